This is an optimization exercise on Yosys and OpenROAD, whose aim is small area, not a production implementation.
Where RTL was checked, it was by simulation tests only, not by an equivalence proof against the original.
Runs are listed by start time; runs that overlapped did not see each other's results, and the first one shown may already differ from the original design.
Some runs may be left out. An edit can pass the tests and still lose a function that they never use.
Function not checked in run 3: the RTL went through the layout flow alone.

## design/flow/constraint.sdc

```tcl
create_clock -name core_clock -period 8.5 [get_ports {clk}]
set_input_delay 1.7000 -clock core_clock [delete_from_list [all_inputs] [get_ports {clk}]]
set_output_delay 1.7000 -clock core_clock [all_outputs]
set_load 0.01 [all_outputs]
```

## design/flow/run.sh

```bash
#!/bin/bash
# synth_recipe.tcl (not shown) runs the flow's synth.tcl, then flattens the netlist and writes it again
# the make line also repeats each setting of config.mk as NAME=value (left out here)
make -C /OpenROAD-flow-scripts/flow DESIGN_CONFIG=/design/flow/config.mk WORK_HOME=/design/flow/orfs CLKGATE_MAP_FILE= SYNTH_SCRIPT=/design/flow/synth_recipe.tcl finish
```

## design/flow/config.mk

```make
export PLATFORM = sky130hd
export DESIGN_NAME = fp_mult
export DESIGN_NICKNAME = fp_mult
export VERILOG_FILES = /design/flow/design.v
export SDC_FILE = /design/flow/constraint.sdc
export NUM_CORES = 4
export LEC_CHECK = 0
export CAP_MARGIN = 20
export CORE_MARGIN = 2
export CORE_UTILIZATION = 40
export SLEW_MARGIN = 20
```

## design/flow/design.v

```verilog
`default_nettype none
module fp_mult (
    input  var logic        clk,
    input  var logic        rst,
    input  var logic        valid_i,
    input  var logic [31:0] num_a_i,
    input  var logic [31:0] num_b_i,
    output var logic [31:0] num_o,
    output var logic        valid_o
);
localparam int unsigned W_MANT     = 23;
localparam int unsigned W_MANT_EXT = W_MANT + 1;
localparam int unsigned W_MULT     = W_MANT_EXT * 2;
localparam int unsigned W_MULT_IDX = $clog2(W_MULT);
localparam int unsigned W_EXP      = 8;
localparam logic [7:0]  BIAS       = 127;
localparam logic [7:0]  LOWEST_SUM = BIAS - 8'(W_MANT_EXT);
logic                  sign_a;
logic                  sign_b;
logic                  res_sign;
logic [W_EXP-1:0]      exponent_a;
logic [W_EXP-1:0]      exponent_b;
logic [W_MANT-1:0]     mantissa_a;
logic [W_MANT-1:0]     mantissa_b;
logic [W_MANT_EXT-1:0] mantissa_ext_a;
logic [W_MANT_EXT-1:0] mantissa_ext_b;
logic [W_MULT-1:0]     mult_res_full;
logic [W_EXP-1:0]      raw_exponent_sum;
logic [W_EXP-1:0]      bias_adjust_sum;
logic [4:0]            subnormal_shift;
logic                  exp_all_high;
logic                  exp_all_low;
logic                  res_sign_p1;
logic [W_EXP-1:0]      raw_exponent_sum_p1;
logic                  exp_all_low_p1;
logic                  exp_all_high_p1;
logic [W_EXP-1:0]      exponent_sum;
logic                  exponent_overflow;
logic                  exponent_underflow;
logic [W_MULT-1:0]     mult_res_full_p1;
logic [4:0]            subnormal_shift_p1;
logic [W_EXP-1:0]      bias_adjust_sum_p1;
logic                  prev_ones;
logic [W_MULT-1:0]     pri_onehot;
logic [W_MULT_IDX-1:0] normalize_shamt;
logic                  valid_p1;
logic                  res_sign_p2;
logic [W_EXP-1:0]      raw_exponent_sum_p2;
logic [W_EXP-1:0]      exponent_sum_p2;
logic                  exponent_overflow_p2;
logic                  exponent_underflow_p2;
logic [W_EXP-1:0]      res_exponent;
logic [W_MANT-1:0]     res_mantissa;
logic [W_MULT-1:0]     mult_res_full_p2;
logic [4:0]            subnormal_shift_p2;
logic [W_MULT_IDX-1:0] normalize_shamt_p2;
logic [W_MULT-1:0]     mult_res_shifted;
always_comb begin
    { sign_a, exponent_a, mantissa_a } = num_a_i;
    { sign_b, exponent_b, mantissa_b } = num_b_i;
    if (exponent_a != '0)
        mantissa_ext_a = { 1'b1, mantissa_a };
    else
        mantissa_ext_a = { 1'b0, mantissa_a };
    if (exponent_b != '0)
        mantissa_ext_b = { 1'b1, mantissa_b };
    else
        mantissa_ext_b = { 1'b0, mantissa_b };
    mult_res_full      = mantissa_ext_a * mantissa_ext_b;
    raw_exponent_sum   = exponent_a + exponent_b;
    bias_adjust_sum    = raw_exponent_sum - BIAS;
    subnormal_shift    = 5'(23'd127 - raw_exponent_sum);
    exp_all_high       =  exponent_a[7] &&  exponent_b[7];
    exp_all_low        = !exponent_a[7] && !exponent_b[7];
    res_sign           = sign_a ^ sign_b;
end
always_ff @(posedge clk)
    if (valid_i) begin
        mult_res_full_p1    <= mult_res_full;
        raw_exponent_sum_p1 <= raw_exponent_sum;
        bias_adjust_sum_p1  <= bias_adjust_sum;
        subnormal_shift_p1  <= subnormal_shift;
        exp_all_high_p1     <= exp_all_high;
        exp_all_low_p1      <= exp_all_low;
        res_sign_p1         <= res_sign;
    end
always_ff @(posedge clk)
    if (rst)
        valid_p1 <= '0;
    else
        valid_p1 <= valid_i;
always_comb begin
    for (int i = W_MULT-1; i >= 0; i--) begin
        prev_ones = '0;
        for (int j = W_MULT-1; j > i; j--)
            prev_ones |= mult_res_full_p1[j];
        pri_onehot[i] = mult_res_full_p1[i] && !prev_ones;
    end
    normalize_shamt = '0;
    for (int unsigned i = 0; i < W_MULT; i++)
        if (pri_onehot[W_MULT-1-i])
            normalize_shamt |= W_MULT_IDX'(i);
    exponent_sum       = bias_adjust_sum_p1 + 8'(mult_res_full_p1[47]);
    exponent_overflow  = exp_all_high_p1 && (!exponent_sum[7] || exponent_sum == '1);
    exponent_underflow = exp_all_low_p1  && (bias_adjust_sum_p1[7] || exponent_sum == '0);
end
always_ff @(posedge clk)
    if (valid_p1) begin
        normalize_shamt_p2    <= normalize_shamt;
        exponent_sum_p2       <= exponent_sum;
        exponent_overflow_p2  <= exponent_overflow;
        exponent_underflow_p2 <= exponent_underflow;
        mult_res_full_p2      <= mult_res_full_p1;
        raw_exponent_sum_p2   <= raw_exponent_sum_p1;
        subnormal_shift_p2    <= subnormal_shift_p1;
        res_sign_p2           <= res_sign_p1;
    end
always_ff @(posedge clk)
    if (rst)
        valid_o <= '0;
    else
        valid_o <= valid_p1;
always_comb begin
    mult_res_shifted = '0;
    if (exponent_overflow_p2) begin
        res_exponent = 8'b11111110;
        res_mantissa = '1;
    end else if (exponent_underflow_p2) begin
        res_exponent = '0;
        if (raw_exponent_sum_p2 > LOWEST_SUM)
            res_mantissa = 23'(mult_res_full_p2[W_MULT-1-:W_MANT_EXT] >> subnormal_shift_p2);
        else
            res_mantissa = '0;
    end else begin
        res_exponent = exponent_sum_p2;
        mult_res_shifted = mult_res_full_p2 << normalize_shamt_p2;
        res_mantissa     = mult_res_shifted[W_MULT-2-:W_MANT];
    end
    num_o = { res_sign_p2, res_exponent, res_mantissa };
end
endmodule
`resetall
```

==> results of run 1 <==
-- worst max path at each step --
stage	start	end	slack [ns]	depth (start not counted)
after floorplan	num_a_i[30]	mult_res_full_p1[46]$_DFFE_PP_	0.38	23
after global placement	num_a_i[30]	mult_res_full_p1[46]$_DFFE_PP_	-0.99	25
after detailed placement	num_a_i[30]	mult_res_full_p1[46]$_DFFE_PP_	-1.12	26
after CTS	num_a_i[28]	mult_res_full_p1[46]$_DFFE_PP_	0.002	25
after global routing	num_b_i[30]	mult_res_full_p1[46]$_DFFE_PP_	-0.007	25
final	num_b_i[0]	mult_res_full_p1[47]$_DFFE_PP_	0.24	25
-- metal layers --
layer	up-vias	global-route usage [%]
met2	493	36.50
met1	10558	27.80
met5	-	0
met4	0	4.418
li1	9475	-
met3	97	2.435
-- cell usage in the layout (no fill, tap or decap), drive strengths merged, types with 27 or more instances in the layout --
cell type	count
ha	186
xnor2	41
mux4	48
a211oi	28
o21ai	56
fa	483
a21oi	96
buf	228
a21o	27
edfxtp	143
inv	537
nor2	82
and2	195
nand2	466
mux2i	72
clkdlybuf4s50	86
-- state kept, by name, indices dropped and copies added, names as in the netlist, 4 cells and up --
register / count
raw_exponent_sum_p1: 5
raw_exponent_sum_p2: 5
subnormal_shift_p1: 4
bias_adjust_sum_p1: 8
mult_res_full_p2: 48
normalize_shamt_p2: 6
exponent_sum_p2: 8
mult_res_full_p1: 48
subnormal_shift_p2: 5
-- cells by family (layout without fill, tap and decap cells) --
family / count (synthesis) / count (layout) / share of synthesized area, %
other: 0 / 1 / 0
XOR/XNOR: 61 / 61 / 1.951
buffers and inverters: 681 / 890 / 9.402
flip-flops: 145 / 145 / 15.82
multiplexers: 133 / 133 / 7.113
AND/OR/NAND/NOR: 863 / 863 / 14.63
AO/OA/AOI/OAI: 304 / 304 / 7.277
adder cells (fa/ha/maj): 669 / 669 / 43.80
-- critical path: stages --
cell,delay [ns]
sky130_fd_sc_hd__clkdlybuf4s50_1,0.40
sky130_fd_sc_hd__buf_4,0.18
sky130_fd_sc_hd__buf_4,0.19
sky130_fd_sc_hd__and2_1,0.18
sky130_fd_sc_hd__fa_1,0.54
sky130_fd_sc_hd__inv_1,0.06
sky130_fd_sc_hd__fa_1,0.53
sky130_fd_sc_hd__inv_1,0.06
sky130_fd_sc_hd__fa_1,0.55
sky130_fd_sc_hd__ha_1,0.14
sky130_fd_sc_hd__inv_1,0.05
sky130_fd_sc_hd__fa_1,0.47
sky130_fd_sc_hd__inv_1,0.05
sky130_fd_sc_hd__fa_1,0.58
sky130_fd_sc_hd__fa_1,0.43
sky130_fd_sc_hd__ha_1,0.34
sky130_fd_sc_hd__a21oi_2,0.09
sky130_fd_sc_hd__o2111ai_1,0.22
sky130_fd_sc_hd__o22ai_2,0.14
sky130_fd_sc_hd__o41a_4,0.48
sky130_fd_sc_hd__o31ai_4,0.32
sky130_fd_sc_hd__a41oi_2,0.19
sky130_fd_sc_hd__a31o_2,0.31
sky130_fd_sc_hd__mux2i_1,0.15
sky130_fd_sc_hd__nand4_1,0.08
-- per-stage QoR --
step	utilization [%]	setup slack (ns)	area, um2	hold slack (ns)	TNS, ns
6_report	47.16	0.2422	31840	0.4167	0
2_1_floorplan	-	0.3812	27390	0.4003	0
3_3_place_gp	45.90	-0.9858	30990	0.4041	-5.738
4_1_cts	46.84	0.002447	31630	0.4226	0
3_5_place_dp	45.90	-1.120	30990	0.4088	-7.203
5_1_grt	47.15	-0.007194	31840	0.4358	-0.01196
-- final cells by class --
type	count	area [um2]	share of cell area, %
Timing Repair Buffer	326	3151	9.895
Clock buffer	18	429.2	1.348
Clock inverter	14	147.6	0.4637
Antenna cell	1	2.502	0.007860
Multi-Input combinational cell	2030	20680	64.96
Inverter	532	1997	6.272
Sequential cell	145	4338	13.62
Tap cell	873	1092	3.431
-- synthesized netlist by cell type, types with 6 or more instances --
cell type	count
sky130_fd_sc_hd__o21ai_0	51
sky130_fd_sc_hd__a21oi_1	95
sky130_fd_sc_hd__o211ai_1	6
sky130_fd_sc_hd__buf_2	11
sky130_fd_sc_hd__xor2_1	20
sky130_fd_sc_hd__a21o_1	27
sky130_fd_sc_hd__nor3_1	24
sky130_fd_sc_hd__nor2b_1	17
sky130_fd_sc_hd__and2_1	195
sky130_fd_sc_hd__a31oi_1	17
sky130_fd_sc_hd__o21bai_1	13
sky130_fd_sc_hd__inv_1	528
sky130_fd_sc_hd__nor4_1	13
sky130_fd_sc_hd__mux2i_1	72
sky130_fd_sc_hd__nor2_1	82
sky130_fd_sc_hd__fa_1	483
sky130_fd_sc_hd__mux2_2	13
sky130_fd_sc_hd__mux4_2	48
sky130_fd_sc_hd__and3_1	6
sky130_fd_sc_hd__a211oi_1	28
sky130_fd_sc_hd__nand3_1	20
sky130_fd_sc_hd__edfxtp_1	143
sky130_fd_sc_hd__nand4_1	9
sky130_fd_sc_hd__clkbuf_1	132
sky130_fd_sc_hd__ha_1	186
sky130_fd_sc_hd__xnor2_1	41
sky130_fd_sc_hd__nand2_1	466
sky130_fd_sc_hd__o221ai_1	12
sky130_fd_sc_hd__nand2b_1	6
-- what timing repair did --
action / CTS / global route
gates resized for setup: 11 / 42
setup buffers: 1 / 1
pin swaps: 7 / 25
hold buffers: 0 / 0
endpoints found under the setup margin: 6 / 10
==> impl_metrics.json, run 1 <==
{
  "tritoncts_num_sinks": 145,
  "worst-setup-path-type": "primary input to flop",
  "clk_root_buffer_cell": "sky130_fd_sc_hd__clkbuf_16",
  "outcome": "timing/DRC/antenna clean",
  "remaining_drc_errors": 0,
  "start_kind": "primary input",
  "antenna_found_initial": 0,
  "area.growth.synth_to_final_pct": 16.24,
  "routed_wl_um": 71350,
  "place.detailed.hpwl_um": 60830,
  "synth.ff_latch_count": 145,
  "number_of_global_route_vias_before_repair": 22475,
  "yosysWarningCount": 1,
  "worst_pin_slew_ns": 0.9676,
  "postSynthCellCount": 2856,
  "fmaxAchievable_ghz": 0.1211,
  "dr_vias_cell": 5.236,
  "route.met2.wl_um": 35700,
  "number_of_max_cap_violations": 0,
  "ys_seq_area_share_pct": 15.82,
  "detail_route.wirelength.met1_um": 31570,
  "max_slew_margin_pct": 35.49,
  "finalSetupViolations": 0,
  "hold_removal_path_class": "flop to flop",
  "placement_rows": 95,
  "clkLatencyLatePin_ns": 0.44,
  "routed-wl-met3_um": 2812,
  "starting_density_of_the_core_pct": 40.57,
  "hold_path_depth": 0,
  "highest_layer": "met4",
  "netlist_top_cells_area": "sky130_fd_sc_hd__fa_1 35%, sky130_fd_sc_hd__edfxtp_1 16%, sky130_fd_sc_hd__ha_1 8.5%",
  "slew_violations": 0,
  "synth_top_area_share_pct": 35.30,
  "hold_end": "raw_exponent_sum_p2[4]$_DFFE_PP_",
  "timing.reg2reg.setup_slack_ns": 5.68,
  "synthArstFlopShare_pct": 0,
  "final_clock_period_utilization_by_the_worst_path_pct": 97.15,
  "global_route.overflow_total": 0,
  "first_pass_grt_wire_length_um": 118000,
  "floorplan.die_area_um2": 70580,
  "clkSlewWorstSetupHoldPaths_ns": 0.06,
  "numCtsBuffers": 17,
  "hp-start": "raw_exponent_sum_p1[4]$_DFFE_PP_",
  "nets": 3788,
  "synth_area_um2": 27390,
  "cts_tree": "yes",
  "largest_net_degree_at_the_start_of_global_routing": 74,
  "worstSetupEndpointType": "flop",
  "core_area_um2": 67510,
  "r2r_cells": 7,
  "synth_top_cell_by_area": "sky130_fd_sc_hd__fa_1",
  "timing.rr.start": "mult_res_full_p1[47]$_DFFE_PP_",
  "num_vias": 20623,
  "finalWeightedCongestion": 0.9457,
  "clock-skew-final_ns": 0.01455,
  "die_w_um": 265.7,
  "chipHeight_um": 265.7,
  "clock_path_buffers": 2,
  "critical_path.max_fanout": 13,
  "ys_types": 75,
  "grtUsageTotal_pct": 20.83,
  "drt_pass1_iterations": 5,
  "timing.final.hold_violations": 0,
  "routed_wire_length_per_instance_um": 18.11,
  "period_minus_slack_ns": 8.258,
  "detail_route.iter0.violations": 1188,
  "io_buffers": 99,
  "fillerInstances": 6296,
  "worstPathArrival_ns": 8.43,
  "cp.required_ns": 8.68,
  "htree_num_levels": 4,
  "stdcell_count": 3939,
  "drive_gt1_share_pct": 11.94,
  "synth-edff-count": 143,
  "ioPinCount": 100,
  "syn-mean-instance-area_um2": 9.590,
  "dpl.cell_count": 3905,
  "antenna_left": 0,
  "synth_ff_type": "sky130_fd_sc_hd__edfxtp_1",
  "crit-reg2reg-capture": "normalize_shamt_p2[0]$_SDFFCE_PP1P_"
}
Power of run 1 is left out: the tool's default activity adds up to more than one toggle a clock period on the data nets, which glitch-free logic cannot reach.
==> run 2, diff against run 1 <==
==> design/flow/design.v (replaced) <==
`default_nettype none
module fa_cell (input a, input b, input c, output s, output co);
    assign s  = a ^ b ^ c;
    assign co = (a & b) | (a & c) | (b & c);
endmodule
module fa1_cell (input a, input b, output s, output co);
    assign s  = ~(a ^ b);
    assign co = a | b;
endmodule
module ha_cell (input a, input b, output s, output co);
    assign s  = a ^ b;
    assign co = a & b;
endmodule
module fp_mult (
    input  var logic        clk,
    input  var logic        rst,
    input  var logic        valid_i,
    input  var logic [31:0] num_a_i,
    input  var logic [31:0] num_b_i,
    output var logic [31:0] num_o,
    output var logic        valid_o
);
logic        sa, sb;
logic [7:0]  ea, eb;
logic [22:0] fa, fb;
logic        pn_a, pn_b, pn;
logic [23:0] n0, n1, n2, n3, n4, n5;
logic [23:0] y0;
logic [7:0]  raw0;
always_comb begin
    {sa, ea, fa} = num_a_i;
    {sb, eb, fb} = num_b_i;
    pn_a = (ea == 8'd0) & eb[7];
    pn_b = (eb == 8'd0) & ea[7];
    pn   = pn_a | pn_b;
    n0   = pn_b ? {1'b0, fb} : {(ea != 8'd0), fa};
    y0   = pn_b ? {1'b1, fa} : {(eb != 8'd0), fb};
    n1   = (pn & ~|n0[23:8])  ? {n0[7:0], 16'd0} : n0;
    n2   = (pn & ~|n1[23:16]) ? {n1[15:0], 8'd0} : n1;
    n3   = (pn & ~|n2[23:20]) ? {n2[19:0], 4'd0} : n2;
    n4   = (pn & ~|n3[23:22]) ? {n3[21:0], 2'd0} : n3;
    n5   = (pn & ~n4[23])     ? {n4[22:0], 1'd0} : n4;
    raw0 = ea + eb;
end
logic [23:0] x_q, y_q;
logic [7:0]  raw_q;
logic        hi_q, lo_q, pn_q, sign_q, valid_q;
always_ff @(posedge clk) begin
    x_q    <= n5;
    y_q    <= y0;
    raw_q  <= raw0;
    hi_q   <= ea[7] & eb[7];
    lo_q   <= ~ea[7] & ~eb[7];
    pn_q   <= pn;
    sign_q <= sa ^ sb;
end
always_ff @(posedge clk)
    if (rst) valid_q <= 1'b0;
    else     valid_q <= valid_i;
logic [25:0] yb;
logic [11:0] one, two, neg;
logic [24:0] pp0, pp1, pp2, pp3, pp4, pp5, pp6, pp7, pp8, pp9, pp10, pp11;
logic [23:0] pp12;
logic [24:0] xe0, xe1;
always_comb begin
    yb = {1'b0, y_q, 1'b0};
    for (int i = 0; i < 12; i++) begin
        one[i] = yb[2*i+1] ^ yb[2*i];
        two[i] = (yb[2*i+2] & ~yb[2*i+1] & ~yb[2*i]) | (~yb[2*i+2] & yb[2*i+1] & yb[2*i]);
        neg[i] = yb[2*i+2];
    end
    xe0 = {1'b0, x_q};
    xe1 = {x_q, 1'b0};
    pp0 = (({25{one[0]}} & xe0) | ({25{two[0]}} & xe1)) ^ {25{neg[0]}};
    pp1 = (({25{one[1]}} & xe0) | ({25{two[1]}} & xe1)) ^ {25{neg[1]}};
    pp2 = (({25{one[2]}} & xe0) | ({25{two[2]}} & xe1)) ^ {25{neg[2]}};
    pp3 = (({25{one[3]}} & xe0) | ({25{two[3]}} & xe1)) ^ {25{neg[3]}};
    pp4 = (({25{one[4]}} & xe0) | ({25{two[4]}} & xe1)) ^ {25{neg[4]}};
    pp5 = (({25{one[5]}} & xe0) | ({25{two[5]}} & xe1)) ^ {25{neg[5]}};
    pp6 = (({25{one[6]}} & xe0) | ({25{two[6]}} & xe1)) ^ {25{neg[6]}};
    pp7 = (({25{one[7]}} & xe0) | ({25{two[7]}} & xe1)) ^ {25{neg[7]}};
    pp8 = (({25{one[8]}} & xe0) | ({25{two[8]}} & xe1)) ^ {25{neg[8]}};
    pp9 = (({25{one[9]}} & xe0) | ({25{two[9]}} & xe1)) ^ {25{neg[9]}};
    pp10 = (({25{one[10]}} & xe0) | ({25{two[10]}} & xe1)) ^ {25{neg[10]}};
    pp11 = (({25{one[11]}} & xe0) | ({25{two[11]}} & xe1)) ^ {25{neg[11]}};
    pp12 = {24{y_q[23]}} & x_q;
end
wire nneg0 = ~neg[0];
wire nneg1 = ~neg[1];
wire nneg2 = ~neg[2];
wire nneg3 = ~neg[3];
wire nneg4 = ~neg[4];
wire nneg5 = ~neg[5];
wire nneg6 = ~neg[6];
wire nneg7 = ~neg[7];
wire nneg8 = ~neg[8];
wire nneg9 = ~neg[9];
wire nneg10 = ~neg[10];
wire nneg11 = ~neg[11];
wire w1;
wire w2;
ha_cell u_w1 (.a(pp0[16]),.b(pp1[14]),.s(w1),.co(w2));
wire w3;
wire w4;
ha_cell u_w3 (.a(pp0[17]),.b(pp1[15]),.s(w3),.co(w4));
wire w5;
wire w6;
fa_cell u_w5 (.a(pp0[18]),.b(pp1[16]),.c(pp2[14]),.s(w5),.co(w6));
wire w7;
wire w8;
ha_cell u_w7 (.a(pp3[12]),.b(pp4[10]),.s(w7),.co(w8));
wire w9;
wire w10;
fa_cell u_w9 (.a(pp0[19]),.b(pp1[17]),.c(pp2[15]),.s(w9),.co(w10));
wire w11;
wire w12;
ha_cell u_w11 (.a(pp3[13]),.b(pp4[11]),.s(w11),.co(w12));
wire w13;
wire w14;
fa_cell u_w13 (.a(pp0[20]),.b(pp1[18]),.c(pp2[16]),.s(w13),.co(w14));
wire w15;
wire w16;
fa_cell u_w15 (.a(pp3[14]),.b(pp4[12]),.c(pp5[10]),.s(w15),.co(w16));
wire w17;
wire w18;
ha_cell u_w17 (.a(pp6[8]),.b(pp7[6]),.s(w17),.co(w18));
wire w19;
wire w20;
fa_cell u_w19 (.a(pp0[21]),.b(pp1[19]),.c(pp2[17]),.s(w19),.co(w20));
wire w21;
wire w22;
fa_cell u_w21 (.a(pp3[15]),.b(pp4[13]),.c(pp5[11]),.s(w21),.co(w22));
wire w23;
wire w24;
ha_cell u_w23 (.a(pp6[9]),.b(pp7[7]),.s(w23),.co(w24));
wire w25;
wire w26;
fa_cell u_w25 (.a(pp0[22]),.b(pp1[20]),.c(pp2[18]),.s(w25),.co(w26));
wire w27;
wire w28;
fa_cell u_w27 (.a(pp3[16]),.b(pp4[14]),.c(pp5[12]),.s(w27),.co(w28));
wire w29;
wire w30;
fa_cell u_w29 (.a(pp6[10]),.b(pp7[8]),.c(pp8[6]),.s(w29),.co(w30));
wire w31;
wire w32;
ha_cell u_w31 (.a(pp9[4]),.b(pp10[2]),.s(w31),.co(w32));
wire w33;
wire w34;
fa_cell u_w33 (.a(pp0[23]),.b(pp1[21]),.c(pp2[19]),.s(w33),.co(w34));
wire w35;
wire w36;
fa_cell u_w35 (.a(pp3[17]),.b(pp4[15]),.c(pp5[13]),.s(w35),.co(w36));
wire w37;
wire w38;
fa_cell u_w37 (.a(pp6[11]),.b(pp7[9]),.c(pp8[7]),.s(w37),.co(w38));
wire w39;
wire w40;
ha_cell u_w39 (.a(pp9[5]),.b(pp10[3]),.s(w39),.co(w40));
wire w41;
wire w42;
fa_cell u_w41 (.a(pp0[24]),.b(pp1[22]),.c(pp2[20]),.s(w41),.co(w42));
wire w43;
wire w44;
fa_cell u_w43 (.a(pp3[18]),.b(pp4[16]),.c(pp5[14]),.s(w43),.co(w44));
wire w45;
wire w46;
fa_cell u_w45 (.a(pp6[12]),.b(pp7[10]),.c(pp8[8]),.s(w45),.co(w46));
wire w47;
wire w48;
fa_cell u_w47 (.a(pp9[6]),.b(pp10[4]),.c(pp11[2]),.s(w47),.co(w48));
wire w49;
wire w50;
fa_cell u_w49 (.a(neg[0]),.b(pp1[23]),.c(pp2[21]),.s(w49),.co(w50));
wire w51;
wire w52;
fa_cell u_w51 (.a(pp3[19]),.b(pp4[17]),.c(pp5[15]),.s(w51),.co(w52));
wire w53;
wire w54;
fa_cell u_w53 (.a(pp6[13]),.b(pp7[11]),.c(pp8[9]),.s(w53),.co(w54));
wire w55;
wire w56;
fa_cell u_w55 (.a(pp9[7]),.b(pp10[5]),.c(pp11[3]),.s(w55),.co(w56));
wire w57;
wire w58;
fa_cell u_w57 (.a(neg[0]),.b(pp1[24]),.c(pp2[22]),.s(w57),.co(w58));
wire w59;
wire w60;
fa_cell u_w59 (.a(pp3[20]),.b(pp4[18]),.c(pp5[16]),.s(w59),.co(w60));
wire w61;
wire w62;
fa_cell u_w61 (.a(pp6[14]),.b(pp7[12]),.c(pp8[10]),.s(w61),.co(w62));
wire w63;
wire w64;
fa_cell u_w63 (.a(pp9[8]),.b(pp10[6]),.c(pp11[4]),.s(w63),.co(w64));
wire w65;
wire w66;
fa_cell u_w65 (.a(nneg0),.b(nneg1),.c(pp2[23]),.s(w65),.co(w66));
wire w67;
wire w68;
fa_cell u_w67 (.a(pp3[21]),.b(pp4[19]),.c(pp5[17]),.s(w67),.co(w68));
wire w69;
wire w70;
fa_cell u_w69 (.a(pp6[15]),.b(pp7[13]),.c(pp8[11]),.s(w69),.co(w70));
wire w71;
wire w72;
fa_cell u_w71 (.a(pp9[9]),.b(pp10[7]),.c(pp11[5]),.s(w71),.co(w72));
wire w73;
wire w74;
fa_cell u_w73 (.a(pp2[24]),.b(pp3[22]),.c(pp4[20]),.s(w73),.co(w74));
wire w75;
wire w76;
fa_cell u_w75 (.a(pp5[18]),.b(pp6[16]),.c(pp7[14]),.s(w75),.co(w76));
wire w77;
wire w78;
fa_cell u_w77 (.a(pp8[12]),.b(pp9[10]),.c(pp10[8]),.s(w77),.co(w78));
wire w79;
wire w80;
ha_cell u_w79 (.a(pp11[6]),.b(pp12[4]),.s(w79),.co(w80));
wire w81;
wire w82;
fa_cell u_w81 (.a(nneg2),.b(pp3[23]),.c(pp4[21]),.s(w81),.co(w82));
wire w83;
wire w84;
fa_cell u_w83 (.a(pp5[19]),.b(pp6[17]),.c(pp7[15]),.s(w83),.co(w84));
wire w85;
wire w86;
fa_cell u_w85 (.a(pp8[13]),.b(pp9[11]),.c(pp10[9]),.s(w85),.co(w86));
wire w87;
wire w88;
fa_cell u_w87 (.a(pp3[24]),.b(pp4[22]),.c(pp5[20]),.s(w87),.co(w88));
wire w89;
wire w90;
fa_cell u_w89 (.a(pp6[18]),.b(pp7[16]),.c(pp8[14]),.s(w89),.co(w90));
wire w91;
wire w92;
ha_cell u_w91 (.a(pp9[12]),.b(pp10[10]),.s(w91),.co(w92));
wire w93;
wire w94;
fa_cell u_w93 (.a(nneg3),.b(pp4[23]),.c(pp5[21]),.s(w93),.co(w94));
wire w95;
wire w96;
fa_cell u_w95 (.a(pp6[19]),.b(pp7[17]),.c(pp8[15]),.s(w95),.co(w96));
wire w97;
wire w98;
fa_cell u_w97 (.a(pp4[24]),.b(pp5[22]),.c(pp6[20]),.s(w97),.co(w98));
wire w99;
wire w100;
ha_cell u_w99 (.a(pp7[18]),.b(pp8[16]),.s(w99),.co(w100));
wire w101;
wire w102;
fa_cell u_w101 (.a(nneg4),.b(pp5[23]),.c(pp6[21]),.s(w101),.co(w102));
wire w103;
wire w104;
ha_cell u_w103 (.a(pp5[24]),.b(pp6[22]),.s(w103),.co(w104));
wire w105;
wire w106;
ha_cell u_w105 (.a(pp0[10]),.b(pp1[8]),.s(w105),.co(w106));
wire w107;
wire w108;
ha_cell u_w107 (.a(pp0[11]),.b(pp1[9]),.s(w107),.co(w108));
wire w109;
wire w110;
fa_cell u_w109 (.a(pp0[12]),.b(pp1[10]),.c(pp2[8]),.s(w109),.co(w110));
wire w111;
wire w112;
ha_cell u_w111 (.a(pp3[6]),.b(pp4[4]),.s(w111),.co(w112));
wire w113;
wire w114;
fa_cell u_w113 (.a(pp0[13]),.b(pp1[11]),.c(pp2[9]),.s(w113),.co(w114));
wire w115;
wire w116;
ha_cell u_w115 (.a(pp3[7]),.b(pp4[5]),.s(w115),.co(w116));
wire w117;
wire w118;
fa_cell u_w117 (.a(pp0[14]),.b(pp1[12]),.c(pp2[10]),.s(w117),.co(w118));
wire w119;
wire w120;
fa_cell u_w119 (.a(pp3[8]),.b(pp4[6]),.c(pp5[4]),.s(w119),.co(w120));
wire w121;
wire w122;
ha_cell u_w121 (.a(pp6[2]),.b(pp7[0]),.s(w121),.co(w122));
wire w123;
wire w124;
fa_cell u_w123 (.a(pp0[15]),.b(pp1[13]),.c(pp2[11]),.s(w123),.co(w124));
wire w125;
wire w126;
fa_cell u_w125 (.a(pp3[9]),.b(pp4[7]),.c(pp5[5]),.s(w125),.co(w126));
wire w127;
wire w128;
ha_cell u_w127 (.a(pp6[3]),.b(pp7[1]),.s(w127),.co(w128));
wire w129;
wire w130;
fa_cell u_w129 (.a(pp2[12]),.b(pp3[10]),.c(pp4[8]),.s(w129),.co(w130));
wire w131;
wire w132;
fa_cell u_w131 (.a(pp5[6]),.b(pp6[4]),.c(pp7[2]),.s(w131),.co(w132));
wire w133;
wire w134;
fa_cell u_w133 (.a(pp8[0]),.b(neg[8]),.c(w1),.s(w133),.co(w134));
wire w135;
wire w136;
fa_cell u_w135 (.a(pp2[13]),.b(pp3[11]),.c(pp4[9]),.s(w135),.co(w136));
wire w137;
wire w138;
fa_cell u_w137 (.a(pp5[7]),.b(pp6[5]),.c(pp7[3]),.s(w137),.co(w138));
wire w139;
wire w140;
fa_cell u_w139 (.a(pp8[1]),.b(w2),.c(w3),.s(w139),.co(w140));
wire w141;
wire w142;
fa_cell u_w141 (.a(pp5[8]),.b(pp6[6]),.c(pp7[4]),.s(w141),.co(w142));
wire w143;
wire w144;
fa_cell u_w143 (.a(pp8[2]),.b(pp9[0]),.c(neg[9]),.s(w143),.co(w144));
wire w145;
wire w146;
fa_cell u_w145 (.a(w4),.b(w5),.c(w7),.s(w145),.co(w146));
wire w147;
wire w148;
fa_cell u_w147 (.a(pp5[9]),.b(pp6[7]),.c(pp7[5]),.s(w147),.co(w148));
wire w149;
wire w150;
fa_cell u_w149 (.a(pp8[3]),.b(pp9[1]),.c(w6),.s(w149),.co(w150));
wire w151;
wire w152;
fa_cell u_w151 (.a(w8),.b(w9),.c(w11),.s(w151),.co(w152));
wire w153;
wire w154;
fa_cell u_w153 (.a(pp8[4]),.b(pp9[2]),.c(pp10[0]),.s(w153),.co(w154));
wire w155;
wire w156;
fa_cell u_w155 (.a(neg[10]),.b(w10),.c(w12),.s(w155),.co(w156));
wire w157;
wire w158;
fa_cell u_w157 (.a(w13),.b(w15),.c(w17),.s(w157),.co(w158));
wire w159;
wire w160;
fa_cell u_w159 (.a(pp8[5]),.b(pp9[3]),.c(pp10[1]),.s(w159),.co(w160));
wire w161;
wire w162;
fa_cell u_w161 (.a(w14),.b(w16),.c(w18),.s(w161),.co(w162));
wire w163;
wire w164;
fa_cell u_w163 (.a(w19),.b(w21),.c(w23),.s(w163),.co(w164));
wire w165;
wire w166;
fa_cell u_w165 (.a(pp11[0]),.b(neg[11]),.c(w20),.s(w165),.co(w166));
wire w167;
wire w168;
fa_cell u_w167 (.a(w22),.b(w24),.c(w25),.s(w167),.co(w168));
wire w169;
wire w170;
fa_cell u_w169 (.a(w27),.b(w29),.c(w31),.s(w169),.co(w170));
wire w171;
wire w172;
fa_cell u_w171 (.a(pp11[1]),.b(w26),.c(w28),.s(w171),.co(w172));
wire w173;
wire w174;
fa_cell u_w173 (.a(w30),.b(w32),.c(w33),.s(w173),.co(w174));
wire w175;
wire w176;
fa_cell u_w175 (.a(w35),.b(w37),.c(w39),.s(w175),.co(w176));
wire w177;
wire w178;
fa_cell u_w177 (.a(pp12[0]),.b(w34),.c(w36),.s(w177),.co(w178));
wire w179;
wire w180;
fa_cell u_w179 (.a(w38),.b(w40),.c(w41),.s(w179),.co(w180));
wire w181;
wire w182;
fa_cell u_w181 (.a(w43),.b(w45),.c(w47),.s(w181),.co(w182));
wire w183;
wire w184;
fa_cell u_w183 (.a(pp12[1]),.b(w42),.c(w44),.s(w183),.co(w184));
wire w185;
wire w186;
fa_cell u_w185 (.a(w46),.b(w48),.c(w49),.s(w185),.co(w186));
wire w187;
wire w188;
fa_cell u_w187 (.a(w51),.b(w53),.c(w55),.s(w187),.co(w188));
wire w189;
wire w190;
fa_cell u_w189 (.a(pp12[2]),.b(w50),.c(w52),.s(w189),.co(w190));
wire w191;
wire w192;
fa_cell u_w191 (.a(w54),.b(w56),.c(w57),.s(w191),.co(w192));
wire w193;
wire w194;
fa_cell u_w193 (.a(w59),.b(w61),.c(w63),.s(w193),.co(w194));
wire w195;
wire w196;
fa_cell u_w195 (.a(pp12[3]),.b(w58),.c(w60),.s(w195),.co(w196));
wire w197;
wire w198;
fa_cell u_w197 (.a(w62),.b(w64),.c(w65),.s(w197),.co(w198));
wire w199;
wire w200;
fa_cell u_w199 (.a(w67),.b(w69),.c(w71),.s(w199),.co(w200));
wire w201;
wire w202;
fa_cell u_w201 (.a(w66),.b(w68),.c(w70),.s(w201),.co(w202));
wire w203;
wire w204;
fa_cell u_w203 (.a(w72),.b(w73),.c(w75),.s(w203),.co(w204));
wire w205;
wire w206;
fa1_cell u_w205 (.a(w77),.b(w79),.s(w205),.co(w206));
wire w207;
wire w208;
fa_cell u_w207 (.a(pp11[7]),.b(pp12[5]),.c(w74),.s(w207),.co(w208));
wire w209;
wire w210;
fa_cell u_w209 (.a(w76),.b(w78),.c(w80),.s(w209),.co(w210));
wire w211;
wire w212;
fa_cell u_w211 (.a(w81),.b(w83),.c(w85),.s(w211),.co(w212));
wire w213;
wire w214;
fa_cell u_w213 (.a(pp11[8]),.b(pp12[6]),.c(w82),.s(w213),.co(w214));
wire w215;
wire w216;
fa_cell u_w215 (.a(w84),.b(w86),.c(w87),.s(w215),.co(w216));
wire w217;
wire w218;
fa1_cell u_w217 (.a(w89),.b(w91),.s(w217),.co(w218));
wire w219;
wire w220;
fa_cell u_w219 (.a(pp9[13]),.b(pp10[11]),.c(pp11[9]),.s(w219),.co(w220));
wire w221;
wire w222;
fa_cell u_w221 (.a(pp12[7]),.b(w88),.c(w90),.s(w221),.co(w222));
wire w223;
wire w224;
fa_cell u_w223 (.a(w92),.b(w93),.c(w95),.s(w223),.co(w224));
wire w225;
wire w226;
fa_cell u_w225 (.a(pp9[14]),.b(pp10[12]),.c(pp11[10]),.s(w225),.co(w226));
wire w227;
wire w228;
fa_cell u_w227 (.a(pp12[8]),.b(w94),.c(w96),.s(w227),.co(w228));
wire w229;
wire w230;
fa1_cell u_w229 (.a(w97),.b(w99),.s(w229),.co(w230));
wire w231;
wire w232;
fa_cell u_w231 (.a(pp7[19]),.b(pp8[17]),.c(pp9[15]),.s(w231),.co(w232));
wire w233;
wire w234;
fa_cell u_w233 (.a(pp10[13]),.b(pp11[11]),.c(pp12[9]),.s(w233),.co(w234));
wire w235;
wire w236;
fa_cell u_w235 (.a(w98),.b(w100),.c(w101),.s(w235),.co(w236));
wire w237;
wire w238;
fa_cell u_w237 (.a(pp7[20]),.b(pp8[18]),.c(pp9[16]),.s(w237),.co(w238));
wire w239;
wire w240;
fa_cell u_w239 (.a(pp10[14]),.b(pp11[12]),.c(pp12[10]),.s(w239),.co(w240));
wire w241;
wire w242;
fa1_cell u_w241 (.a(w102),.b(w103),.s(w241),.co(w242));
wire w243;
wire w244;
fa_cell u_w243 (.a(nneg5),.b(pp6[23]),.c(pp7[21]),.s(w243),.co(w244));
wire w245;
wire w246;
fa_cell u_w245 (.a(pp8[19]),.b(pp9[17]),.c(pp10[15]),.s(w245),.co(w246));
wire w247;
wire w248;
fa_cell u_w247 (.a(pp11[13]),.b(pp12[11]),.c(w104),.s(w247),.co(w248));
wire w249;
wire w250;
fa_cell u_w249 (.a(pp6[24]),.b(pp7[22]),.c(pp8[20]),.s(w249),.co(w250));
wire w251;
wire w252;
fa_cell u_w251 (.a(pp9[18]),.b(pp10[16]),.c(pp11[14]),.s(w251),.co(w252));
wire w253;
assign w253 = ~pp12[12];
wire w254;
wire w255;
fa_cell u_w254 (.a(nneg6),.b(pp7[23]),.c(pp8[21]),.s(w254),.co(w255));
wire w256;
wire w257;
fa_cell u_w256 (.a(pp9[19]),.b(pp10[17]),.c(pp11[15]),.s(w256),.co(w257));
wire w258;
wire w259;
fa_cell u_w258 (.a(pp7[24]),.b(pp8[22]),.c(pp9[20]),.s(w258),.co(w259));
wire w260;
wire w261;
ha_cell u_w260 (.a(pp10[18]),.b(pp11[16]),.s(w260),.co(w261));
wire w262;
wire w263;
fa_cell u_w262 (.a(nneg7),.b(pp8[23]),.c(pp9[21]),.s(w262),.co(w263));
wire w264;
wire w265;
ha_cell u_w264 (.a(pp8[24]),.b(pp9[22]),.s(w264),.co(w265));
wire w266;
wire w267;
ha_cell u_w266 (.a(pp0[6]),.b(pp1[4]),.s(w266),.co(w267));
wire w268;
wire w269;
ha_cell u_w268 (.a(pp0[7]),.b(pp1[5]),.s(w268),.co(w269));
wire w270;
wire w271;
fa_cell u_w270 (.a(pp0[8]),.b(pp1[6]),.c(pp2[4]),.s(w270),.co(w271));
wire w272;
wire w273;
ha_cell u_w272 (.a(pp3[2]),.b(pp4[0]),.s(w272),.co(w273));
wire w274;
wire w275;
fa_cell u_w274 (.a(pp0[9]),.b(pp1[7]),.c(pp2[5]),.s(w274),.co(w275));
wire w276;
wire w277;
ha_cell u_w276 (.a(pp3[3]),.b(pp4[1]),.s(w276),.co(w277));
wire w278;
wire w279;
fa_cell u_w278 (.a(pp2[6]),.b(pp3[4]),.c(pp4[2]),.s(w278),.co(w279));
wire w280;
wire w281;
fa_cell u_w280 (.a(pp5[0]),.b(neg[5]),.c(w105),.s(w280),.co(w281));
wire w282;
wire w283;
fa_cell u_w282 (.a(pp2[7]),.b(pp3[5]),.c(pp4[3]),.s(w282),.co(w283));
wire w284;
wire w285;
fa_cell u_w284 (.a(pp5[1]),.b(w106),.c(w107),.s(w284),.co(w285));
wire w286;
wire w287;
fa_cell u_w286 (.a(pp5[2]),.b(pp6[0]),.c(neg[6]),.s(w286),.co(w287));
wire w288;
wire w289;
fa_cell u_w288 (.a(w108),.b(w109),.c(w111),.s(w288),.co(w289));
wire w290;
wire w291;
fa_cell u_w290 (.a(pp5[3]),.b(pp6[1]),.c(w110),.s(w290),.co(w291));
wire w292;
wire w293;
fa_cell u_w292 (.a(w112),.b(w113),.c(w115),.s(w292),.co(w293));
wire w294;
wire w295;
fa_cell u_w294 (.a(neg[7]),.b(w114),.c(w116),.s(w294),.co(w295));
wire w296;
wire w297;
fa_cell u_w296 (.a(w117),.b(w119),.c(w121),.s(w296),.co(w297));
wire w298;
wire w299;
fa_cell u_w298 (.a(w118),.b(w120),.c(w122),.s(w298),.co(w299));
wire w300;
wire w301;
fa_cell u_w300 (.a(w123),.b(w125),.c(w127),.s(w300),.co(w301));
wire w302;
wire w303;
fa_cell u_w302 (.a(w124),.b(w126),.c(w128),.s(w302),.co(w303));
wire w304;
wire w305;
fa_cell u_w304 (.a(w129),.b(w131),.c(w133),.s(w304),.co(w305));
wire w306;
wire w307;
fa_cell u_w306 (.a(w130),.b(w132),.c(w134),.s(w306),.co(w307));
wire w308;
wire w309;
fa_cell u_w308 (.a(w135),.b(w137),.c(w139),.s(w308),.co(w309));
wire w310;
wire w311;
fa_cell u_w310 (.a(w136),.b(w138),.c(w140),.s(w310),.co(w311));
wire w312;
wire w313;
fa_cell u_w312 (.a(w141),.b(w143),.c(w145),.s(w312),.co(w313));
wire w314;
wire w315;
fa_cell u_w314 (.a(w142),.b(w144),.c(w146),.s(w314),.co(w315));
wire w316;
wire w317;
fa_cell u_w316 (.a(w147),.b(w149),.c(w151),.s(w316),.co(w317));
wire w318;
wire w319;
fa_cell u_w318 (.a(w148),.b(w150),.c(w152),.s(w318),.co(w319));
wire w320;
wire w321;
fa_cell u_w320 (.a(w153),.b(w155),.c(w157),.s(w320),.co(w321));
wire w322;
wire w323;
fa_cell u_w322 (.a(w154),.b(w156),.c(w158),.s(w322),.co(w323));
wire w324;
wire w325;
fa_cell u_w324 (.a(w159),.b(w161),.c(w163),.s(w324),.co(w325));
wire w326;
wire w327;
fa_cell u_w326 (.a(w160),.b(w162),.c(w164),.s(w326),.co(w327));
wire w328;
wire w329;
fa_cell u_w328 (.a(w165),.b(w167),.c(w169),.s(w328),.co(w329));
wire w330;
wire w331;
fa_cell u_w330 (.a(w166),.b(w168),.c(w170),.s(w330),.co(w331));
wire w332;
wire w333;
fa_cell u_w332 (.a(w171),.b(w173),.c(w175),.s(w332),.co(w333));
wire w334;
wire w335;
fa_cell u_w334 (.a(w172),.b(w174),.c(w176),.s(w334),.co(w335));
wire w336;
wire w337;
fa_cell u_w336 (.a(w177),.b(w179),.c(w181),.s(w336),.co(w337));
wire w338;
wire w339;
fa_cell u_w338 (.a(w178),.b(w180),.c(w182),.s(w338),.co(w339));
wire w340;
wire w341;
fa_cell u_w340 (.a(w183),.b(w185),.c(w187),.s(w340),.co(w341));
wire w342;
wire w343;
fa_cell u_w342 (.a(w184),.b(w186),.c(w188),.s(w342),.co(w343));
wire w344;
wire w345;
fa_cell u_w344 (.a(w189),.b(w191),.c(w193),.s(w344),.co(w345));
wire w346;
wire w347;
fa_cell u_w346 (.a(w190),.b(w192),.c(w194),.s(w346),.co(w347));
wire w348;
wire w349;
fa_cell u_w348 (.a(w195),.b(w197),.c(w199),.s(w348),.co(w349));
wire w350;
wire w351;
fa_cell u_w350 (.a(w196),.b(w198),.c(w200),.s(w350),.co(w351));
wire w352;
wire w353;
fa_cell u_w352 (.a(w201),.b(w203),.c(w205),.s(w352),.co(w353));
wire w354;
wire w355;
fa_cell u_w354 (.a(w202),.b(w204),.c(w206),.s(w354),.co(w355));
wire w356;
wire w357;
fa_cell u_w356 (.a(w207),.b(w209),.c(w211),.s(w356),.co(w357));
wire w358;
wire w359;
fa_cell u_w358 (.a(w208),.b(w210),.c(w212),.s(w358),.co(w359));
wire w360;
wire w361;
fa_cell u_w360 (.a(w213),.b(w215),.c(w217),.s(w360),.co(w361));
wire w362;
wire w363;
fa_cell u_w362 (.a(w214),.b(w216),.c(w218),.s(w362),.co(w363));
wire w364;
wire w365;
fa_cell u_w364 (.a(w219),.b(w221),.c(w223),.s(w364),.co(w365));
wire w366;
wire w367;
fa_cell u_w366 (.a(w220),.b(w222),.c(w224),.s(w366),.co(w367));
wire w368;
wire w369;
fa_cell u_w368 (.a(w225),.b(w227),.c(w229),.s(w368),.co(w369));
wire w370;
wire w371;
fa_cell u_w370 (.a(w226),.b(w228),.c(w230),.s(w370),.co(w371));
wire w372;
wire w373;
fa_cell u_w372 (.a(w231),.b(w233),.c(w235),.s(w372),.co(w373));
wire w374;
wire w375;
fa_cell u_w374 (.a(w232),.b(w234),.c(w236),.s(w374),.co(w375));
wire w376;
wire w377;
fa_cell u_w376 (.a(w237),.b(w239),.c(w241),.s(w376),.co(w377));
wire w378;
wire w379;
fa_cell u_w378 (.a(w238),.b(w240),.c(w242),.s(w378),.co(w379));
wire w380;
wire w381;
fa_cell u_w380 (.a(w243),.b(w245),.c(w247),.s(w380),.co(w381));
wire w382;
wire w383;
fa_cell u_w382 (.a(w244),.b(w246),.c(w248),.s(w382),.co(w383));
wire w384;
wire w385;
fa_cell u_w384 (.a(w249),.b(w251),.c(w253),.s(w384),.co(w385));
wire w386;
wire w387;
fa_cell u_w386 (.a(pp12[13]),.b(w250),.c(w252),.s(w386),.co(w387));
wire w388;
wire w389;
fa_cell u_w388 (.a(pp12[12]),.b(w254),.c(w256),.s(w388),.co(w389));
wire w390;
wire w391;
fa_cell u_w390 (.a(pp12[14]),.b(w255),.c(w257),.s(w390),.co(w391));
wire w392;
wire w393;
fa1_cell u_w392 (.a(w258),.b(w260),.s(w392),.co(w393));
wire w394;
wire w395;
fa_cell u_w394 (.a(pp10[19]),.b(pp11[17]),.c(pp12[15]),.s(w394),.co(w395));
wire w396;
wire w397;
fa_cell u_w396 (.a(w259),.b(w261),.c(w262),.s(w396),.co(w397));
wire w398;
wire w399;
fa_cell u_w398 (.a(pp10[20]),.b(pp11[18]),.c(pp12[16]),.s(w398),.co(w399));
wire w400;
wire w401;
fa1_cell u_w400 (.a(w263),.b(w264),.s(w400),.co(w401));
wire w402;
wire w403;
fa_cell u_w402 (.a(nneg8),.b(pp9[23]),.c(pp10[21]),.s(w402),.co(w403));
wire w404;
wire w405;
fa_cell u_w404 (.a(pp11[19]),.b(pp12[17]),.c(w265),.s(w404),.co(w405));
wire w406;
wire w407;
fa_cell u_w406 (.a(pp9[24]),.b(pp10[22]),.c(pp11[20]),.s(w406),.co(w407));
wire w408;
assign w408 = ~pp12[18];
wire w409;
wire w410;
fa_cell u_w409 (.a(nneg9),.b(pp10[23]),.c(pp11[21]),.s(w409),.co(w410));
wire w411;
wire w412;
ha_cell u_w411 (.a(pp10[24]),.b(pp11[22]),.s(w411),.co(w412));
wire w413;
wire w414;
ha_cell u_w413 (.a(pp0[4]),.b(pp1[2]),.s(w413),.co(w414));
wire w415;
wire w416;
ha_cell u_w415 (.a(pp0[5]),.b(pp1[3]),.s(w415),.co(w416));
wire w417;
wire w418;
fa_cell u_w417 (.a(pp2[2]),.b(pp3[0]),.c(neg[3]),.s(w417),.co(w418));
wire w419;
wire w420;
fa_cell u_w419 (.a(pp2[3]),.b(pp3[1]),.c(w267),.s(w419),.co(w420));
wire w421;
wire w422;
fa_cell u_w421 (.a(neg[4]),.b(w269),.c(w270),.s(w421),.co(w422));
wire w423;
wire w424;
fa_cell u_w423 (.a(w271),.b(w273),.c(w274),.s(w423),.co(w424));
wire w425;
wire w426;
fa_cell u_w425 (.a(w275),.b(w277),.c(w278),.s(w425),.co(w426));
wire w427;
wire w428;
fa_cell u_w427 (.a(w279),.b(w281),.c(w282),.s(w427),.co(w428));
wire w429;
wire w430;
fa_cell u_w429 (.a(w283),.b(w285),.c(w286),.s(w429),.co(w430));
wire w431;
wire w432;
fa_cell u_w431 (.a(w287),.b(w289),.c(w290),.s(w431),.co(w432));
wire w433;
wire w434;
fa_cell u_w433 (.a(w291),.b(w293),.c(w294),.s(w433),.co(w434));
wire w435;
wire w436;
fa_cell u_w435 (.a(w295),.b(w297),.c(w298),.s(w435),.co(w436));
wire w437;
wire w438;
fa_cell u_w437 (.a(w299),.b(w301),.c(w302),.s(w437),.co(w438));
wire w439;
wire w440;
fa_cell u_w439 (.a(w303),.b(w305),.c(w306),.s(w439),.co(w440));
wire w441;
wire w442;
fa_cell u_w441 (.a(w307),.b(w309),.c(w310),.s(w441),.co(w442));
wire w443;
wire w444;
fa_cell u_w443 (.a(w311),.b(w313),.c(w314),.s(w443),.co(w444));
wire w445;
wire w446;
fa_cell u_w445 (.a(w315),.b(w317),.c(w318),.s(w445),.co(w446));
wire w447;
wire w448;
fa_cell u_w447 (.a(w319),.b(w321),.c(w322),.s(w447),.co(w448));
wire w449;
wire w450;
fa_cell u_w449 (.a(w323),.b(w325),.c(w326),.s(w449),.co(w450));
wire w451;
wire w452;
fa_cell u_w451 (.a(w327),.b(w329),.c(w330),.s(w451),.co(w452));
wire w453;
wire w454;
fa_cell u_w453 (.a(w331),.b(w333),.c(w334),.s(w453),.co(w454));
wire w455;
wire w456;
fa_cell u_w455 (.a(w335),.b(w337),.c(w338),.s(w455),.co(w456));
wire w457;
wire w458;
fa_cell u_w457 (.a(w339),.b(w341),.c(w342),.s(w457),.co(w458));
wire w459;
wire w460;
fa_cell u_w459 (.a(w343),.b(w345),.c(w346),.s(w459),.co(w460));
wire w461;
wire w462;
fa_cell u_w461 (.a(w347),.b(w349),.c(w350),.s(w461),.co(w462));
wire w463;
wire w464;
fa_cell u_w463 (.a(w351),.b(w353),.c(w354),.s(w463),.co(w464));
wire w465;
wire w466;
fa_cell u_w465 (.a(w355),.b(w357),.c(w358),.s(w465),.co(w466));
wire w467;
wire w468;
fa_cell u_w467 (.a(w359),.b(w361),.c(w362),.s(w467),.co(w468));
wire w469;
wire w470;
fa_cell u_w469 (.a(w363),.b(w365),.c(w366),.s(w469),.co(w470));
wire w471;
wire w472;
fa_cell u_w471 (.a(w367),.b(w369),.c(w370),.s(w471),.co(w472));
wire w473;
wire w474;
fa_cell u_w473 (.a(w371),.b(w373),.c(w374),.s(w473),.co(w474));
wire w475;
wire w476;
fa_cell u_w475 (.a(w375),.b(w377),.c(w378),.s(w475),.co(w476));
wire w477;
wire w478;
fa_cell u_w477 (.a(w379),.b(w381),.c(w382),.s(w477),.co(w478));
wire w479;
wire w480;
fa_cell u_w479 (.a(w383),.b(w385),.c(w386),.s(w479),.co(w480));
wire w481;
wire w482;
fa_cell u_w481 (.a(w387),.b(w389),.c(w390),.s(w481),.co(w482));
wire w483;
wire w484;
fa_cell u_w483 (.a(w391),.b(w393),.c(w394),.s(w483),.co(w484));
wire w485;
wire w486;
fa_cell u_w485 (.a(w395),.b(w397),.c(w398),.s(w485),.co(w486));
wire w487;
wire w488;
fa_cell u_w487 (.a(w399),.b(w401),.c(w402),.s(w487),.co(w488));
wire w489;
wire w490;
fa_cell u_w489 (.a(w403),.b(w405),.c(w406),.s(w489),.co(w490));
wire w491;
wire w492;
fa_cell u_w491 (.a(pp12[19]),.b(w407),.c(pp12[18]),.s(w491),.co(w492));
wire w493;
wire w494;
fa_cell u_w493 (.a(pp12[20]),.b(w410),.c(w411),.s(w493),.co(w494));
wire w495;
wire w496;
fa_cell u_w495 (.a(nneg10),.b(pp11[23]),.c(pp12[21]),.s(w495),.co(w496));
wire w497;
wire w498;
ha_cell u_w497 (.a(pp11[24]),.b(pp12[22]),.s(w497),.co(w498));
wire w499;
wire w500;
ha_cell u_w499 (.a(pp0[2]),.b(pp1[0]),.s(w499),.co(w500));
wire w501;
wire w502;
ha_cell u_w501 (.a(pp0[3]),.b(pp1[1]),.s(w501),.co(w502));
wire w503;
wire w504;
fa_cell u_w503 (.a(pp2[0]),.b(neg[2]),.c(w413),.s(w503),.co(w504));
wire w505;
wire w506;
fa_cell u_w505 (.a(pp2[1]),.b(w414),.c(w415),.s(w505),.co(w506));
wire w507;
wire w508;
fa_cell u_w507 (.a(w266),.b(w416),.c(w417),.s(w507),.co(w508));
wire w509;
wire w510;
fa_cell u_w509 (.a(w268),.b(w418),.c(w419),.s(w509),.co(w510));
wire w511;
wire w512;
fa_cell u_w511 (.a(w272),.b(w420),.c(w421),.s(w511),.co(w512));
wire w513;
wire w514;
fa_cell u_w513 (.a(w276),.b(w422),.c(w423),.s(w513),.co(w514));
wire w515;
wire w516;
fa_cell u_w515 (.a(w280),.b(w424),.c(w425),.s(w515),.co(w516));
wire w517;
wire w518;
fa_cell u_w517 (.a(w284),.b(w426),.c(w427),.s(w517),.co(w518));
wire w519;
wire w520;
fa_cell u_w519 (.a(w288),.b(w428),.c(w429),.s(w519),.co(w520));
wire w521;
wire w522;
fa_cell u_w521 (.a(w292),.b(w430),.c(w431),.s(w521),.co(w522));
wire w523;
wire w524;
fa_cell u_w523 (.a(w296),.b(w432),.c(w433),.s(w523),.co(w524));
wire w525;
wire w526;
fa_cell u_w525 (.a(w300),.b(w434),.c(w435),.s(w525),.co(w526));
wire w527;
wire w528;
fa_cell u_w527 (.a(w304),.b(w436),.c(w437),.s(w527),.co(w528));
wire w529;
wire w530;
fa_cell u_w529 (.a(w308),.b(w438),.c(w439),.s(w529),.co(w530));
wire w531;
wire w532;
fa_cell u_w531 (.a(w312),.b(w440),.c(w441),.s(w531),.co(w532));
wire w533;
wire w534;
fa_cell u_w533 (.a(w316),.b(w442),.c(w443),.s(w533),.co(w534));
wire w535;
wire w536;
fa_cell u_w535 (.a(w320),.b(w444),.c(w445),.s(w535),.co(w536));
wire w537;
wire w538;
fa_cell u_w537 (.a(w324),.b(w446),.c(w447),.s(w537),.co(w538));
wire w539;
wire w540;
fa_cell u_w539 (.a(w328),.b(w448),.c(w449),.s(w539),.co(w540));
wire w541;
wire w542;
fa_cell u_w541 (.a(w332),.b(w450),.c(w451),.s(w541),.co(w542));
wire w543;
wire w544;
fa_cell u_w543 (.a(w336),.b(w452),.c(w453),.s(w543),.co(w544));
wire w545;
wire w546;
fa_cell u_w545 (.a(w340),.b(w454),.c(w455),.s(w545),.co(w546));
wire w547;
wire w548;
fa_cell u_w547 (.a(w344),.b(w456),.c(w457),.s(w547),.co(w548));
wire w549;
wire w550;
fa_cell u_w549 (.a(w348),.b(w458),.c(w459),.s(w549),.co(w550));
wire w551;
wire w552;
fa_cell u_w551 (.a(w352),.b(w460),.c(w461),.s(w551),.co(w552));
wire w553;
wire w554;
fa_cell u_w553 (.a(w356),.b(w462),.c(w463),.s(w553),.co(w554));
wire w555;
wire w556;
fa_cell u_w555 (.a(w360),.b(w464),.c(w465),.s(w555),.co(w556));
wire w557;
wire w558;
fa_cell u_w557 (.a(w364),.b(w466),.c(w467),.s(w557),.co(w558));
wire w559;
wire w560;
fa_cell u_w559 (.a(w368),.b(w468),.c(w469),.s(w559),.co(w560));
wire w561;
wire w562;
fa_cell u_w561 (.a(w372),.b(w470),.c(w471),.s(w561),.co(w562));
wire w563;
wire w564;
fa_cell u_w563 (.a(w376),.b(w472),.c(w473),.s(w563),.co(w564));
wire w565;
wire w566;
fa_cell u_w565 (.a(w380),.b(w474),.c(w475),.s(w565),.co(w566));
wire w567;
wire w568;
fa_cell u_w567 (.a(w384),.b(w476),.c(w477),.s(w567),.co(w568));
wire w569;
wire w570;
fa_cell u_w569 (.a(w388),.b(w478),.c(w479),.s(w569),.co(w570));
wire w571;
wire w572;
fa_cell u_w571 (.a(w392),.b(w480),.c(w481),.s(w571),.co(w572));
wire w573;
wire w574;
fa_cell u_w573 (.a(w396),.b(w482),.c(w483),.s(w573),.co(w574));
wire w575;
wire w576;
fa_cell u_w575 (.a(w400),.b(w484),.c(w485),.s(w575),.co(w576));
wire w577;
wire w578;
fa_cell u_w577 (.a(w404),.b(w486),.c(w487),.s(w577),.co(w578));
wire w579;
wire w580;
fa_cell u_w579 (.a(w408),.b(w488),.c(w489),.s(w579),.co(w580));
wire w581;
wire w582;
fa_cell u_w581 (.a(w409),.b(w490),.c(w491),.s(w581),.co(w582));
wire w583;
wire w584;
fa1_cell u_w583 (.a(w492),.b(w493),.s(w583),.co(w584));
wire w585;
wire w586;
fa_cell u_w585 (.a(w412),.b(w494),.c(w495),.s(w585),.co(w586));
wire w587;
wire w588;
fa1_cell u_w587 (.a(w496),.b(w497),.s(w587),.co(w588));
wire w589;
wire w590;
fa_cell u_w589 (.a(nneg11),.b(pp12[23]),.c(w498),.s(w589),.co(w590));
logic [47:0] ra, rb, prod;
assign ra = {w588, w586, w584, w582, w580, w578, w576, w574, w572, w570, w568, w566, w564, w562, w560, w558, w556, w554, w552, w550, w548, w546, w544, w542, w540, w538, w536, w534, w532, w530, w528, w526, w524, w522, w520, w518, w516, w514, w512, w510, w508, w506, w504, w502, w500, neg[1], pp0[1], pp0[0]};
assign rb = {w589, w587, w585, w583, w581, w579, w577, w575, w573, w571, w569, w567, w565, w563, w561, w559, w557, w555, w553, w551, w549, w547, w545, w543, w541, w539, w537, w535, w533, w531, w529, w527, w525, w523, w521, w519, w517, w515, w513, w511, w509, w507, w505, w503, w501, w499, 1'b0, neg[0]};
wire adg0 = pp0[0] & neg[0];
wire adp0 = pp0[0] ^ neg[0];
wire adg2 = neg[1] & w499;
wire adp2 = neg[1] ^ w499;
wire adg3 = w500 & w501;
wire adp3 = w500 ^ w501;
wire adg4 = w502 & w503;
wire adp4 = w502 ^ w503;
wire adg5 = w504 & w505;
wire adp5 = w504 ^ w505;
wire adg6 = w506 & w507;
wire adp6 = w506 ^ w507;
wire adg7 = w508 & w509;
wire adp7 = w508 ^ w509;
wire adg8 = w510 & w511;
wire adp8 = w510 ^ w511;
wire adg9 = w512 & w513;
wire adp9 = w512 ^ w513;
wire adg10 = w514 & w515;
wire adp10 = w514 ^ w515;
wire adg11 = w516 & w517;
wire adp11 = w516 ^ w517;
wire adg12 = w518 & w519;
wire adp12 = w518 ^ w519;
wire adg13 = w520 & w521;
wire adp13 = w520 ^ w521;
wire adg14 = w522 & w523;
wire adp14 = w522 ^ w523;
wire adg15 = w524 & w525;
wire adp15 = w524 ^ w525;
wire adg16 = w526 & w527;
wire adp16 = w526 ^ w527;
wire adg17 = w528 & w529;
wire adp17 = w528 ^ w529;
wire adg18 = w530 & w531;
wire adp18 = w530 ^ w531;
wire adg19 = w532 & w533;
wire adp19 = w532 ^ w533;
wire adg20 = w534 & w535;
wire adp20 = w534 ^ w535;
wire adg21 = w536 & w537;
wire adp21 = w536 ^ w537;
wire adg22 = w538 & w539;
wire adp22 = w538 ^ w539;
wire adg23 = w540 & w541;
wire adp23 = w540 ^ w541;
wire adg24 = w542 & w543;
wire adp24 = w542 ^ w543;
wire adg25 = w544 & w545;
wire adp25 = w544 ^ w545;
wire adg26 = w546 & w547;
wire adp26 = w546 ^ w547;
wire adg27 = w548 & w549;
wire adp27 = w548 ^ w549;
wire adg28 = w550 & w551;
wire adp28 = w550 ^ w551;
wire adg29 = w552 & w553;
wire adp29 = w552 ^ w553;
wire adg30 = w554 & w555;
wire adp30 = w554 ^ w555;
wire adg31 = w556 & w557;
wire adp31 = w556 ^ w557;
wire adg32 = w558 & w559;
wire adp32 = w558 ^ w559;
wire adg33 = w560 & w561;
wire adp33 = w560 ^ w561;
wire adg34 = w562 & w563;
wire adp34 = w562 ^ w563;
wire adg35 = w564 & w565;
wire adp35 = w564 ^ w565;
wire adg36 = w566 & w567;
wire adp36 = w566 ^ w567;
wire adg37 = w568 & w569;
wire adp37 = w568 ^ w569;
wire adg38 = w570 & w571;
wire adp38 = w570 ^ w571;
wire adg39 = w572 & w573;
wire adp39 = w572 ^ w573;
wire adg40 = w574 & w575;
wire adp40 = w574 ^ w575;
wire adg41 = w576 & w577;
wire adp41 = w576 ^ w577;
wire adg42 = w578 & w579;
wire adp42 = w578 ^ w579;
wire adg43 = w580 & w581;
wire adp43 = w580 ^ w581;
wire adg44 = w582 & w583;
wire adp44 = w582 ^ w583;
wire adg45 = w584 & w585;
wire adp45 = w584 ^ w585;
wire adg46 = w586 & w587;
wire adp46 = w586 ^ w587;
wire adg47 = w588 & w589;
wire adp47 = w588 ^ w589;
wire adu0_1G = (pp0[1] & adg0);
wire adu0_1P = (pp0[1] & adp0);
wire adu0_3G = (adg3 | (adp3 & adg2));
wire adu0_3P = (adp3 & adp2);
wire adu0_5G = (adg5 | (adp5 & adg4));
wire adu0_5P = (adp5 & adp4);
wire adu0_7G = (adg7 | (adp7 & adg6));
wire adu0_7P = (adp7 & adp6);
wire adu0_9G = (adg9 | (adp9 & adg8));
wire adu0_9P = (adp9 & adp8);
wire adu0_11G = (adg11 | (adp11 & adg10));
wire adu0_11P = (adp11 & adp10);
wire adu0_13G = (adg13 | (adp13 & adg12));
wire adu0_13P = (adp13 & adp12);
wire adu0_15G = (adg15 | (adp15 & adg14));
wire adu0_15P = (adp15 & adp14);
wire adu0_17G = (adg17 | (adp17 & adg16));
wire adu0_17P = (adp17 & adp16);
wire adu0_19G = (adg19 | (adp19 & adg18));
wire adu0_19P = (adp19 & adp18);
wire adu0_21G = (adg21 | (adp21 & adg20));
wire adu0_21P = (adp21 & adp20);
wire adu0_23G = (adg23 | (adp23 & adg22));
wire adu0_23P = (adp23 & adp22);
wire adu0_25G = (adg25 | (adp25 & adg24));
wire adu0_25P = (adp25 & adp24);
wire adu0_27G = (adg27 | (adp27 & adg26));
wire adu0_27P = (adp27 & adp26);
wire adu0_29G = (adg29 | (adp29 & adg28));
wire adu0_29P = (adp29 & adp28);
wire adu0_31G = (adg31 | (adp31 & adg30));
wire adu0_31P = (adp31 & adp30);
wire adu0_33G = (adg33 | (adp33 & adg32));
wire adu0_33P = (adp33 & adp32);
wire adu0_35G = (adg35 | (adp35 & adg34));
wire adu0_35P = (adp35 & adp34);
wire adu0_37G = (adg37 | (adp37 & adg36));
wire adu0_37P = (adp37 & adp36);
wire adu0_39G = (adg39 | (adp39 & adg38));
wire adu0_39P = (adp39 & adp38);
wire adu0_41G = (adg41 | (adp41 & adg40));
wire adu0_41P = (adp41 & adp40);
wire adu0_43G = (adg43 | (adp43 & adg42));
wire adu0_43P = (adp43 & adp42);
wire adu0_45G = (adg45 | (adp45 & adg44));
wire adu0_45P = (adp45 & adp44);
wire adu0_47G = (adg47 | (adp47 & adg46));
wire adu0_47P = (adp47 & adp46);
wire adu1_3G = (adu0_3G | (adu0_3P & adu0_1G));
wire adu1_3P = (adu0_3P & adu0_1P);
wire adu1_7G = (adu0_7G | (adu0_7P & adu0_5G));
wire adu1_7P = (adu0_7P & adu0_5P);
wire adu1_11G = (adu0_11G | (adu0_11P & adu0_9G));
wire adu1_11P = (adu0_11P & adu0_9P);
wire adu1_15G = (adu0_15G | (adu0_15P & adu0_13G));
wire adu1_15P = (adu0_15P & adu0_13P);
wire adu1_19G = (adu0_19G | (adu0_19P & adu0_17G));
wire adu1_19P = (adu0_19P & adu0_17P);
wire adu1_23G = (adu0_23G | (adu0_23P & adu0_21G));
wire adu1_23P = (adu0_23P & adu0_21P);
wire adu1_27G = (adu0_27G | (adu0_27P & adu0_25G));
wire adu1_27P = (adu0_27P & adu0_25P);
wire adu1_31G = (adu0_31G | (adu0_31P & adu0_29G));
wire adu1_31P = (adu0_31P & adu0_29P);
wire adu1_35G = (adu0_35G | (adu0_35P & adu0_33G));
wire adu1_35P = (adu0_35P & adu0_33P);
wire adu1_39G = (adu0_39G | (adu0_39P & adu0_37G));
wire adu1_39P = (adu0_39P & adu0_37P);
wire adu1_43G = (adu0_43G | (adu0_43P & adu0_41G));
wire adu1_43P = (adu0_43P & adu0_41P);
wire adu1_47G = (adu0_47G | (adu0_47P & adu0_45G));
wire adu1_47P = (adu0_47P & adu0_45P);
wire adu2_7G = (adu1_7G | (adu1_7P & adu1_3G));
wire adu2_7P = (adu1_7P & adu1_3P);
wire adu2_15G = (adu1_15G | (adu1_15P & adu1_11G));
wire adu2_15P = (adu1_15P & adu1_11P);
wire adu2_23G = (adu1_23G | (adu1_23P & adu1_19G));
wire adu2_23P = (adu1_23P & adu1_19P);
wire adu2_31G = (adu1_31G | (adu1_31P & adu1_27G));
wire adu2_31P = (adu1_31P & adu1_27P);
wire adu2_39G = (adu1_39G | (adu1_39P & adu1_35G));
wire adu2_39P = (adu1_39P & adu1_35P);
wire adu2_47G = (adu1_47G | (adu1_47P & adu1_43G));
wire adu2_47P = (adu1_47P & adu1_43P);
wire adu3_15G = (adu2_15G | (adu2_15P & adu2_7G));
wire adu3_15P = (adu2_15P & adu2_7P);
wire adu3_31G = (adu2_31G | (adu2_31P & adu2_23G));
wire adu3_31P = (adu2_31P & adu2_23P);
wire adu3_47G = (adu2_47G | (adu2_47P & adu2_39G));
wire adu3_47P = (adu2_47P & adu2_39P);
wire adu4_31G = (adu3_31G | (adu3_31P & adu3_15G));
wire adu4_31P = (adu3_31P & adu3_15P);
wire add7_47G = (adu3_47G | (adu3_47P & adu4_31G));
wire add7_47P = (adu3_47P & adu4_31P);
wire add8_23G = (adu2_23G | (adu2_23P & adu3_15G));
wire add8_23P = (adu2_23P & adu3_15P);
wire add8_39G = (adu2_39G | (adu2_39P & adu4_31G));
wire add8_39P = (adu2_39P & adu4_31P);
wire add9_11G = (adu1_11G | (adu1_11P & adu2_7G));
wire add9_11P = (adu1_11P & adu2_7P);
wire add9_19G = (adu1_19G | (adu1_19P & adu3_15G));
wire add9_19P = (adu1_19P & adu3_15P);
wire add9_27G = (adu1_27G | (adu1_27P & add8_23G));
wire add9_27P = (adu1_27P & add8_23P);
wire add9_35G = (adu1_35G | (adu1_35P & adu4_31G));
wire add9_35P = (adu1_35P & adu4_31P);
wire add9_43G = (adu1_43G | (adu1_43P & add8_39G));
wire add9_43P = (adu1_43P & add8_39P);
wire add10_5G = (adu0_5G | (adu0_5P & adu1_3G));
wire add10_5P = (adu0_5P & adu1_3P);
wire add10_9G = (adu0_9G | (adu0_9P & adu2_7G));
wire add10_9P = (adu0_9P & adu2_7P);
wire add10_13G = (adu0_13G | (adu0_13P & add9_11G));
wire add10_13P = (adu0_13P & add9_11P);
wire add10_17G = (adu0_17G | (adu0_17P & adu3_15G));
wire add10_17P = (adu0_17P & adu3_15P);
wire add10_21G = (adu0_21G | (adu0_21P & add9_19G));
wire add10_21P = (adu0_21P & add9_19P);
wire add10_25G = (adu0_25G | (adu0_25P & add8_23G));
wire add10_25P = (adu0_25P & add8_23P);
wire add10_29G = (adu0_29G | (adu0_29P & add9_27G));
wire add10_29P = (adu0_29P & add9_27P);
wire add10_33G = (adu0_33G | (adu0_33P & adu4_31G));
wire add10_33P = (adu0_33P & adu4_31P);
wire add10_37G = (adu0_37G | (adu0_37P & add9_35G));
wire add10_37P = (adu0_37P & add9_35P);
wire add10_41G = (adu0_41G | (adu0_41P & add8_39G));
wire add10_41P = (adu0_41P & add8_39P);
wire add10_45G = (adu0_45G | (adu0_45P & add9_43G));
wire add10_45P = (adu0_45P & add9_43P);
wire add11_2G = (adg2 | (adp2 & adu0_1G));
wire add11_2P = (adp2 & adu0_1P);
wire add11_4G = (adg4 | (adp4 & adu1_3G));
wire add11_4P = (adp4 & adu1_3P);
wire add11_6G = (adg6 | (adp6 & add10_5G));
wire add11_6P = (adp6 & add10_5P);
wire add11_8G = (adg8 | (adp8 & adu2_7G));
wire add11_8P = (adp8 & adu2_7P);
wire add11_10G = (adg10 | (adp10 & add10_9G));
wire add11_10P = (adp10 & add10_9P);
wire add11_12G = (adg12 | (adp12 & add9_11G));
wire add11_12P = (adp12 & add9_11P);
wire add11_14G = (adg14 | (adp14 & add10_13G));
wire add11_14P = (adp14 & add10_13P);
wire add11_16G = (adg16 | (adp16 & adu3_15G));
wire add11_16P = (adp16 & adu3_15P);
wire add11_18G = (adg18 | (adp18 & add10_17G));
wire add11_18P = (adp18 & add10_17P);
wire add11_20G = (adg20 | (adp20 & add9_19G));
wire add11_20P = (adp20 & add9_19P);
wire add11_22G = (adg22 | (adp22 & add10_21G));
wire add11_22P = (adp22 & add10_21P);
wire add11_24G = (adg24 | (adp24 & add8_23G));
wire add11_24P = (adp24 & add8_23P);
wire add11_26G = (adg26 | (adp26 & add10_25G));
wire add11_26P = (adp26 & add10_25P);
wire add11_28G = (adg28 | (adp28 & add9_27G));
wire add11_28P = (adp28 & add9_27P);
wire add11_30G = (adg30 | (adp30 & add10_29G));
wire add11_30P = (adp30 & add10_29P);
wire add11_32G = (adg32 | (adp32 & adu4_31G));
wire add11_32P = (adp32 & adu4_31P);
wire add11_34G = (adg34 | (adp34 & add10_33G));
wire add11_34P = (adp34 & add10_33P);
wire add11_36G = (adg36 | (adp36 & add9_35G));
wire add11_36P = (adp36 & add9_35P);
wire add11_38G = (adg38 | (adp38 & add10_37G));
wire add11_38P = (adp38 & add10_37P);
wire add11_40G = (adg40 | (adp40 & add8_39G));
wire add11_40P = (adp40 & add8_39P);
wire add11_42G = (adg42 | (adp42 & add10_41G));
wire add11_42P = (adp42 & add10_41P);
wire add11_44G = (adg44 | (adp44 & add9_43G));
wire add11_44P = (adp44 & add9_43P);
wire add11_46G = (adg46 | (adp46 & add10_45G));
wire add11_46P = (adp46 & add10_45P);
assign prod[23] = (adp23 ^ add11_22G);
assign prod[24] = (adp24 ^ add8_23G);
assign prod[25] = (adp25 ^ add11_24G);
assign prod[26] = (adp26 ^ add10_25G);
assign prod[27] = (adp27 ^ add11_26G);
assign prod[28] = (adp28 ^ add9_27G);
assign prod[29] = (adp29 ^ add11_28G);
assign prod[30] = (adp30 ^ add10_29G);
assign prod[31] = (adp31 ^ add11_30G);
assign prod[32] = (adp32 ^ adu4_31G);
assign prod[33] = (adp33 ^ add11_32G);
assign prod[34] = (adp34 ^ add10_33G);
assign prod[35] = (adp35 ^ add11_34G);
assign prod[36] = (adp36 ^ add9_35G);
assign prod[37] = (adp37 ^ add11_36G);
assign prod[38] = (adp38 ^ add10_37G);
assign prod[39] = (adp39 ^ add11_38G);
assign prod[40] = (adp40 ^ add8_39G);
assign prod[41] = (adp41 ^ add11_40G);
assign prod[42] = (adp42 ^ add10_41G);
assign prod[43] = (adp43 ^ add11_42G);
assign prod[44] = (adp44 ^ add9_43G);
assign prod[45] = (adp45 ^ add11_44G);
assign prod[46] = (adp46 ^ add10_45G);
assign prod[47] = (adp47 ^ add11_46G);
assign prod[22:0] = '0;
logic [7:0]  e0, e1, e;
logic        p47, ovf0, ovf1, ovf, unf_e, raw127, unf, gt103;
logic [4:0]  sub, r;
logic [24:0] v, v1, v2, v3, v4, v5;
logic [7:0]  res_exp;
logic [22:0] res_man;
always_comb begin
    e0     = raw_q + 8'd129;
    e1     = raw_q + 8'd130;
    ovf0   = hi_q & (~e0[7] | (e0 == 8'hff));
    ovf1   = hi_q & (~e1[7] | (e1 == 8'hff));
    unf_e  = lo_q & e0[7];                      
    raw127 = lo_q & (raw_q == 8'd127);          
    gt103  = raw_q > 8'd103;
    sub    = gt103 ? ~raw_q[4:0] : 5'd31;
    r      = unf_e ? ((sub == 5'd31) ? 5'd31 : sub + 5'd1) : 5'd0;
    p47    = prod[47] & ~pn_q;
    e      = p47 ? e1 : e0;
    ovf    = p47 ? ovf1 : ovf0;
    unf    = unf_e | (raw127 & ~p47);
    v      = prod[47:23];
    v1     = r[4] ? {16'd0, v[24:16]} : v;
    v2     = r[3] ? {8'd0, v1[24:8]}  : v1;
    v3     = r[2] ? {4'd0, v2[24:4]}  : v2;
    v4     = r[1] ? {2'd0, v3[24:2]}  : v3;
    v5     = (unf_e ? r[0] : (prod[47] | raw127)) ? {1'd0, v4[24:1]} : v4;
    res_man = v5[22:0] | {23{ovf}};
    res_exp = ovf ? 8'd254 : (unf ? 8'd0 : e);
end
always_ff @(posedge clk)
    num_o <= {sign_q, res_exp, res_man};
always_ff @(posedge clk)
    if (rst) valid_o <= 1'b0;
    else     valid_o <= valid_q;
endmodule
`resetall
--- a/design/flow/config.mk
+++ b/design/flow/config.mk
@@ -6,6 +6,8 @@
 export NUM_CORES = 4
 export LEC_CHECK = 0
+export ABC_AREA = 1
 export CAP_MARGIN = 20
 export CORE_MARGIN = 2
-export CORE_UTILIZATION = 40
+export CORE_UTILIZATION = 65
 export SLEW_MARGIN = 20
+export SYNTH_HIERARCHICAL = 1
==> run 2 against run 1 <==
Net effect:
- cell count fell by 27%
- die area fell by 56%
- first-iteration DRC count rose by 100%
- count of clock-buffer cells in the layout fell by 9
- non-clock buffer count fell by 139
- critical path depth rose by 6
- critical path type is now flop to flop
==> impl_metrics.json, run 2 <==
{
  "outcome": "timing/DRC/antenna clean",
  "area.growth.synth_to_final_pct": 8.544,
  "start_kind": "flop",
  "grt.met1_usage_pct": 51.97,
  "seqCellArea_um2": 1884,
  "antenna_left": 0,
  "num_vias": 18454,
  "floorplan.die_area_um2": 31020,
  "dr_vias_cell": 6.439,
  "io_buffers": 99,
  "starting_density_of_the_core_pct": 65.50,
  "grt_most_used_layer": "met2",
  "fillerInstances": 2419,
  "ys_seq_area_share_pct": 9.772,
  "synthTopCellsByCount": "469 x sky130_fd_sc_hd__nand2_1, 304 x sky130_fd_sc_hd__xor2_1, 275 x sky130_fd_sc_hd__o22ai_1",
  "period_minus_slack_ns": 8.063,
  "synthMostInstantiatedCell": "sky130_fd_sc_hd__nand2_1",
  "worst-setup-path-type": "flop to flop",
  "crit-reg2reg-capture": "num_o[22]$_DFF_P_",
  "postSynthCellCount": 2461,
  "global_route.overflow_total": 0,
  "tritoncts_num_sinks": 94,
  "ys_types": 49,
  "timing.rr.start": "y_q[5]$_DFF_P_",
  "timing.final.hold_violations": 0,
  "clk_root_buffer_cell": "sky130_fd_sc_hd__clkbuf_16",
  "core_area_um2": 29400,
  "routed_wire_length_per_instance_um": 22.62,
  "cts_tree": "yes",
  "totalNegativeSetupSlack_ns": 0,
  "yosysWarningCount": 7,
  "drive_gt1_share_pct": 6.704,
  "finalSetupViolations": 0,
  "place.detailed.hpwl_um": 49590,
  "critical_path.max_fanout": 31,
  "syn-mean-instance-area_um2": 7.825,
  "largestRegisters": "num_o: 32 flops, x_q: 24 flops, y_q: 24 flops",
  "synth.ff_latch_count": 94,
  "placement_rows": 63,
  "number_of_max_cap_violations": 0,
  "timing.reg2reg.setup_slack_ns": 0.44,
  "synth_top_cell_by_area": "sky130_fd_sc_hd__fa_1",
  "hp-start": "sign_q$_DFF_P_",
  "fmaxAchievable_ghz": 0.1240,
  "finalWeightedCongestion": 1.008,
  "max_slew_margin_pct": 18.81,
  "clock_path_buffers": 2,
  "die_w_um": 176.1,
  "drt_pass1_iterations": 6,
  "synth_area_um2": 19260,
  "grt_use_met2_pct": 66.42,
  "clock-skew-final_ns": 0.01613,
  "clkLatencyLatePin_ns": 0.39,
  "worst_path_max_delay_cell": "sky130_fd_sc_hd__fa_1",
  "remaining_drc_errors": 0,
  "synth_top_area_share_pct": 27.96,
  "hold_path_depth": 0,
  "crit_path_max_incr_delay_ns": 0.63,
  "hold_end": "num_o[31]$_DFF_P_",
  "rsz0062_at_grt": "no",
  "mostFrequentLayoutCell": "sky130_fd_sc_hd__nand2_1",
  "htree_num_levels": 3,
  "synth_ff_type": "sky130_fd_sc_hd__dfxtp_1",
  "detail_route.iter0.violations": 2419,
  "antenna_found_initial": 0,
  "number_of_global_route_vias_before_repair": 18279,
  "worstPathArrival_ns": 8.29,
  "chipHeight_um": 176.1,
  "grtUsageTotal_pct": 42.06,
  "worstSetupEndpointType": "flop",
  "routed_wl_um": 64820,
  "largest_net_degree_at_the_start_of_global_routing": 65,
  "largest_reg_flops": 32,
  "ioPinCount": 100,
  "layout.cells.most_common_list": "469 x sky130_fd_sc_hd__nand2_1, 304 x sky130_fd_sc_hd__xor2_1, 275 x sky130_fd_sc_hd__o22ai_1, 269 x sky130_fd_sc_hd__fa_1, 227 x sky130_fd_sc_hd__inv_1",
  "largest_register": "num_o",
  "worst_path_most_repeated_cell": "sky130_fd_sc_hd__fa_1",
  "synth-edff-count": 0,
  "first_pass_grt_wire_length_um": 99480,
  "hold_removal_path_class": "flop to flop",
  "clkSlewWorstSetupHoldPaths_ns": 0.09,
  "r2r_cells": 31,
  "slew_violations": 0,
  "final_clock_period_utilization_by_the_worst_path_pct": 94.85,
  "groute.layer.met3.usage_pct": 10.94,
  "synthArstFlopShare_pct": 0,
  "antennaDiodeCount": 0,
  "netlist_top_cells_area": "sky130_fd_sc_hd__fa_1 28%, sky130_fd_sc_hd__xor2_1 14%, sky130_fd_sc_hd__dfxtp_1 9.8%",
  "nets": 2903,
  "multiInputGateArea_um2": 15700,
  "worst_pin_slew_ns": 1.201,
  "cp.required_ns": 8.72,
  "postCtsSetupRepairBufs": 0,
  "numCtsBuffers": 9
}
run 2: cell types whose count changed in the layout (fill, tap and decap cells not counted), moves of 143 or more:
cell,previous run,this run
sky130_fd_sc_hd__edfxtp_1,143,0
sky130_fd_sc_hd__and2_1,194,0
sky130_fd_sc_hd__inv_1,528,227
sky130_fd_sc_hd__o22ai_1,5,275
sky130_fd_sc_hd__fa_1,481,269
sky130_fd_sc_hd__xor2_1,20,304
run 2: critical path: cells and delay by family, from the launching register on:
| family | cells | cell delay (ns) |
|---|---|---|
| compound gates | 5 | 1.15 |
| xor+xnor | 1 | 0.17 |
| fa+ha+maj | 7 | 3.36 |
| buf+inv | 5 | 1.08 |
| flops | 1 | 0.40 |
| simple gates | 13 | 1.70 |
run 2: cells by family after synthesis:
kind of cell | share of synthesized area (%)
AND/OR/NAND/NOR | 16.67
AO/OA/AOI/OAI | 15.42
buffers and inverters | 8.778
adder cells (fa/ha/maj) | 34.20
XOR/XNOR | 14.24
flip-flops | 9.772
multiplexers | 0.9291
run 2: layer usage:
layer  vias up  part of all wire, %  wire length [um]
met5         -                    0                 0
met4         0                  6.6              4300
met3       289                   11              7217
met2      1311                   45             29140
met1      8728                   37             24160
li1       8126                    -                 -
run 2: worst max path at each step:
stage / from / endpoint / slack, ns / depth (start not counted)
4_1_cts: y_q[11]$_DFF_P_ / num_o[22]$_DFF_P_ / 0.29 / 30
3_3_place_gp: y_q[9]$_DFF_P_ / num_o[22]$_DFF_P_ / 0.54 / 31
3_5_place_dp: y_q[9]$_DFF_P_ / num_o[22]$_DFF_P_ / 0.30 / 31
2_1_floorplan: y_q[5]$_DFF_P_ / num_o[22]$_DFF_P_ / 1.02 / 33
6_report: y_q[5]$_DFF_P_ / num_o[22]$_DFF_P_ / 0.44 / 31
5_1_grt: y_q[15]$_DFF_P_ / num_o[22]$_DFF_P_ / 0.06 / 32
run 2: area by class of cell:
class	instances	share of cell area, %
Sequential cell	94	9.015
Tap cell	390	2.334
Clock buffer	9	1.077
Clock inverter	7	0.3532
Multi-Input combinational cell	1946	75.12
Inverter	233	4.184
Timing Repair Buffer	187	7.919
run 2: repair_timing:
action | 4_1_cts | 5_1_grt
gates resized for setup | 0 | 5
hold buffers | 0 | 0
endpoints found under the setup margin | 0 | 31
run 2: per-stage QoR:
| stage | worst slack, ns | cells | util, % | hold WS [ns] | cell area, um2 |
|---|---|---|---|---|---|
| 2_1_floorplan | 1.018 | 2461 | - | 0.3096 | 19260 |
| 3_3_place_gp | 0.5411 | 2850 | 70.00 | 0.3171 | 20580 |
| 3_5_place_dp | 0.3027 | 2850 | 70.00 | 0.3219 | 20580 |
| 4_1_cts | 0.2886 | 2866 | 71.02 | 0.3443 | 20880 |
| 5_1_grt | 0.05989 | 2866 | 71.09 | 0.3516 | 20900 |
| 6_report | 0.4374 | 2866 | 71.09 | 0.3433 | 20900 |
run 2: per-module statistics from Yosys, one instance, submodules excluded:
module / cell area, um2 / cells inside
fa_cell: 20.02 / 1
fp_mult: 13540 / 2135
ha_cell: 12.51 / 1
fa1_cell: 27.53 / 5
Power of run 2 is left out for the same reason.
## Run 3: large edit since run 2, in outline
design/flow/design.v: 1320 -> 2225 lines; modules unchanged: 0
  fa_cell: edited, 4 -> 4 lines
  ha_cell: edited, 4 -> 4 lines
  xor2_cell: new, 3 lines
  xnor2_cell: new, 3 lines
  nand2_cell: new, 3 lines
  nor2_cell: new, 3 lines
  or2_cell: new, 3 lines
  inv_cell: new, 3 lines
  aoi21_cell: new, 3 lines
  oai21_cell: new, 3 lines
  sel3_cell: new, 3 lines
  fp_mult: edited, 1306 -> 2188 lines, shown in part
  removed: fa1_cell
==> module fa_cell as of run 3 <==
module fa_cell (input a, input b, input c, output s, output co);
    assign s = a ^ b ^ c;
    assign co = (a & b) | (a & c) | (b & c);
endmodule
==> module ha_cell as of run 3 <==
module ha_cell (input a, input b, output s, output co);
    assign s = a ^ b;
    assign co = a & b;
endmodule
==> module xor2_cell as of run 3 <==
module xor2_cell (input a, input b, output y);
    assign y = a ^ b;
endmodule
==> module xnor2_cell as of run 3 <==
module xnor2_cell (input a, input b, output y);
    assign y = ~(a ^ b);
endmodule
==> module nand2_cell as of run 3 <==
module nand2_cell (input a, input b, output y);
    assign y = ~(a & b);
endmodule
==> module nor2_cell as of run 3 <==
module nor2_cell (input a, input b, output y);
    assign y = ~(a | b);
endmodule
==> module or2_cell as of run 3 <==
module or2_cell (input a, input b, output y);
    assign y = a | b;
endmodule
==> module inv_cell as of run 3 <==
module inv_cell (input a, output y);
    assign y = ~a;
endmodule
==> module aoi21_cell as of run 3 <==
module aoi21_cell (input a, input b, input c, output y);
    assign y = ~((a & b) | c);
endmodule
==> module oai21_cell as of run 3 <==
module oai21_cell (input a, input b, input c, output y);
    assign y = ~((a | b) & c);
endmodule
==> module sel3_cell as of run 3 <==
module sel3_cell (input s1, input s2, input s3, input a, input b, input c, output y);
    assign y = ~((s1 & a) | (s2 & b) | (s3 & c));
endmodule
==> module fp_mult, changes in run 3, first 42 of 2786 lines <==
@@ -45,1233 +45,2103 @@
     if (rst) valid_q <= 1'b0;
     else     valid_q <= valid_i;
-logic [25:0] yb;
-logic [11:0] one, two, neg;
-logic [24:0] pp0, pp1, pp2, pp3, pp4, pp5, pp6, pp7, pp8, pp9, pp10, pp11;
-logic [23:0] pp12;
-logic [24:0] xe0, xe1;
-always_comb begin
-    yb = {1'b0, y_q, 1'b0};
+logic [11:0] s1, s2, s3;
+always_comb
     for (int i = 0; i < 12; i++) begin
-        one[i] = yb[2*i+1] ^ yb[2*i];
-        two[i] = (yb[2*i+2] & ~yb[2*i+1] & ~yb[2*i]) | (~yb[2*i+2] & yb[2*i+1] & yb[2*i]);
-        neg[i] = yb[2*i+2];
+        s1[i] = ~y_q[2*i+1] &  y_q[2*i];
+        s2[i] =  y_q[2*i+1] & ~y_q[2*i];
+        s3[i] =  y_q[2*i+1] &  y_q[2*i];
     end
-    xe0 = {1'b0, x_q};
-    xe1 = {x_q, 1'b0};
-    pp0 = (({25{one[0]}} & xe0) | ({25{two[0]}} & xe1)) ^ {25{neg[0]}};
-    pp1 = (({25{one[1]}} & xe0) | ({25{two[1]}} & xe1)) ^ {25{neg[1]}};
-    pp2 = (({25{one[2]}} & xe0) | ({25{two[2]}} & xe1)) ^ {25{neg[2]}};
-    pp3 = (({25{one[3]}} & xe0) | ({25{two[3]}} & xe1)) ^ {25{neg[3]}};
-    pp4 = (({25{one[4]}} & xe0) | ({25{two[4]}} & xe1)) ^ {25{neg[4]}};
-    pp5 = (({25{one[5]}} & xe0) | ({25{two[5]}} & xe1)) ^ {25{neg[5]}};
-    pp6 = (({25{one[6]}} & xe0) | ({25{two[6]}} & xe1)) ^ {25{neg[6]}};
-    pp7 = (({25{one[7]}} & xe0) | ({25{two[7]}} & xe1)) ^ {25{neg[7]}};
-    pp8 = (({25{one[8]}} & xe0) | ({25{two[8]}} & xe1)) ^ {25{neg[8]}};
-    pp9 = (({25{one[9]}} & xe0) | ({25{two[9]}} & xe1)) ^ {25{neg[9]}};
-    pp10 = (({25{one[10]}} & xe0) | ({25{two[10]}} & xe1)) ^ {25{neg[10]}};
-    pp11 = (({25{one[11]}} & xe0) | ({25{two[11]}} & xe1)) ^ {25{neg[11]}};
-    pp12 = {24{y_q[23]}} & x_q;
-end
-wire nneg0 = ~neg[0];
-wire nneg1 = ~neg[1];
-wire nneg2 = ~neg[2];
-wire nneg3 = ~neg[3];
-wire nneg4 = ~neg[4];
-wire nneg5 = ~neg[5];
--- a/design/flow/config.mk
+++ b/design/flow/config.mk
@@ -6,8 +6,9 @@
 export NUM_CORES = 4
 export LEC_CHECK = 0
-export ABC_AREA = 1
 export CAP_MARGIN = 20
+export CELL_PAD_IN_SITES_DETAIL_PLACEMENT = 2
+export CELL_PAD_IN_SITES_GLOBAL_PLACEMENT = 2
 export CORE_MARGIN = 2
-export CORE_UTILIZATION = 65
+export CORE_UTILIZATION = 40
 export SLEW_MARGIN = 20
 export SYNTH_HIERARCHICAL = 1
==> run 3 against run 2 <==
Net effect:
- still clean
- clock skew shrank 0.0030 ns
- first-iteration DRC count grew 50%
- synthesized area shrank 14%
- core utilization shrank 23 points
- critical path type unchanged
- critical endpoint is now exp_q[6]$_DFF_P_
- largest cell class unchanged
==> impl_metrics.json, run 3 <==
{
  "worst_path_most_repeated_cell": "sky130_fd_sc_hd__fa_1",
  "detail_route.wirelength.met1_um": 30170,
  "number_of_max_cap_violations": 0,
  "largestRegisters": "v_q: 25 flops, x_q: 24 flops, y_q: 24 flops",
  "antenna_found_initial": 1,
  "dr_vias_cell": 7.215,
  "yosysWarningCount": 7,
  "synth_top_area_share_pct": 26.49,
  "syn-mean-instance-area_um2": 9.799,
  "finalWeightedCongestion": 0.9239,
  "antenna_left": 0,
  "clock-skew-final_ns": 0.01318,
  "worstPathBufferInverterCount": 4,
  "fmaxAchievable_ghz": 0.1234,
  "max_slew_margin_pct": 19.61,
  "drt_pass1_iterations": 15,
  "dpl.cell_count": 2437,
  "synthArstFlopShare_pct": 0,
  "critical_path.max_fanout": 5,
  "detailed_place.area_um2": 19090,
  "finalSetupViolations": 0,
  "final_clock_period_utilization_by_the_worst_path_pct": 95.37,
  "outcome": "timing/DRC/antenna clean",
  "netlist_top_cells_area": "sky130_fd_sc_hd__fa_1 26%, sky130_fd_sc_hd__a222oi_1 19%, sky130_fd_sc_hd__dfxtp_1 12%",
  "worstSetupEndpointType": "flop",
  "synth-edff-count": 0,
  "worst_pin_slew_ns": 1.206,
  "slew_violations": 0,
  "critPathTopFamily": "adder cells",
  "synthMostInstantiatedCell": "sky130_fd_sc_hd__a222oi_1",
  "synth_area_um2": 16630,
  "worstPathArrival_ns": 8.37,
  "htree_num_levels": 3,
  "mostFrequentLayoutCell": "sky130_fd_sc_hd__a222oi_1",
  "clkLatencyLatePin_ns": 0.38,
  "largest_register": "v_q",
  "final_design_area_no_fill_um2": 19770,
  "number_of_global_route_vias_before_repair": 18791,
  "remaining_drc_errors": 0,
  "hold_removal_path_class": "flop to flop",
  "num_vias": 17778,
  "highest_layer": "met4",
  "routed_wire_length_per_instance_um": 30.95,
  "tritoncts_num_sinks": 102,
  "ys_seq_area_share_pct": 12.28,
  "cts_tree": "yes",
  "fillerInstances": 4365,
  "io_buffers": 99,
  "synthTopCellsByCount": "310 x sky130_fd_sc_hd__a222oi_1, 220 x sky130_fd_sc_hd__fa_1, 162 x sky130_fd_sc_hd__nand2_1",
  "layout.core_utilization_pct": 48.31,
  "place.detailed.hpwl_um": 56790,
  "clk_root_buffer_cell": "sky130_fd_sc_hd__clkbuf_16",
  "worst-setup-path-type": "flop to flop",
  "routed-wl-met3_um": 8917,
  "ioPinCount": 100,
  "clock_path_buffers": 2,
  "cts_hold_repair.buffers": 0,
  "placement_rows": 74,
  "layout.cells.most_common_list": "310 x sky130_fd_sc_hd__a222oi_1, 218 x sky130_fd_sc_hd__fa_1, 162 x sky130_fd_sc_hd__nand2_1, 119 x sky130_fd_sc_hd__buf_4, 112 x sky130_fd_sc_hd__nor2_1",
  "numCtsBuffers": 9,
  "grtUsageTotal_pct": 33.84,
  "starting_density_of_the_core_pct": 40.63,
  "clkSlewWorstSetupHoldPaths_ns": 0.08,
  "routed_wl_um": 76270,
  "route.met2.wl_um": 35100,
  "cp.required_ns": 8.77,
  "detail_route.iter0.violations": 3631,
  "synth.ff_latch_count": 102,
  "die_w_um": 207.9,
  "first_pass_grt_wire_length_um": 115000,
  "chipHeight_um": 207.9,
  "crit_path_max_incr_delay_ns": 0.78,
  "synth_ff_type": "sky130_fd_sc_hd__dfxtp_1",
  "largest_net_degree_at_the_start_of_global_routing": 41,
  "seqCellArea_um2": 2044,
  "period_minus_slack_ns": 8.107,
  "multiInputGateArea_um2": 14720,
  "ys_types": 72,
  "postSynthCellCount": 1697,
  "timing.final.hold_violations": 0,
  "nets": 2250,
  "stdcell_count": 2464,
  "area.growth.synth_to_final_pct": 18.90,
  "synth_top_cell_by_area": "sky130_fd_sc_hd__fa_1",
  "floorplan.die_area_um2": 43220,
  "worst_path_max_delay_cell": "sky130_fd_sc_hd__a222oi_1",
  "global_route.overflow_total": 0,
  "core_area_um2": 40920,
  "largest_reg_flops": 25,
  "drive_gt1_share_pct": 14.81,
  "start_kind": "flop"
}
-- run 3: changes by cell type in the layout (fill, tap and decap cells not counted), sizes merged, moves of 70 or more --
cell	delta
xor2	-226
o22ai	-272
inv	-200
mux2i	+107
nand2	-313
a21oi	+70
a222oi	+310
nand3	-117
-- run 3: what timing repair did --
| item | in CTS | in global routing |
|---|---|---|
| pin swaps | 0 | 18 |
| setup buffers | 0 | 10 |
| setup endpoints to repair | 7 | 9 |
| resized for setup | 3 | 45 |
-- run 3: logic make-up after synthesis --
family / after synthesis / synth area share, %
compound gates: 577 / 29.95
simple gates: 430 / 11.94
fa+ha+maj: 257 / 29.27
xor+xnor: 130 / 6.847
mux: 119 / 7.449
flops: 102 / 12.28
buf+inv: 81 / 2.242
other cells: 1 / 0.02255
-- run 3: Yosys stat by module, one instance, submodules excluded, excerpt --
module	flops+latches	cells	copies in the design
inv_cell	0	1	15
xor2_cell	0	1	69
fp_mult	102	790	1
or2_cell	0	1	21
xnor2_cell	0	1	44
nand2_cell	0	1	39
sel3_cell	0	1	310
ha_cell	0	1	23
nor2_cell	0	1	61
fa_cell	0	1	219
-- run 3: cell type report --
| cell class | count | share of cell area [%] |
|---|---|---|
| multi-input cells | 1560 | 74.47 |
| diodes | 1 | 0.01266 |
| inverters | 35 | 0.6835 |
| well taps | 532 | 3.367 |
| clock buffers | 9 | 1.139 |
| flip-flops and latches | 102 | 10.34 |
| clock inverters | 7 | 0.4620 |
| repair buffers | 218 | 9.530 |
-- run 3: metal layers --
layer / global-route usage (%) / up-vias
met2: 53.79 / 1222
met4: 9.171 / 0
met5: 0.2225 / -
met1: 45.01 / 9079
met3: 9.781 / 200
li1: - / 7277
-- run 3: worst paths after layout --
kind | from | to | slack, ns | cells past startpoint
worst max register to register | x_q[3]$_DFF_P_ | exp_q[6]$_DFF_P_ | 0.39 | 34
worst min register to register | sign_q$_DFF_P_ | sgn_q$_DFF_P_ | 0.34 | 0
worst max-delay path | x_q[3]$_DFF_P_ | exp_q[6]$_DFF_P_ | 0.39 | 34
worst min-delay path | sign_q$_DFF_P_ | sgn_q$_DFF_P_ | 0.34 | 0
-- run 3: worst reg2reg max path, delay by kind of cell (launching register included) --
family | cells | cell delay [ns]
adder cells (fa/ha/maj) | 6 | 2.91
flip-flops | 1 | 0.44
AND/OR/NAND/NOR | 9 | 1.33
XOR/XNOR | 2 | 0.46
AO/OA/AOI/OAI | 13 | 2.26
buffers and inverters | 4 | 0.62
-- run 3: through the flow --
step           setup TNS, ns  hold WS (ns)  setup WS (ns)
6_report                   0        0.3371         0.3932
5_1_grt              -0.2071        0.3517        -0.1103
4_1_cts                    0        0.3431        0.01555
3_5_place_dp          -1.372        0.3236        -0.3689
3_3_place_gp        -0.04282        0.3144       -0.04282
2_1_floorplan              0        0.3096         0.3552
Power of run 3 is not shown: the default activity estimate is doubtful for this run.
==> run 4, diff against run 3 <==
--- a/design/flow/design.v
+++ b/design/flow/design.v
@@ -336,5 +336,5 @@
 inv_cell u_w135 (.a(w111), .y(w135));
 wire w136;
-sel3_cell u_w136 (.s1(s1[0]), .s2(s2[0]), .s3(s3[0]), .a(x_q[0]), .b(1'b0), .c(x_q[0]), .y(w136));
+nand2_cell u_w136 (.a(y_q[0]), .b(x_q[0]), .y(w136));
 wire w137;
 sel3_cell u_w137 (.s1(s1[0]), .s2(s2[0]), .s3(s3[0]), .a(x_q[1]), .b(x_q[0]), .c(w1), .y(w137));
@@ -386,7 +386,7 @@
 sel3_cell u_w160 (.s1(s1[0]), .s2(s2[0]), .s3(s3[0]), .a(1'b0), .b(x_q[23]), .c(w134), .y(w160));
 wire w161;
-sel3_cell u_w161 (.s1(s1[0]), .s2(s2[0]), .s3(s3[0]), .a(1'b0), .b(1'b0), .c(w135), .y(w161));
+nand2_cell u_w161 (.a(s3[0]), .b(w135), .y(w161));
 wire w162;
-sel3_cell u_w162 (.s1(s1[1]), .s2(s2[1]), .s3(s3[1]), .a(x_q[0]), .b(1'b0), .c(x_q[0]), .y(w162));
+nand2_cell u_w162 (.a(y_q[2]), .b(x_q[0]), .y(w162));
 wire w163;
 sel3_cell u_w163 (.s1(s1[1]), .s2(s2[1]), .s3(s3[1]), .a(x_q[1]), .b(x_q[0]), .c(w1), .y(w163));
@@ -438,7 +438,7 @@
 sel3_cell u_w186 (.s1(s1[1]), .s2(s2[1]), .s3(s3[1]), .a(1'b0), .b(x_q[23]), .c(w134), .y(w186));
 wire w187;
-sel3_cell u_w187 (.s1(s1[1]), .s2(s2[1]), .s3(s3[1]), .a(1'b0), .b(1'b0), .c(w135), .y(w187));
+nand2_cell u_w187 (.a(s3[1]), .b(w135), .y(w187));
 wire w188;
-sel3_cell u_w188 (.s1(s1[2]), .s2(s2[2]), .s3(s3[2]), .a(x_q[0]), .b(1'b0), .c(x_q[0]), .y(w188));
+nand2_cell u_w188 (.a(y_q[4]), .b(x_q[0]), .y(w188));
 wire w189;
 sel3_cell u_w189 (.s1(s1[2]), .s2(s2[2]), .s3(s3[2]), .a(x_q[1]), .b(x_q[0]), .c(w1), .y(w189));
@@ -490,7 +490,7 @@
 sel3_cell u_w212 (.s1(s1[2]), .s2(s2[2]), .s3(s3[2]), .a(1'b0), .b(x_q[23]), .c(w134), .y(w212));
 wire w213;
-sel3_cell u_w213 (.s1(s1[2]), .s2(s2[2]), .s3(s3[2]), .a(1'b0), .b(1'b0), .c(w135), .y(w213));
+nand2_cell u_w213 (.a(s3[2]), .b(w135), .y(w213));
 wire w214;
-sel3_cell u_w214 (.s1(s1[3]), .s2(s2[3]), .s3(s3[3]), .a(x_q[0]), .b(1'b0), .c(x_q[0]), .y(w214));
+nand2_cell u_w214 (.a(y_q[6]), .b(x_q[0]), .y(w214));
 wire w215;
 sel3_cell u_w215 (.s1(s1[3]), .s2(s2[3]), .s3(s3[3]), .a(x_q[1]), .b(x_q[0]), .c(w1), .y(w215));
@@ -542,7 +542,7 @@
 sel3_cell u_w238 (.s1(s1[3]), .s2(s2[3]), .s3(s3[3]), .a(1'b0), .b(x_q[23]), .c(w134), .y(w238));
 wire w239;
-sel3_cell u_w239 (.s1(s1[3]), .s2(s2[3]), .s3(s3[3]), .a(1'b0), .b(1'b0), .c(w135), .y(w239));
+nand2_cell u_w239 (.a(s3[3]), .b(w135), .y(w239));
 wire w240;
-sel3_cell u_w240 (.s1(s1[4]), .s2(s2[4]), .s3(s3[4]), .a(x_q[0]), .b(1'b0), .c(x_q[0]), .y(w240));
+nand2_cell u_w240 (.a(y_q[8]), .b(x_q[0]), .y(w240));
 wire w241;
 sel3_cell u_w241 (.s1(s1[4]), .s2(s2[4]), .s3(s3[4]), .a(x_q[1]), .b(x_q[0]), .c(w1), .y(w241));
@@ -594,7 +594,7 @@
 sel3_cell u_w264 (.s1(s1[4]), .s2(s2[4]), .s3(s3[4]), .a(1'b0), .b(x_q[23]), .c(w134), .y(w264));
 wire w265;
-sel3_cell u_w265 (.s1(s1[4]), .s2(s2[4]), .s3(s3[4]), .a(1'b0), .b(1'b0), .c(w135), .y(w265));
+nand2_cell u_w265 (.a(s3[4]), .b(w135), .y(w265));
 wire w266;
-sel3_cell u_w266 (.s1(s1[5]), .s2(s2[5]), .s3(s3[5]), .a(x_q[0]), .b(1'b0), .c(x_q[0]), .y(w266));
+nand2_cell u_w266 (.a(y_q[10]), .b(x_q[0]), .y(w266));
 wire w267;
 sel3_cell u_w267 (.s1(s1[5]), .s2(s2[5]), .s3(s3[5]), .a(x_q[1]), .b(x_q[0]), .c(w1), .y(w267));
@@ -646,7 +646,7 @@
 sel3_cell u_w290 (.s1(s1[5]), .s2(s2[5]), .s3(s3[5]), .a(1'b0), .b(x_q[23]), .c(w134), .y(w290));
 wire w291;
-sel3_cell u_w291 (.s1(s1[5]), .s2(s2[5]), .s3(s3[5]), .a(1'b0), .b(1'b0), .c(w135), .y(w291));
+nand2_cell u_w291 (.a(s3[5]), .b(w135), .y(w291));
 wire w292;
-sel3_cell u_w292 (.s1(s1[6]), .s2(s2[6]), .s3(s3[6]), .a(x_q[0]), .b(1'b0), .c(x_q[0]), .y(w292));
+nand2_cell u_w292 (.a(y_q[12]), .b(x_q[0]), .y(w292));
 wire w293;
 sel3_cell u_w293 (.s1(s1[6]), .s2(s2[6]), .s3(s3[6]), .a(x_q[1]), .b(x_q[0]), .c(w1), .y(w293));
@@ -698,7 +698,7 @@
 sel3_cell u_w316 (.s1(s1[6]), .s2(s2[6]), .s3(s3[6]), .a(1'b0), .b(x_q[23]), .c(w134), .y(w316));
 wire w317;
-sel3_cell u_w317 (.s1(s1[6]), .s2(s2[6]), .s3(s3[6]), .a(1'b0), .b(1'b0), .c(w135), .y(w317));
+nand2_cell u_w317 (.a(s3[6]), .b(w135), .y(w317));
 wire w318;
-sel3_cell u_w318 (.s1(s1[7]), .s2(s2[7]), .s3(s3[7]), .a(x_q[0]), .b(1'b0), .c(x_q[0]), .y(w318));
+nand2_cell u_w318 (.a(y_q[14]), .b(x_q[0]), .y(w318));
 wire w319;
 sel3_cell u_w319 (.s1(s1[7]), .s2(s2[7]), .s3(s3[7]), .a(x_q[1]), .b(x_q[0]), .c(w1), .y(w319));
@@ -750,7 +750,7 @@
 sel3_cell u_w342 (.s1(s1[7]), .s2(s2[7]), .s3(s3[7]), .a(1'b0), .b(x_q[23]), .c(w134), .y(w342));
 wire w343;
-sel3_cell u_w343 (.s1(s1[7]), .s2(s2[7]), .s3(s3[7]), .a(1'b0), .b(1'b0), .c(w135), .y(w343));
+nand2_cell u_w343 (.a(s3[7]), .b(w135), .y(w343));
 wire w344;
-sel3_cell u_w344 (.s1(s1[8]), .s2(s2[8]), .s3(s3[8]), .a(x_q[0]), .b(1'b0), .c(x_q[0]), .y(w344));
+nand2_cell u_w344 (.a(y_q[16]), .b(x_q[0]), .y(w344));
 wire w345;
 sel3_cell u_w345 (.s1(s1[8]), .s2(s2[8]), .s3(s3[8]), .a(x_q[1]), .b(x_q[0]), .c(w1), .y(w345));
@@ -802,7 +802,7 @@
 sel3_cell u_w368 (.s1(s1[8]), .s2(s2[8]), .s3(s3[8]), .a(1'b0), .b(x_q[23]), .c(w134), .y(w368));
 wire w369;
-sel3_cell u_w369 (.s1(s1[8]), .s2(s2[8]), .s3(s3[8]), .a(1'b0), .b(1'b0), .c(w135), .y(w369));
+nand2_cell u_w369 (.a(s3[8]), .b(w135), .y(w369));
 wire w370;
-sel3_cell u_w370 (.s1(s1[9]), .s2(s2[9]), .s3(s3[9]), .a(x_q[0]), .b(1'b0), .c(x_q[0]), .y(w370));
+nand2_cell u_w370 (.a(y_q[18]), .b(x_q[0]), .y(w370));
 wire w371;
 sel3_cell u_w371 (.s1(s1[9]), .s2(s2[9]), .s3(s3[9]), .a(x_q[1]), .b(x_q[0]), .c(w1), .y(w371));
@@ -854,7 +854,7 @@
 sel3_cell u_w394 (.s1(s1[9]), .s2(s2[9]), .s3(s3[9]), .a(1'b0), .b(x_q[23]), .c(w134), .y(w394));
 wire w395;
-sel3_cell u_w395 (.s1(s1[9]), .s2(s2[9]), .s3(s3[9]), .a(1'b0), .b(1'b0), .c(w135), .y(w395));
+nand2_cell u_w395 (.a(s3[9]), .b(w135), .y(w395));
 wire w396;
-sel3_cell u_w396 (.s1(s1[10]), .s2(s2[10]), .s3(s3[10]), .a(x_q[0]), .b(1'b0), .c(x_q[0]), .y(w396));
+nand2_cell u_w396 (.a(y_q[20]), .b(x_q[0]), .y(w396));
 wire w397;
 sel3_cell u_w397 (.s1(s1[10]), .s2(s2[10]), .s3(s3[10]), .a(x_q[1]), .b(x_q[0]), .c(w1), .y(w397));
@@ -906,7 +906,7 @@
 sel3_cell u_w420 (.s1(s1[10]), .s2(s2[10]), .s3(s3[10]), .a(1'b0), .b(x_q[23]), .c(w134), .y(w420));
 wire w421;
-sel3_cell u_w421 (.s1(s1[10]), .s2(s2[10]), .s3(s3[10]), .a(1'b0), .b(1'b0), .c(w135), .y(w421));
+nand2_cell u_w421 (.a(s3[10]), .b(w135), .y(w421));
 wire w422;
-sel3_cell u_w422 (.s1(s1[11]), .s2(s2[11]), .s3(s3[11]), .a(x_q[0]), .b(1'b0), .c(x_q[0]), .y(w422));
+nand2_cell u_w422 (.a(y_q[22]), .b(x_q[0]), .y(w422));
 wire w423;
 sel3_cell u_w423 (.s1(s1[11]), .s2(s2[11]), .s3(s3[11]), .a(x_q[1]), .b(x_q[0]), .c(w1), .y(w423));
@@ -958,473 +958,473 @@
 sel3_cell u_w446 (.s1(s1[11]), .s2(s2[11]), .s3(s3[11]), .a(1'b0), .b(x_q[23]), .c(w134), .y(w446));
 wire w447;
-sel3_cell u_w447 (.s1(s1[11]), .s2(s2[11]), .s3(s3[11]), .a(1'b0), .b(1'b0), .c(w135), .y(w447));
+nand2_cell u_w447 (.a(s3[11]), .b(w135), .y(w447));
 wire w448;
-xnor2_cell u_w448 (.a(w154), .b(w178), .y(w448));
+xnor2_cell u_w448 (.a(w370), .b(w346), .y(w448));
 wire w449;
-or2_cell u_w449 (.a(w154), .b(w178), .y(w449));
+or2_cell u_w449 (.a(w370), .b(w346), .y(w449));
 wire w450;
 wire w451;
-fa_cell u_w450 (.a(w155), .b(w179), .c(w203), .s(w450), .co(w451));
+fa_cell u_w450 (.a(w371), .b(w347), .c(w323), .s(w450), .co(w451));
 wire w452;
 wire w453;
-fa_cell u_w452 (.a(w156), .b(w180), .c(w204), .s(w452), .co(w453));
+fa_cell u_w452 (.a(w396), .b(w372), .c(w348), .s(w452), .co(w453));
 wire w454;
-xnor2_cell u_w454 (.a(w228), .b(w252), .y(w454));
+xnor2_cell u_w454 (.a(w324), .b(w300), .y(w454));
 wire w455;
-or2_cell u_w455 (.a(w228), .b(w252), .y(w455));
+or2_cell u_w455 (.a(w324), .b(w300), .y(w455));
 wire w456;
 wire w457;
-fa_cell u_w456 (.a(w157), .b(w181), .c(w205), .s(w456), .co(w457));
+fa_cell u_w456 (.a(w397), .b(w373), .c(w349), .s(w456), .co(w457));
 wire w458;
 wire w459;
-fa_cell u_w458 (.a(w229), .b(w253), .c(w277), .s(w458), .co(w459));
+fa_cell u_w458 (.a(w325), .b(w301), .c(w277), .s(w458), .co(w459));
 wire w460;
 wire w461;
-fa_cell u_w460 (.a(w158), .b(w182), .c(w206), .s(w460), .co(w461));
+fa_cell u_w460 (.a(w422), .b(w398), .c(w374), .s(w460), .co(w461));
 wire w462;
 wire w463;
-fa_cell u_w462 (.a(w230), .b(w254), .c(w278), .s(w462), .co(w463));
+fa_cell u_w462 (.a(w350), .b(w326), .c(w302), .s(w462), .co(w463));
 wire w464;
-xnor2_cell u_w464 (.a(w302), .b(w326), .y(w464));
+xnor2_cell u_w464 (.a(w278), .b(w254), .y(w464));
 wire w465;
-or2_cell u_w465 (.a(w302), .b(w326), .y(w465));
+or2_cell u_w465 (.a(w278), .b(w254), .y(w465));
 wire w466;
 wire w467;
-fa_cell u_w466 (.a(w159), .b(w183), .c(w207), .s(w466), .co(w467));
+fa_cell u_w466 (.a(w423), .b(w399), .c(w375), .s(w466), .co(w467));
 wire w468;
 wire w469;
-fa_cell u_w468 (.a(w231), .b(w255), .c(w279), .s(w468), .co(w469));
+fa_cell u_w468 (.a(w351), .b(w327), .c(w303), .s(w468), .co(w469));
 wire w470;
 wire w471;
-fa_cell u_w470 (.a(w303), .b(w327), .c(w351), .s(w470), .co(w471));
+fa_cell u_w470 (.a(w279), .b(w255), .c(w231), .s(w470), .co(w471));
 wire w472;
 wire w473;
-fa_cell u_w472 (.a(w160), .b(w184), .c(w208), .s(w472), .co(w473));
+fa_cell u_w472 (.a(w424), .b(w400), .c(w376), .s(w472), .co(w473));
 wire w474;
 wire w475;
-fa_cell u_w474 (.a(w232), .b(w256), .c(w280), .s(w474), .co(w475));
+fa_cell u_w474 (.a(w352), .b(w328), .c(w304), .s(w474), .co(w475));
 wire w476;
 wire w477;
-fa_cell u_w476 (.a(w304), .b(w328), .c(w352), .s(w476), .co(w477));
+fa_cell u_w476 (.a(w280), .b(w256), .c(w232), .s(w476), .co(w477));
 wire w478;
 wire w479;
-fa_cell u_w478 (.a(w161), .b(w185), .c(w209), .s(w478), .co(w479));
+fa_cell u_w478 (.a(w425), .b(w401), .c(w377), .s(w478), .co(w479));
 wire w480;
 wire w481;
-fa_cell u_w480 (.a(w233), .b(w257), .c(w281), .s(w480), .co(w481));
+fa_cell u_w480 (.a(w353), .b(w329), .c(w305), .s(w480), .co(w481));
 wire w482;
 wire w483;
-fa_cell u_w482 (.a(w305), .b(w329), .c(w353), .s(w482), .co(w483));
+fa_cell u_w482 (.a(w281), .b(w257), .c(w233), .s(w482), .co(w483));
 wire w484;
 wire w485;
-fa_cell u_w484 (.a(w186), .b(w210), .c(w234), .s(w484), .co(w485));
+fa_cell u_w484 (.a(w426), .b(w402), .c(w378), .s(w484), .co(w485));
 wire w486;
 wire w487;
-fa_cell u_w486 (.a(w258), .b(w282), .c(w306), .s(w486), .co(w487));
+fa_cell u_w486 (.a(w354), .b(w330), .c(w306), .s(w486), .co(w487));
 wire w488;
-xnor2_cell u_w488 (.a(w330), .b(w354), .y(w488));
+xnor2_cell u_w488 (.a(w282), .b(w258), .y(w488));
 wire w489;
-or2_cell u_w489 (.a(w330), .b(w354), .y(w489));
+or2_cell u_w489 (.a(w282), .b(w258), .y(w489));
 wire w490;
 wire w491;
-fa_cell u_w490 (.a(w187), .b(w211), .c(w235), .s(w490), .co(w491));
+fa_cell u_w490 (.a(w427), .b(w403), .c(w379), .s(w490), .co(w491));
 wire w492;
 wire w493;
-fa_cell u_w492 (.a(w259), .b(w283), .c(w307), .s(w492), .co(w493));
+fa_cell u_w492 (.a(w355), .b(w331), .c(w307), .s(w492), .co(w493));
 wire w494;
-xnor2_cell u_w494 (.a(w331), .b(w355), .y(w494));
+xnor2_cell u_w494 (.a(w283), .b(w259), .y(w494));
 wire w495;
-or2_cell u_w495 (.a(w331), .b(w355), .y(w495));
+or2_cell u_w495 (.a(w283), .b(w259), .y(w495));
 wire w496;
 wire w497;
-fa_cell u_w496 (.a(w212), .b(w236), .c(w260), .s(w496), .co(w497));
+fa_cell u_w496 (.a(w428), .b(w404), .c(w380), .s(w496), .co(w497));
 wire w498;
 wire w499;
-fa_cell u_w498 (.a(w284), .b(w308), .c(w332), .s(w498), .co(w499));
+fa_cell u_w498 (.a(w356), .b(w332), .c(w308), .s(w498), .co(w499));
 wire w500;
 wire w501;
-fa_cell u_w500 (.a(w213), .b(w237), .c(w261), .s(w500), .co(w501));
+fa_cell u_w500 (.a(w429), .b(w405), .c(w381), .s(w500), .co(w501));
 wire w502;
-xnor2_cell u_w502 (.a(w285), .b(w309), .y(w502));
+xnor2_cell u_w502 (.a(w357), .b(w333), .y(w502));
 wire w503;
-or2_cell u_w503 (.a(w285), .b(w309), .y(w503));
+or2_cell u_w503 (.a(w357), .b(w333), .y(w503));
 wire w504;
 wire w505;
-fa_cell u_w504 (.a(w238), .b(w262), .c(w286), .s(w504), .co(w505));
+fa_cell u_w504 (.a(w430), .b(w406), .c(w382), .s(w504), .co(w505));
 wire w506;
-xnor2_cell u_w506 (.a(w239), .b(w263), .y(w506));
+xnor2_cell u_w506 (.a(w431), .b(w407), .y(w506));
 wire w507;
-or2_cell u_w507 (.a(w239), .b(w263), .y(w507));
+or2_cell u_w507 (.a(w431), .b(w407), .y(w507));
 wire w508;
-xnor2_cell u_w508 (.a(w148), .b(w172), .y(w508));
+xnor2_cell u_w508 (.a(w292), .b(w268), .y(w508));
 wire w509;
-or2_cell u_w509 (.a(w148), .b(w172), .y(w509));
+or2_cell u_w509 (.a(w292), .b(w268), .y(w509));
 wire w510;
 wire w511;
-fa_cell u_w510 (.a(w149), .b(w173), .c(w197), .s(w510), .co(w511));
+fa_cell u_w510 (.a(w293), .b(w269), .c(w245), .s(w510), .co(w511));
 wire w512;
 wire w513;
-fa_cell u_w512 (.a(w150), .b(w174), .c(w198), .s(w512), .co(w513));
+fa_cell u_w512 (.a(w318), .b(w294), .c(w270), .s(w512), .co(w513));
 wire w514;
-xnor2_cell u_w514 (.a(w222), .b(w246), .y(w514));
+xnor2_cell u_w514 (.a(w246), .b(w222), .y(w514));
 wire w515;
-or2_cell u_w515 (.a(w222), .b(w246), .y(w515));
+or2_cell u_w515 (.a(w246), .b(w222), .y(w515));
 wire w516;
 wire w517;
-fa_cell u_w516 (.a(w151), .b(w175), .c(w199), .s(w516), .co(w517));
+fa_cell u_w516 (.a(w319), .b(w295), .c(w271), .s(w516), .co(w517));
 wire w518;
 wire w519;
-fa_cell u_w518 (.a(w223), .b(w247), .c(w271), .s(w518), .co(w519));
+fa_cell u_w518 (.a(w247), .b(w223), .c(w199), .s(w518), .co(w519));
 wire w520;
 wire w521;
-fa_cell u_w520 (.a(w152), .b(w176), .c(w200), .s(w520), .co(w521));
+fa_cell u_w520 (.a(w344), .b(w320), .c(w296), .s(w520), .co(w521));
 wire w522;
 wire w523;
-fa_cell u_w522 (.a(w224), .b(w248), .c(w272), .s(w522), .co(w523));
+fa_cell u_w522 (.a(w272), .b(w248), .c(w224), .s(w522), .co(w523));
 wire w524;
-xnor2_cell u_w524 (.a(w296), .b(w320), .y(w524));
+xnor2_cell u_w524 (.a(w200), .b(w176), .y(w524));
 wire w525;
-or2_cell u_w525 (.a(w296), .b(w320), .y(w525));
+or2_cell u_w525 (.a(w200), .b(w176), .y(w525));
 wire w526;
 wire w527;
-fa_cell u_w526 (.a(w153), .b(w177), .c(w201), .s(w526), .co(w527));
+fa_cell u_w526 (.a(w345), .b(w321), .c(w297), .s(w526), .co(w527));
 wire w528;
 wire w529;
-fa_cell u_w528 (.a(w225), .b(w249), .c(w273), .s(w528), .co(w529));
+fa_cell u_w528 (.a(w273), .b(w249), .c(w225), .s(w528), .co(w529));
 wire w530;
 wire w531;
-fa_cell u_w530 (.a(w297), .b(w321), .c(w345), .s(w530), .co(w531));
+fa_cell u_w530 (.a(w201), .b(w177), .c(w153), .s(w530), .co(w531));
 wire w532;
 wire w533;
-fa_cell u_w532 (.a(w202), .b(w226), .c(w250), .s(w532), .co(w533));
+fa_cell u_w532 (.a(w322), .b(w298), .c(w274), .s(w532), .co(w533));
 wire w534;
 wire w535;
-fa_cell u_w534 (.a(w274), .b(w298), .c(w322), .s(w534), .co(w535));
+fa_cell u_w534 (.a(w448), .b(w250), .c(w226), .s(w534), .co(w535));
 wire w536;
 wire w537;
-fa_cell u_w536 (.a(w346), .b(w370), .c(w448), .s(w536), .co(w537));
+fa_cell u_w536 (.a(w202), .b(w178), .c(w154), .s(w536), .co(w537));
 wire w538;
 wire w539;
-fa_cell u_w538 (.a(w227), .b(w251), .c(w275), .s(w538), .co(w539));
+fa_cell u_w538 (.a(w299), .b(w449), .c(w275), .s(w538), .co(w539));
 wire w540;
 wire w541;
-fa_cell u_w540 (.a(w299), .b(w323), .c(w347), .s(w540), .co(w541));
+fa_cell u_w540 (.a(w251), .b(w227), .c(w203), .s(w540), .co(w541));
 wire w542;
 wire w543;
-fa_cell u_w542 (.a(w371), .b(w449), .c(w450), .s(w542), .co(w543));
+fa_cell u_w542 (.a(w450), .b(w179), .c(w155), .s(w542), .co(w543));
 wire w544;
 wire w545;
-fa_cell u_w544 (.a(w276), .b(w300), .c(w324), .s(w544), .co(w545));
+fa_cell u_w544 (.a(w276), .b(w252), .c(w451), .s(w544), .co(w545));
 wire w546;
 wire w547;
-fa_cell u_w546 (.a(w348), .b(w372), .c(w396), .s(w546), .co(w547));
+fa_cell u_w546 (.a(w228), .b(w452), .c(w454), .s(w546), .co(w547));
 wire w548;
 wire w549;
-fa_cell u_w548 (.a(w451), .b(w452), .c(w454), .s(w548), .co(w549));
+fa_cell u_w548 (.a(w204), .b(w180), .c(w156), .s(w548), .co(w549));
 wire w550;
 wire w551;
-fa_cell u_w550 (.a(w301), .b(w325), .c(w349), .s(w550), .co(w551));
+fa_cell u_w550 (.a(w453), .b(w253), .c(w455), .s(w550), .co(w551));
 wire w552;
 wire w553;
-fa_cell u_w552 (.a(w373), .b(w397), .c(w453), .s(w552), .co(w553));
+fa_cell u_w552 (.a(w229), .b(w456), .c(w205), .s(w552), .co(w553));
 wire w554;
 wire w555;
-fa_cell u_w554 (.a(w455), .b(w456), .c(w458), .s(w554), .co(w555));
+fa_cell u_w554 (.a(w181), .b(w157), .c(w458), .s(w554), .co(w555));
 wire w556;
 wire w557;
-fa_cell u_w556 (.a(w350), .b(w374), .c(w398), .s(w556), .co(w557));
+fa_cell u_w556 (.a(w457), .b(w460), .c(w230), .s(w556), .co(w557));
 wire w558;
 wire w559;
-fa_cell u_w558 (.a(w422), .b(w457), .c(w459), .s(w558), .co(w559));
+fa_cell u_w558 (.a(w206), .b(w459), .c(w182), .s(w558), .co(w559));
 wire w560;
 wire w561;
-fa_cell u_w560 (.a(w460), .b(w462), .c(w464), .s(w560), .co(w561));
+fa_cell u_w560 (.a(w462), .b(w464), .c(w158), .s(w560), .co(w561));
 wire w562;
 wire w563;
-fa_cell u_w562 (.a(w375), .b(w399), .c(w423), .s(w562), .co(w563));
+fa_cell u_w562 (.a(w461), .b(w466), .c(w463), .s(w562), .co(w563));
 wire w564;
 wire w565;
-fa_cell u_w564 (.a(w461), .b(w463), .c(w465), .s(w564), .co(w565));
+fa_cell u_w564 (.a(w207), .b(w465), .c(w183), .s(w564), .co(w565));
 wire w566;
 wire w567;
-fa_cell u_w566 (.a(w466), .b(w468), .c(w470), .s(w566), .co(w567));
+fa_cell u_w566 (.a(w468), .b(w159), .c(w470), .s(w566), .co(w567));
 wire w568;
 wire w569;
-fa_cell u_w568 (.a(w376), .b(w400), .c(w424), .s(w568), .co(w569));
+fa_cell u_w568 (.a(w467), .b(w472), .c(w469), .s(w568), .co(w569));
 wire w570;
 wire w571;
-fa_cell u_w570 (.a(w467), .b(w469), .c(w471), .s(w570), .co(w571));
+fa_cell u_w570 (.a(w208), .b(w184), .c(w474), .s(w570), .co(w571));
 wire w572;
 wire w573;
-fa_cell u_w572 (.a(w472), .b(w474), .c(w476), .s(w572), .co(w573));
+fa_cell u_w572 (.a(w160), .b(w471), .c(w476), .s(w572), .co(w573));
 wire w574;
 wire w575;
-fa_cell u_w574 (.a(w377), .b(w401), .c(w425), .s(w574), .co(w575));
+fa_cell u_w574 (.a(w473), .b(w478), .c(w475), .s(w574), .co(w575));
 wire w576;
 wire w577;
-fa_cell u_w576 (.a(w473), .b(w475), .c(w477), .s(w576), .co(w577));
+fa_cell u_w576 (.a(w209), .b(w185), .c(w480), .s(w576), .co(w577));
 wire w578;
 wire w579;
-fa_cell u_w578 (.a(w478), .b(w480), .c(w482), .s(w578), .co(w579));
+fa_cell u_w578 (.a(w161), .b(w477), .c(w482), .s(w578), .co(w579));
 wire w580;
 wire w581;
-fa_cell u_w580 (.a(w378), .b(w402), .c(w426), .s(w580), .co(w581));
+fa_cell u_w580 (.a(w479), .b(w484), .c(w234), .s(w580), .co(w581));
 wire w582;
 wire w583;
-fa_cell u_w582 (.a(w479), .b(w481), .c(w483), .s(w582), .co(w583));
+fa_cell u_w582 (.a(w481), .b(w210), .c(w186), .s(w582), .co(w583));
 wire w584;
 wire w585;
-fa_cell u_w584 (.a(w484), .b(w486), .c(w488), .s(w584), .co(w585));
+fa_cell u_w584 (.a(w486), .b(w488), .c(w483), .s(w584), .co(w585));
 wire w586;
 wire w587;
-fa_cell u_w586 (.a(w379), .b(w403), .c(w427), .s(w586), .co(w587));
+fa_cell u_w586 (.a(w485), .b(w490), .c(w235), .s(w586), .co(w587));
 wire w588;
 wire w589;
-fa_cell u_w588 (.a(w485), .b(w487), .c(w489), .s(w588), .co(w589));
+fa_cell u_w588 (.a(w487), .b(w211), .c(w489), .s(w588), .co(w589));
 wire w590;
 wire w591;
-fa_cell u_w590 (.a(w490), .b(w492), .c(w494), .s(w590), .co(w591));
+fa_cell u_w590 (.a(w187), .b(w492), .c(w494), .s(w590), .co(w591));
 wire w592;
 wire w593;
-fa_cell u_w592 (.a(w356), .b(w380), .c(w404), .s(w592), .co(w593));
+fa_cell u_w592 (.a(w491), .b(w284), .c(w260), .s(w592), .co(w593));
 wire w594;
 wire w595;
-fa_cell u_w594 (.a(w428), .b(w491), .c(w493), .s(w594), .co(w595));
+fa_cell u_w594 (.a(w496), .b(w236), .c(w493), .s(w594), .co(w595));
 wire w596;
 wire w597;
-fa_cell u_w596 (.a(w495), .b(w496), .c(w498), .s(w596), .co(w597));
+fa_cell u_w596 (.a(w212), .b(w495), .c(w498), .s(w596), .co(w597));
 wire w598;
 wire w599;
-fa_cell u_w598 (.a(w333), .b(w357), .c(w381), .s(w598), .co(w599));
+fa_cell u_w598 (.a(w309), .b(w497), .c(w285), .s(w598), .co(w599));
 wire w600;
 wire w601;
-fa_cell u_w600 (.a(w405), .b(w429), .c(w497), .s(w600), .co(w601));
+fa_cell u_w600 (.a(w502), .b(w261), .c(w500), .s(w600), .co(w601));
 wire w602;
 wire w603;
-fa_cell u_w602 (.a(w499), .b(w500), .c(w502), .s(w602), .co(w603));
+fa_cell u_w602 (.a(w237), .b(w499), .c(w213), .s(w602), .co(w603));
 wire w604;
 wire w605;
-fa_cell u_w604 (.a(w310), .b(w334), .c(w358), .s(w604), .co(w605));
+fa_cell u_w604 (.a(w358), .b(w334), .c(w310), .s(w604), .co(w605));
 wire w606;
 wire w607;
-fa_cell u_w606 (.a(w382), .b(w406), .c(w430), .s(w606), .co(w607));
+fa_cell u_w606 (.a(w501), .b(w286), .c(w503), .s(w606), .co(w607));
 wire w608;
 wire w609;
-fa_cell u_w608 (.a(w501), .b(w503), .c(w504), .s(w608), .co(w609));
+fa_cell u_w608 (.a(w262), .b(w504), .c(w238), .s(w608), .co(w609));
 wire w610;
 wire w611;
-fa_cell u_w610 (.a(w287), .b(w311), .c(w335), .s(w610), .co(w611));
+fa_cell u_w610 (.a(w383), .b(w359), .c(w506), .s(w610), .co(w611));
 wire w612;
 wire w613;
-fa_cell u_w612 (.a(w359), .b(w383), .c(w407), .s(w612), .co(w613));
+fa_cell u_w612 (.a(w335), .b(w311), .c(w505), .s(w612), .co(w613));
 wire w614;
 wire w615;
-fa_cell u_w614 (.a(w431), .b(w505), .c(w506), .s(w614), .co(w615));
+fa_cell u_w614 (.a(w287), .b(w263), .c(w239), .s(w614), .co(w615));
 wire w616;
 wire w617;
-fa_cell u_w616 (.a(w264), .b(w288), .c(w312), .s(w616), .co(w617));
+fa_cell u_w616 (.a(w432), .b(w408), .c(w384), .s(w616), .co(w617));
 wire w618;
 wire w619;
-fa_cell u_w618 (.a(w336), .b(w360), .c(w384), .s(w618), .co(w619));
+fa_cell u_w618 (.a(w360), .b(w507), .c(w336), .s(w618), .co(w619));
 wire w620;
 wire w621;
-fa_cell u_w620 (.a(w408), .b(w432), .c(w507), .s(w620), .co(w621));
+fa_cell u_w620 (.a(w312), .b(w288), .c(w264), .s(w620), .co(w621));
 wire w622;
 wire w623;
-fa_cell u_w622 (.a(w265), .b(w289), .c(w313), .s(w622), .co(w623));
+fa_cell u_w622 (.a(w433), .b(w409), .c(w385), .s(w622), .co(w623));
 wire w624;
 wire w625;
-fa_cell u_w624 (.a(w337), .b(w361), .c(w385), .s(w624), .co(w625));
+fa_cell u_w624 (.a(w361), .b(w337), .c(w313), .s(w624), .co(w625));
 wire w626;
-xnor2_cell u_w626 (.a(w409), .b(w433), .y(w626));
+xnor2_cell u_w626 (.a(w289), .b(w265), .y(w626));
 wire w627;
-or2_cell u_w627 (.a(w409), .b(w433), .y(w627));
+or2_cell u_w627 (.a(w289), .b(w265), .y(w627));
 wire w628;
 wire w629;
-fa_cell u_w628 (.a(w290), .b(w314), .c(w338), .s(w628), .co(w629));
+fa_cell u_w628 (.a(w434), .b(w410), .c(w386), .s(w628), .co(w629));
 wire w630;
 wire w631;
-fa_cell u_w630 (.a(w362), .b(w386), .c(w410), .s(w630), .co(w631));
+fa_cell u_w630 (.a(w362), .b(w338), .c(w314), .s(w630), .co(w631));
 wire w632;
 wire w633;
-fa_cell u_w632 (.a(w291), .b(w315), .c(w339), .s(w632), .co(w633));
+fa_cell u_w632 (.a(w435), .b(w411), .c(w387), .s(w632), .co(w633));
 wire w634;
-xnor2_cell u_w634 (.a(w363), .b(w387), .y(w634));
+xnor2_cell u_w634 (.a(w363), .b(w339), .y(w634));
 wire w635;
-or2_cell u_w635 (.a(w363), .b(w387), .y(w635));
+or2_cell u_w635 (.a(w363), .b(w339), .y(w635));
 wire w636;
 wire w637;
-fa_cell u_w636 (.a(w316), .b(w340), .c(w364), .s(w636), .co(w637));
+fa_cell u_w636 (.a(w436), .b(w412), .c(w388), .s(w636), .co(w637));
 wire w638;
-xnor2_cell u_w638 (.a(w317), .b(w341), .y(w638));
+xnor2_cell u_w638 (.a(w437), .b(w413), .y(w638));
 wire w639;
-or2_cell u_w639 (.a(w317), .b(w341), .y(w639));
+or2_cell u_w639 (.a(w437), .b(w413), .y(w639));
 wire w640;
-xnor2_cell u_w640 (.a(w144), .b(w168), .y(w640));
+xnor2_cell u_w640 (.a(w240), .b(w216), .y(w640));
 wire w641;
-or2_cell u_w641 (.a(w144), .b(w168), .y(w641));
+or2_cell u_w641 (.a(w240), .b(w216), .y(w641));
 wire w642;
 wire w643;
-fa_cell u_w642 (.a(w145), .b(w169), .c(w193), .s(w642), .co(w643));
+fa_cell u_w642 (.a(w241), .b(w217), .c(w193), .s(w642), .co(w643));
 wire w644;
 wire w645;
-fa_cell u_w644 (.a(w146), .b(w170), .c(w194), .s(w644), .co(w645));
+fa_cell u_w644 (.a(w266), .b(w242), .c(w218), .s(w644), .co(w645));
 wire w646;
-xnor2_cell u_w646 (.a(w218), .b(w242), .y(w646));
+xnor2_cell u_w646 (.a(w194), .b(w170), .y(w646));
 wire w647;
-or2_cell u_w647 (.a(w218), .b(w242), .y(w647));
+or2_cell u_w647 (.a(w194), .b(w170), .y(w647));
 wire w648;
 wire w649;
-fa_cell u_w648 (.a(w147), .b(w171), .c(w195), .s(w648), .co(w649));
+fa_cell u_w648 (.a(w267), .b(w243), .c(w219), .s(w648), .co(w649));
 wire w650;
 wire w651;
-fa_cell u_w650 (.a(w219), .b(w243), .c(w267), .s(w650), .co(w651));
+fa_cell u_w650 (.a(w195), .b(w171), .c(w147), .s(w650), .co(w651));
 wire w652;
 wire w653;
-fa_cell u_w652 (.a(w196), .b(w220), .c(w244), .s(w652), .co(w653));
+fa_cell u_w652 (.a(w244), .b(w220), .c(w196), .s(w652), .co(w653));
 wire w654;
 wire w655;
-fa_cell u_w654 (.a(w268), .b(w292), .c(w508), .s(w654), .co(w655));
+fa_cell u_w654 (.a(w508), .b(w172), .c(w148), .s(w654), .co(w655));
 wire w656;
 wire w657;
-fa_cell u_w656 (.a(w221), .b(w245), .c(w269), .s(w656), .co(w657));
+fa_cell u_w656 (.a(w221), .b(w509), .c(w197), .s(w656), .co(w657));
 wire w658;
 wire w659;
-fa_cell u_w658 (.a(w293), .b(w509), .c(w510), .s(w658), .co(w659));
+fa_cell u_w658 (.a(w173), .b(w149), .c(w510), .s(w658), .co(w659));
 wire w660;
 wire w661;
-fa_cell u_w660 (.a(w270), .b(w294), .c(w318), .s(w660), .co(w661));
+fa_cell u_w660 (.a(w198), .b(w174), .c(w511), .s(w660), .co(w661));
 wire w662;
 wire w663;
-fa_cell u_w662 (.a(w511), .b(w512), .c(w514), .s(w662), .co(w663));
+fa_cell u_w662 (.a(w150), .b(w512), .c(w514), .s(w662), .co(w663));
 wire w664;
 wire w665;
-fa_cell u_w664 (.a(w295), .b(w319), .c(w513), .s(w664), .co(w665));
+fa_cell u_w664 (.a(w513), .b(w175), .c(w515), .s(w664), .co(w665));
 wire w666;
 wire w667;
-fa_cell u_w666 (.a(w515), .b(w516), .c(w518), .s(w666), .co(w667));
+fa_cell u_w666 (.a(w151), .b(w516), .c(w518), .s(w666), .co(w667));
 wire w668;
 wire w669;
-fa_cell u_w668 (.a(w344), .b(w517), .c(w519), .s(w668), .co(w669));
+fa_cell u_w668 (.a(w517), .b(w520), .c(w152), .s(w668), .co(w669));
 wire w670;
 wire w671;
-fa_cell u_w670 (.a(w520), .b(w522), .c(w524), .s(w670), .co(w671));
+fa_cell u_w670 (.a(w519), .b(w522), .c(w524), .s(w670), .co(w671));
 wire w672;
 wire w673;
-fa_cell u_w672 (.a(w521), .b(w523), .c(w525), .s(w672), .co(w673));
+fa_cell u_w672 (.a(w521), .b(w526), .c(w523), .s(w672), .co(w673));
 wire w674;
 wire w675;
-fa_cell u_w674 (.a(w526), .b(w528), .c(w530), .s(w674), .co(w675));
+fa_cell u_w674 (.a(w525), .b(w528), .c(w530), .s(w674), .co(w675));
 wire w676;
 wire w677;
-fa_cell u_w676 (.a(w527), .b(w529), .c(w531), .s(w676), .co(w677));
+fa_cell u_w676 (.a(w527), .b(w532), .c(w529), .s(w676), .co(w677));
 wire w678;
 wire w679;
-fa_cell u_w678 (.a(w532), .b(w534), .c(w536), .s(w678), .co(w679));
+fa_cell u_w678 (.a(w534), .b(w531), .c(w536), .s(w678), .co(w679));
 wire w680;
 wire w681;
-fa_cell u_w680 (.a(w533), .b(w535), .c(w537), .s(w680), .co(w681));
+fa_cell u_w680 (.a(w533), .b(w538), .c(w535), .s(w680), .co(w681));
 wire w682;
 wire w683;
-fa_cell u_w682 (.a(w538), .b(w540), .c(w542), .s(w682), .co(w683));
+fa_cell u_w682 (.a(w540), .b(w537), .c(w542), .s(w682), .co(w683));
 wire w684;
 wire w685;
-fa_cell u_w684 (.a(w539), .b(w541), .c(w543), .s(w684), .co(w685));
+fa_cell u_w684 (.a(w539), .b(w541), .c(w544), .s(w684), .co(w685));
 wire w686;
 wire w687;
-fa_cell u_w686 (.a(w544), .b(w546), .c(w548), .s(w686), .co(w687));
+fa_cell u_w686 (.a(w546), .b(w543), .c(w548), .s(w686), .co(w687));
 wire w688;
 wire w689;
-fa_cell u_w688 (.a(w545), .b(w547), .c(w549), .s(w688), .co(w689));
+fa_cell u_w688 (.a(w545), .b(w547), .c(w550), .s(w688), .co(w689));
 wire w690;
 wire w691;
-fa_cell u_w690 (.a(w550), .b(w552), .c(w554), .s(w690), .co(w691));
+fa_cell u_w690 (.a(w552), .b(w549), .c(w554), .s(w690), .co(w691));
 wire w692;
 wire w693;
-fa_cell u_w692 (.a(w551), .b(w553), .c(w555), .s(w692), .co(w693));
+fa_cell u_w692 (.a(w551), .b(w553), .c(w556), .s(w692), .co(w693));
 wire w694;
 wire w695;
-fa_cell u_w694 (.a(w556), .b(w558), .c(w560), .s(w694), .co(w695));
+fa_cell u_w694 (.a(w555), .b(w558), .c(w560), .s(w694), .co(w695));
 wire w696;
 wire w697;
-fa_cell u_w696 (.a(w557), .b(w559), .c(w561), .s(w696), .co(w697));
+fa_cell u_w696 (.a(w557), .b(w559), .c(w562), .s(w696), .co(w697));
 wire w698;
 wire w699;
-fa_cell u_w698 (.a(w562), .b(w564), .c(w566), .s(w698), .co(w699));
+fa_cell u_w698 (.a(w561), .b(w564), .c(w566), .s(w698), .co(w699));
 wire w700;
 wire w701;
-fa_cell u_w700 (.a(w563), .b(w565), .c(w567), .s(w700), .co(w701));
+fa_cell u_w700 (.a(w563), .b(w565), .c(w568), .s(w700), .co(w701));
 wire w702;
 wire w703;
-fa_cell u_w702 (.a(w568), .b(w570), .c(w572), .s(w702), .co(w703));
+fa_cell u_w702 (.a(w570), .b(w567), .c(w572), .s(w702), .co(w703));
 wire w704;
 wire w705;
-fa_cell u_w704 (.a(w569), .b(w571), .c(w573), .s(w704), .co(w705));
+fa_cell u_w704 (.a(w569), .b(w571), .c(w574), .s(w704), .co(w705));
 wire w706;
 wire w707;
-fa_cell u_w706 (.a(w574), .b(w576), .c(w578), .s(w706), .co(w707));
+fa_cell u_w706 (.a(w576), .b(w573), .c(w578), .s(w706), .co(w707));
 wire w708;
 wire w709;
-fa_cell u_w708 (.a(w575), .b(w577), .c(w579), .s(w708), .co(w709));
+fa_cell u_w708 (.a(w575), .b(w580), .c(w577), .s(w708), .co(w709));
 wire w710;
 wire w711;
-fa_cell u_w710 (.a(w580), .b(w582), .c(w584), .s(w710), .co(w711));
+fa_cell u_w710 (.a(w582), .b(w579), .c(w584), .s(w710), .co(w711));
 wire w712;
 wire w713;
-fa_cell u_w712 (.a(w581), .b(w583), .c(w585), .s(w712), .co(w713));
+fa_cell u_w712 (.a(w581), .b(w586), .c(w583), .s(w712), .co(w713));
 wire w714;
 wire w715;
-fa_cell u_w714 (.a(w586), .b(w588), .c(w590), .s(w714), .co(w715));
+fa_cell u_w714 (.a(w588), .b(w590), .c(w585), .s(w714), .co(w715));
 wire w716;
 wire w717;
-fa_cell u_w716 (.a(w587), .b(w589), .c(w591), .s(w716), .co(w717));
+fa_cell u_w716 (.a(w587), .b(w592), .c(w589), .s(w716), .co(w717));
 wire w718;
 wire w719;
-fa_cell u_w718 (.a(w592), .b(w594), .c(w596), .s(w718), .co(w719));
+fa_cell u_w718 (.a(w591), .b(w594), .c(w596), .s(w718), .co(w719));
 wire w720;
 wire w721;
-fa_cell u_w720 (.a(w593), .b(w595), .c(w597), .s(w720), .co(w721));
+fa_cell u_w720 (.a(w593), .b(w598), .c(w600), .s(w720), .co(w721));
 wire w722;
 wire w723;
-fa_cell u_w722 (.a(w598), .b(w600), .c(w602), .s(w722), .co(w723));
+fa_cell u_w722 (.a(w595), .b(w597), .c(w602), .s(w722), .co(w723));
 wire w724;
 wire w725;
-fa_cell u_w724 (.a(w599), .b(w601), .c(w603), .s(w724), .co(w725));
+fa_cell u_w724 (.a(w599), .b(w604), .c(w601), .s(w724), .co(w725));
 wire w726;
 wire w727;
-fa_cell u_w726 (.a(w604), .b(w606), .c(w608), .s(w726), .co(w727));
+fa_cell u_w726 (.a(w606), .b(w603), .c(w608), .s(w726), .co(w727));
 wire w728;
 wire w729;
-fa_cell u_w728 (.a(w605), .b(w607), .c(w609), .s(w728), .co(w729));
+fa_cell u_w728 (.a(w605), .b(w610), .c(w607), .s(w728), .co(w729));
 wire w730;
 wire w731;
-fa_cell u_w730 (.a(w610), .b(w612), .c(w614), .s(w730), .co(w731));
+fa_cell u_w730 (.a(w612), .b(w609), .c(w614), .s(w730), .co(w731));
 wire w732;
 wire w733;
-fa_cell u_w732 (.a(w611), .b(w613), .c(w615), .s(w732), .co(w733));
+fa_cell u_w732 (.a(w616), .b(w611), .c(w618), .s(w732), .co(w733));
 wire w734;
 wire w735;
-fa_cell u_w734 (.a(w616), .b(w618), .c(w620), .s(w734), .co(w735));
+fa_cell u_w734 (.a(w613), .b(w615), .c(w620), .s(w734), .co(w735));
 wire w736;
 wire w737;
-fa_cell u_w736 (.a(w617), .b(w619), .c(w621), .s(w736), .co(w737));
+fa_cell u_w736 (.a(w617), .b(w622), .c(w619), .s(w736), .co(w737));
 wire w738;
 wire w739;
-fa_cell u_w738 (.a(w622), .b(w624), .c(w626), .s(w738), .co(w739));
+fa_cell u_w738 (.a(w626), .b(w624), .c(w621), .s(w738), .co(w739));
 wire w740;
 wire w741;
-fa_cell u_w740 (.a(w434), .b(w623), .c(w625), .s(w740), .co(w741));
+fa_cell u_w740 (.a(w623), .b(w290), .c(w628), .s(w740), .co(w741));
 wire w742;
 wire w743;
-fa_cell u_w742 (.a(w627), .b(w628), .c(w630), .s(w742), .co(w743));
+fa_cell u_w742 (.a(w625), .b(w627), .c(w630), .s(w742), .co(w743));
 wire w744;
 wire w745;
-fa_cell u_w744 (.a(w411), .b(w435), .c(w629), .s(w744), .co(w745));
+fa_cell u_w744 (.a(w315), .b(w629), .c(w291), .s(w744), .co(w745));
 wire w746;
 wire w747;
-fa_cell u_w746 (.a(w631), .b(w632), .c(w634), .s(w746), .co(w747));
+fa_cell u_w746 (.a(w634), .b(w632), .c(w631), .s(w746), .co(w747));
 wire w748;
 wire w749;
-fa_cell u_w748 (.a(w388), .b(w412), .c(w436), .s(w748), .co(w749));
+fa_cell u_w748 (.a(w364), .b(w340), .c(w316), .s(w748), .co(w749));
 wire w750;
 wire w751;
@@ -1432,44 +1432,44 @@
 wire w752;
 wire w753;
-fa_cell u_w752 (.a(w365), .b(w389), .c(w413), .s(w752), .co(w753));
+fa_cell u_w752 (.a(w389), .b(w365), .c(w341), .s(w752), .co(w753));
 wire w754;
 wire w755;
-fa_cell u_w754 (.a(w437), .b(w637), .c(w638), .s(w754), .co(w755));
+fa_cell u_w754 (.a(w638), .b(w317), .c(w637), .s(w754), .co(w755));
 wire w756;
 wire w757;
-fa_cell u_w756 (.a(w342), .b(w366), .c(w390), .s(w756), .co(w757));
+fa_cell u_w756 (.a(w438), .b(w414), .c(w390), .s(w756), .co(w757));
 wire w758;
 wire w759;
-fa_cell u_w758 (.a(w414), .b(w438), .c(w639), .s(w758), .co(w759));
+fa_cell u_w758 (.a(w366), .b(w639), .c(w342), .s(w758), .co(w759));
 wire w760;
 wire w761;
-fa_cell u_w760 (.a(w343), .b(w367), .c(w391), .s(w760), .co(w761));
+fa_cell u_w760 (.a(w439), .b(w415), .c(w391), .s(w760), .co(w761));
 wire w762;
-xnor2_cell u_w762 (.a(w415), .b(w439), .y(w762));
+xnor2_cell u_w762 (.a(w367), .b(w343), .y(w762));
 wire w763;
-or2_cell u_w763 (.a(w415), .b(w439), .y(w763));
+or2_cell u_w763 (.a(w367), .b(w343), .y(w763));
 wire w764;
 wire w765;
-fa_cell u_w764 (.a(w368), .b(w392), .c(w416), .s(w764), .co(w765));
+fa_cell u_w764 (.a(w440), .b(w416), .c(w392), .s(w764), .co(w765));
 wire w766;
-xnor2_cell u_w766 (.a(w369), .b(w393), .y(w766));
+xnor2_cell u_w766 (.a(w441), .b(w417), .y(w766));
 wire w767;
-or2_cell u_w767 (.a(w369), .b(w393), .y(w767));
+or2_cell u_w767 (.a(w441), .b(w417), .y(w767));
 wire w768;
-xnor2_cell u_w768 (.a(w142), .b(w166), .y(w768));
+xnor2_cell u_w768 (.a(w214), .b(w190), .y(w768));
 wire w769;
-or2_cell u_w769 (.a(w142), .b(w166), .y(w769));
+or2_cell u_w769 (.a(w214), .b(w190), .y(w769));
 wire w770;
 wire w771;
-fa_cell u_w770 (.a(w143), .b(w167), .c(w191), .s(w770), .co(w771));
+fa_cell u_w770 (.a(w215), .b(w191), .c(w167), .s(w770), .co(w771));
 wire w772;
 wire w773;
-fa_cell u_w772 (.a(w192), .b(w216), .c(w240), .s(w772), .co(w773));
+fa_cell u_w772 (.a(w192), .b(w168), .c(w144), .s(w772), .co(w773));
 wire w774;
 wire w775;
-fa_cell u_w774 (.a(w217), .b(w241), .c(w641), .s(w774), .co(w775));
+fa_cell u_w774 (.a(w169), .b(w641), .c(w145), .s(w774), .co(w775));
 wire w776;
 wire w777;
-fa_cell u_w776 (.a(w266), .b(w643), .c(w644), .s(w776), .co(w777));
+fa_cell u_w776 (.a(w146), .b(w643), .c(w644), .s(w776), .co(w777));
 wire w778;
 wire w779;
@@ -1477,8 +1477,8 @@
 wire w780;
 wire w781;
-fa_cell u_w780 (.a(w649), .b(w651), .c(w652), .s(w780), .co(w781));
+fa_cell u_w780 (.a(w649), .b(w652), .c(w651), .s(w780), .co(w781));
 wire w782;
 wire w783;
-fa_cell u_w782 (.a(w653), .b(w655), .c(w656), .s(w782), .co(w783));
+fa_cell u_w782 (.a(w653), .b(w656), .c(w655), .s(w782), .co(w783));
 wire w784;
 wire w785;
@@ -1489,5 +1489,5 @@
 wire w788;
 wire w789;
-fa_cell u_w788 (.a(w665), .b(w667), .c(w668), .s(w788), .co(w789));
+fa_cell u_w788 (.a(w665), .b(w668), .c(w667), .s(w788), .co(w789));
 wire w790;
 wire w791;
@@ -1495,94 +1495,94 @@
 wire w792;
 wire w793;
-fa_cell u_w792 (.a(w673), .b(w675), .c(w676), .s(w792), .co(w793));
+fa_cell u_w792 (.a(w673), .b(w676), .c(w675), .s(w792), .co(w793));
 wire w794;
 wire w795;
-fa_cell u_w794 (.a(w677), .b(w679), .c(w680), .s(w794), .co(w795));
+fa_cell u_w794 (.a(w677), .b(w680), .c(w679), .s(w794), .co(w795));
 wire w796;
 wire w797;
-fa_cell u_w796 (.a(w681), .b(w683), .c(w684), .s(w796), .co(w797));
+fa_cell u_w796 (.a(w681), .b(w684), .c(w683), .s(w796), .co(w797));
 wire w798;
 wire w799;
-fa_cell u_w798 (.a(w685), .b(w687), .c(w688), .s(w798), .co(w799));
+fa_cell u_w798 (.a(w685), .b(w688), .c(w687), .s(w798), .co(w799));
 wire w800;
 wire w801;
-fa_cell u_w800 (.a(w689), .b(w691), .c(w692), .s(w800), .co(w801));
+fa_cell u_w800 (.a(w689), .b(w692), .c(w691), .s(w800), .co(w801));
 wire w802;
 wire w803;
-fa_cell u_w802 (.a(w693), .b(w695), .c(w696), .s(w802), .co(w803));
+fa_cell u_w802 (.a(w693), .b(w696), .c(w695), .s(w802), .co(w803));
 wire w804;
 wire w805;
-fa_cell u_w804 (.a(w697), .b(w699), .c(w700), .s(w804), .co(w805));
+fa_cell u_w804 (.a(w697), .b(w700), .c(w699), .s(w804), .co(w805));
 wire w806;
 wire w807;
-fa_cell u_w806 (.a(w701), .b(w703), .c(w704), .s(w806), .co(w807));
+fa_cell u_w806 (.a(w701), .b(w704), .c(w703), .s(w806), .co(w807));
 wire w808;
 wire w809;
-fa_cell u_w808 (.a(w705), .b(w707), .c(w708), .s(w808), .co(w809));
+fa_cell u_w808 (.a(w705), .b(w708), .c(w707), .s(w808), .co(w809));
 wire w810;
 wire w811;
-fa_cell u_w810 (.a(w709), .b(w711), .c(w712), .s(w810), .co(w811));
+fa_cell u_w810 (.a(w709), .b(w712), .c(w711), .s(w810), .co(w811));
 wire w812;
 wire w813;
-fa_cell u_w812 (.a(w713), .b(w715), .c(w716), .s(w812), .co(w813));
+fa_cell u_w812 (.a(w713), .b(w716), .c(w715), .s(w812), .co(w813));
 wire w814;
 wire w815;
-fa_cell u_w814 (.a(w717), .b(w719), .c(w720), .s(w814), .co(w815));
+fa_cell u_w814 (.a(w717), .b(w720), .c(w719), .s(w814), .co(w815));
 wire w816;
 wire w817;
-fa_cell u_w816 (.a(w721), .b(w723), .c(w724), .s(w816), .co(w817));
+fa_cell u_w816 (.a(w721), .b(w724), .c(w723), .s(w816), .co(w817));
 wire w818;
 wire w819;
-fa_cell u_w818 (.a(w725), .b(w727), .c(w728), .s(w818), .co(w819));
+fa_cell u_w818 (.a(w725), .b(w728), .c(w727), .s(w818), .co(w819));
 wire w820;
 wire w821;
-fa_cell u_w820 (.a(w729), .b(w731), .c(w732), .s(w820), .co(w821));
+fa_cell u_w820 (.a(w729), .b(w732), .c(w731), .s(w820), .co(w821));
 wire w822;
 wire w823;
-fa_cell u_w822 (.a(w733), .b(w735), .c(w736), .s(w822), .co(w823));
+fa_cell u_w822 (.a(w733), .b(w736), .c(w735), .s(w822), .co(w823));
 wire w824;
 wire w825;
-fa_cell u_w824 (.a(w737), .b(w739), .c(w740), .s(w824), .co(w825));
+fa_cell u_w824 (.a(w737), .b(w740), .c(w739), .s(w824), .co(w825));
 wire w826;
 wire w827;
-fa_cell u_w826 (.a(w741), .b(w743), .c(w744), .s(w826), .co(w827));
+fa_cell u_w826 (.a(w741), .b(w744), .c(w743), .s(w826), .co(w827));
 wire w828;
 wire w829;
-fa_cell u_w828 (.a(w745), .b(w747), .c(w748), .s(w828), .co(w829));
+fa_cell u_w828 (.a(w745), .b(w748), .c(w750), .s(w828), .co(w829));
 wire w830;
 wire w831;
-fa_cell u_w830 (.a(w749), .b(w751), .c(w752), .s(w830), .co(w831));
+fa_cell u_w830 (.a(w749), .b(w752), .c(w751), .s(w830), .co(w831));
 wire w832;
 wire w833;
-fa_cell u_w832 (.a(w753), .b(w755), .c(w756), .s(w832), .co(w833));
+fa_cell u_w832 (.a(w756), .b(w753), .c(w758), .s(w832), .co(w833));
 wire w834;
 wire w835;
-fa_cell u_w834 (.a(w757), .b(w759), .c(w760), .s(w834), .co(w835));
+fa_cell u_w834 (.a(w757), .b(w762), .c(w760), .s(w834), .co(w835));
 wire w836;
 wire w837;
-fa_cell u_w836 (.a(w440), .b(w761), .c(w763), .s(w836), .co(w837));
+fa_cell u_w836 (.a(w368), .b(w761), .c(w763), .s(w836), .co(w837));
 wire w838;
 wire w839;
-fa_cell u_w838 (.a(w417), .b(w441), .c(w765), .s(w838), .co(w839));
+fa_cell u_w838 (.a(w393), .b(w369), .c(w766), .s(w838), .co(w839));
 wire w840;
 wire w841;
-fa_cell u_w840 (.a(w394), .b(w418), .c(w442), .s(w840), .co(w841));
+fa_cell u_w840 (.a(w442), .b(w418), .c(w394), .s(w840), .co(w841));
 wire w842;
-xnor2_cell u_w842 (.a(w395), .b(w419), .y(w842));
+xnor2_cell u_w842 (.a(w443), .b(w419), .y(w842));
 wire w843;
-or2_cell u_w843 (.a(w395), .b(w419), .y(w843));
+or2_cell u_w843 (.a(w443), .b(w419), .y(w843));
 wire w844;
-xnor2_cell u_w844 (.a(w140), .b(w164), .y(w844));
+xnor2_cell u_w844 (.a(w188), .b(w164), .y(w844));
 wire w845;
-or2_cell u_w845 (.a(w140), .b(w164), .y(w845));
+or2_cell u_w845 (.a(w188), .b(w164), .y(w845));
 wire w846;
 wire w847;
-fa_cell u_w846 (.a(w141), .b(w165), .c(w189), .s(w846), .co(w847));
+fa_cell u_w846 (.a(w189), .b(w165), .c(w141), .s(w846), .co(w847));
 wire w848;
 wire w849;
-fa_cell u_w848 (.a(w190), .b(w214), .c(w768), .s(w848), .co(w849));
+fa_cell u_w848 (.a(w166), .b(w142), .c(w768), .s(w848), .co(w849));
 wire w850;
 wire w851;
-fa_cell u_w850 (.a(w215), .b(w769), .c(w770), .s(w850), .co(w851));
+fa_cell u_w850 (.a(w143), .b(w769), .c(w770), .s(w850), .co(w851));
 wire w852;
 wire w853;
@@ -1617,5 +1617,5 @@
 wire w872;
 wire w873;
-fa_cell u_w872 (.a(w678), .b(w791), .c(w792), .s(w872), .co(w873));
+fa_cell u_w872 (.a(w791), .b(w678), .c(w792), .s(w872), .co(w873));
 wire w874;
 wire w875;
@@ -1671,5 +1671,5 @@
 wire w908;
 wire w909;
-fa_cell u_w908 (.a(w750), .b(w827), .c(w828), .s(w908), .co(w909));
+fa_cell u_w908 (.a(w747), .b(w828), .c(w827), .s(w908), .co(w909));
 wire w910;
 wire w911;
@@ -1677,8 +1677,8 @@
 wire w912;
 wire w913;
-fa_cell u_w912 (.a(w758), .b(w831), .c(w832), .s(w912), .co(w913));
+fa_cell u_w912 (.a(w755), .b(w832), .c(w831), .s(w912), .co(w913));
 wire w914;
 wire w915;
-fa_cell u_w914 (.a(w762), .b(w833), .c(w834), .s(w914), .co(w915));
+fa_cell u_w914 (.a(w759), .b(w834), .c(w833), .s(w914), .co(w915));
 wire w916;
 wire w917;
@@ -1686,30 +1686,30 @@
 wire w918;
 wire w919;
-fa_cell u_w918 (.a(w766), .b(w837), .c(w838), .s(w918), .co(w919));
+fa_cell u_w918 (.a(w765), .b(w838), .c(w837), .s(w918), .co(w919));
 wire w920;
 wire w921;
-fa_cell u_w920 (.a(w767), .b(w839), .c(w840), .s(w920), .co(w921));
+fa_cell u_w920 (.a(w767), .b(w840), .c(w839), .s(w920), .co(w921));
 wire w922;
 wire w923;
-fa_cell u_w922 (.a(w443), .b(w841), .c(w842), .s(w922), .co(w923));
+fa_cell u_w922 (.a(w395), .b(w842), .c(w841), .s(w922), .co(w923));
 wire w924;
 wire w925;
-fa_cell u_w924 (.a(w420), .b(w444), .c(w843), .s(w924), .co(w925));
+fa_cell u_w924 (.a(w444), .b(w420), .c(w843), .s(w924), .co(w925));
 wire w926;
-xnor2_cell u_w926 (.a(w421), .b(w445), .y(w926));
+xnor2_cell u_w926 (.a(w445), .b(w421), .y(w926));
 wire w927;
-or2_cell u_w927 (.a(w421), .b(w445), .y(w927));
+or2_cell u_w927 (.a(w445), .b(w421), .y(w927));
 wire w928;
-nor2_cell u_w928 (.a(w138), .b(w162), .y(w928));
+nor2_cell u_w928 (.a(w162), .b(w138), .y(w928));
 wire w929;
-xor2_cell u_w929 (.a(w138), .b(w162), .y(w929));
+xor2_cell u_w929 (.a(w162), .b(w138), .y(w929));
 wire w930;
-nor2_cell u_w930 (.a(w139), .b(w163), .y(w930));
+nor2_cell u_w930 (.a(w163), .b(w139), .y(w930));
 wire w931;
-xor2_cell u_w931 (.a(w139), .b(w163), .y(w931));
+xor2_cell u_w931 (.a(w163), .b(w139), .y(w931));
 wire w932;
-nor2_cell u_w932 (.a(w188), .b(w844), .y(w932));
+nor2_cell u_w932 (.a(w140), .b(w844), .y(w932));
 wire w933;
-xor2_cell u_w933 (.a(w188), .b(w844), .y(w933));
+xor2_cell u_w933 (.a(w140), .b(w844), .y(w933));
 wire w934;
 nor2_cell u_w934 (.a(w845), .b(w846), .y(w934));
==> run 4 against run 3 <==
Net effect:
- fmax about the same
- global-route usage shrank 0.94 points
- critical path depth stayed put
- still clean on timing, DRC and antenna
- highest routed layer unchanged
- largest cell class unchanged
==> impl_metrics.json, run 4 <==
{
  "outcome": "timing/DRC/antenna clean",
  "synth_area_um2": 16480,
  "antenna_found_initial": 0,
  "multiInputGateArea_um2": 14190,
  "clk_root_buffer_cell": "sky130_fd_sc_hd__clkbuf_16",
  "synthTopCellsByCount": "287 x sky130_fd_sc_hd__a222oi_1, 220 x sky130_fd_sc_hd__fa_1, 185 x sky130_fd_sc_hd__nand2_1",
  "finalWeightedCongestion": 0.8863,
  "clkLatencyLatePin_ns": 0.38,
  "num_vias": 17237,
  "largest_net_degree_at_the_start_of_global_routing": 41,
  "detail_route.iter0.violations": 3184,
  "fmaxAchievable_ghz": 0.1233,
  "max_slew_margin_pct": 23.54,
  "worstSetupEndpointType": "flop",
  "first_pass_grt_wire_length_um": 111200,
  "antenna_left": 0,
  "die_w_um": 207.0,
  "routed_wl_um": 72520,
  "postSynthCellCount": 1697,
  "hold_slack_ns": 0.3348,
  "grt.met1_usage_pct": 42.54,
  "hold_end": "sgn_q$_DFF_P_",
  "worst_path_most_repeated_cell": "sky130_fd_sc_hd__a21oi_2",
  "cts_tree": "yes",
  "fillerInstances": 4408,
  "largest_register": "v_q",
  "critical_path.max_fanout": 12,
  "clock-skew-final_ns": 0.01413,
  "seqCellArea_um2": 2043,
  "drt_pass1_iterations": 14,
  "hold_removal_path_class": "flop to flop",
  "yosysWarningCount": 7,
  "r2r_cells": 34,
  "crit_path_max_incr_delay_ns": 0.54,
  "global_route.overflow_total": 0,
  "largestRegisters": "v_q: 25 flops, x_q: 24 flops, y_q: 24 flops",
  "largest_reg_flops": 25,
  "setup_ws_ns": 0.3905,
  "core_area_um2": 40740,
  "timing.reg2reg.setup_slack_ns": 0.39,
  "worst-setup-path-type": "flop to flop",
  "timing.final.hold_violations": 0,
  "grt_use_met2_pct": 53.78,
  "synth-edff-count": 0,
  "crit-reg2reg-capture": "exp_q[6]$_DFF_P_",
  "layout.core_utilization_pct": 47.03,
  "mostFrequentLayoutCell": "sky130_fd_sc_hd__a222oi_1",
  "slew_violations": 0,
  "synthMostInstantiatedCell": "sky130_fd_sc_hd__a222oi_1",
  "io_buffers": 99,
  "ys_seq_area_share_pct": 12.39,
  "number_of_max_cap_violations": 0,
  "clkSlewWorstSetupHoldPaths_ns": 0.09,
  "syn-mean-instance-area_um2": 9.714,
  "synth_top_area_share_pct": 26.72,
  "finalSetupViolations": 0,
  "timing.rr.start": "x_q[1]$_DFF_P_",
  "number_of_global_route_vias_before_repair": 18464,
  "final_design_area_no_fill_um2": 19160,
  "ys_types": 72,
  "netlist_top_cells_area": "sky130_fd_sc_hd__fa_1 27%, sky130_fd_sc_hd__a222oi_1 17%, sky130_fd_sc_hd__dfxtp_1 12%",
  "worst_path_max_delay_cell": "sky130_fd_sc_hd__fa_1",
  "remaining_drc_errors": 0,
  "detailed_place.area_um2": 18770,
  "place.detailed.hpwl_um": 54130,
  "nets": 2206,
  "ioPinCount": 100,
  "synth_ff_type": "sky130_fd_sc_hd__dfxtp_1",
  "numCtsBuffers": 9,
  "cp.required_ns": 8.77,
  "grt_most_used_layer": "met2",
  "synthArstFlopShare_pct": 0,
  "starting_density_of_the_core_pct": 40.46,
  "hold_path_depth": 0,
  "placement_rows": 74,
  "antennaDiodeCount": 0,
  "chipHeight_um": 207.0,
  "drive_gt1_share_pct": 12.56,
  "period_minus_slack_ns": 8.110,
  "dr_vias_cell": 7.126,
  "tritoncts_num_sinks": 102,
  "start_kind": "flop",
  "layout.cells.most_common_list": "287 x sky130_fd_sc_hd__a222oi_1, 220 x sky130_fd_sc_hd__fa_1, 185 x sky130_fd_sc_hd__nand2_1, 115 x sky130_fd_sc_hd__nor2_1, 110 x sky130_fd_sc_hd__buf_4",
  "final_clock_period_utilization_by_the_worst_path_pct": 95.41,
  "post-place-ws_ns": 0.07662,
  "routed_wire_length_per_instance_um": 29.98,
  "worstPathArrival_ns": 8.38,
  "clock_path_buffers": 2,
  "area.growth.synth_to_final_pct": 16.22,
  "grtUsageTotal_pct": 32.90,
  "worst_pin_slew_ns": 1.147,
  "floorplan.die_area_um2": 42850,
  "synth.ff_latch_count": 102,
  "groute.layer.met3.usage_pct": 7.596,
  "htree_num_levels": 3,
  "synth_top_cell_by_area": "sky130_fd_sc_hd__fa_1",
  "hp-start": "sign_q$_DFF_P_"
}
-- run 4: cell count changes after synthesis, sizes merged --
| cell | previous run | this run |
|---|---|---|
| nand2 | 163 | 186 |
| a222oi | 310 | 287 |
-- run 4: cell families after synthesis --
| logic type | count (synthesis) | share of synthesized area (%) |
|---|---|---|
| simple gates | 453 | 12.57 |
| buf+inv | 81 | 2.262 |
| mux | 119 | 7.514 |
| flops | 102 | 12.39 |
| fa+ha+maj | 257 | 29.53 |
| compound gates | 554 | 28.81 |
| xor+xnor | 130 | 6.907 |
| other cells | 1 | 0.02275 |
-- run 4: timing repair --
action,in CTS,in global routing
endpoints found under the setup margin,0,9
gates resized for setup,0,12
hold buffers,0,0
buffers inserted,0,1
-- run 4: stage by stage --
step           TNS [ns]  std cells
2_1_floorplan         0       1708
3_3_place_gp          0       2402
3_5_place_dp          0       2402
4_1_cts               0       2418
5_1_grt        -0.03134       2419
6_report              0       2419
-- run 4: per-layer routing --
layer	up-vias	part of all wire [%]
li1	7140	-
met1	8767	40
met2	1131	47
met3	199	10
met4	0	3.8
met5	-	0
-- run 4: critical path, delay by kind of cell, from the launching register on --
kind                     cells  cell delay [ns]
flip-flops                   1             0.35
adder cells (fa/ha/maj)      6             2.82
AO/OA/AOI/OAI               17             2.78
XOR/XNOR                     3             0.59
AND/OR/NAND/NOR              5             0.89
buffers and inverters        3             0.54
-- run 4: per-module statistics from Yosys (local to each module, per instance), a selection --
module / flops+latches / cell area [um2] / cells inside / times used
sel3_cell: 0 / 10.01 / 1 / 287
xor2_cell: 0 / 8.758 / 1 / 69
fp_mult: 102 / 6500 / 790 / 1
ha_cell: 0 / 12.51 / 1 / 23
or2_cell: 0 / 6.256 / 1 / 21
nor2_cell: 0 / 3.754 / 1 / 61
aoi21_cell: 0 / 8.758 / 1 / 72
nand2_cell: 0 / 3.754 / 1 / 62
inv_cell: 0 / 3.754 / 1 / 15
-- run 4: worst max path at each step --
stage / start / end / slack [ns] / depth (start not counted)
after floorplan: x_q[3]$_DFF_P_ / exp_q[6]$_DFF_P_ / 0.67 / 32
after global placement: x_q[1]$_DFF_P_ / exp_q[6]$_DFF_P_ / 0.47 / 34
after detailed placement: x_q[3]$_DFF_P_ / exp_q[6]$_DFF_P_ / 0.08 / 34
after CTS: x_q[1]$_DFF_P_ / exp_q[6]$_DFF_P_ / 0.02 / 34
after global routing: x_q[3]$_DFF_P_ / exp_q[6]$_DFF_P_ / -0.02 / 34
final: x_q[1]$_DFF_P_ / exp_q[6]$_DFF_P_ / 0.39 / 34
-- run 4: layout make-up --
class,count,area share (%)
multi-input combinational,1525,74.08
inverter,35,0.6857
timing repair buffer,209,9.483
tap,532,3.474
clock buffer,9,1.176
sequential,102,10.66
clock inverter,7,0.4376
Power of run 4 is not shown: the default activity estimate is doubtful for this run.
==> run 5, diff against run 4 <==
--- a/design/flow/design.v
+++ b/design/flow/design.v
@@ -48,5 +48,5 @@
 logic [22:0] fa, fb;
 logic        pn_a, pn_b, pn;
-logic [23:0] n0, n1, n2, n3, n4, n5;
+logic [23:0] n0, n1, n2, n3;
 logic [23:0] y0;
 logic [7:0]  raw0;
@@ -62,6 +62,4 @@
     n2   = (pn & ~|n1[23:16]) ? {n1[15:0], 8'd0} : n1;
     n3   = (pn & ~|n2[23:20]) ? {n2[19:0], 4'd0} : n2;
-    n4   = (pn & ~|n3[23:22]) ? {n3[21:0], 2'd0} : n3;
-    n5   = (pn & ~n4[23])     ? {n4[22:0], 1'd0} : n4;
     raw0 = ea + eb;
 end
@@ -70,5 +68,5 @@
 logic        hi_q, lo_q, pn_q, sign_q, valid_q;
 always_ff @(posedge clk) begin
-    x_q    <= n5;
+    x_q    <= n3;
     y_q    <= y0;
     raw_q  <= raw0;
@@ -384,5 +382,5 @@
 sel3_cell u_w159 (.s1(s1[0]), .s2(s2[0]), .s3(s3[0]), .a(x_q[23]), .b(x_q[22]), .c(w133), .y(w159));
 wire w160;
-sel3_cell u_w160 (.s1(s1[0]), .s2(s2[0]), .s3(s3[0]), .a(1'b0), .b(x_q[23]), .c(w134), .y(w160));
+sel3_cell u_w160 (.s1(s1[0]), .s2(s2[0]), .s3(s3[0]), .a(s2[0]), .b(x_q[23]), .c(w134), .y(w160));
 wire w161;
 nand2_cell u_w161 (.a(s3[0]), .b(w135), .y(w161));
@@ -436,5 +434,5 @@
 sel3_cell u_w185 (.s1(s1[1]), .s2(s2[1]), .s3(s3[1]), .a(x_q[23]), .b(x_q[22]), .c(w133), .y(w185));
 wire w186;
-sel3_cell u_w186 (.s1(s1[1]), .s2(s2[1]), .s3(s3[1]), .a(1'b0), .b(x_q[23]), .c(w134), .y(w186));
+sel3_cell u_w186 (.s1(s1[1]), .s2(s2[1]), .s3(s3[1]), .a(s2[1]), .b(x_q[23]), .c(w134), .y(w186));
 wire w187;
 nand2_cell u_w187 (.a(s3[1]), .b(w135), .y(w187));
@@ -488,5 +486,5 @@
 sel3_cell u_w211 (.s1(s1[2]), .s2(s2[2]), .s3(s3[2]), .a(x_q[23]), .b(x_q[22]), .c(w133), .y(w211));
 wire w212;
-sel3_cell u_w212 (.s1(s1[2]), .s2(s2[2]), .s3(s3[2]), .a(1'b0), .b(x_q[23]), .c(w134), .y(w212));
+sel3_cell u_w212 (.s1(s1[2]), .s2(s2[2]), .s3(s3[2]), .a(s2[2]), .b(x_q[23]), .c(w134), .y(w212));
 wire w213;
 nand2_cell u_w213 (.a(s3[2]), .b(w135), .y(w213));
@@ -540,5 +538,5 @@
 sel3_cell u_w237 (.s1(s1[3]), .s2(s2[3]), .s3(s3[3]), .a(x_q[23]), .b(x_q[22]), .c(w133), .y(w237));
 wire w238;
-sel3_cell u_w238 (.s1(s1[3]), .s2(s2[3]), .s3(s3[3]), .a(1'b0), .b(x_q[23]), .c(w134), .y(w238));
+sel3_cell u_w238 (.s1(s1[3]), .s2(s2[3]), .s3(s3[3]), .a(s2[3]), .b(x_q[23]), .c(w134), .y(w238));
 wire w239;
 nand2_cell u_w239 (.a(s3[3]), .b(w135), .y(w239));
@@ -592,5 +590,5 @@
 sel3_cell u_w263 (.s1(s1[4]), .s2(s2[4]), .s3(s3[4]), .a(x_q[23]), .b(x_q[22]), .c(w133), .y(w263));
 wire w264;
-sel3_cell u_w264 (.s1(s1[4]), .s2(s2[4]), .s3(s3[4]), .a(1'b0), .b(x_q[23]), .c(w134), .y(w264));
+sel3_cell u_w264 (.s1(s1[4]), .s2(s2[4]), .s3(s3[4]), .a(s2[4]), .b(x_q[23]), .c(w134), .y(w264));
 wire w265;
 nand2_cell u_w265 (.a(s3[4]), .b(w135), .y(w265));
@@ -644,5 +642,5 @@
 sel3_cell u_w289 (.s1(s1[5]), .s2(s2[5]), .s3(s3[5]), .a(x_q[23]), .b(x_q[22]), .c(w133), .y(w289));
 wire w290;
-sel3_cell u_w290 (.s1(s1[5]), .s2(s2[5]), .s3(s3[5]), .a(1'b0), .b(x_q[23]), .c(w134), .y(w290));
+sel3_cell u_w290 (.s1(s1[5]), .s2(s2[5]), .s3(s3[5]), .a(s2[5]), .b(x_q[23]), .c(w134), .y(w290));
 wire w291;
 nand2_cell u_w291 (.a(s3[5]), .b(w135), .y(w291));
@@ -696,5 +694,5 @@
 sel3_cell u_w315 (.s1(s1[6]), .s2(s2[6]), .s3(s3[6]), .a(x_q[23]), .b(x_q[22]), .c(w133), .y(w315));
 wire w316;
-sel3_cell u_w316 (.s1(s1[6]), .s2(s2[6]), .s3(s3[6]), .a(1'b0), .b(x_q[23]), .c(w134), .y(w316));
+sel3_cell u_w316 (.s1(s1[6]), .s2(s2[6]), .s3(s3[6]), .a(s2[6]), .b(x_q[23]), .c(w134), .y(w316));
 wire w317;
 nand2_cell u_w317 (.a(s3[6]), .b(w135), .y(w317));
@@ -748,5 +746,5 @@
 sel3_cell u_w341 (.s1(s1[7]), .s2(s2[7]), .s3(s3[7]), .a(x_q[23]), .b(x_q[22]), .c(w133), .y(w341));
 wire w342;
-sel3_cell u_w342 (.s1(s1[7]), .s2(s2[7]), .s3(s3[7]), .a(1'b0), .b(x_q[23]), .c(w134), .y(w342));
+sel3_cell u_w342 (.s1(s1[7]), .s2(s2[7]), .s3(s3[7]), .a(s2[7]), .b(x_q[23]), .c(w134), .y(w342));
 wire w343;
 nand2_cell u_w343 (.a(s3[7]), .b(w135), .y(w343));
@@ -800,5 +798,5 @@
 sel3_cell u_w367 (.s1(s1[8]), .s2(s2[8]), .s3(s3[8]), .a(x_q[23]), .b(x_q[22]), .c(w133), .y(w367));
 wire w368;
-sel3_cell u_w368 (.s1(s1[8]), .s2(s2[8]), .s3(s3[8]), .a(1'b0), .b(x_q[23]), .c(w134), .y(w368));
+sel3_cell u_w368 (.s1(s1[8]), .s2(s2[8]), .s3(s3[8]), .a(s2[8]), .b(x_q[23]), .c(w134), .y(w368));
 wire w369;
 nand2_cell u_w369 (.a(s3[8]), .b(w135), .y(w369));
@@ -852,5 +850,5 @@
 sel3_cell u_w393 (.s1(s1[9]), .s2(s2[9]), .s3(s3[9]), .a(x_q[23]), .b(x_q[22]), .c(w133), .y(w393));
 wire w394;
-sel3_cell u_w394 (.s1(s1[9]), .s2(s2[9]), .s3(s3[9]), .a(1'b0), .b(x_q[23]), .c(w134), .y(w394));
+sel3_cell u_w394 (.s1(s1[9]), .s2(s2[9]), .s3(s3[9]), .a(s2[9]), .b(x_q[23]), .c(w134), .y(w394));
 wire w395;
 nand2_cell u_w395 (.a(s3[9]), .b(w135), .y(w395));
@@ -904,5 +902,5 @@
 sel3_cell u_w419 (.s1(s1[10]), .s2(s2[10]), .s3(s3[10]), .a(x_q[23]), .b(x_q[22]), .c(w133), .y(w419));
 wire w420;
-sel3_cell u_w420 (.s1(s1[10]), .s2(s2[10]), .s3(s3[10]), .a(1'b0), .b(x_q[23]), .c(w134), .y(w420));
+sel3_cell u_w420 (.s1(s1[10]), .s2(s2[10]), .s3(s3[10]), .a(s2[10]), .b(x_q[23]), .c(w134), .y(w420));
 wire w421;
 nand2_cell u_w421 (.a(s3[10]), .b(w135), .y(w421));
@@ -956,5 +954,5 @@
 sel3_cell u_w445 (.s1(s1[11]), .s2(s2[11]), .s3(s3[11]), .a(x_q[23]), .b(x_q[22]), .c(w133), .y(w445));
 wire w446;
-sel3_cell u_w446 (.s1(s1[11]), .s2(s2[11]), .s3(s3[11]), .a(1'b0), .b(x_q[23]), .c(w134), .y(w446));
+sel3_cell u_w446 (.s1(s1[11]), .s2(s2[11]), .s3(s3[11]), .a(s2[11]), .b(x_q[23]), .c(w134), .y(w446));
 wire w447;
 nand2_cell u_w447 (.a(s3[11]), .b(w135), .y(w447));
@@ -1881,303 +1879,317 @@
 xor2_cell u_w1017 (.a(w446), .b(w927), .y(w1017));
 wire w1018;
-aoi21_cell u_w1018 (.a(w967), .b(w964), .c(w966), .y(w1018));
+aoi21_cell u_w1018 (.a(w963), .b(w960), .c(w962), .y(w1018));
 wire w1019;
-aoi21_cell u_w1019 (.a(w963), .b(w960), .c(w962), .y(w1019));
+aoi21_cell u_w1019 (.a(w959), .b(w956), .c(w958), .y(w1019));
 wire w1020;
-aoi21_cell u_w1020 (.a(w959), .b(w956), .c(w958), .y(w1020));
+nand2_cell u_w1020 (.a(w963), .b(w961), .y(w1020));
 wire w1021;
-nand2_cell u_w1021 (.a(w963), .b(w961), .y(w1021));
+oai21_cell u_w1021 (.a(w1020), .b(w1019), .c(w1018), .y(w1021));
 wire w1022;
-oai21_cell u_w1022 (.a(w1021), .b(w1020), .c(w1019), .y(w1022));
+aoi21_cell u_w1022 (.a(w955), .b(w952), .c(w954), .y(w1022));
 wire w1023;
-aoi21_cell u_w1023 (.a(w955), .b(w952), .c(w954), .y(w1023));
+aoi21_cell u_w1023 (.a(w951), .b(w948), .c(w950), .y(w1023));
 wire w1024;
-aoi21_cell u_w1024 (.a(w951), .b(w948), .c(w950), .y(w1024));
+nand2_cell u_w1024 (.a(w955), .b(w953), .y(w1024));
 wire w1025;
-nand2_cell u_w1025 (.a(w955), .b(w953), .y(w1025));
+oai21_cell u_w1025 (.a(w1024), .b(w1023), .c(w1022), .y(w1025));
 wire w1026;
-oai21_cell u_w1026 (.a(w1025), .b(w1024), .c(w1023), .y(w1026));
+aoi21_cell u_w1026 (.a(w947), .b(w944), .c(w946), .y(w1026));
 wire w1027;
-aoi21_cell u_w1027 (.a(w947), .b(w944), .c(w946), .y(w1027));
+aoi21_cell u_w1027 (.a(w943), .b(w940), .c(w942), .y(w1027));
 wire w1028;
-aoi21_cell u_w1028 (.a(w943), .b(w940), .c(w942), .y(w1028));
+nand2_cell u_w1028 (.a(w947), .b(w945), .y(w1028));
 wire w1029;
-nand2_cell u_w1029 (.a(w947), .b(w945), .y(w1029));
+oai21_cell u_w1029 (.a(w1028), .b(w1027), .c(w1026), .y(w1029));
 wire w1030;
-oai21_cell u_w1030 (.a(w1029), .b(w1028), .c(w1027), .y(w1030));
+nand2_cell u_w1030 (.a(w951), .b(w949), .y(w1030));
 wire w1031;
-nand2_cell u_w1031 (.a(w951), .b(w949), .y(w1031));
+nor2_cell u_w1031 (.a(w1024), .b(w1030), .y(w1031));
 wire w1032;
-nor2_cell u_w1032 (.a(w1025), .b(w1031), .y(w1032));
+aoi21_cell u_w1032 (.a(w1031), .b(w1029), .c(w1025), .y(w1032));
 wire w1033;
-aoi21_cell u_w1033 (.a(w1032), .b(w1030), .c(w1026), .y(w1033));
+aoi21_cell u_w1033 (.a(w939), .b(w936), .c(w938), .y(w1033));
 wire w1034;
-aoi21_cell u_w1034 (.a(w939), .b(w936), .c(w938), .y(w1034));
+aoi21_cell u_w1034 (.a(w935), .b(w932), .c(w934), .y(w1034));
 wire w1035;
-aoi21_cell u_w1035 (.a(w935), .b(w932), .c(w934), .y(w1035));
+nand2_cell u_w1035 (.a(w939), .b(w937), .y(w1035));
 wire w1036;
-nand2_cell u_w1036 (.a(w939), .b(w937), .y(w1036));
+oai21_cell u_w1036 (.a(w1035), .b(w1034), .c(w1033), .y(w1036));
 wire w1037;
-oai21_cell u_w1037 (.a(w1036), .b(w1035), .c(w1034), .y(w1037));
+aoi21_cell u_w1037 (.a(w931), .b(w928), .c(w930), .y(w1037));
 wire w1038;
-aoi21_cell u_w1038 (.a(w931), .b(w928), .c(w930), .y(w1038));
+nand2_cell u_w1038 (.a(w935), .b(w933), .y(w1038));
 wire w1039;
-nand2_cell u_w1039 (.a(w935), .b(w933), .y(w1039));
+nor2_cell u_w1039 (.a(w1035), .b(w1038), .y(w1039));
 wire w1040;
-nor2_cell u_w1040 (.a(w1036), .b(w1039), .y(w1040));
+inv_cell u_w1040 (.a(w1037), .y(w1040));
 wire w1041;
-inv_cell u_w1041 (.a(w1038), .y(w1041));
+aoi21_cell u_w1041 (.a(w1039), .b(w1040), .c(w1036), .y(w1041));
 wire w1042;
-aoi21_cell u_w1042 (.a(w1040), .b(w1041), .c(w1037), .y(w1042));
+nand2_cell u_w1042 (.a(w943), .b(w941), .y(w1042));
 wire w1043;
-nand2_cell u_w1043 (.a(w943), .b(w941), .y(w1043));
+nor2_cell u_w1043 (.a(w1028), .b(w1042), .y(w1043));
 wire w1044;
-nor2_cell u_w1044 (.a(w1029), .b(w1043), .y(w1044));
+nand2_cell u_w1044 (.a(w1031), .b(w1043), .y(w1044));
 wire w1045;
-nand2_cell u_w1045 (.a(w1032), .b(w1044), .y(w1045));
+oai21_cell u_w1045 (.a(w1044), .b(w1041), .c(w1032), .y(w1045));
 wire w1046;
-oai21_cell u_w1046 (.a(w1045), .b(w1042), .c(w1033), .y(w1046));
+nand2_cell u_w1046 (.a(w959), .b(w957), .y(w1046));
 wire w1047;
-nand2_cell u_w1047 (.a(w959), .b(w957), .y(w1047));
+nor2_cell u_w1047 (.a(w1020), .b(w1046), .y(w1047));
 wire w1048;
-nor2_cell u_w1048 (.a(w1021), .b(w1047), .y(w1048));
+aoi21_cell u_w1048 (.a(w1047), .b(w1045), .c(w1021), .y(w1048));
 wire w1049;
-aoi21_cell u_w1049 (.a(w1048), .b(w1046), .c(w1022), .y(w1049));
+inv_cell u_w1049 (.a(w1048), .y(w1049));
 wire w1050;
-nand2_cell u_w1050 (.a(w967), .b(w965), .y(w1050));
+aoi21_cell u_w1050 (.a(w965), .b(w1049), .c(w964), .y(w1050));
 wire w1051;
-oai21_cell u_w1051 (.a(w1050), .b(w1049), .c(w1018), .y(w1051));
+aoi21_cell u_w1051 (.a(w967), .b(w964), .c(w966), .y(w1051));
 wire w1052;
-aoi21_cell u_w1052 (.a(w969), .b(w1051), .c(w968), .y(w1052));
+nand2_cell u_w1052 (.a(w967), .b(w965), .y(w1052));
 wire w1053;
-aoi21_cell u_w1053 (.a(w971), .b(w968), .c(w970), .y(w1053));
+oai21_cell u_w1053 (.a(w1052), .b(w1048), .c(w1051), .y(w1053));
 wire w1054;
-nand2_cell u_w1054 (.a(w971), .b(w969), .y(w1054));
+aoi21_cell u_w1054 (.a(w969), .b(w1053), .c(w968), .y(w1054));
 wire w1055;
-oai21_cell u_w1055 (.a(w1054), .b(w1018), .c(w1053), .y(w1055));
+aoi21_cell u_w1055 (.a(w971), .b(w968), .c(w970), .y(w1055));
 wire w1056;
-nor2_cell u_w1056 (.a(w1054), .b(w1050), .y(w1056));
+nand2_cell u_w1056 (.a(w971), .b(w969), .y(w1056));
 wire w1057;
-aoi21_cell u_w1057 (.a(w1056), .b(w1022), .c(w1055), .y(w1057));
+oai21_cell u_w1057 (.a(w1056), .b(w1051), .c(w1055), .y(w1057));
 wire w1058;
-nand2_cell u_w1058 (.a(w1056), .b(w1048), .y(w1058));
+nor2_cell u_w1058 (.a(w1056), .b(w1052), .y(w1058));
 wire w1059;
-inv_cell u_w1059 (.a(w1046), .y(w1059));
+aoi21_cell u_w1059 (.a(w1058), .b(w1021), .c(w1057), .y(w1059));
 wire w1060;
-oai21_cell u_w1060 (.a(w1058), .b(w1059), .c(w1057), .y(w1060));
+nand2_cell u_w1060 (.a(w1058), .b(w1047), .y(w1060));
 wire w1061;
-aoi21_cell u_w1061 (.a(w973), .b(w1060), .c(w972), .y(w1061));
+inv_cell u_w1061 (.a(w1045), .y(w1061));
 wire w1062;
-aoi21_cell u_w1062 (.a(w975), .b(w972), .c(w974), .y(w1062));
+oai21_cell u_w1062 (.a(w1060), .b(w1061), .c(w1059), .y(w1062));
 wire w1063;
-nand2_cell u_w1063 (.a(w975), .b(w973), .y(w1063));
+aoi21_cell u_w1063 (.a(w973), .b(w1062), .c(w972), .y(w1063));
 wire w1064;
-inv_cell u_w1064 (.a(w1060), .y(w1064));
+aoi21_cell u_w1064 (.a(w975), .b(w972), .c(w974), .y(w1064));
 wire w1065;
-oai21_cell u_w1065 (.a(w1063), .b(w1064), .c(w1062), .y(w1065));
+nand2_cell u_w1065 (.a(w975), .b(w973), .y(w1065));
 wire w1066;
-aoi21_cell u_w1066 (.a(w977), .b(w1065), .c(w976), .y(w1066));
+inv_cell u_w1066 (.a(w1062), .y(w1066));
 wire w1067;
-aoi21_cell u_w1067 (.a(w979), .b(w976), .c(w978), .y(w1067));
+oai21_cell u_w1067 (.a(w1065), .b(w1066), .c(w1064), .y(w1067));
 wire w1068;
-nand2_cell u_w1068 (.a(w979), .b(w977), .y(w1068));
+aoi21_cell u_w1068 (.a(w977), .b(w1067), .c(w976), .y(w1068));
 wire w1069;
-oai21_cell u_w1069 (.a(w1068), .b(w1062), .c(w1067), .y(w1069));
+aoi21_cell u_w1069 (.a(w979), .b(w976), .c(w978), .y(w1069));
 wire w1070;
-nor2_cell u_w1070 (.a(w1068), .b(w1063), .y(w1070));
+nand2_cell u_w1070 (.a(w979), .b(w977), .y(w1070));
 wire w1071;
-aoi21_cell u_w1071 (.a(w1070), .b(w1060), .c(w1069), .y(w1071));
+oai21_cell u_w1071 (.a(w1070), .b(w1064), .c(w1069), .y(w1071));
 wire w1072;
-inv_cell u_w1072 (.a(w1071), .y(w1072));
+nor2_cell u_w1072 (.a(w1070), .b(w1065), .y(w1072));
 wire w1073;
-aoi21_cell u_w1073 (.a(w981), .b(w1072), .c(w980), .y(w1073));
+aoi21_cell u_w1073 (.a(w1072), .b(w1062), .c(w1071), .y(w1073));
 wire w1074;
-aoi21_cell u_w1074 (.a(w983), .b(w980), .c(w982), .y(w1074));
+inv_cell u_w1074 (.a(w1073), .y(w1074));
 wire w1075;
-nand2_cell u_w1075 (.a(w983), .b(w981), .y(w1075));
+aoi21_cell u_w1075 (.a(w981), .b(w1074), .c(w980), .y(w1075));
 wire w1076;
-oai21_cell u_w1076 (.a(w1075), .b(w1071), .c(w1074), .y(w1076));
+aoi21_cell u_w1076 (.a(w983), .b(w980), .c(w982), .y(w1076));
 wire w1077;
-aoi21_cell u_w1077 (.a(w985), .b(w1076), .c(w984), .y(w1077));
+nand2_cell u_w1077 (.a(w983), .b(w981), .y(w1077));
 wire w1078;
-aoi21_cell u_w1078 (.a(w987), .b(w984), .c(w986), .y(w1078));
+oai21_cell u_w1078 (.a(w1077), .b(w1073), .c(w1076), .y(w1078));
 wire w1079;
-nand2_cell u_w1079 (.a(w987), .b(w985), .y(w1079));
+aoi21_cell u_w1079 (.a(w985), .b(w1078), .c(w984), .y(w1079));
 wire w1080;
-oai21_cell u_w1080 (.a(w1079), .b(w1074), .c(w1078), .y(w1080));
+aoi21_cell u_w1080 (.a(w987), .b(w984), .c(w986), .y(w1080));
 wire w1081;
-nor2_cell u_w1081 (.a(w1079), .b(w1075), .y(w1081));
+nand2_cell u_w1081 (.a(w987), .b(w985), .y(w1081));
 wire w1082;
-aoi21_cell u_w1082 (.a(w1081), .b(w1069), .c(w1080), .y(w1082));
+oai21_cell u_w1082 (.a(w1081), .b(w1076), .c(w1080), .y(w1082));
 wire w1083;
-nand2_cell u_w1083 (.a(w1081), .b(w1070), .y(w1083));
+nor2_cell u_w1083 (.a(w1081), .b(w1077), .y(w1083));
 wire w1084;
-oai21_cell u_w1084 (.a(w1083), .b(w1057), .c(w1082), .y(w1084));
+aoi21_cell u_w1084 (.a(w1083), .b(w1071), .c(w1082), .y(w1084));
 wire w1085;
-nor2_cell u_w1085 (.a(w1083), .b(w1058), .y(w1085));
+nand2_cell u_w1085 (.a(w1083), .b(w1072), .y(w1085));
 wire w1086;
-aoi21_cell u_w1086 (.a(w1085), .b(w1046), .c(w1084), .y(w1086));
+oai21_cell u_w1086 (.a(w1085), .b(w1059), .c(w1084), .y(w1086));
 wire w1087;
-inv_cell u_w1087 (.a(w1086), .y(w1087));
+nor2_cell u_w1087 (.a(w1085), .b(w1060), .y(w1087));
 wire w1088;
-aoi21_cell u_w1088 (.a(w989), .b(w1087), .c(w988), .y(w1088));
+aoi21_cell u_w1088 (.a(w1087), .b(w1045), .c(w1086), .y(w1088));
 wire w1089;
-aoi21_cell u_w1089 (.a(w991), .b(w988), .c(w990), .y(w1089));
+inv_cell u_w1089 (.a(w1088), .y(w1089));
 wire w1090;
-nand2_cell u_w1090 (.a(w991), .b(w989), .y(w1090));
+aoi21_cell u_w1090 (.a(w989), .b(w1089), .c(w988), .y(w1090));
 wire w1091;
-oai21_cell u_w1091 (.a(w1090), .b(w1086), .c(w1089), .y(w1091));
+aoi21_cell u_w1091 (.a(w991), .b(w988), .c(w990), .y(w1091));
 wire w1092;
-aoi21_cell u_w1092 (.a(w993), .b(w1091), .c(w992), .y(w1092));
+nand2_cell u_w1092 (.a(w991), .b(w989), .y(w1092));
 wire w1093;
-aoi21_cell u_w1093 (.a(w995), .b(w992), .c(w994), .y(w1093));
+oai21_cell u_w1093 (.a(w1092), .b(w1088), .c(w1091), .y(w1093));
 wire w1094;
-nand2_cell u_w1094 (.a(w995), .b(w993), .y(w1094));
+aoi21_cell u_w1094 (.a(w993), .b(w1093), .c(w992), .y(w1094));
 wire w1095;
-oai21_cell u_w1095 (.a(w1094), .b(w1089), .c(w1093), .y(w1095));
+aoi21_cell u_w1095 (.a(w995), .b(w992), .c(w994), .y(w1095));
 wire w1096;
-nor2_cell u_w1096 (.a(w1094), .b(w1090), .y(w1096));
+nand2_cell u_w1096 (.a(w995), .b(w993), .y(w1096));
 wire w1097;
-aoi21_cell u_w1097 (.a(w1096), .b(w1087), .c(w1095), .y(w1097));
+oai21_cell u_w1097 (.a(w1096), .b(w1091), .c(w1095), .y(w1097));
 wire w1098;
-inv_cell u_w1098 (.a(w1097), .y(w1098));
+nor2_cell u_w1098 (.a(w1096), .b(w1092), .y(w1098));
 wire w1099;
-aoi21_cell u_w1099 (.a(w997), .b(w1098), .c(w996), .y(w1099));
+aoi21_cell u_w1099 (.a(w1098), .b(w1089), .c(w1097), .y(w1099));
 wire w1100;
-aoi21_cell u_w1100 (.a(w999), .b(w996), .c(w998), .y(w1100));
+inv_cell u_w1100 (.a(w1099), .y(w1100));
 wire w1101;
-nand2_cell u_w1101 (.a(w999), .b(w997), .y(w1101));
+aoi21_cell u_w1101 (.a(w997), .b(w1100), .c(w996), .y(w1101));
 wire w1102;
-oai21_cell u_w1102 (.a(w1101), .b(w1097), .c(w1100), .y(w1102));
+aoi21_cell u_w1102 (.a(w999), .b(w996), .c(w998), .y(w1102));
 wire w1103;
-aoi21_cell u_w1103 (.a(w1001), .b(w1102), .c(w1000), .y(w1103));
+nand2_cell u_w1103 (.a(w999), .b(w997), .y(w1103));
 wire w1104;
-aoi21_cell u_w1104 (.a(w1003), .b(w1000), .c(w1002), .y(w1104));
+oai21_cell u_w1104 (.a(w1103), .b(w1099), .c(w1102), .y(w1104));
 wire w1105;
-nand2_cell u_w1105 (.a(w1003), .b(w1001), .y(w1105));
+aoi21_cell u_w1105 (.a(w1001), .b(w1104), .c(w1000), .y(w1105));
 wire w1106;
-oai21_cell u_w1106 (.a(w1105), .b(w1100), .c(w1104), .y(w1106));
+aoi21_cell u_w1106 (.a(w1003), .b(w1000), .c(w1002), .y(w1106));
 wire w1107;
-nor2_cell u_w1107 (.a(w1105), .b(w1101), .y(w1107));
+nand2_cell u_w1107 (.a(w1003), .b(w1001), .y(w1107));
 wire w1108;
-aoi21_cell u_w1108 (.a(w1107), .b(w1095), .c(w1106), .y(w1108));
+oai21_cell u_w1108 (.a(w1107), .b(w1102), .c(w1106), .y(w1108));
 wire w1109;
-nand2_cell u_w1109 (.a(w1107), .b(w1096), .y(w1109));
+nor2_cell u_w1109 (.a(w1107), .b(w1103), .y(w1109));
 wire w1110;
-oai21_cell u_w1110 (.a(w1109), .b(w1086), .c(w1108), .y(w1110));
+aoi21_cell u_w1110 (.a(w1109), .b(w1097), .c(w1108), .y(w1110));
 wire w1111;
-aoi21_cell u_w1111 (.a(w1005), .b(w1110), .c(w1004), .y(w1111));
+nand2_cell u_w1111 (.a(w1109), .b(w1098), .y(w1111));
 wire w1112;
-aoi21_cell u_w1112 (.a(w1007), .b(w1004), .c(w1006), .y(w1112));
+oai21_cell u_w1112 (.a(w1111), .b(w1088), .c(w1110), .y(w1112));
 wire w1113;
-nand2_cell u_w1113 (.a(w1007), .b(w1005), .y(w1113));
+aoi21_cell u_w1113 (.a(w1005), .b(w1112), .c(w1004), .y(w1113));
 wire w1114;
-inv_cell u_w1114 (.a(w1110), .y(w1114));
+aoi21_cell u_w1114 (.a(w1007), .b(w1004), .c(w1006), .y(w1114));
 wire w1115;
-oai21_cell u_w1115 (.a(w1113), .b(w1114), .c(w1112), .y(w1115));
+nand2_cell u_w1115 (.a(w1007), .b(w1005), .y(w1115));
 wire w1116;
-aoi21_cell u_w1116 (.a(w1009), .b(w1115), .c(w1008), .y(w1116));
+inv_cell u_w1116 (.a(w1112), .y(w1116));
 wire w1117;
-aoi21_cell u_w1117 (.a(w1011), .b(w1008), .c(w1010), .y(w1117));
+oai21_cell u_w1117 (.a(w1115), .b(w1116), .c(w1114), .y(w1117));
 wire w1118;
-nand2_cell u_w1118 (.a(w1011), .b(w1009), .y(w1118));
+aoi21_cell u_w1118 (.a(w1009), .b(w1117), .c(w1008), .y(w1118));
 wire w1119;
-oai21_cell u_w1119 (.a(w1118), .b(w1112), .c(w1117), .y(w1119));
+aoi21_cell u_w1119 (.a(w1011), .b(w1008), .c(w1010), .y(w1119));
 wire w1120;
-nor2_cell u_w1120 (.a(w1118), .b(w1113), .y(w1120));
+nand2_cell u_w1120 (.a(w1011), .b(w1009), .y(w1120));
 wire w1121;
-aoi21_cell u_w1121 (.a(w1120), .b(w1110), .c(w1119), .y(w1121));
+oai21_cell u_w1121 (.a(w1120), .b(w1114), .c(w1119), .y(w1121));
 wire w1122;
-inv_cell u_w1122 (.a(w1121), .y(w1122));
+nor2_cell u_w1122 (.a(w1120), .b(w1115), .y(w1122));
 wire w1123;
-aoi21_cell u_w1123 (.a(w1013), .b(w1122), .c(w1012), .y(w1123));
+aoi21_cell u_w1123 (.a(w1122), .b(w1112), .c(w1121), .y(w1123));
 wire w1124;
-aoi21_cell u_w1124 (.a(w1015), .b(w1012), .c(w1014), .y(w1124));
+inv_cell u_w1124 (.a(w1123), .y(w1124));
 wire w1125;
-nand2_cell u_w1125 (.a(w1015), .b(w1013), .y(w1125));
+aoi21_cell u_w1125 (.a(w1013), .b(w1124), .c(w1012), .y(w1125));
 wire w1126;
-oai21_cell u_w1126 (.a(w1125), .b(w1121), .c(w1124), .y(w1126));
+aoi21_cell u_w1126 (.a(w1015), .b(w1012), .c(w1014), .y(w1126));
 wire w1127;
-aoi21_cell u_w1127 (.a(w1017), .b(w1126), .c(w1016), .y(w1127));
+nand2_cell u_w1127 (.a(w1015), .b(w1013), .y(w1127));
 wire w1128;
-xnor2_cell u_w1128 (.a(w971), .b(w1052), .y(w1128));
+oai21_cell u_w1128 (.a(w1127), .b(w1123), .c(w1126), .y(w1128));
 wire w1129;
-xor2_cell u_w1129 (.a(w973), .b(w1060), .y(w1129));
+aoi21_cell u_w1129 (.a(w1017), .b(w1128), .c(w1016), .y(w1129));
 wire w1130;
-xnor2_cell u_w1130 (.a(w975), .b(w1061), .y(w1130));
+xor2_cell u_w1130 (.a(w965), .b(w1049), .y(w1130));
 wire w1131;
-xor2_cell u_w1131 (.a(w977), .b(w1065), .y(w1131));
+xnor2_cell u_w1131 (.a(w967), .b(w1050), .y(w1131));
 wire w1132;
-xnor2_cell u_w1132 (.a(w979), .b(w1066), .y(w1132));
+xor2_cell u_w1132 (.a(w969), .b(w1053), .y(w1132));
 wire w1133;
-xor2_cell u_w1133 (.a(w981), .b(w1072), .y(w1133));
+xnor2_cell u_w1133 (.a(w971), .b(w1054), .y(w1133));
 wire w1134;
-xnor2_cell u_w1134 (.a(w983), .b(w1073), .y(w1134));
+xor2_cell u_w1134 (.a(w973), .b(w1062), .y(w1134));
 wire w1135;
-xor2_cell u_w1135 (.a(w985), .b(w1076), .y(w1135));
+xnor2_cell u_w1135 (.a(w975), .b(w1063), .y(w1135));
 wire w1136;
-xnor2_cell u_w1136 (.a(w987), .b(w1077), .y(w1136));
+xor2_cell u_w1136 (.a(w977), .b(w1067), .y(w1136));
 wire w1137;
-xor2_cell u_w1137 (.a(w989), .b(w1087), .y(w1137));
+xnor2_cell u_w1137 (.a(w979), .b(w1068), .y(w1137));
 wire w1138;
-xnor2_cell u_w1138 (.a(w991), .b(w1088), .y(w1138));
+xor2_cell u_w1138 (.a(w981), .b(w1074), .y(w1138));
 wire w1139;
-xor2_cell u_w1139 (.a(w993), .b(w1091), .y(w1139));
+xnor2_cell u_w1139 (.a(w983), .b(w1075), .y(w1139));
 wire w1140;
-xnor2_cell u_w1140 (.a(w995), .b(w1092), .y(w1140));
+xor2_cell u_w1140 (.a(w985), .b(w1078), .y(w1140));
 wire w1141;
-xor2_cell u_w1141 (.a(w997), .b(w1098), .y(w1141));
+xnor2_cell u_w1141 (.a(w987), .b(w1079), .y(w1141));
 wire w1142;
-xnor2_cell u_w1142 (.a(w999), .b(w1099), .y(w1142));
+xor2_cell u_w1142 (.a(w989), .b(w1089), .y(w1142));
 wire w1143;
-xor2_cell u_w1143 (.a(w1001), .b(w1102), .y(w1143));
+xnor2_cell u_w1143 (.a(w991), .b(w1090), .y(w1143));
 wire w1144;
-xnor2_cell u_w1144 (.a(w1003), .b(w1103), .y(w1144));
+xor2_cell u_w1144 (.a(w993), .b(w1093), .y(w1144));
 wire w1145;
-xor2_cell u_w1145 (.a(w1005), .b(w1110), .y(w1145));
+xnor2_cell u_w1145 (.a(w995), .b(w1094), .y(w1145));
 wire w1146;
-xnor2_cell u_w1146 (.a(w1007), .b(w1111), .y(w1146));
+xor2_cell u_w1146 (.a(w997), .b(w1100), .y(w1146));
 wire w1147;
-xor2_cell u_w1147 (.a(w1009), .b(w1115), .y(w1147));
+xnor2_cell u_w1147 (.a(w999), .b(w1101), .y(w1147));
 wire w1148;
-xnor2_cell u_w1148 (.a(w1011), .b(w1116), .y(w1148));
+xor2_cell u_w1148 (.a(w1001), .b(w1104), .y(w1148));
 wire w1149;
-xor2_cell u_w1149 (.a(w1013), .b(w1122), .y(w1149));
+xnor2_cell u_w1149 (.a(w1003), .b(w1105), .y(w1149));
 wire w1150;
-xnor2_cell u_w1150 (.a(w1015), .b(w1123), .y(w1150));
+xor2_cell u_w1150 (.a(w1005), .b(w1112), .y(w1150));
 wire w1151;
-xor2_cell u_w1151 (.a(w1017), .b(w1126), .y(w1151));
+xnor2_cell u_w1151 (.a(w1007), .b(w1113), .y(w1151));
 wire w1152;
-xor2_cell u_w1152 (.a(w447), .b(w1127), .y(w1152));
-logic [47:23] prod;
-assign prod[23] = w1128;
-assign prod[24] = w1129;
-assign prod[25] = w1130;
-assign prod[26] = w1131;
-assign prod[27] = w1132;
-assign prod[28] = w1133;
-assign prod[29] = w1134;
-assign prod[30] = w1135;
-assign prod[31] = w1136;
-assign prod[32] = w1137;
-assign prod[33] = w1138;
-assign prod[34] = w1139;
-assign prod[35] = w1140;
-assign prod[36] = w1141;
-assign prod[37] = w1142;
-assign prod[38] = w1143;
-assign prod[39] = w1144;
-assign prod[40] = w1145;
-assign prod[41] = w1146;
-assign prod[42] = w1147;
-assign prod[43] = w1148;
-assign prod[44] = w1149;
-assign prod[45] = w1150;
-assign prod[46] = w1151;
-assign prod[47] = w1152;
+xor2_cell u_w1152 (.a(w1009), .b(w1117), .y(w1152));
+wire w1153;
+xnor2_cell u_w1153 (.a(w1011), .b(w1118), .y(w1153));
+wire w1154;
+xor2_cell u_w1154 (.a(w1013), .b(w1124), .y(w1154));
+wire w1155;
+xnor2_cell u_w1155 (.a(w1015), .b(w1125), .y(w1155));
+wire w1156;
+xor2_cell u_w1156 (.a(w1017), .b(w1128), .y(w1156));
+wire w1157;
+xor2_cell u_w1157 (.a(w447), .b(w1129), .y(w1157));
+logic [47:20] prod;
+assign prod[20] = w1130;
+assign prod[21] = w1131;
+assign prod[22] = w1132;
+assign prod[23] = w1133;
+assign prod[24] = w1134;
+assign prod[25] = w1135;
+assign prod[26] = w1136;
+assign prod[27] = w1137;
+assign prod[28] = w1138;
+assign prod[29] = w1139;
+assign prod[30] = w1140;
+assign prod[31] = w1141;
+assign prod[32] = w1142;
+assign prod[33] = w1143;
+assign prod[34] = w1144;
+assign prod[35] = w1145;
+assign prod[36] = w1146;
+assign prod[37] = w1147;
+assign prod[38] = w1148;
+assign prod[39] = w1149;
+assign prod[40] = w1150;
+assign prod[41] = w1151;
+assign prod[42] = w1152;
+assign prod[43] = w1153;
+assign prod[44] = w1154;
+assign prod[45] = w1155;
+assign prod[46] = w1156;
+assign prod[47] = w1157;
 logic [7:0]  e0, e1, exp0, exp1;
 logic        p47, ovf0, ovf1, ovf, unf_e, raw127, gt103;
 logic [4:0]  sub, r;
-logic [24:0] v1, v2, v3, v4, v5;
+logic [27:0] v1, v2, v3, v4, v5;
+logic [2:0]  lz;
 logic [7:0]  res_exp;
 logic [22:0] res_man;
@@ -2191,12 +2203,19 @@
     gt103  = raw_q > 8'd103;
     sub    = gt103 ? ~raw_q[4:0] : 5'd31;
-    r      = unf_e ? ((sub == 5'd31) ? 5'd31 : sub + 5'd1) : 5'd0;
     exp0   = ovf0 ? 8'd254 : ((unf_e | raw127) ? 8'd0 : e0);
     exp1   = ovf1 ? 8'd254 : (unf_e ? 8'd0 : e1);
+    casez (prod[47:43])
+        5'b1????: lz = 3'd0;
+        5'b01???: lz = 3'd1;
+        5'b001??: lz = 3'd2;
+        5'b0001?: lz = 3'd3;
+        default:  lz = 3'd4;
+    endcase
+    r      = unf_e ? ((sub == 5'd31) ? 5'd31 : sub + 5'd4) : (raw127 ? 5'd4 : 5'd4 - {2'd0, lz});
     p47    = prod[47] & ~pn_q;
     ovf    = p47 ? ovf1 : ovf0;
     res_exp = p47 ? exp1 : exp0;
 end
-logic [24:0] v_q;
+logic [27:0] v_q;
 logic [4:0]  r_q;
 logic        ovf_q;
@@ -2204,6 +2223,6 @@
 logic        sgn_q;
 always_ff @(posedge clk) begin
-    v_q   <= prod[47:23];
-    r_q   <= {r[4:1], unf_e ? r[0] : (prod[47] | raw127)};
+    v_q   <= prod[47:20];
+    r_q   <= r;
     ovf_q <= ovf;
     exp_q <= res_exp;
@@ -2214,9 +2233,9 @@
     else     valid_o <= valid_q;
 always_comb begin
-    v1 = r_q[4] ? {16'd0, v_q[24:16]} : v_q;
-    v2 = r_q[3] ? {8'd0, v1[24:8]}    : v1;
-    v3 = r_q[2] ? {4'd0, v2[24:4]}    : v2;
-    v4 = r_q[1] ? {2'd0, v3[24:2]}    : v3;
-    v5 = r_q[0] ? {1'd0, v4[24:1]}    : v4;
+    v1 = r_q[4] ? {16'd0, v_q[27:16]} : v_q;
+    v2 = r_q[3] ? {8'd0, v1[27:8]}    : v1;
+    v3 = r_q[2] ? {4'd0, v2[27:4]}    : v2;
+    v4 = r_q[1] ? {2'd0, v3[27:2]}    : v3;
+    v5 = r_q[0] ? {1'd0, v4[27:1]}    : v4;
     res_man = v5[22:0] | {23{ovf_q}};
     num_o   = {sgn_q, exp_q, res_man};
==> run 5 against run 4 <==
Net effect:
- still clean on timing, DRC and antenna
- synthesized cell count is 3.8% lower
- worst setup slack improved by 0.092 ns
- critical path depth down 2
- synthesized area decreased by 2.2%
- non-clock buffer count shrank 2
- fmax up 1.1%
- critical endpoint unchanged
- highest routed layer unchanged
==> impl_metrics.json, run 5 <==
{
  "worst_path_most_repeated_cell": "sky130_fd_sc_hd__o21ai_1",
  "slew_violations": 0,
  "postSynthCellCount": 1632,
  "place.detailed.hpwl_um": 53530,
  "clock-skew-final_ns": 0.01025,
  "synth_area_um2": 16120,
  "timing.final.hold_violations": 0,
  "antennaDiodeCount": 0,
  "layout.cells.most_common_list": "287 x sky130_fd_sc_hd__a222oi_1, 220 x sky130_fd_sc_hd__fa_1, 187 x sky130_fd_sc_hd__nand2_1, 121 x sky130_fd_sc_hd__nor2_1, 108 x sky130_fd_sc_hd__buf_4",
  "num_vias": 16581,
  "grt_use_met2_pct": 53.52,
  "dr_vias_cell": 7.086,
  "clkLatencyLatePin_ns": 0.38,
  "crit_path_max_incr_delay_ns": 0.55,
  "clk_root_buffer_cell": "sky130_fd_sc_hd__clkbuf_16",
  "layout.core_utilization_pct": 47.24,
  "synth.ff_latch_count": 105,
  "totalNegativeSetupSlack_ns": 0,
  "detail_route.iter0.violations": 2953,
  "area.growth.synth_to_final_pct": 16.46,
  "global_route.overflow_total": 0,
  "hold_removal_path_class": "flop to flop",
  "placement_rows": 73,
  "outcome": "timing/DRC/antenna clean",
  "synth_top_cell_by_area": "sky130_fd_sc_hd__fa_1",
  "synth_ff_type": "sky130_fd_sc_hd__dfxtp_1",
  "crit-reg2reg-capture": "exp_q[6]$_DFF_P_",
  "worst_path_max_delay_cell": "sky130_fd_sc_hd__fa_1",
  "io_buffers": 99,
  "ys_types": 66,
  "ioPinCount": 100,
  "antenna_left": 0,
  "start_kind": "flop",
  "largest_net_degree_at_the_start_of_global_routing": 56,
  "final_clock_period_utilization_by_the_worst_path_pct": 94.32,
  "die_w_um": 204.7,
  "ys_seq_area_share_pct": 13.04,
  "antenna_found_initial": 0,
  "chipHeight_um": 204.7,
  "hold_slack_ns": 0.3431,
  "worstPathArrival_ns": 8.32,
  "nets": 2136,
  "tritoncts_num_sinks": 105,
  "htree_num_levels": 3,
  "number_of_global_route_vias_before_repair": 17676,
  "synthArstFlopShare_pct": 0,
  "finalSetupViolations": 0,
  "core_area_um2": 39730,
  "remaining_drc_errors": 0,
  "routed_wl_um": 70640,
  "cts_tree": "yes",
  "number_of_max_cap_violations": 0,
  "worstSetupEndpointType": "flop",
  "fillerInstances": 4272,
  "r2r_cells": 32,
  "synthTopCellsByCount": "287 x sky130_fd_sc_hd__a222oi_1, 220 x sky130_fd_sc_hd__fa_1, 187 x sky130_fd_sc_hd__nand2_1",
  "yosysWarningCount": 7,
  "largestRegisters": "v_q: 28 flops, x_q: 24 flops, y_q: 24 flops",
  "synth-edff-count": 0,
  "clkSlewWorstSetupHoldPaths_ns": 0.08,
  "critical_path.startpoint": "x_q[10]$_DFF_P_",
  "largest_register": "v_q",
  "finalWeightedCongestion": 0.9141,
  "period_minus_slack_ns": 8.018,
  "max_slew_margin_pct": 31.21,
  "synth_top_area_share_pct": 27.33,
  "fmaxAchievable_ghz": 0.1247,
  "grtUsageTotal_pct": 33.54,
  "routed_wire_length_per_instance_um": 30.19,
  "grt.met1_usage_pct": 43.89,
  "rsz0062_at_grt": "no",
  "numCtsBuffers": 9,
  "cp.required_ns": 8.80,
  "timing.rr.start": "x_q[10]$_DFF_P_",
  "cts_hold_repair.buffers": 0,
  "syn-mean-instance-area_um2": 9.875,
  "worst_pin_slew_ns": 1.032,
  "grt_most_used_layer": "met2",
  "drt_pass1_iterations": 15,
  "floorplan.die_area_um2": 41910,
  "synthMostInstantiatedCell": "sky130_fd_sc_hd__a222oi_1",
  "critical_path.max_fanout": 10,
  "starting_density_of_the_core_pct": 40.56,
  "drive_gt1_share_pct": 13.83,
  "largest_reg_flops": 28,
  "groute.layer.met3.usage_pct": 8.066,
  "worst-setup-path-type": "flop to flop",
  "netlist_top_cells_area": "sky130_fd_sc_hd__fa_1 27%, sky130_fd_sc_hd__a222oi_1 18%, sky130_fd_sc_hd__dfxtp_1 13%",
  "hp-start": "sign_q$_DFF_P_",
  "mostFrequentLayoutCell": "sky130_fd_sc_hd__a222oi_1",
  "first_pass_grt_wire_length_um": 107600,
  "crit_path_end": "exp_q[6]$_DFF_P_",
  "timing.reg2reg.setup_slack_ns": 0.48,
  "clock_path_buffers": 2
}
-- run 5: changes by cell type in the layout (fill, tap and decap cells not counted), moves of 5 or more --
cell | previous run | this run
sky130_fd_sc_hd__a2bb2oi_1 | 1 | 6
sky130_fd_sc_hd__conb_1 | 12 | 0
sky130_fd_sc_hd__mux2i_1 | 108 | 62
sky130_fd_sc_hd__mux4_2 | 3 | 8
sky130_fd_sc_hd__nand2b_1 | 15 | 5
sky130_fd_sc_hd__nand3_1 | 13 | 7
sky130_fd_sc_hd__nor2_1 | 115 | 121
sky130_fd_sc_hd__o211ai_1 | 1 | 7
sky130_fd_sc_hd__o21ai_0 | 46 | 32
-- run 5: worst min path at each step --
stage                     to  slack, ns  cells past startpoint
2_1_floorplan  sgn_q$_DFF_P_       0.31                      0
3_3_place_gp   sgn_q$_DFF_P_       0.32                      0
3_5_place_dp   sgn_q$_DFF_P_       0.32                      0
4_1_cts        sgn_q$_DFF_P_       0.35                      0
5_1_grt        sgn_q$_DFF_P_       0.36                      0
6_report       sgn_q$_DFF_P_       0.34                      0
-- run 5: critical path: cells and delay by family, from the launching register on --
| kind | cells | cell delay (ns) |
|---|---|---|
| AOI/OAI and AO/OA | 17 | 2.93 |
| DFF | 1 | 0.42 |
| xor gates and xnor gates | 3 | 0.75 |
| buffers and inverters | 2 | 0.28 |
| adders and majority gates | 6 | 2.89 |
| and+or+nand+nor | 4 | 0.67 |
-- run 5: per-layer routing --
layer / routed length [um] / vias up
met5: 0 / -
met4: 2707 / 0
met3: 7414 / 188
met2: 32190 / 1030
met1: 28320 / 8466
li1: - / 6897
-- run 5: final cells by class --
cell class,instances,area [um2],share of cell area [%]
clock buffer,9,225.2,1.200
timing repair buffer,207,1802,9.600
multi-input combinational,1450,13780,73.40
sequential,105,2103,11.21
clock inverter,6,62.56,0.3333
tap,525,656.9,3.500
inverter,38,142.6,0.7600
-- run 5: kinds of logic after synthesis --
| group | Yosys count | share of synthesized area, % |
|---|---|---|
| AO/OA/AOI/OAI | 549 | 29.66 |
| AND/OR/NAND/NOR | 430 | 11.95 |
| adder cells (fa/ha/maj) | 258 | 30.28 |
| XOR/XNOR | 131 | 7.120 |
| flip-flops | 105 | 13.04 |
| multiplexers | 82 | 5.807 |
| buffers and inverters | 77 | 2.143 |
-- run 5: metrics by stage --
step                      instances  cell area, um2  worst slack, ns
after CTS                      2339           18690         0.005504
after detailed placement       2324           18370          -0.1077
after global placement         2324           18370           0.4020
after floorplan                1632           16120           0.6069
after global routing           2340           18770         0.002470
final                          2340           18770           0.4824
-- run 5: Yosys stat by module (local to each module, per instance), excerpt --
| module | area (um2) | times used | cells inside | flops+latches |
|---|---|---|---|---|
| fa_cell | 20.02 | 219 | 1 | 0 |
| nand2_cell | 3.754 | 62 | 1 | 0 |
| or2_cell | 6.256 | 21 | 1 | 0 |
| ha_cell | 12.51 | 23 | 1 | 0 |
| oai21_cell | 5.005 | 34 | 1 | 0 |
| inv_cell | 3.754 | 16 | 1 | 0 |
| aoi21_cell | 8.758 | 73 | 1 | 0 |
| xnor2_cell | 8.758 | 45 | 1 | 0 |
| nor2_cell | 3.754 | 61 | 1 | 0 |
| xor2_cell | 8.758 | 71 | 1 | 0 |
-- run 5: repair_timing --
action | CTS | global route
resized for setup | 4 | 13
endpoints found under the setup margin | 3 | 11
buffers inserted | 0 | 1
pin swaps | 0 | 1
Power of run 5 is not shown: the default activity estimate is doubtful for this run.
==> run 6, diff against run 5 <==
--- a/design/flow/config.mk
+++ b/design/flow/config.mk
@@ -11,4 +11,5 @@
 export CORE_MARGIN = 2
 export CORE_UTILIZATION = 40
+export CTS_BUF_LIST = sky130_fd_sc_hd__clkbuf_4 sky130_fd_sc_hd__clkbuf_8
 export SLEW_MARGIN = 20
 export SYNTH_HIERARCHICAL = 1
==> run 6 against run 5 <==
Net effect:
- still clean
- synthesized cell count stayed put
- global-route usage shrank 0.21 points
- worst setup slack worse by 0.084 ns
- count of clock-buffer cells in the layout stayed put
- non-clock buffer count unchanged
- routed wire length shrank 0.16%
- clock skew increased by 0.010 ns
- critical endpoint unchanged
==> impl_metrics.json, run 6 <==
{
  "number_of_max_cap_violations": 0,
  "ys_types": 66,
  "dpl.cell_count": 2324,
  "synth-edff-count": 0,
  "hold_end": "sgn_q$_DFF_P_",
  "ioPinCount": 100,
  "starting_density_of_the_core_pct": 40.56,
  "dr_vias_cell": 7.070,
  "critical_path_cell_count": 32,
  "cts_hold_repair.buffers": 0,
  "syn-mean-instance-area_um2": 9.875,
  "global_route.overflow_total": 0,
  "die_w_um": 204.7,
  "hp-start": "sign_q$_DFF_P_",
  "clock_path_buffers": 2,
  "period_minus_slack_ns": 8.101,
  "clkLatencyLatePin_ns": 0.43,
  "fillerInstances": 4286,
  "timing.final.hold_violations": 0,
  "floorplan.die_area_um2": 41910,
  "critical_path.max_fanout": 10,
  "htree_num_levels": 3,
  "core_area_um2": 39730,
  "netlist_top_cells_area": "sky130_fd_sc_hd__fa_1 27%, sky130_fd_sc_hd__a222oi_1 18%, sky130_fd_sc_hd__dfxtp_1 13%",
  "worst_pin_slew_ns": 1.041,
  "stdcell_count": 2341,
  "outcome": "timing/DRC/antenna clean",
  "r2r_cells": 32,
  "start_kind": "flop",
  "timing.reg2reg.setup_slack_ns": 0.40,
  "drt_pass1_iterations": 20,
  "critPathTopFamily": "adder cells",
  "remaining_drc_errors": 0,
  "max_slew_margin_pct": 30.62,
  "yosysWarningCount": 7,
  "slew_violations": 0,
  "synthArstFlopShare_pct": 0,
  "largest_net_degree_at_the_start_of_global_routing": 56,
  "ys_seq_area_share_pct": 13.04,
  "rsz0062_at_grt": "no",
  "placement_rows": 73,
  "chipHeight_um": 204.7,
  "clkSlewWorstSetupHoldPaths_ns": 0.12,
  "hold_path_depth": 0,
  "nets": 2136,
  "largest_reg_flops": 28,
  "clock-skew-final_ns": 0.02067,
  "synth_area_um2": 16120,
  "antenna_left": 0,
  "synth.ff_latch_count": 105,
  "largest_register": "v_q",
  "synth_top_cell_by_area": "sky130_fd_sc_hd__fa_1",
  "worstPathBufferInverterCount": 2,
  "finalSetupViolations": 0,
  "final_clock_period_utilization_by_the_worst_path_pct": 95.31,
  "worstPathArrival_ns": 8.45,
  "num_vias": 16552,
  "area.growth.synth_to_final_pct": 16.08,
  "place.detailed.hpwl_um": 53530,
  "grtUsageTotal_pct": 33.33,
  "io_buffers": 99,
  "crit_path_max_incr_delay_ns": 0.56,
  "worst_path_max_delay_cell": "sky130_fd_sc_hd__fa_1",
  "detail_route.iter0.violations": 2992,
  "timing.rr.start": "x_q[10]$_DFF_P_",
  "synth_top_area_share_pct": 27.33,
  "mostFrequentLayoutCell": "sky130_fd_sc_hd__a222oi_1",
  "postSynthCellCount": 1632,
  "cp.required_ns": 8.85,
  "finalWeightedCongestion": 0.9141,
  "cts_tree": "yes",
  "first_pass_grt_wire_length_um": 106900,
  "tritoncts_num_sinks": 105,
  "drive_gt1_share_pct": 14.10,
  "synthMostInstantiatedCell": "sky130_fd_sc_hd__a222oi_1",
  "numCtsBuffers": 9,
  "synthTopCellsByCount": "287 x sky130_fd_sc_hd__a222oi_1, 220 x sky130_fd_sc_hd__fa_1, 187 x sky130_fd_sc_hd__nand2_1",
  "clk_root_buffer_cell": "sky130_fd_sc_hd__clkbuf_8",
  "largestRegisters": "v_q: 28 flops, x_q: 24 flops, y_q: 24 flops",
  "number_of_global_route_vias_before_repair": 17524,
  "fmaxAchievable_ghz": 0.1234,
  "antenna_found_initial": 0,
  "hold_removal_path_class": "flop to flop",
  "synth_ff_type": "sky130_fd_sc_hd__dfxtp_1",
  "routed_wire_length_per_instance_um": 30.12,
  "crit-reg2reg-capture": "exp_q[6]$_DFF_P_",
  "worst-setup-path-type": "flop to flop",
  "routed_wl_um": 70520,
  "layout.cells.most_common_list": "287 x sky130_fd_sc_hd__a222oi_1, 220 x sky130_fd_sc_hd__fa_1, 187 x sky130_fd_sc_hd__nand2_1, 121 x sky130_fd_sc_hd__nor2_1, 108 x sky130_fd_sc_hd__buf_4",
  "worstSetupEndpointType": "flop"
}
run 6: cell counts after synthesis:
No cell type changed its count.
run 6: kinds of logic after synthesis:
logic type,synth area share [%]
simple gates,11.95
buf+inv,2.143
fa+ha+maj,30.28
flops,13.04
compound gates,29.66
mux,5.807
xor+xnor,7.120
run 6: area by class of cell:
cell class	instances	area, um2	share of cell area [%]
inverter	38	142.6	0.7625
tap	525	656.9	3.511
antenna	1	2.502	0.01338
clock buffer	9	123.9	0.6622
clock inverter	6	62.56	0.3344
sequential	105	2103	11.24
timing repair buffer	207	1802	9.631
multi-input combinational	1450	13810	73.84
run 6: what timing repair did:
action                     in CTS  in global routing
buffers inserted                0                  1
gates resized for setup         4                 18
pin swaps                       0                  2
setup endpoints to repair       3                 11
run 6: worst max path at each step:
stage                      start          endpoint  slack [ns]
3_3_place_gp   x_q[2]$_SDFF_PP0_  exp_q[6]$_DFF_P_        0.40
2_1_floorplan  x_q[3]$_SDFF_PP0_  exp_q[6]$_DFF_P_        0.61
6_report         x_q[10]$_DFF_P_  exp_q[6]$_DFF_P_        0.40
4_1_cts        x_q[2]$_SDFF_PP0_  exp_q[6]$_DFF_P_       0.009
3_5_place_dp   x_q[2]$_SDFF_PP0_  exp_q[6]$_DFF_P_       -0.11
5_1_grt          x_q[10]$_DFF_P_  exp_q[3]$_DFF_P_        0.05
run 6: routing by layer:
metal / share of wire, % / vias to the layer above / global-route usage [%]
li1: - / 6896 / -
met1: 40 / 8441 / 43.67
met2: 46 / 1035 / 53.58
met3: 10 / 180 / 8.081
met4: 3.6 / 0 / 11.59
met5: 0 / - / 0
run 6: Yosys stat by module (local to each module, per instance):
module,flip-flops and latches,copies in the design,cells,area (um2)
fp_mult,105,1,720,6092
fa_cell,0,219,1,20.02
ha_cell,0,23,1,12.51
sel3_cell,0,287,1,10.01
aoi21_cell,0,73,1,8.758
xnor2_cell,0,45,1,8.758
xor2_cell,0,71,1,8.758
or2_cell,0,21,1,6.256
oai21_cell,0,34,1,5.005
inv_cell,0,16,1,3.754
nand2_cell,0,62,1,3.754
nor2_cell,0,61,1,3.754
run 6: metrics by stage:
step	TNS (ns)	setup WS, ns	cell area [um2]	utilization, %	hold slack (ns)
after floorplan	0	0.6069	16120	-	0.3096
after global placement	0	0.4020	18370	46.23	0.3169
after detailed placement	-0.1710	-0.1077	18370	46.23	0.3183
after CTS	0	0.008844	18580	46.77	0.3531
after global routing	0	0.05148	18700	47.08	0.3614
final	0	0.3988	18710	47.08	0.3513
Power of run 6 is not shown: the default activity estimate is doubtful for this run.
==> run 7, diff against run 6 <==
==> design/flow/flow/run.sh (new file) <==
#!/bin/bash
# The standard layout (standard.sh: its synthesis and the ORFS steps to
# finish), with two changes:
# - the buffers that buffer_ports puts on every input and output port are the
#   smallest buffer cell, sky130_fd_sc_hd__buf_1 (repair may still resize them);
# - after global routing, cells on paths with positive slack are downsized
#   (ORFS RECOVER_POWER).
set -e
echo 'export BUFFER_PORTS_ARGS = -buffer_cell sky130_fd_sc_hd__buf_1' >> config.mk
echo 'export RECOVER_POWER = 100' >> config.mk
bash standard.sh > standard.log 2>&1
==> design/flow/standard.sh (new file) <==
#!/bin/bash
# synth_recipe.tcl (not shown) runs the flow's synth.tcl, then flattens the netlist and writes it again
# the make line also repeats each setting of config.mk as NAME=value (left out here)
make -C /OpenROAD-flow-scripts/flow DESIGN_CONFIG=/design/flow/config.mk WORK_HOME=/design/flow/orfs CLKGATE_MAP_FILE= SYNTH_SCRIPT=/design/flow/synth_recipe.tcl "${@:-finish}"
--- a/design/flow/config.mk
+++ b/design/flow/config.mk
@@ -11,5 +11,6 @@
 export CORE_MARGIN = 2
 export CORE_UTILIZATION = 40
-export CTS_BUF_LIST = sky130_fd_sc_hd__clkbuf_4 sky130_fd_sc_hd__clkbuf_8
 export SLEW_MARGIN = 20
 export SYNTH_HIERARCHICAL = 1
+export BUFFER_PORTS_ARGS = -buffer_cell sky130_fd_sc_hd__buf_1
+export RECOVER_POWER = 100
removed: design/flow/run.sh
==> run 7 against run 6 <==
Net effect:
- now fails the layout checks on max-capacitance violations, max-slew violations
- critical path depth decreased by 2
- register-to-register slack improved by 0.07 ns
- worst setup slack improved by 0.066 ns
- core utilization decreased by 1.3 points
- worst hold slack got worse by 0.0063 ns
- via count decreased by 0.63%
- synthesized area unchanged
- die area unchanged
- design area decreased by 2.7%
- global-route usage decreased by 0.25 points
- critical endpoint unchanged
==> impl_metrics.json, run 7 <==
{
  "postCtsSetupRepairBufs": 0,
  "starting_density_of_the_core_pct": 40.56,
  "floorplan.die_area_um2": 41910,
  "clock-skew-final_ns": 0.01656,
  "rsz0062_at_grt": "no",
  "cts_hold_repair.buffers": 0,
  "netlist_top_cells_area": "sky130_fd_sc_hd__fa_1 27%, sky130_fd_sc_hd__a222oi_1 18%, sky130_fd_sc_hd__dfxtp_1 13%",
  "max_slew_margin_pct": -79.53,
  "worst_path_max_delay_cell": "sky130_fd_sc_hd__xnor2_2",
  "timing.rr.start": "x_q[3]$_SDFF_PP0_",
  "largestRegisters": "v_q: 28 flops, x_q: 24 flops, y_q: 24 flops",
  "stdcell_count": 2342,
  "number_of_global_route_vias_before_repair": 17264,
  "antennaDiodeCount": 0,
  "ioPinCount": 100,
  "clock_path_buffers": 2,
  "largest_register": "v_q",
  "io_buffers": 99,
  "mostFrequentLayoutCell": "sky130_fd_sc_hd__a222oi_1",
  "synthArstFlopShare_pct": 0,
  "tritoncts_num_sinks": 105,
  "crit_path_max_incr_delay_ns": 0.69,
  "outcome": "finished with violations",
  "synth.ff_latch_count": 105,
  "hold_removal_path_class": "flop to flop",
  "grtUsageTotal_pct": 33.08,
  "yosysWarningCount": 7,
  "crit-reg2reg-capture": "exp_q[6]$_DFF_P_",
  "start_kind": "flop",
  "routed_wire_length_per_instance_um": 29.84,
  "nets": 2137,
  "fillerInstances": 4349,
  "placement_rows": 73,
  "place.detailed.hpwl_um": 52790,
  "synth_ff_type": "sky130_fd_sc_hd__dfxtp_1",
  "core_area_um2": 39730,
  "worstSetupEndpointType": "flop",
  "dpl.cell_count": 2326,
  "postSynthCellCount": 1632,
  "hp-start": "sign_q$_DFF_P_",
  "htree_num_levels": 3,
  "critical_path.max_fanout": 9,
  "first_pass_grt_wire_length_um": 106300,
  "drive_gt1_share_pct": 13.21,
  "synth_area_um2": 16120,
  "synthTopCellsByCount": "287 x sky130_fd_sc_hd__a222oi_1, 220 x sky130_fd_sc_hd__fa_1, 187 x sky130_fd_sc_hd__nand2_1",
  "synthMostInstantiatedCell": "sky130_fd_sc_hd__a222oi_1",
  "cts_tree": "yes",
  "violations": "max-capacitance violations, max-slew violations",
  "largest_reg_flops": 28,
  "r2r_cells": 30,
  "drt_pass1_iterations": 15,
  "final_clock_period_utilization_by_the_worst_path_pct": 94.54,
  "worstPathArrival_ns": 8.34,
  "clkSlewWorstSetupHoldPaths_ns": 0.09,
  "clk_root_buffer_cell": "sky130_fd_sc_hd__clkbuf_16",
  "remaining_drc_errors": 0,
  "antenna_found_initial": 0,
  "finalWeightedCongestion": 0.9088,
  "worst-setup-path-type": "flop to flop",
  "timing.final.hold_violations": 0,
  "hold_path_depth": 0,
  "chipHeight_um": 204.7,
  "area.growth.synth_to_final_pct": 12.97,
  "antenna_left": 0,
  "die_w_um": 204.7,
  "layout.cells.most_common_list": "287 x sky130_fd_sc_hd__a222oi_1, 220 x sky130_fd_sc_hd__fa_1, 188 x sky130_fd_sc_hd__nand2_1, 121 x sky130_fd_sc_hd__nor2_1, 105 x sky130_fd_sc_hd__dfxtp_1",
  "largest_net_degree_at_the_start_of_global_routing": 56,
  "number_of_max_cap_violations": 2,
  "synth_top_cell_by_area": "sky130_fd_sc_hd__fa_1",
  "timing.reg2reg.setup_slack_ns": 0.46,
  "clkLatencyLatePin_ns": 0.38,
  "worst_pin_slew_ns": 2.693,
  "finalSetupViolations": 0,
  "syn-mean-instance-area_um2": 9.875,
  "synth-edff-count": 0,
  "global_route.overflow_total": 0,
  "num_vias": 16447,
  "slew_violations": 105,
  "period_minus_slack_ns": 8.036,
  "synth_top_area_share_pct": 27.33,
  "fmaxAchievable_ghz": 0.1244,
  "ys_types": 66,
  "worst_path_most_repeated_cell": "sky130_fd_sc_hd__fa_1",
  "detail_route.iter0.violations": 2852,
  "ys_seq_area_share_pct": 13.04,
  "hold_end": "sgn_q$_DFF_P_",
  "dr_vias_cell": 7.023,
  "routed_wl_um": 69900,
  "cp.required_ns": 8.80,
  "numCtsBuffers": 9
}
## run 7: cell counts after synthesis
Identical to the previous run, type by type.
## run 7: how the worst max path moves through the flow
stage / from / end / slack [ns] / cells after the start
2_1_floorplan: x_q[3]$_SDFF_PP0_ / exp_q[6]$_DFF_P_ / 0.61 / 31
3_3_place_gp: x_q[3]$_SDFF_PP0_ / exp_q[6]$_DFF_P_ / 0.03 / 32
3_5_place_dp: x_q[3]$_SDFF_PP0_ / exp_q[6]$_DFF_P_ / -0.22 / 32
4_1_cts: x_q[3]$_SDFF_PP0_ / exp_q[6]$_DFF_P_ / 0.01 / 32
5_1_grt: x_q[4]$_DFF_P_ / exp_q[6]$_DFF_P_ / 0.001 / 32
6_report: x_q[3]$_SDFF_PP0_ / exp_q[6]$_DFF_P_ / 0.46 / 30
## run 7: area by class of cell
cell class	count	area [um2]	share of cell area [%]
multi-input combinational	1450	13780	75.68
sequential	105	2102	11.55
timing repair buffer	208	1184	6.501
tap	525	656.9	3.608
clock buffer	9	225.2	1.237
inverter	38	142.6	0.7835
clock inverter	7	117.6	0.6460
## run 7: metal layers
layer / vias up / global-route usage (%) / wire (um)
met5: - / 0 / 0
met4: 0 / 10.20 / 2041
met3: 147 / 7.286 / 6997
met2: 1013 / 53.35 / 32400
met1: 8379 / 44.18 / 28450
li1: 6908 / - / -
## run 7: through the flow
step / cell area [um2] / setup WS, ns / hold slack (ns) / utilization [%] / TNS (ns)
floorplan: 16120 / 0.6069 / 0.3096 / - / 0
global placement: 17780 / 0.03443 / 0.3123 / 44.75 / 0
detailed placement: 17790 / -0.2228 / 0.3150 / 44.76 / -0.6276
CTS: 18170 / 0.01030 / 0.3473 / 45.72 / 0
global route: 18210 / 0.001487 / 0.3598 / 45.82 / 0
finish: 18210 / 0.4644 / 0.3450 / 45.82 / 0
## run 7: what timing repair did
item,4_1_cts,5_1_grt
setup endpoints to repair,6,11
pin swaps,1,2
endpoints found under the hold margin,0,0
resized for setup,5,21
## run 7: worst max-delay path: cells and delay by family, from the launching register on
kind            cells  cell delay [ns]
compound gates     13             2.20
xor+xnor            3             1.26
fa+ha+maj           6             2.87
buf+inv             1             0.17
flops               1             0.34
simple gates        7             1.12
## run 7: logic make-up (layout without fill, tap and decap cells)
logic type	count (synthesis)	after routing	share of synthesized area, %
DFF	105	105	13.04
buffers and inverters	77	262	2.143
adders and majority gates	258	258	30.28
muxes	82	82	5.807
and+or+nand+nor	430	430	11.95
AOI/OAI and AO/OA	549	549	29.66
xor gates and xnor gates	131	131	7.120
## run 7: modules after synthesis, one instance, submodules excluded
module,cells inside,area (um2),flip-flops and latches,copies in the design
aoi21_cell,1,8.758,0,73
fa_cell,1,20.02,0,219
fp_mult,720,6092,105,1
ha_cell,1,12.51,0,23
inv_cell,1,3.754,0,16
nand2_cell,1,3.754,0,62
nor2_cell,1,3.754,0,61
oai21_cell,1,5.005,0,34
or2_cell,1,6.256,0,21
sel3_cell,1,10.01,0,287
xnor2_cell,1,8.758,0,45
xor2_cell,1,8.758,0,71
Power of run 7 is not shown: the default activity estimate is doubtful for this run.
==> run 8, diff against run 7 <==
==> design/flow/flow/run.sh (replaced) <==
#!/bin/bash
# The standard layout (standard.sh: its synthesis and the ORFS steps to
# finish), with three changes:
# - the buffers that buffer_ports puts on every input and output port are the
#   smallest buffer cell, sky130_fd_sc_hd__buf_1 (repair may still resize them);
# - after global routing, cells on paths with positive slack are downsized
#   (ORFS RECOVER_POWER);
# - timing-driven global placement does not keep the buffers its repair
#   inserts (GPL_KEEP_OVERFLOW 0); the later repair steps add what is needed.
set -e
echo 'export BUFFER_PORTS_ARGS = -buffer_cell sky130_fd_sc_hd__buf_1' >> config.mk
echo 'export RECOVER_POWER = 100' >> config.mk
echo 'export GPL_KEEP_OVERFLOW = 0' >> config.mk
bash standard.sh > standard.log 2>&1
--- a/design/flow/config.mk
+++ b/design/flow/config.mk
@@ -15,2 +15,3 @@
 export BUFFER_PORTS_ARGS = -buffer_cell sky130_fd_sc_hd__buf_1
 export RECOVER_POWER = 100
+export GPL_KEEP_OVERFLOW = 0
==> run 8 against run 7 <==
Net effect:
- the layout still fails its checks (max-capacitance violations, max-slew violations)
- via count fell by 2.3%
- worst hold slack got worse by 0.0055 ns
- worst setup slack worse by 0.22 ns
- critical path depth shrank 1
- synthesized area unchanged
- fmax fell by 2.7%
- synthesized cell count is the same
- global-route usage fell by 0.71 points
- non-clock buffer count down 76
- count of clock-buffer cells in the layout increased by 1
- critical endpoint unchanged
==> impl_metrics.json, run 8 <==
{
  "outcome": "finished with violations",
  "violations": "max-capacitance violations, max-slew violations",
  "routed_wl_um": 69070,
  "area.growth.synth_to_final_pct": 13.04,
  "antenna_left": 0,
  "post_synth_and_or_nand_nor_area_fraction_pct": 11.95,
  "largest_register": "v_q",
  "synth_area_um2": 16120,
  "largestRegisters": "v_q: 28 flops, x_q: 24 flops, y_q: 24 flops",
  "fillerInstances": 4268,
  "worstSetupEndpointType": "flop",
  "floorplan.die_area_um2": 41910,
  "max_slew_margin_pct": -14.64,
  "critPathTopFamily": "compound AO/OA/AOI/OAI gates",
  "critical_path.max_fanout": 26,
  "number_of_global_route_vias_before_repair": 16803,
  "clock_path_buffers": 2,
  "synthTopCellsByCount": "287 x sky130_fd_sc_hd__a222oi_1, 220 x sky130_fd_sc_hd__fa_1, 187 x sky130_fd_sc_hd__nand2_1",
  "multiInputGateArea_um2": 14210,
  "fmaxAchievable_ghz": 0.1211,
  "yosysWarningCount": 7,
  "netlist_top_cells_area": "sky130_fd_sc_hd__fa_1 27%, sky130_fd_sc_hd__a222oi_1 18%, sky130_fd_sc_hd__dfxtp_1 13%",
  "tritoncts_num_sinks": 105,
  "global_route.overflow_total": 0,
  "ys_types": 66,
  "cp.required_ns": 8.75,
  "start_kind": "flop",
  "drive_gt1_share_pct": 14.47,
  "ys_seq_area_share_pct": 13.04,
  "share_of_synthesized_cell_area_in_full_adder_half_adder_and_majority_cells_pct": 30.28,
  "worst_path_most_repeated_cell": "sky130_fd_sc_hd__a21oi_2",
  "starting_density_of_the_core_pct": 40.56,
  "hold_removal_path_class": "flop to flop",
  "synth_top_family_by_area": "adder cells",
  "synth_top_area_share_pct": 27.33,
  "chipHeight_um": 204.7,
  "synthMostInstantiatedCell": "sky130_fd_sc_hd__a222oi_1",
  "hold_slack_ns": 0.3395,
  "numCtsBuffers": 9,
  "place.detailed.hpwl_um": 50650,
  "synth.mux.area_fraction_pct": 5.807,
  "mostFrequentLayoutCell": "sky130_fd_sc_hd__a222oi_1",
  "drt_pass1_iterations": 17,
  "synth-edff-count": 0,
  "detail_route.iter0.violations": 3031,
  "clk_root_buffer_cell": "sky130_fd_sc_hd__clkbuf_16",
  "antenna_found_initial": 0,
  "largest_net_degree_at_the_start_of_global_routing": 39,
  "clkSlewWorstSetupHoldPaths_ns": 0.08,
  "remaining_drc_errors": 0,
  "cts_tree": "yes",
  "finalWeightedCongestion": 0.8904,
  "totalNegativeSetupSlack_ns": 0,
  "nets": 2061,
  "period_minus_slack_ns": 8.260,
  "final_clock_period_utilization_by_the_worst_path_pct": 97.18,
  "worstPathArrival_ns": 8.51,
  "synth_top_cell_by_area": "sky130_fd_sc_hd__fa_1",
  "slew_violations": 33,
  "postSynthCellCount": 1632,
  "synth_xor_area_share_pct": 7.120,
  "core_area_um2": 39730,
  "synth.ff_latch_count": 105,
  "crit_path_max_incr_delay_ns": 0.84,
  "first_pass_grt_wire_length_um": 104300,
  "routed_wire_length_per_instance_um": 30.47,
  "worst-setup-path-type": "flop to flop",
  "worstPathBufferInverterCount": 1,
  "finalSetupViolations": 0,
  "clock-skew-final_ns": 0.01427,
  "io_buffers": 99,
  "ioPinCount": 100,
  "die_w_um": 204.7,
  "complex_gate_fraction_of_the_synthesized_area_pct": 29.66,
  "layout.cells.most_common_list": "287 x sky130_fd_sc_hd__a222oi_1, 220 x sky130_fd_sc_hd__fa_1, 187 x sky130_fd_sc_hd__nand2_1, 120 x sky130_fd_sc_hd__nor2_1, 98 x sky130_fd_sc_hd__buf_1",
  "dr_vias_cell": 7.085,
  "synth_ff_type": "sky130_fd_sc_hd__dfxtp_1",
  "num_vias": 16061,
  "grtUsageTotal_pct": 32.36,
  "number_of_max_cap_violations": 1,
  "timing.reg2reg.setup_slack_ns": 0.24,
  "timing.final.hold_violations": 0,
  "htree_num_levels": 3,
  "syn-mean-instance-area_um2": 9.875,
  "cts_hold_repair.buffers": 0,
  "placement_rows": 73,
  "largest_reg_flops": 28,
  "synthArstFlopShare_pct": 0,
  "worst_pin_slew_ns": 1.720,
  "worst_path_max_delay_cell": "sky130_fd_sc_hd__xor2_2",
  "clkLatencyLatePin_ns": 0.38,
  "seqCellArea_um2": 2173
}
-- run 8: worst reg2reg max path: cells and delay by family (launching register included) --
family	cells	cell delay (ns)
AO/OA/AOI/OAI	15	2.76
XOR/XNOR	3	1.31
adder cells (fa/ha/maj)	5	2.60
buffers and inverters	1	0.11
flip-flops	1	0.59
AND/OR/NAND/NOR	5	0.75
-- run 8: cell families after synthesis --
family                   Yosys count
AO/OA/AOI/OAI                    549
XOR/XNOR                         131
adder cells (fa/ha/maj)          258
buffers and inverters             77
flip-flops                       105
multiplexers                      82
AND/OR/NAND/NOR                  430
-- run 8: area by class of cell --
type                       count  share of cell area (%)
antenna                        1                 0.01374
clock buffer                  10                   1.257
clock inverter                 6                  0.3503
inverter                      38                  0.7830
multi-input combinational   1450                   78.01
sequential                   105                   11.93
tap                          525                   3.606
timing repair buffer         132                   4.052
-- run 8: metal layers --
layer  share of wire (%)  wire (um)  global-route usage (%)  vias up
li1                    -          -                       -     6749
met1                  41      28590                   43.59     8261
met2                  47      32260                   52.50      916
met3                 9.4       6502                   6.682      135
met4                 2.5       1721                   9.110        0
met5                   0          0                       0        -
-- run 8: path summary, 6_finish.rpt --
| check | from | end | cells past startpoint |
|---|---|---|---|
| min | sign_q$_DFF_P_ | sgn_q$_DFF_P_ | 0 |
| max reg2reg | x_q[9]$_DFF_P_ | exp_q[6]$_DFF_P_ | 29 |
| max | x_q[9]$_DFF_P_ | exp_q[6]$_DFF_P_ | 29 |
| min reg2reg | sign_q$_DFF_P_ | sgn_q$_DFF_P_ | 0 |
-- run 8: Yosys stat by module (local to each module, per instance), excerpt --
module	cell area [um2]	flops+latches	cells inside
fp_mult	6092	105	720
fa_cell	20.02	0	1
ha_cell	12.51	0	1
sel3_cell	10.01	0	1
xor2_cell	8.758	0	1
xnor2_cell	8.758	0	1
aoi21_cell	8.758	0	1
or2_cell	6.256	0	1
oai21_cell	5.005	0	1
nor2_cell	3.754	0	1
inv_cell	3.754	0	1
-- run 8: through the flow --
| step | instance area, um2 | cells | util, % | worst slack, ns |
|---|---|---|---|---|
| after floorplan | 16120 | 1632 | - | 0.6069 |
| after global routing | 18210 | 2266 | 45.84 | -0.1020 |
| after detailed placement | 17440 | 2234 | 43.89 | -1.729 |
| final | 18220 | 2267 | 45.85 | 0.2397 |
| after global placement | 16940 | 2217 | 42.64 | -1.266 |
| after CTS | 17990 | 2254 | 45.28 | 0.01979 |
-- run 8: timing repair --
action                     in CTS  in global routing
setup endpoints to repair      18                 11
resized for setup              57                 27
pin swaps                       3                  8
setup buffers                   4                 11
Power of run 8 is not shown: the default activity estimate is doubtful for this run.
==> run 9, diff against run 8 <==
==> design/flow/flow/run.sh (replaced) <==
#!/bin/bash
# The standard layout (standard.sh: its synthesis and the ORFS steps to
# finish), with two changes:
# - the buffers that buffer_ports puts on every input and output port are the
#   smallest buffer cell, sky130_fd_sc_hd__buf_1 (repair may still resize them);
# - after global routing, cells on paths with positive slack are downsized
#   (ORFS RECOVER_POWER).
set -e
echo 'export BUFFER_PORTS_ARGS = -buffer_cell sky130_fd_sc_hd__buf_1' >> config.mk
echo 'export RECOVER_POWER = 100' >> config.mk
bash standard.sh > standard.log 2>&1
--- a/design/flow/config.mk
+++ b/design/flow/config.mk
@@ -10,8 +10,7 @@
 export CELL_PAD_IN_SITES_GLOBAL_PLACEMENT = 2
 export CORE_MARGIN = 2
-export CORE_UTILIZATION = 40
+export CORE_UTILIZATION = 50
 export SLEW_MARGIN = 20
 export SYNTH_HIERARCHICAL = 1
 export BUFFER_PORTS_ARGS = -buffer_cell sky130_fd_sc_hd__buf_1
 export RECOVER_POWER = 100
-export GPL_KEEP_OVERFLOW = 0
==> run 9 against run 8 <==
Net effect:
- the run now fails in clock tree synthesis (4_1_cts)
- synthesized cell count did not move
- synthesized area did not move
==> impl_metrics.json, run 9 <==
{
  "synth_top_family_by_area": "adder cells",
  "starting_density_of_the_core_pct": 50.94,
  "htree_num_levels": 3,
  "ioPinCount": 100,
  "clk_root_buffer_cell": "sky130_fd_sc_hd__clkbuf_16",
  "post_synth_and_or_nand_nor_area_fraction_pct": 11.95,
  "die_w_um": 183.5,
  "synth_top_cell_by_area": "sky130_fd_sc_hd__fa_1",
  "synth_xor_area_share_pct": 7.120,
  "first-error": "[ERROR DPL-0033] detailed placement checks failed during check placement.",
  "clock_path_buffers": 2,
  "synthMostInstantiatedCell": "sky130_fd_sc_hd__a222oi_1",
  "netlist_top_cells_area": "sky130_fd_sc_hd__fa_1 27%, sky130_fd_sc_hd__a222oi_1 18%, sky130_fd_sc_hd__dfxtp_1 13%",
  "yosysWarningCount": 7,
  "synth_top_area_share_pct": 27.33,
  "dpl.cell_count": 2191,
  "post_cts_resized": 62,
  "synth-edff-count": 0,
  "synth.ff_latch_count": 105,
  "finalWeightedCongestion": 0.9596,
  "synthTopCellsByCount": "287 x sky130_fd_sc_hd__a222oi_1, 220 x sky130_fd_sc_hd__fa_1, 187 x sky130_fd_sc_hd__nand2_1",
  "ys_types": 66,
  "failing_step": "clock tree synthesis (4_1_cts)",
  "tritoncts_num_sinks": 105,
  "post-place-ws_ns": -0.7162,
  "chipHeight_um": 183.5,
  "synth_ff_type": "sky130_fd_sc_hd__dfxtp_1",
  "synth.mux.area_fraction_pct": 5.807,
  "outcome": "stopped before the end",
  "synth_area_um2": 16120,
  "placement_rows": 65,
  "share_of_synthesized_cell_area_in_full_adder_half_adder_and_majority_cells_pct": 30.28,
  "place.detailed.hpwl_um": 60850,
  "synthArstFlopShare_pct": 0,
  "ys_seq_area_share_pct": 13.04,
  "cts_hold_repair.buffers": 0,
  "postSynthCellCount": 1632,
  "complex_gate_fraction_of_the_synthesized_area_pct": 29.66,
  "numCtsBuffers": 9,
  "io_buffers": 99,
  "syn-mean-instance-area_um2": 9.875,
  "postCtsSetupRepairBufs": 4
}
## run 9: modules after synthesis (local to each module, per instance)
module | area (um2) | flip-flops and latches
xor2_cell | 8.758 | 0
oai21_cell | 5.005 | 0
sel3_cell | 10.01 | 0
ha_cell | 12.51 | 0
nand2_cell | 3.754 | 0
or2_cell | 6.256 | 0
fa_cell | 20.02 | 0
xnor2_cell | 8.758 | 0
aoi21_cell | 8.758 | 0
nor2_cell | 3.754 | 0
fp_mult | 6092 | 105
inv_cell | 3.754 | 0
## run 9: logic make-up after synthesis
family | after synthesis
mux | 82
compound gates | 549
flops | 105
xor+xnor | 131
buf+inv | 77
simple gates | 430
fa+ha+maj | 258
## run 9: worst max-delay path by stage
stage                      startpoint               end  slack [ns]  depth (start not counted)
floorplan           x_q[3]$_SDFF_PP0_  exp_q[6]$_DFF_P_        0.61                         31
detailed placement     x_q[9]$_DFF_P_  exp_q[6]$_DFF_P_       -0.72                         32
global placement       x_q[9]$_DFF_P_  exp_q[6]$_DFF_P_        0.29                         30
## run 9: stage by stage
stage / utilization (%) / area (um2) / TNS [ns] / hold slack (ns)
floorplan: - / 16120 / 0 / 0.3096
global placement: 55.37 / 17520 / 0 / 0.3153
detailed placement: 55.40 / 17530 / -4.601 / 0.3197
==> run 10, diff against run 9 <==
==> design/flow/flow/run.sh (replaced) <==
#!/bin/bash
# The standard layout (standard.sh: its synthesis and the ORFS steps to
# finish), with one change: the buffers that buffer_ports puts on every input
# and output port are the smallest buffer cell, sky130_fd_sc_hd__buf_1,
# instead of the default choice. The repair steps may still resize them.
set -e
echo 'export BUFFER_PORTS_ARGS = -buffer_cell sky130_fd_sc_hd__buf_1' >> config.mk
bash standard.sh > standard.log 2>&1
--- a/design/flow/config.mk
+++ b/design/flow/config.mk
@@ -10,7 +10,6 @@
 export CELL_PAD_IN_SITES_GLOBAL_PLACEMENT = 2
 export CORE_MARGIN = 2
-export CORE_UTILIZATION = 50
+export CORE_UTILIZATION = 40
 export SLEW_MARGIN = 20
 export SYNTH_HIERARCHICAL = 1
 export BUFFER_PORTS_ARGS = -buffer_cell sky130_fd_sc_hd__buf_1
-export RECOVER_POWER = 100
==> run 10 against run 9 <==
Net effect:
- the run now finishes clean
- synthesized cell count unchanged
- synthesized area did not move
==> impl_metrics.json, run 10 <==
{
  "final_clock_period_utilization_by_the_worst_path_pct": 94.34,
  "routed_wl_um": 70060,
  "numCtsBuffers": 9,
  "synth_ff_type": "sky130_fd_sc_hd__dfxtp_1",
  "htree_num_levels": 3,
  "start_kind": "flop",
  "placement_rows": 73,
  "timing.final.hold_violations": 0,
  "final_design_area_no_fill_um2": 18280,
  "place.detailed.hpwl_um": 52790,
  "crit_path_max_incr_delay_ns": 0.69,
  "dr_vias_cell": 7.066,
  "cts_hold_repair.buffers": 0,
  "ioPinCount": 100,
  "antennaDiodeCount": 0,
  "critical_path.startpoint": "x_q[3]$_SDFF_PP0_",
  "rsz0062_at_grt": "no",
  "netlist_top_cells_area": "sky130_fd_sc_hd__fa_1 27%, sky130_fd_sc_hd__a222oi_1 18%, sky130_fd_sc_hd__dfxtp_1 13%",
  "synth-edff-count": 0,
  "synthMostInstantiatedCell": "sky130_fd_sc_hd__a222oi_1",
  "detailed_place.area_um2": 17790,
  "antenna_found_initial": 0,
  "worstPathArrival_ns": 8.32,
  "largest_register": "v_q",
  "period_minus_slack_ns": 8.019,
  "nets": 2137,
  "starting_density_of_the_core_pct": 40.56,
  "first_pass_grt_wire_length_um": 106300,
  "synth_top_area_share_pct": 27.33,
  "ys_seq_area_share_pct": 13.04,
  "largest_net_degree_at_the_start_of_global_routing": 56,
  "cts_tree": "yes",
  "hp-start": "sign_q$_DFF_P_",
  "clk_root_buffer_cell": "sky130_fd_sc_hd__clkbuf_16",
  "die_w_um": 204.7,
  "drive_gt1_share_pct": 14.36,
  "max_slew_margin_pct": 17.51,
  "synth_area_um2": 16120,
  "fmaxAchievable_ghz": 0.1247,
  "clock-skew-final_ns": 0.01776,
  "remaining_drc_errors": 0,
  "floorplan.die_area_um2": 41910,
  "io_buffers": 99,
  "clkSlewWorstSetupHoldPaths_ns": 0.09,
  "number_of_max_cap_violations": 0,
  "worst-setup-path-type": "flop to flop",
  "grtUsageTotal_pct": 33.08,
  "worst_path_max_delay_cell": "sky130_fd_sc_hd__xnor2_2",
  "finalWeightedCongestion": 0.9088,
  "global_route.overflow_total": 0,
  "clkLatencyLatePin_ns": 0.38,
  "critical_path.max_fanout": 9,
  "largestRegisters": "v_q: 28 flops, x_q: 24 flops, y_q: 24 flops",
  "drt_pass1_iterations": 14,
  "largest_reg_flops": 28,
  "tritoncts_num_sinks": 105,
  "routed_wire_length_per_instance_um": 29.91,
  "ys_types": 66,
  "chipHeight_um": 204.7,
  "critPathTopFamily": "adder cells",
  "num_vias": 16548,
  "cp.required_ns": 8.80,
  "synth.ff_latch_count": 105,
  "yosysWarningCount": 7,
  "antenna_left": 0,
  "postCtsSetupRepairBufs": 0,
  "synthTopCellsByCount": "287 x sky130_fd_sc_hd__a222oi_1, 220 x sky130_fd_sc_hd__fa_1, 187 x sky130_fd_sc_hd__nand2_1",
  "timing.rr.start": "x_q[3]$_SDFF_PP0_",
  "detail_route.iter0.violations": 2788,
  "hold_removal_path_class": "flop to flop",
  "postSynthCellCount": 1632,
  "area.growth.synth_to_final_pct": 13.45,
  "mostFrequentLayoutCell": "sky130_fd_sc_hd__a222oi_1",
  "outcome": "timing/DRC/antenna clean",
  "syn-mean-instance-area_um2": 9.875,
  "synthArstFlopShare_pct": 0,
  "worstSetupEndpointType": "flop",
  "worst_pin_slew_ns": 1.235,
  "finalSetupViolations": 0,
  "core_area_um2": 39730,
  "worstPathBufferInverterCount": 1,
  "layout.cells.most_common_list": "287 x sky130_fd_sc_hd__a222oi_1, 220 x sky130_fd_sc_hd__fa_1, 187 x sky130_fd_sc_hd__nand2_1, 121 x sky130_fd_sc_hd__nor2_1, 108 x sky130_fd_sc_hd__buf_4",
  "slew_violations": 0,
  "clock_path_buffers": 2,
  "fillerInstances": 4339,
  "synth_top_cell_by_area": "sky130_fd_sc_hd__fa_1",
  "number_of_global_route_vias_before_repair": 17264
}
==> run 10: worst register-to-register path, delay by kind of cell (launching register included) <==
| family | cells | cell delay, ns |
|---|---|---|
| adder cells (fa/ha/maj) | 6 | 2.86 |
| buffers and inverters | 1 | 0.17 |
| AND/OR/NAND/NOR | 7 | 1.11 |
| flip-flops | 1 | 0.34 |
| XOR/XNOR | 3 | 1.25 |
| AO/OA/AOI/OAI | 13 | 2.19 |
==> run 10: kinds of logic after synthesis <==
family | synth area share (%)
AO/OA/AOI/OAI | 29.66
XOR/XNOR | 7.120
adder cells (fa/ha/maj) | 30.28
buffers and inverters | 2.143
flip-flops | 13.04
multiplexers | 5.807
AND/OR/NAND/NOR | 11.95
==> run 10: path summary, 6_finish.rpt <==
path	to	slack [ns]	cells after the start
max	exp_q[6]$_DFF_P_	0.48	30
min	sgn_q$_DFF_P_	0.35	0
max reg2reg	exp_q[6]$_DFF_P_	0.48	30
min reg2reg	sgn_q$_DFF_P_	0.35	0
==> run 10: final cells by class <==
class / count / area (um2) / share of cell area (%)
Multi-Input combinational cell: 1450 / 13840 / 75.68
Sequential cell: 105 / 2102 / 11.50
Timing Repair Buffer: 208 / 1202 / 6.577
Tap cell: 525 / 656.9 / 3.593
Clock buffer: 9 / 225.2 / 1.232
Inverter: 38 / 142.6 / 0.7802
Clock inverter: 7 / 117.6 / 0.6433
==> run 10: per-stage QoR <==
step           utilization (%)  std cells  hold WS, ns  TNS [ns]  setup slack (ns)
6_report                 46.01       2342       0.3453         0            0.4809
5_1_grt                  46.01       2342       0.3598         0           0.01541
4_1_cts                  45.72       2342       0.3473         0           0.01030
3_5_place_dp             44.76       2326       0.3150   -0.6276           -0.2228
3_3_place_gp             44.75       2326       0.3123         0           0.03443
2_1_floorplan                -       1632       0.3096         0            0.6069
==> run 10: timing repair <==
| action | CTS | global route |
|---|---|---|
| setup endpoints to repair | 6 | 11 |
| pin swaps | 1 | 2 |
| gates cloned | 0 | 0 |
| gates resized for setup | 5 | 21 |
==> run 10: per-module statistics from Yosys (local to each module, per instance) <==
module / times used / area [um2]
aoi21_cell: 73 / 8.758
fa_cell: 219 / 20.02
fp_mult: 1 / 6092
ha_cell: 23 / 12.51
inv_cell: 16 / 3.754
nand2_cell: 62 / 3.754
nor2_cell: 61 / 3.754
oai21_cell: 34 / 5.005
or2_cell: 21 / 6.256
sel3_cell: 287 / 10.01
xnor2_cell: 45 / 8.758
xor2_cell: 71 / 8.758
==> run 10: routing by layer <==
metal  vias to the layer above  share of wire [%]  global-route usage (%)
met5                         -                  0                       0
met4                         0                2.9                   10.20
met3                       146                9.8                   7.286
met2                      1050                 46                   53.35
met1                      8453                 41                   44.18
li1                       6899                  -                       -
Power of run 10 is not shown: the default activity estimate is doubtful for this run.

-- re-timing with driven ports --
In the flow no input, the clock included, has a driving cell. The finished layouts below were timed again as built, in two steps.
Step 1 assumes that a clkbuf_16 drives the clock port and a buf_2 every other input.
Step 2 adds t to the input delays and takes it off the output delays; t is the mean of the earliest and latest rising clock arrival at the registers after step 1. Input paths then give back, and output paths get back, about the clock's delay inside the block.
a / b / c = ideal / step 1 / step 2; a / b = the first two.
run | shift t [ns] | slack for setup (ns) | clock arrival spread, ns | worst slew at a driven data input, ns
run 1 | 0.480 | 0.242 / 0.268 / -0.212 | 0.015 / 0.016 | 0.04
run 2 | 0.438 | 0.437 / 0.437 / 0.437 | 0.016 / 0.016 | 0.05
run 3 | 0.425 | 0.393 / 0.393 / 0.393 | 0.013 / 0.013 | 0.05
run 4 | 0.428 | 0.390 / 0.390 / 0.390 | 0.014 / 0.014 | 0.05
run 5 | 0.425 | 0.482 / 0.482 / 0.482 | 0.012 / 0.011 | 0.07
run 6 | 0.466 | 0.399 / 0.399 / 0.399 | 0.024 / 0.024 | 0.07
run 7 | 0.423 | 0.464 / 0.464 / 0.464 | 0.017 / 0.017 | 0.06
run 8 | 0.427 | 0.240 / 0.240 / 0.240 | 0.014 / 0.015 | 0.07
run 10 | 0.425 | 0.481 / 0.481 / 0.481 | 0.018 / 0.018 | 0.06
With both steps, setup timing fails in run 1, where it was met with ideal ports. For run 1, which loses most, drivers alone change the setup slack by +0.026 ns; drivers and shift together by -0.454 ns.
